What follows belongs to an exercise in optimizing a design on an open flow for small area, a short achievable clock period and few clock cycles; a production flow would make more cautious choices. RTL that was checked went through simulation tests only; none was proved equivalent to the original. The runs stand in the order in which they began. Some may have run side by side, so a run need not build on the results above it, and the first need not be the original design. The series may have gaps, and a smaller design here may also do less where the tests do not look. Only the layout flow was run in runs 2, 3 and 7; the RTL was not checked for function there. Power is estimated from default activity; no workload was simulated.

$ cat design/flow/config.mk
export PLATFORM = sky130hd
export DESIGN_NAME = TopLevel
export DESIGN_NICKNAME = TopLevel
export VERILOG_FILES = /design/flow/design.v
export SDC_FILE = /design/flow/constraint.sdc
export NUM_CORES = 8
export LEC_CHECK = 0
export CAP_MARGIN = 40
export CORE_MARGIN = 2
export CORE_UTILIZATION = 40
export SLEW_MARGIN = 40
$ cat design/flow/constraint.sdc
create_clock -name core_clock -period 115.0 [get_ports {clock}]
set_input_delay 23.0000 -clock core_clock [delete_from_list [all_inputs] [get_ports {clock}]]
set_output_delay 23.0000 -clock core_clock [all_outputs]
set_load 0.01 [all_outputs]
$ cat design/flow/design.v
`timescale 1ns / 1ns
module Adder(
    input [31:0] a,
    input [31:0] b,
    output [31:0] sum
    );
    wire [32:0] carry;
    assign carry[0] = 1'b0;
    genvar i;
    generate
        for (i = 0; i < 32; i = i + 1) begin : bit_slice
            assign carry[i + 1] = a[i] * b[i] + (a[i] ^ b[i]) * carry[i];
            assign sum[i] = a[i] ^ b[i] ^ carry[i];
        end
    endgenerate
endmodule
module Shift(input [31:0] B, input[3:0] Op, input [31:0] A, input usigned,output [31:0] res);
	wire [31:0] left_shift;
	wire [31:0] right_shift;
	wire [31:0] aright_shift;
	assign left_shift = B << A[4:0];
	assign right_shift = B >> A[4:0];
	assign aright_shift = $signed(B) >>> A[4:0];
	assign res = (Op[0] == 1)? left_shift : (Op[1] == 1? aright_shift : right_shift);
endmodule
module BitOp(input[31:0] A, input[31:0] B, input[3:0] Op, output [31:0] res);
	wire [31:0] and_res;
	wire [31:0] or_res;
	wire [31:0] xor_res;
	wire [31:0] nor_res;
	assign and_res = A & B;
	assign or_res = A | B;
	assign xor_res = A ^ B;
	assign nor_res = ~or_res;
	assign res = Op[2] == 0? (Op[0] == 0? and_res : or_res) : (Op[0] == 0 ? xor_res : nor_res);
endmodule
module Leg(input[31:0] A, input[31:0] B, input[3:0] Op ,input usigned,output [31:0] res);
    wire less_res, less_equal_res;
    wire greater_res, greater_equal_res;
    wire less_v_res, unsigned_less_v_res, unsigned_less_res;
    wire eq_res;
	assign less_v_res = $signed(A) < $signed(B);
	assign unsigned_less_v_res = A < B;
    assign less_res = $signed(A) < 0;  
	assign less_equal_res = $signed(A) <= 0;
	assign greater_equal_res = $signed(A) >= 0;
	assign greater_res = $signed(A) > 0;
	assign eq_res = A == B;
	assign res = (~Op[3]&&~Op[2]&&~Op[1])?eq_res:(Op[2]==0 && Op[1]==0 && Op[0]==1) ? (usigned==1 ? unsigned_less_v_res: less_v_res):(Op[2]==1 ? (Op[0]==1 ? greater_equal_res : less_res):(Op[0]==1 ? greater_res : less_equal_res)); 	
endmodule
 module ALU(PC, PCSrc, A, B, Op, usigned, C, zero, over);
    input [31:0] PC;
    input [31:0] A;
    input [31:0] B;
    input [3:0] Op;
    input [2:0] PCSrc;
    input usigned;
    output [31:0] C;
    output zero;
    output over;
    wire [31:0] shift_res, aoxn_res, sum_res, leg_res, PC_res;
    wire [31:0] neg_B, b_input;
	wire cout;
	Adder neg(~B, 32'b1, neg_B);
	assign b_input = Op[0]? neg_B : B;
    Shift shift(B, Op, A, usigned, shift_res);
	BitOp bitOp(A, B, Op, aoxn_res);
	Adder adder(A, b_input, sum_res);
	Adder adder_pc(PC, 32'b1000, PC_res);
    Leg leg(A, B, Op, usigned, leg_res);
	assign over = (~Op[3] & ~Op[2] & ~Op[1]) ? ((usigned) & ((A[31] == b_input[31]) & (A[31] != sum_res[31]))) : 0;
    assign C = (PCSrc == 3'b011)? PC_res : (Op[3]? ((~Op[2] & ~Op[1] & Op[0])? leg_res : shift_res) : ((~Op[2] & ~Op[1])? sum_res : (Op[2] & Op[1])? (B << 16) : aoxn_res));
    assign zero = (C == 0) ? 1 : 0;
endmodule
`timescale 1ns / 1ns
module CU(PC, Inst, Func, busy, EX_md, B_code, RegDst, Se, RegWrite, ALUXSrc, ALUYSrc, ALUControl, MemWrite, PCSrc, MemtoReg, load_option, save_option, usigned, c_adventure, md_control, md_start, is_md, next_inst, block);
    input [5:0] Func;
    input [31:0] PC, Inst;
    input c_adventure, busy, EX_md, next_inst;
    output RegDst, Se, RegWrite, ALUXSrc, ALUYSrc, MemWrite, MemtoReg, usigned, md_start, B_code, block, is_md;
    output [2:0] PCSrc, load_option, md_control;
    output [1:0] save_option;
    output [3:0] ALUControl;
    wire R_type=~Inst[31] & ~Inst[30] & ~Inst[29] & ~Inst[28] & ~Inst[27] & ~Inst[26];
    wire ID_lb = Inst[31] & ~Inst[30] & ~Inst[29] & ~Inst[28] & ~Inst[27] & ~Inst[26];
    wire ID_lbu = Inst[31] & ~Inst[30] & ~Inst[29] & Inst[28] & ~Inst[27] & ~Inst[26];
    wire ID_lh = Inst[31] & ~Inst[30] & ~Inst[29] & ~Inst[28] & ~Inst[27] & Inst[26];
    wire ID_lhu = Inst[31] & ~Inst[30] & ~Inst[29] & Inst[28] & ~Inst[27] & Inst[26];
    wire ID_lw = Inst[31] & ~Inst[30] & ~Inst[29] & ~Inst[28] & Inst[27] & Inst[26];
    wire ID_sb = Inst[31] & ~Inst[30] & Inst[29] & ~Inst[28] & ~Inst[27] & ~Inst[26];
    wire ID_sh = Inst[31] & ~Inst[30] & Inst[29] & ~Inst[28] & ~Inst[27] & Inst[26];
    wire ID_sw = Inst[31] & ~Inst[30] & Inst[29] & ~Inst[28] & Inst[27] & Inst[26];
    wire ID_add = R_type & Func[5] & ~Func[4] & ~Func[3] & ~Func[2] & ~Func[1] & ~Func[0];
    wire ID_addu = R_type & Func[5] & ~Func[4] & ~Func[3] & ~Func[2] & ~Func[1] & Func[0];
    wire ID_sub = R_type & Func[5] & ~Func[4] & ~Func[3] & ~Func[2] & Func[1] & ~Func[0];
    wire ID_subu = R_type & Func[5] & ~Func[4] & ~Func[3] & ~Func[2] & Func[1] & Func[0];
    wire ID_sll = R_type & ~Func[5] & ~Func[4] & ~Func[3] & ~Func[2] & ~Func[1] & ~Func[0] & (PC != 0);
    wire ID_srl = R_type & ~Func[5] & ~Func[4] & ~Func[3] & ~Func[2] & Func[1] & ~Func[0];
    wire ID_sra = R_type & ~Func[5] & ~Func[4] & ~Func[3] & ~Func[2] & Func[1] & Func[0];
    wire ID_sllv = R_type & ~Func[5] & ~Func[4] & ~Func[3] & Func[2] & ~Func[1] & ~Func[0];
    wire ID_srlv = R_type & ~Func[5] & ~Func[4] & ~Func[3] & Func[2] & Func[1] & ~Func[0];
    wire ID_srav = R_type & ~Func[5] & ~Func[4] & ~Func[3] & Func[2] & Func[1] & Func[0];
    wire ID_and = R_type & Func[5] & ~Func[4] & ~Func[3] & Func[2] & ~Func[1] & ~Func[0];
    wire ID_or = R_type & Func[5] & ~Func[4] & ~Func[3] & Func[2] & ~Func[1] & Func[0];
    wire ID_xor = R_type & Func[5] & ~Func[4] & ~Func[3] & Func[2] & Func[1] & ~Func[0];
    wire ID_nor = R_type & Func[5] & ~Func[4] & ~Func[3] & Func[2] & Func[1] & Func[0];
    wire ID_addi = ~Inst[31] & ~Inst[30] & Inst[29] & ~Inst[28] & ~Inst[27] & ~Inst[26];
    wire ID_addiu = ~Inst[31] & ~Inst[30] & Inst[29] & ~Inst[28] & ~Inst[27] & Inst[26];
    wire ID_andi = ~Inst[31] & ~Inst[30] & Inst[29] & Inst[28] & ~Inst[27] & ~Inst[26];
    wire ID_ori = ~Inst[31] & ~Inst[30] & Inst[29] & Inst[28] & ~Inst[27] & Inst[26];
    wire ID_xori = ~Inst[31] & ~Inst[30] & Inst[29] & Inst[28] & Inst[27] & ~Inst[26];
    wire ID_lui = ~Inst[31] & ~Inst[30] & Inst[29] & Inst[28] & Inst[27] & Inst[26];
    wire ID_slt = R_type & Func[5] & ~Func[4] & Func[3] & ~Func[2] & Func[1] & ~Func[0];
    wire ID_slti = ~Inst[31] & ~Inst[30] & Inst[29] & ~Inst[28] & Inst[27] & ~Inst[26];
    wire ID_sltiu = ~Inst[31] & ~Inst[30] & Inst[29] & ~Inst[28] & Inst[27] & Inst[26];
    wire ID_sltu = R_type & Func[5] & ~Func[4] & Func[3] & ~Func[2] & Func[1] & Func[0];
    wire ID_beq = ~Inst[31] & ~Inst[30] & ~Inst[29] & Inst[28] & ~Inst[27] & ~Inst[26];
    wire ID_bne = ~Inst[31] & ~Inst[30] & ~Inst[29] & Inst[28] & ~Inst[27] & Inst[26];
    wire ID_blez = ~Inst[31] & ~Inst[30] & ~Inst[29] & Inst[28] & Inst[27] & ~Inst[26];
    wire ID_bgtz = ~Inst[31] & ~Inst[30] & ~Inst[29] & Inst[28] & Inst[27] & Inst[26];
    wire ID_bltz = ~Inst[31] & ~Inst[30] & ~Inst[29] & ~Inst[28] & ~Inst[27] & Inst[26] & ~Inst[16];
    wire ID_bgez = ~Inst[31] & ~Inst[30] & ~Inst[29] & ~Inst[28] & ~Inst[27] & Inst[26] & Inst[16];
    wire ID_j = ~Inst[31] & ~Inst[30] & ~Inst[29] & ~Inst[28] & Inst[27] & ~Inst[26];
    wire ID_jal = ~Inst[31] & ~Inst[30] & ~Inst[29] & ~Inst[28] & Inst[27] & Inst[26];
    wire ID_jalr = R_type & ~Func[5] & ~Func[4] & Func[3] & ~Func[2] & ~Func[1] & Func[0];
    wire ID_jr = R_type & ~Func[5] & ~Func[4] & Func[3] & ~Func[2] & ~Func[1] & ~Func[0];
    wire ID_mult = R_type & ~Func[5] & Func[4] & Func[3] & ~Func[2] & ~Func[1] & ~Func[0];
    wire ID_multu = R_type & ~Func[5] & Func[4] & Func[3] & ~Func[2] & ~Func[1] & Func[0];
    wire ID_div = R_type & ~Func[5] & Func[4] & Func[3] & ~Func[2] & Func[1] & ~Func[0];
    wire ID_divu = R_type & ~Func[5] & Func[4] & Func[3] & ~Func[2] & Func[1] & Func[0];
    wire ID_mthi = R_type & ~Func[5] & Func[4] & ~Func[3] & ~Func[2] & ~Func[1] & Func[0];
    wire ID_mtlo = R_type & ~Func[5] & Func[4] & ~Func[3] & ~Func[2] & Func[1] & Func[0];
    wire ID_mfhi = R_type & ~Func[5] & Func[4] & ~Func[3] & ~Func[2] & ~Func[1] & ~Func[0];
    wire ID_mflo = R_type & ~Func[5] & Func[4] & ~Func[3] & ~Func[2] & Func[1] & ~Func[0];
    assign RegDst = ID_lb | ID_lbu | ID_lh | ID_lhu | ID_lw | ID_addi | ID_addiu | ID_andi | ID_ori | ID_xori | ID_lui | ID_slti | ID_sltiu;
    assign Se = ID_lb | ID_lbu | ID_lh | ID_lhu | ID_lw | ID_sb | ID_sh | ID_sw | ID_addi | ID_addiu | ID_slti | ID_sltiu | ID_beq | ID_bne | ID_blez | ID_bgtz | ID_bltz | ID_bgez;
    assign RegWrite = ID_lb | ID_lbu | ID_lh | ID_lhu | ID_lw | ID_add | ID_addu | ID_sub | ID_subu | ID_sll | ID_srl | ID_sra | ID_sllv | ID_srlv | ID_srav | ID_and | ID_or | ID_xor | ID_nor | ID_addi | ID_addiu | ID_andi | ID_ori | ID_xori | ID_lui | ID_slt | ID_slti | ID_sltiu | ID_sltu | ID_mfhi | ID_mflo | ID_jalr;
    assign ALUXSrc = ID_sll | ID_srl | ID_sra;
    assign ALUYSrc = ID_add | ID_addu | ID_sub | ID_subu | ID_and | ID_or | ID_xor | ID_nor | ID_slt | ID_sltu | ID_beq | ID_bne | ID_j | ID_jal | ID_jalr | ID_jr | ID_sll | ID_srl | ID_sra | ID_sllv | ID_srlv | ID_srav;
    assign ALUControl[0] =ID_sub | ID_subu | ID_sll | ID_sllv | ID_or | ID_nor | ID_ori | ID_slt | ID_slti | ID_sltiu | ID_sltu | ID_beq | ID_bne | ID_bgtz | ID_bgez;
    assign ALUControl[1] =ID_sll | ID_sllv | ID_and | ID_or | ID_andi | ID_ori | ID_lui | ID_blez | ID_bgtz | ID_sra | ID_srav;
    assign ALUControl[2] =ID_sll | ID_sllv | ID_xor | ID_nor | ID_xori | ID_lui | ID_bltz | ID_bgez | ID_sra | ID_srav;
    assign ALUControl[3] =ID_srl | ID_sra | ID_srlv | ID_srav | ID_slt | ID_slti | ID_sltiu | ID_sltu | ID_blez | ID_bgtz | ID_bltz | ID_bgez | ID_sll | ID_sllv;
    assign MemWrite = ID_sb | ID_sh | ID_sw;
    assign PCSrc[0] = (ID_blez & c_adventure) | (ID_bgtz & c_adventure)| (ID_bltz & c_adventure)| (ID_bgez & c_adventure)| ID_jal | ID_jalr | (ID_beq & c_adventure) | (ID_bne & ~c_adventure);
    assign PCSrc[1] = ID_j | ID_jal;
    assign PCSrc[2] = ID_jalr | ID_jr;
    assign MemtoReg = ID_lb | ID_lbu | ID_lh | ID_lhu | ID_lw;
    assign load_option[0] = ID_lb | ID_lbu | ID_lh | ID_lhu;
    assign load_option[1] = ID_lh | ID_lhu;
    assign load_option[2] = ID_lh | ID_lb;
    assign save_option[0] = ID_sb;
    assign save_option[1] = ID_sh;
    assign usigned = ID_lbu | ID_lhu | ID_addu | ID_subu | ID_addiu | ID_sltiu | ID_sltu;
    assign B_code = Inst[16];
    assign md_control[0] = ID_multu | ID_divu | ID_mtlo | ID_mflo;
    assign md_control[1] = ID_div | ID_divu | ID_mtlo | ID_mthi;
    assign md_control[2] = ID_multu | ID_mult | ID_div | ID_divu;
    assign md_start = ID_multu | ID_mult | ID_div | ID_divu | ID_mthi | ID_mtlo | ID_mfhi | ID_mflo;
    assign is_md = ID_multu | ID_divu | ID_div | ID_divu;
    assign block = (EX_md | next_inst) & md_start;
endmodule
`timescale 1ns / 1ns
module Save2BE(
    save_option, BE
);
    input [1:0] save_option;
    output [3:0] BE;
    wire sb = ~save_option[1] & save_option[0];
    wire sh = save_option[1] & ~save_option[0];
    wire sw = ~save_option[1] & ~save_option[0];
    assign BE[0] = sb | sh | sw;
    assign BE[1] = sh | sw;
    assign BE[2] = sw;
    assign BE[3] = sw;    
endmodule 
module DataMemory(
    Addr, BE, Din, MemWrite, mem_we, mem_be, mem_wdata
);
    input [31:0] Din;
    input [31:0] Addr;
    input [3:0] BE;
    input MemWrite;
    output mem_we;
    output reg [3:0] mem_be;
    output reg [31:0] mem_wdata;
    wire [7:0] Din_b;
    wire [15:0] Din_h;
    assign Din_b = Din[7:0];
    assign Din_h = Din[15:0];
    always @(*) begin
        mem_be = 4'b0000;
        mem_wdata = Din;
        if (BE[3] == 1) begin
            mem_be = 4'b1111;
        end else if (BE[1] == 1) begin
            mem_wdata = {Din_h, Din_h};
            if (Addr[1] == 1) begin
                mem_be = 4'b1100;
            end else begin
                mem_be = 4'b0011;
            end
        end else if (BE[0] == 1) begin
            mem_wdata = {Din_b, Din_b, Din_b, Din_b};
            if (Addr[1] == 1) begin
                if (Addr[0] == 1) begin
                    mem_be = 4'b1000;
                end else begin
                    mem_be = 4'b0100;
                end
            end else begin
                if (Addr[0] == 1) begin
                    mem_be = 4'b0010;
                end else begin
                    mem_be = 4'b0001;
                end   
            end
        end
    end
    assign mem_we = MemWrite && (mem_be != 4'b0000);
endmodule
`timescale 1ns / 1ns
module FU(
    EX_RegWrite, EX_WriteReg, EX_MemtoReg, ME_RegWrite, ME_WriteReg, ME_MemtoReg, EX_PCSrc, ME_PCSrc, 
    ID_rs, ID_rt, ID_FA, ID_FB, ID_Op, ID_func, c_adventure, stall, stall2, EX_start
);
    input [4:0] EX_WriteReg, ME_WriteReg, ID_rs, ID_rt;
    input EX_RegWrite, ME_RegWrite, EX_MemtoReg, ME_MemtoReg, c_adventure, EX_start;
    input [5:0] ID_Op, ID_func;
    input [2:0] EX_PCSrc, ME_PCSrc;
    output reg [1:0] ID_FA, ID_FB;
    output stall, stall2;
    wire R_type = ~ID_Op[5] & ~ID_Op[4] & ~ID_Op[3] & ~ID_Op[2] & ~ID_Op[1] & ~ID_Op[0];
    wire ID_beq = ~ID_Op[5] & ~ID_Op[4] & ~ID_Op[3] & ID_Op[2] & ~ID_Op[1] & ~ID_Op[0];
    wire ID_bne = ~ID_Op[5] & ~ID_Op[4] & ~ID_Op[3] & ID_Op[2] & ~ID_Op[1] & ID_Op[0];
    wire ID_jalr = R_type & ~ID_func[5] & ~ID_func[4] & ID_func[3] & ~ID_func[2] & ~ID_func[1] & ID_func[0];
    wire ID_lui = ~ID_Op[5] & ~ID_Op[4] & ID_Op[3] & ID_Op[2] & ID_Op[1] & ID_Op[0];
    wire ID_jr = R_type & ~ID_func[5] & ~ID_func[4] & ID_func[3] & ~ID_func[2] & ~ID_func[1] & ~ID_func[0];
    wire ID_bz = ~ID_Op[5] & ~ID_Op[4] & ~ID_Op[3] & ((ID_Op[2] & ID_Op[1]) | (~ID_Op[2] & ~ID_Op[1] & ID_Op[0]));
    wire ID_rs_early = ID_beq | ID_bne | ID_jalr | ID_jr | ID_bz;
    wire ID_rt_early = ID_beq | ID_bne;
    wire EX_late = (EX_RegWrite == 1) & (EX_WriteReg != 0) & (EX_start | (EX_PCSrc == 3'b101));
    wire ME_load = (ME_RegWrite == 1) & (ME_MemtoReg == 1) & (ME_WriteReg != 0);
    wire stall_early = (((ID_rs_early & (ID_rs == EX_WriteReg)) | (ID_rt_early & (ID_rt == EX_WriteReg))) & EX_late) |
                       (((ID_rs_early & (ID_rs == ME_WriteReg)) | (ID_rt_early & (ID_rt == ME_WriteReg))) & ME_load);
    always @ (*) begin
        ID_FA = 2'b00;
        if ((((ID_rs == EX_WriteReg) & (EX_WriteReg != 0) & (EX_RegWrite == 1)) | ((ID_rs == 5'b11111) & (EX_PCSrc == 3'b011))) & ~(ID_jr & EX_MemtoReg)) begin
            ID_FA = 2'b01;
        end else if ((((ID_rs == ME_WriteReg) & (ME_WriteReg != 0) & (ME_RegWrite == 1)) | ((ID_rs == 5'b11111) & (ME_PCSrc == 3'b011))) & ~(ID_jr & ME_MemtoReg)) begin
            ID_FA = 2'b10;
        end
    end
    always @ (*) begin
        ID_FB = 2'b00;
        if (((ID_rt == EX_WriteReg) & (EX_WriteReg != 0) & (EX_RegWrite == 1)) | ((ID_rt == 5'b11111) & (EX_PCSrc == 3'b011))) begin
            ID_FB = 2'b01;
        end else if (((ID_rt == ME_WriteReg) & (ME_WriteReg != 0) & (ME_RegWrite == 1)) | ((ID_rt == 5'b11111) & (ME_PCSrc == 3'b011))) begin
            ID_FB = 2'b10;
        end
    end
    assign stall = stall2 | stall_early | (((ID_rs == EX_WriteReg) | (ID_rt == EX_WriteReg)) & (EX_MemtoReg == 1) & (EX_WriteReg != 0) & (EX_RegWrite == 1) & ~ID_lui) | (((ID_rs == ME_WriteReg) | (ID_rt == ME_WriteReg)) & (ME_MemtoReg == 1) & (ME_WriteReg != 0) & (ME_RegWrite == 1) & ID_beq);
    assign stall2 = ((ID_rs == EX_WriteReg) | (ID_rt == EX_WriteReg)) & (EX_MemtoReg == 1) & (EX_WriteReg != 0) & (EX_RegWrite == 1) & ID_beq;
endmodule
`timescale 1ns / 1ns
module MUX2X5(rd, rt, RegDst, Y);
    input [4:0] rd, rt;
    input RegDst;
    output [4:0] Y;
    function [4:0] select;
        input [4:0] rd, rt;
        input RegDst;
        case(RegDst)
            1:select = rt;
            0:select = rd;
        endcase
    endfunction
    assign Y = select(rd, rt, RegDst);
endmodule
module MUX2X32(A, B, signal, C);
    input [31:0] A, B;
    input signal;
    output [31:0] C;
    function [31:0] select;
        input [31:0] A, B;
        input signal;
        case(signal)
            0: select = A;
            1: select = B;
        endcase
    endfunction
    assign C = select(A, B, signal);
endmodule
module MUX3X32(A, B, C, signal, D);
    input [31:0] A, B, C;
    input [1:0] signal;
    output [31:0] D;
    function [31:0] select;
        input [31:0] A, B, C;
        input [1:0] signal;
        case(signal)
            2'b00: select = A;
            2'b01: select = B;
            2'b10: select = C;
        endcase
    endfunction
    assign D = select (A, B, C, signal);
endmodule
module MUX3X32_WriteInput(A, B, C, signal, D);
    input [31:0] A, B, C;
    input [1:0] signal;
    output [31:0] D;
    function [31:0] select;
        input [31:0] A, B, C;
        input [1:0] signal;
        case(signal)
            2'b00: select = A;
            2'b01: select = C;
            2'b10: select = B;
            2'b11: select = C;
        endcase
    endfunction
    assign D = select (A, B, C, signal);
endmodule
module MUX4X32_addr (PCAdd4, B, J, Jr, PCSrc, choice);
    input [31:0] PCAdd4, B, J, Jr;
    input [2:0] PCSrc;
    output [31:0] choice;
    function [31:0] select;
        input [31:0] PCAdd4, B, J, Jr;
        input [2:0] PCSrc;
        case(PCSrc)
            3'b000: select = PCAdd4;
            3'b001: select = B;
            3'b010: select = J;
            3'b011: select = J;
            3'b100: select = Jr;
            3'b101: select = Jr;
        endcase
    endfunction
    assign choice = select (PCAdd4, B, J, Jr, PCSrc);
endmodule
module MUX5X32(A, B, D, C, E, signal, F);
    input [31:0] A, B, D, C, E;
    input [2:0] signal;
    output [31:0] F;
    function [31:0] select;
        input [31:0] A, B, D, C, E;
        input [2:0] signal;
        case(signal)
            3'b000: select = E;
            3'b101: select = A;
            3'b001: select = B;
            3'b111: select = D;
            3'b011: select = C;
        endcase
    endfunction
    assign F = select(A, B, D, C, E, signal);
endmodule
module MultiplicationDivisionUnit(
    input logic reset,
    input logic clock,
    input logic [31:0] operand1,
    input logic [31:0] operand2,
    input logic [2:0] operation,
    input logic start,
    output logic busy,
    output logic [31:0] dataRead
);
localparam MUL_DELAY_CYCLES = 1;
localparam DIV_DELAY_CYCLES = 1;
localparam logic [2:0] MDU_READ_HI            = 3'd0;
localparam logic [2:0] MDU_READ_LO            = 3'd1;
localparam logic [2:0] MDU_WRITE_HI           = 3'd2;
localparam logic [2:0] MDU_WRITE_LO           = 3'd3;
localparam logic [2:0] MDU_START_SIGNED_MUL   = 3'd4;
localparam logic [2:0] MDU_START_UNSIGNED_MUL = 3'd5;
localparam logic [2:0] MDU_START_SIGNED_DIV   = 3'd6;
localparam logic [2:0] MDU_START_UNSIGNED_DIV = 3'd7;
logic [31:0] hi, lo;
logic remainingCycleCount;      
logic [31:0] savedOperand1, savedOperand2;
logic [2:0] savedOperation;
logic [63:0] resultSignedMul;
logic [63:0] resultUnsignedMul;
logic [63:0] resultSignedDiv;
logic [63:0] resultUnsignedDiv;
logic [31:0] magnitude1, magnitude2;
assign magnitude1 = savedOperand1[31] ? -savedOperand1 : savedOperand1;
assign magnitude2 = savedOperand2[31] ? -savedOperand2 : savedOperand2;
always_comb begin
    resultSignedMul   = $signed(savedOperand1) * $signed(savedOperand2);
    resultUnsignedMul = savedOperand1 * savedOperand2;
    resultSignedDiv   = {
        savedOperand1[31] ? -(magnitude1 % magnitude2) : (magnitude1 % magnitude2),
        (savedOperand1[31] ^ savedOperand2[31]) ? -(magnitude1 / magnitude2) : (magnitude1 / magnitude2)
    };
    resultUnsignedDiv = {
        savedOperand1 % savedOperand2,
        savedOperand1 / savedOperand2
    };
end
always_ff @ (posedge clock) begin
    if (reset) begin
        hi <= 0;
        lo <= 0;
        remainingCycleCount <= 0;
    end
    else begin
        if (remainingCycleCount != 0)
            remainingCycleCount <= remainingCycleCount - 1;
        if (remainingCycleCount == 1)
            case (savedOperation)
                MDU_START_SIGNED_MUL:   {hi, lo} <= resultSignedMul;
                MDU_START_UNSIGNED_MUL: {hi, lo} <= resultUnsignedMul;
                MDU_START_SIGNED_DIV:   if (savedOperand2 != 0) {hi, lo} <= resultSignedDiv;
                MDU_START_UNSIGNED_DIV: if (savedOperand2 != 0) {hi, lo} <= resultUnsignedDiv;
            endcase
        else if (remainingCycleCount == 0) begin
            case (operation)
                MDU_START_SIGNED_MUL, MDU_START_UNSIGNED_MUL,
                MDU_START_SIGNED_DIV, MDU_START_UNSIGNED_DIV: begin
                    if (start) begin
                        case (operation)
                            MDU_START_SIGNED_MUL, MDU_START_UNSIGNED_MUL: remainingCycleCount <= MUL_DELAY_CYCLES;
                            MDU_START_SIGNED_DIV, MDU_START_UNSIGNED_DIV: remainingCycleCount <= DIV_DELAY_CYCLES;
                        endcase
                        savedOperand1 <= operand1;
                        savedOperand2 <= operand2;
                        savedOperation <= operation;
                    end
                end
                MDU_WRITE_HI: hi <= operand1;
                MDU_WRITE_LO: lo <= operand1;
            endcase
        end
    end
end
always_comb
    busy = remainingCycleCount != 0;
always_comb begin
    dataRead = 0;
    case (operation)
        MDU_READ_HI: dataRead = hi;
        MDU_READ_LO: dataRead = lo;
    endcase
end
endmodule
`timescale 1ns / 1ns
module PC(NextPC, clock, reset, address, stall, stall2, block);  
    input clock;
    input reset;     
    input[31:0] NextPC;
    input stall, stall2, block;
    output reg[31:0] address;
    wire enable;
    assign enable = ~stall & ~stall2 & ~block;
    always @(posedge clock) begin  
        if (reset) begin
            address <= 32'h00003000; 
        end else if(enable == 1) begin
            address <= NextPC;  
        end
    end  
endmodule
`timescale 1ns / 1ns
module PCAdd4(PC, PCAdd4);
    input [31:0] PC;
    output [31:0] PCAdd4;
    Adder adder(PC, 32'b100, PCAdd4);
endmodule
`timescale 1ns / 1ns
module REG_EX_MEM(
    EX_RegWrite, EX_RegDst, EX_MemWrite, EX_MemtoReg, EX_WriteReg, EX_Qb, EX_Alu_Result, EX_load_option, EX_save_option, EX_PC, EX_PCSrc, EX_md_Result, EX_start, clock, reset, busy, 
    ME_RegWrite, ME_RegDst, ME_MemWrite, ME_MemtoReg, ME_WriteReg, ME_Qb, ME_Result, ME_load_option, ME_save_option, ME_PC, ME_PCSrc
);
    input [31:0] EX_Alu_Result, EX_md_Result, EX_Qb, EX_PC;
    input [4:0] EX_WriteReg;
    input [2:0] EX_load_option, EX_PCSrc;
    input [1:0] EX_save_option;
    input clock, reset;
    input EX_RegWrite, EX_RegDst, EX_MemWrite, EX_MemtoReg, EX_start, busy;
    output reg [31:0] ME_Result, ME_Qb, ME_PC;
    output reg [4:0] ME_WriteReg;
    output reg [2:0] ME_load_option, ME_PCSrc;
    output reg [1:0] ME_save_option;
    output reg ME_RegWrite, ME_RegDst, ME_MemWrite, ME_MemtoReg;
    always @(posedge clock) begin  
      if (reset) begin
          ME_Result <= 0;
          ME_MemtoReg <= 0;
          ME_MemWrite <= 0;
          ME_Qb <= 0;
          ME_RegDst <= 0;
          ME_RegWrite <= 0;
          ME_WriteReg <= 0;
          ME_load_option <= 0;
          ME_save_option <= 0;
          ME_PC <= 0;
          ME_PCSrc <= 0;
      end else begin
        ME_Result <= (EX_start & ~busy)? EX_md_Result : EX_Alu_Result;
        ME_MemtoReg <= EX_MemtoReg;
        ME_MemWrite <= EX_MemWrite;
        ME_Qb <= EX_Qb;
        ME_RegDst <= EX_RegDst;
        ME_RegWrite <= EX_RegWrite;
        ME_WriteReg <= EX_WriteReg;
        ME_load_option <= EX_load_option;
        ME_save_option <= EX_save_option;
        ME_PC <= EX_PC;
        ME_PCSrc <= EX_PCSrc;
      end
    end
endmodule
`timescale 1ns / 1ns
module REG_ID_EX(ID_B_code, ID_sa, ID_RegDst, ID_RegWrite, ID_ALUXSrc, ID_ALUYSrc, ID_ALUControl, ID_MemWrite, ID_MemtoReg, ID_WriteReg, ID_usigned, ID_Qa, ID_Qb, ID_Ext32, ID_FA, ID_FB, ID_load_option, ID_save_option, ID_PC, ID_PCSrc, ID_md_control, ID_start, ID_md, clock, reset,
                 EX_B_code, EX_sa, EX_RegDst, EX_RegWrite, EX_ALUXSrc, EX_ALUYSrc, EX_ALUControl, EX_MemWrite, EX_MemtoReg, EX_WriteReg, EX_usigned, EX_Qa, EX_Qb, EX_Ext32, EX_FA, EX_FB, EX_load_option, EX_save_option, EX_PC, EX_PCSrc, EX_md_control, EX_start, EX_md, stall, stall2, block);
    input [31:0] ID_Qa, ID_Qb, ID_Ext32, ID_sa, ID_PC;
    input [4:0] ID_WriteReg;
    input [1:0] ID_FA, ID_FB;
    input [3:0] ID_ALUControl;
    input [2:0] ID_load_option, ID_PCSrc, ID_md_control;
    input [1:0] ID_save_option;
    input clock, reset, stall, stall2, block;
    input ID_RegDst, ID_RegWrite, ID_ALUYSrc, ID_MemWrite, ID_MemtoReg, ID_ALUXSrc, ID_usigned, ID_B_code, ID_start, ID_md;
    wire enable;
    assign enable = ~stall & ~stall2 & ~block;
    output reg [31:0] EX_Qa, EX_Qb, EX_Ext32, EX_sa, EX_PC;
    output reg [1:0] EX_FA, EX_FB;
    output reg [3:0] EX_ALUControl;
    output reg [4:0] EX_WriteReg;
    output reg [2:0] EX_load_option, EX_PCSrc, EX_md_control;
    output reg [1:0] EX_save_option;
    output reg EX_RegDst, EX_RegWrite, EX_ALUYSrc, EX_MemWrite, EX_MemtoReg, EX_ALUXSrc, EX_usigned, EX_B_code, EX_start, EX_md;
    always @(posedge clock) begin  
        if (reset || enable == 0) begin  
            EX_sa <= 0;
            EX_ALUControl <= 0;
            EX_ALUXSrc <= 0;
            EX_ALUYSrc <= 0;
            EX_Ext32 <= 0;
            EX_FA <= 0;
            EX_FB <= 0;
            EX_MemtoReg <= 0;
            EX_MemWrite <= 0;
            EX_Qa <= 0;
            EX_Qb <= 0;
            EX_RegDst <= 0;
            EX_RegWrite <= 0;
            EX_WriteReg <= 0;  
            EX_usigned <= 0;
            EX_B_code <= 0;
            EX_load_option <= 0;
            EX_save_option <= 0;
            EX_PC <= 0;
            EX_PCSrc <= 0;
            EX_start <= 0;
            EX_md_control <= 0;
            EX_md <= 0;
        end else begin
            EX_sa <= ID_sa;
            EX_ALUControl <= ID_ALUControl;
            EX_ALUXSrc <= ID_ALUXSrc;
            EX_ALUYSrc <= ID_ALUYSrc;
            EX_Ext32 <= ID_Ext32;
            EX_FA <= ID_FA;
            EX_FB <= ID_FB;
            EX_MemtoReg <= ID_MemtoReg;
            EX_MemWrite <= ID_MemWrite;
            EX_Qa <= ID_Qa;
            EX_Qb <= ID_Qb;
            EX_RegDst <= ID_RegDst;
            EX_RegWrite <= ID_RegWrite;
            EX_WriteReg <= ID_WriteReg;  
            EX_usigned <= ID_usigned;
            EX_B_code <= ID_B_code;
            EX_load_option <= ID_load_option;
            EX_save_option <= ID_save_option;
            EX_PC <= ID_PC;
            EX_PCSrc <= ID_PCSrc;
            EX_start <= ID_start;
            EX_md_control <= ID_md_control;
            EX_md <= ID_md;
        end  
    end
endmodule
`timescale 1ns / 1ns
module REG_IF_ID (IF_PCAdd4, IF_Inst, IF_PC, clock, reset, ID_PCAdd4, ID_Inst, ID_PC, stall, stall2, block);
    input [31:0] IF_PCAdd4, IF_Inst, IF_PC;
    input clock, reset, stall, stall2, block;
    output reg [31:0] ID_PCAdd4, ID_Inst, ID_PC;
    wire enable;
    assign enable = ~stall & ~stall2 & ~block;
    always @(posedge clock) begin 
        if (reset) begin
            ID_Inst <= 0;
            ID_PCAdd4 <= 0 ;
            ID_PC <= 0;          
        end else if(enable == 1)begin
            ID_PCAdd4 <= IF_PCAdd4;
            ID_Inst <= IF_Inst;   
            ID_PC <= IF_PC;          
        end
    end  
endmodule
`timescale 1ns / 1ns
module REG_MEM_WB(
    ME_RegWrite, ME_MemtoReg, ME_Alu_Result, ME_Dout, ME_WriteReg, ME_load_option, ME_PC, ME_PCSrc, clock, reset,
    WB_RegWrite, WB_MemtoReg, WB_Alu_Result, WB_Dout, WB_WriteReg, WB_load_option, WB_PC, WB_PCSrc
);
    input [31:0] ME_Alu_Result, ME_Dout, ME_PC;
    input [4:0] ME_WriteReg;
    input [2:0] ME_load_option, ME_PCSrc;
    input clock, reset, ME_RegWrite, ME_MemtoReg;
    output reg [31:0] WB_Alu_Result, WB_Dout, WB_PC;
    output reg [4:0] WB_WriteReg;
    output reg [2:0] WB_load_option, WB_PCSrc;
    output reg WB_RegWrite, WB_MemtoReg;
    always @(posedge clock) begin  
      if (reset) begin
          WB_RegWrite <= 0;
          WB_MemtoReg <= 0;
          WB_Alu_Result <= 0;
          WB_Dout <= 0;
          WB_WriteReg <= 0;
          WB_load_option <= 0;
          WB_PC <= 0;
          WB_PCSrc <= 0;
      end else begin
        WB_RegWrite <= ME_RegWrite;
        WB_MemtoReg <= ME_MemtoReg;
        WB_Alu_Result <= ME_Alu_Result;
        WB_Dout <= ME_Dout;
        WB_WriteReg <= ME_WriteReg;
        WB_load_option <= ME_load_option;
        WB_PC <= ME_PC;
        WB_PCSrc <= ME_PCSrc;
      end
    end
endmodule
`timescale 1ns / 1ns
module RegisterFile(ReadReg1, ReadReg2, rd, WriteData, WriteReg, RegWrite, clock, reset, ReadData1, ReadData2, PCSrc, WB_PC, PC, we, waddr);
    input [4:0] ReadReg1, rd;
    input [4:0] ReadReg2;
    input [31:0] WriteData, PC;
    input [4:0] WriteReg;
    input RegWrite; 
    input clock;
    input reset;
    input [2:0] PCSrc;
    input [31:0] WB_PC;
    output [31:0] ReadData1;
    output [31:0] ReadData2;
    output reg we;
    output reg [4:0] waddr;
    reg [31:0] regFile[1:31];
    assign ReadData1 = (ReadReg1 == 0) ? 32'b0 : (we && waddr == ReadReg1) ? WriteData : regFile[ReadReg1];
    assign ReadData2 = (ReadReg2 == 0) ? 32'b0 : (we && waddr == ReadReg2) ? WriteData : regFile[ReadReg2];
    always @(*) begin
        we = 1'b0;
        waddr = WriteReg;
        if (PCSrc == 3'b101 && RegWrite) begin
            we = (WriteReg != 0);
        end else if (PCSrc == 3'b101) begin
            waddr = rd;
            we = (rd != 0);
        end else if (PCSrc == 3'b011) begin
            waddr = 5'd31;
            we = 1'b1;
        end else if (RegWrite) begin
            we = (WriteReg != 0);
        end 
    end
    always @(posedge clock) begin
        if (we) begin
            regFile[waddr] <= WriteData;
        end
    end
endmodule
`timescale 1ns / 1ns
module Shifter32L2(X,Sh);
    input [31:0] X;
    output [31:0] Sh;
    parameter z=2'b00;
    assign Sh={X[29:0],z};
endmodule
module ShifterCombination(X,PCADD4,Sh);
    input [25:0] X;
    input [31:0] PCADD4;
    output [31:0] Sh;
    parameter z=2'b00;
    assign Sh={PCADD4[31:28],X[25:0],z};
endmodule
`timescale 1ns / 1ns
module EXT16T32 (
    X, Se, Y
);
    input [15:0] X;
    input Se;
    output [31:0] Y;
    wire [31:0] E0, E1;
    wire [15:0] e = {16{X[15]}};
    parameter z = 16'b0;
    assign E0 = {z, X};
    assign E1 = {e, X};
    MUX2X32 mux2x32(E0, E1, Se, Y);
endmodule   
module EXT5T32 (
    sa, Y
);
    input [4:0] sa;
    output [31:0] Y;
    wire [31:0] E;
    parameter z = 27'b0;
    assign Y = {z, sa};
endmodule   
module data_ext_load (
    Dout, Addr, load_option, ext_Dout
);
    input [31:0] Dout;
    input [31:0] Addr;
    input [2:0] load_option;
    output [31:0] ext_Dout;
    wire [31:0] lb, lbu, lh, lhu, lw;
    wire [23:0] e1 = {24{Dout[7]}};
    wire [23:0] e2 = {24{Dout[15]}};
    wire [23:0] e3 = {24{Dout[23]}};
    wire [23:0] e4 = {24{Dout[31]}};
    wire [15:0] e5 = {16{Dout[15]}};
    wire [15:0] e6 = {16{Dout[31]}};
    parameter z1 = 24'b0;
    parameter z2 = 16'b0;
    assign lb = (Addr[1] == 1)? (Addr[0] == 1 ? {e4, Dout[31:24]} : {e3, Dout[23:16]}) : (Addr[0] == 1 ? {e2, Dout[15:8]} : {e1, Dout[7:0]});
    assign lh = (Addr[1] == 1)? {e6, Dout[31:16]} : {e5, Dout[15:0]};
    assign lbu = (Addr[1] == 1)? (Addr[0] == 1 ? {z1, Dout[31:24]} : {z1, Dout[23:16]}) : (Addr[0] == 1 ? {z1, Dout[15:8]} : {z1, Dout[7:0]});
    assign lhu = (Addr[1] == 1)? {z2, Dout[31:16]} : {z2, Dout[15:0]};
    assign lw = Dout;
    MUX5X32 mux5x32(lb, lbu, lh, lhu, lw, load_option, ext_Dout);
endmodule
`timescale 1ns / 1ns
module if_c_adventure(
    A, B, Op, usigned, c_adventure
);
    input [31:0] A, B;
    input [3:0] Op;
    input usigned;
    output c_adventure;
    wire less_res, less_v_res;
    wire unsigned_less_res, unsigned_less_v_res;
    wire less_equal_res;
    wire greater_equal_res;
    wire greater_res;
    wire eq_res;
	assign less_v_res = $signed(A) < $signed(B);
	assign unsigned_less_v_res = A < B ;
    assign less_res = $signed(A) < 0 ; 
	assign less_equal_res = $signed(A) <= 0 ;
	assign greater_equal_res = $signed(A) >= 0 ;
	assign greater_res = $signed(A) > 0 ;
	assign eq_res = A == B;
	assign c_adventure = (~Op[3] & ~Op[2] & ~Op[1]) ? eq_res : (Op[2] == 0 & Op[1] == 0 & Op[0] == 1) ? (usigned == 1 ? unsigned_less_v_res : less_v_res) : (Op[2] == 1 ? (Op[0] == 1 ? greater_equal_res : less_res) : (Op[0] == 1 ? greater_res : less_equal_res)); 	
endmodule
`timescale 1ns / 1ns
module TopLevel(reset, clock, imem_addr, imem_rdata, dmem_addr, dmem_we, dmem_be, dmem_wdata, dmem_rdata, rf_we, rf_waddr, rf_wdata, halt);
    input clock, reset;
    output [31:0] imem_addr;
    input [31:0] imem_rdata;
    output [31:0] dmem_addr;
    output dmem_we;
    output [3:0] dmem_be;
    output [31:0] dmem_wdata;
    input [31:0] dmem_rdata;
    output rf_we;
    output [4:0] rf_waddr;
    output [31:0] rf_wdata;
    output reg halt;
    wire [31:0] WriteInput, Alu_Y, Alu_X;
    wire [3:0] BE;
    wire c_adventure, stall, stall2, over;
    logic busy, block;
    wire Se, zero;
    reg EX_sys, ME_sys, WB_sys;
    wire [31:0] IF_PC, IF_Choose, IF_PCAdd4, IF_Inst;
    wire [31:0] ID_Ext32_L2, ID_B, ID_J, ID_PCAdd4, ID_Qa, ID_Qb, ID_rs, ID_rt, ID_Ext32, ID_Inst, ID_sa, ID_PC;
    wire [4:0] ID_WriteReg;
    wire [3:0] ID_ALUControl;
    wire [2:0] ID_PCSrc, ID_load_option, ID_md_control;
    wire [1:0] ID_FB, ID_FA, ID_save_option;
    wire ID_RegDst, ID_RegWrite, ID_ALUXSrc, ID_ALUYSrc, ID_MemtoReg, ID_MemWrite, ID_usigned, ID_B_code, ID_start, ID_md;
    wire [31:0] EX_NUM_X, EX_NUM_Y, EX_Alu_Result, EX_Qa, EX_Qb, EX_Ext32, EX_sa, EX_PC, EX_md_Result;
    wire [4:0] EX_WriteReg;
    wire [3:0] EX_ALUControl;
    wire [2:0] EX_PCSrc, EX_load_option, EX_md_control;
    wire [1:0] EX_FA, EX_FB, EX_save_option;
    wire EX_MemtoReg, EX_MemWrite, EX_usigned, EX_B_code, EX_RegDst, EX_RegWrite, EX_ALUXSrc, EX_ALUYSrc, EX_start, EX_md;
    logic [2:0] operation;
    wire [31:0] ME_Result, ME_Alu_Result, ME_NUM_Y, ME_Dout, ME_PC;
    wire [4:0] ME_WriteReg;
    wire [2:0] ME_PCSrc, ME_load_option;
    wire [1:0] ME_save_option;
    wire ME_RegDst, ME_MemtoReg, ME_MemWrite, ME_RegWrite;
    wire [31:0] WB_Alu_Result, WB_Dout, WB_ext_Dout, WB_PC;
    wire [4:0] WB_WriteReg;
    wire [2:0] WB_PCSrc, WB_load_option;
    wire WB_MemtoReg, WB_RegWrite;
    MUX4X32_addr mux4x32(IF_PCAdd4, ID_B, ID_J, ID_rs, ID_PCSrc, IF_Choose);
    PC PC(IF_Choose, clock, reset, IF_PC, stall, stall2, block);
    PCAdd4 PCAdd4(IF_PC, IF_PCAdd4);
    assign imem_addr = IF_PC;
    assign IF_Inst = imem_rdata;
    REG_IF_ID REG_IF_ID(IF_PCAdd4, IF_Inst, IF_PC, clock, reset, ID_PCAdd4, ID_Inst, ID_PC, stall, stall2, block);
    always@ (posedge clock) begin
        if (reset) begin
            EX_sys <= 1'b0;
            ME_sys <= 1'b0;
            WB_sys <= 1'b0;
            halt <= 1'b0;
        end else begin
            EX_sys <= (ID_Inst[31:26] == 6'b000000 && ID_Inst[4:0] == 5'b01100) & ~stall & ~stall2 & ~block;
            ME_sys <= EX_sys;
            WB_sys <= ME_sys;
            halt <= halt | WB_sys;
        end
    end
    CU CU(ID_PC, ID_Inst, ID_Inst[5:0], busy, EX_md, ID_B_code, ID_RegDst, Se, ID_RegWrite, ID_ALUXSrc, ID_ALUYSrc, ID_ALUControl, ID_MemWrite, ID_PCSrc, ID_MemtoReg, ID_load_option, ID_save_option, ID_usigned, c_adventure, ID_md_control, ID_start, ID_md, EX_md_control[2], block);
    MUX2X5 mux2x5(ID_Inst[15:11], ID_Inst[20:16], ID_RegDst, ID_WriteReg);
    RegisterFile register_file(ID_Inst[25:21], ID_Inst[20:16], ID_Inst[15:11], WriteInput, WB_WriteReg, WB_RegWrite, clock, reset, ID_Qa, ID_Qb, WB_PCSrc, WB_PC, WB_PC, rf_we, rf_waddr);
    assign rf_wdata = WriteInput;
    if_c_adventure if_c_adventure(ID_rs, ID_rt, ID_ALUControl, ID_usigned, c_adventure);
    FU FU(EX_RegWrite, EX_WriteReg, EX_MemtoReg, ME_RegWrite, ME_WriteReg, ME_MemtoReg, EX_PCSrc, ME_PCSrc, ID_Inst[25:21], ID_Inst[20:16], ID_FA, ID_FB, ID_Inst[31:26], ID_Inst[5:0], c_adventure, stall, stall2, EX_start);
    MUX3X32 mux3x32_ID_X(ID_Qa, EX_Alu_Result, ME_Alu_Result, ID_FA, ID_rs);
    MUX3X32 mux3x32_ID_Y(ID_Qb, EX_Alu_Result, ME_Alu_Result, ID_FB, ID_rt);
    EXT16T32 ext16t32(ID_Inst[15:0], Se, ID_Ext32);
    EXT5T32 ext5t32(ID_Inst[10:6], ID_sa);
    Shifter32L2 shifter(ID_Ext32, ID_Ext32_L2);
    Adder adder(ID_PCAdd4, ID_Ext32_L2, ID_B);
    ShifterCombination get_j_address(ID_Inst[25:0], ID_PCAdd4, ID_J);
    REG_ID_EX REG_ID_EX(ID_B_code, ID_sa, ID_RegDst, ID_RegWrite, ID_ALUXSrc, ID_ALUYSrc, ID_ALUControl, ID_MemWrite, ID_MemtoReg, ID_WriteReg, ID_usigned, ID_Qa, ID_Qb, ID_Ext32, ID_FA, ID_FB, ID_load_option, ID_save_option, ID_PC, ID_PCSrc, ID_md_control, ID_start, ID_md, clock, reset,
                 EX_B_code, EX_sa, EX_RegDst, EX_RegWrite, EX_ALUXSrc, EX_ALUYSrc, EX_ALUControl, EX_MemWrite, EX_MemtoReg, EX_WriteReg, EX_usigned, EX_Qa, EX_Qb, EX_Ext32, EX_FA, EX_FB, EX_load_option, EX_save_option, EX_PC, EX_PCSrc, EX_md_control, EX_start, EX_md, stall, stall2, block);
    assign operation = (EX_md_control == 3'b000) ? 3'd0 :
                   (EX_md_control == 3'b001) ? 3'd1 :
                   (EX_md_control == 3'b010) ? 3'd2 :
                   (EX_md_control == 3'b011) ? 3'd3 :
                   (EX_md_control == 3'b100) ? 3'd4 :
                   (EX_md_control == 3'b101) ? 3'd5 :
                   (EX_md_control == 3'b110) ? 3'd6 : 3'd7;  
    MUX3X32 mux3x32_ex_X(EX_Qa, ME_Alu_Result, WriteInput, EX_FA, EX_NUM_X);
    MUX2X32 choose_alu_x(EX_NUM_X, EX_sa, EX_ALUXSrc, Alu_X);
    MUX3X32 mux3x32_ex_Y(EX_Qb, ME_Alu_Result, WriteInput, EX_FB, EX_NUM_Y);
    MUX2X32 choose_alu_y(EX_Ext32, EX_NUM_Y, EX_ALUYSrc, Alu_Y);
    MultiplicationDivisionUnit MDU(reset, clock, EX_NUM_X, EX_NUM_Y, operation, EX_start, busy, EX_md_Result);
    ALU ALU(EX_PC, EX_PCSrc, Alu_X, Alu_Y, EX_ALUControl, EX_usigned, EX_Alu_Result, zero, over);
    REG_EX_MEM REG_EX_MEM(EX_RegWrite, EX_RegDst, EX_MemWrite, EX_MemtoReg, EX_WriteReg, EX_NUM_Y, EX_Alu_Result, EX_load_option, EX_save_option, EX_PC, EX_PCSrc, EX_md_Result, EX_start, clock, reset, EX_md_control[2], 
                          ME_RegWrite, ME_RegDst, ME_MemWrite, ME_MemtoReg, ME_WriteReg, ME_NUM_Y, ME_Result, ME_load_option, ME_save_option, ME_PC, ME_PCSrc);
    Save2BE save_to_BE(ME_save_option, BE);
    MUX2X32 mux2x32_2(ME_Result, ME_PC + 8, ME_PCSrc[0], ME_Alu_Result);
    DataMemory data_memory(ME_Alu_Result, BE, ME_NUM_Y, ME_MemWrite, dmem_we, dmem_be, dmem_wdata);
    assign dmem_addr = ME_Alu_Result;
    assign ME_Dout = dmem_rdata;
    REG_MEM_WB REG_MEM_WB(ME_RegWrite, ME_MemtoReg, ME_Alu_Result, ME_Dout, ME_WriteReg, ME_load_option, ME_PC, ME_PCSrc, clock, reset,
                          WB_RegWrite, WB_MemtoReg, WB_Alu_Result, WB_Dout, WB_WriteReg, WB_load_option, WB_PC, WB_PCSrc);
    data_ext_load data_ext_load(WB_Dout, WB_Alu_Result, WB_load_option, WB_ext_Dout);
    MUX2X32 mux2x32_3(WB_Alu_Result, WB_ext_Dout, WB_MemtoReg, WriteInput);
endmodule
$ cat design/flow/run.sh
#!/bin/bash
# synth_recipe.tcl (not shown) runs the flow's synth.tcl, then flattens the netlist and writes it again
# the make line also repeats each setting of config.mk as NAME=value (left out here)
make -C /OpenROAD-flow-scripts/flow DESIGN_CONFIG=/design/flow/config.mk WORK_HOME=/design/flow/orfs CLKGATE_MAP_FILE= SYNTH_SCRIPT=/design/flow/synth_recipe.tcl finish
==> reports/qor.yml, run 1 <==
run_status:
  status: "complete, no violations"
logic_synthesis:
  synth_seq_area_share_pct: 21.30
  synth_edf_count: 1059
  synth-adder-area-share_pct: 25.82
  ys_ff_latch: 1599
  yosys.area.top_type: "edfxtp_1"
  synthArstFlopShare_pct: 0
  netlist_top_cells_area: "edfxtp_1, fa_1, ha_1, mux4_2, dfxtp_1"
  ys_types: 127
  synthSimpleGateAreaFrac_pct: 15.94
  synth_top_area_share_pct: 15.90
  synthCells: 22240
  yosysWarnings: 15
  synth_top_family_by_area: "adder cells"
  postSynthAreaPerCell_sq_um: 8.992
  synthesis.area_sq_um: 200000
  synth_xor_xnor_area_share_pct: 4.370
  synthMuxAreaShare_pct: 8.931
  ys.flop_type: "edfxtp_1"
  synth_compound_gate_area_share_pct: 17.55
drt:
  wl_per_cell_microns: 36.31
  drtIter0Drc: 24570
  post-route-drc-count: 0
  viasPerCell: 6.438
  drt_pass1_iterations: 7
  wl_mm: 1059
  via_count: 187700
  postRouteAntennaNets: 0
timing:
  drv_slew: 0
  hold_viol: 0
  fmaxAchievable_mhz: 10.22
  slew_headroom_pct: 31.45
  tns_ns: 0
  rsz0062_at_grt: "false"
  period_share_pct: 85.09
  final.min_clock_period_ns: 97.86
  setup_viol: 0
  worst_pin_slew_ns: 1.002
  skew_ns: 0.1008
critical_path:
  start_kind: "flop"
  worstPathArrival_ns: 98.55
  path_common_cell: "ha_1"
  slowest_delay_ns: 0.89
  critPathSlowestCell: "nor4_4"
  critPathMaxFanout: 52
  worst-setup-path-type: "flop to flop"
  crit_required_ns: 115.69
  end_kind: "flop"
global_route:
  grt_pass1_vias: 181200
  grt_overflow_total: 0
  antenna_found_initial: 137
  grt_usage_pct: 40.69
  grt_max_degree: 187
  grt_pass1_wl_mm: 1456
run:
  max-cap-violations: 0
placement:
  gp_congestion: 1.106
  port_buffers: 205
  placed_area_sq_um: 214300
  hpwl_mm: 829.8
power:
  p_int_mw: 1.058
  swShare_pct: 32.79
  power.share.sequential_pct: 40.9
  powerDensity_nw_per_um2: 7.129
  pwr-share-clk_pct: 37.5
  max-vdd-ir-drop_v: 0.00001232
  combinationalPowerShare_pct: 21.6
  p_leak_nw: 92.56
  netSwitchingPower_mw: 0.5162
floorplanning:
  chipHeight_microns: 711.1
  dieArea_sq_um: 505700
  rows: 259
  io_pins: 206
  coreArea_sq_um: 497800
  initial_core_util_pct: 40.18
  die_w_microns: 711.1
cts:
  clock_path_buffers: 4
  cts.sinks: 1599
  cts_tree: "yes"
  cts_resized: 0
  clkSlewWorstSetupHoldPaths_ns: 0.06
  htree_levels: 4
  worstSkewPairLatency_ns: 0.93
  cts_buffers: 177
  cts_root_buf: "clkbuf_16"
  post_cts_buffers: 0
  ctsHoldBuffers: 0
hold_path:
  hold_path.class: "flop to flop"
layout:
  nets: 25550
  syn2layout_area_growth_pct: 10.41
  finish.instance_area_sq_um: 220800
  drive_above_1_share_pct: 11.08
-- kinds of logic after synthesis --
group                    Yosys count
XOR/XNOR                         998
buffers and inverters           3186
flip-flops                      1599
AND/OR/NAND/NOR                 6915
adder cells (fa/ha/maj)         3208
AO/OA/AOI/OAI                   5303
multiplexers                    1035
-- worst paths after layout --
check / start / end / slack [ns] / depth (start not counted)
worst max-delay path: MDU.savedOperand2[10]$_DFFE_PP_ / MDU.lo[24]$_SDFFE_PP0P_ / 17.14 / 328
worst min-delay path: REG_EX_MEM.ME_load_option[1]$_SDFF_PP0_ / REG_MEM_WB.WB_load_option[1]$_SDFF_PP0_ / 0.44 / 1
worst max register to register: MDU.savedOperand2[10]$_DFFE_PP_ / MDU.lo[24]$_SDFFE_PP0P_ / 17.14 / 328
worst min register to register: REG_EX_MEM.ME_load_option[1]$_SDFF_PP0_ / REG_MEM_WB.WB_load_option[1]$_SDFF_PP0_ / 0.44 / 1
-- synth_stat cells, types with 110 or more instances --
master and instances:
a21oi_1 1438, o22ai_1 110, and3_1 137, fa_1 1532, o21a_1 298, ha_1 1676
o31ai_1 134, nor2_1 1928, xor2_1 358, or2_2 132, edfxtp_1 1059, o211ai_1 246
dfxtp_1 540, o21bai_1 110, nand4_1 177, buf_1 241, nor4_1 115, a31oi_1 229
nand2_1 2461, mux4_2 582, inv_1 2002, a21o_1 453, a221oi_1 149, nor3_1 467
nand3_1 367, nand2b_1 191, clkbuf_1 792, mux2_2 161, a211oi_1 197, nor2b_1 287
and2_1 271, xnor2_1 640, o21ai_0 937, mux2i_1 289, or3_1 148
-- sequential cells by signal (all words and copies together) (netlist names), 4 cells and up, named ones only --
register                  count
MDU.hi                       32
MDU.lo                       32
MDU.savedOperand1            32
MDU.savedOperand2            32
PC.address                   32
REG_EX_MEM.ME_PC             32
REG_EX_MEM.ME_Qb             32
REG_EX_MEM.ME_Result         32
REG_EX_MEM.ME_WriteReg        5
REG_ID_EX.EX_ALUControl       4
REG_ID_EX.EX_Ext32           14
REG_ID_EX.EX_PC              32
REG_ID_EX.EX_Qa              32
REG_ID_EX.EX_Qb              32
REG_ID_EX.EX_WriteReg         5
REG_ID_EX.EX_sa               4
REG_IF_ID.ID_Inst            32
REG_IF_ID.ID_PC              30
REG_IF_ID.ID_PCAdd4          32
REG_MEM_WB.WB_Alu_Result     32
REG_MEM_WB.WB_Dout           32
REG_MEM_WB.WB_WriteReg        5
register_file.regFile       992
-- cell usage in the layout (no fill, tap or decap), types with 364 or more instances in the layout --
master,netlist,final
edfxtp_1,1059,1059
o21ai_0,937,876
nand3_1,367,364
mux4_2,582,582
nor2_1,1928,1872
buf_4,17,732
ha_1,1676,1675
xnor2_1,640,587
nor3_1,467,454
dfxtp_1,540,522
nand2_1,2461,2456
a21o_1,453,452
inv_1,2002,1987
a21oi_1,1438,1405
fa_1,1532,1530
-- routing by layer --
layer	wire, microns	GRT usage, %	vias up
met5	353	0	-
met1	421300	53.54	94440
li1	-	-	79430
met3	113400	10.66	2498
met4	80260	25.46	54
met2	443500	59.52	11300
-- per-stage QoR --
step	utilization, %	hold slack (ns)	setup slack [ns]	cells	power (mW)
2_1_floorplan	-	0.4138	33.56	22240	0.8025
3_3_place_gp	42.77	0.4210	15.94	28680	0.9721
3_5_place_dp	43.06	0.4285	19.46	28730	0.9752
4_1_cts	44.22	0.4445	19.12	29040	1.561
5_1_grt	44.33	0.4516	11.91	29090	1.600
6_report	44.37	0.4371	17.14	29160	1.574
-- cell type report --
type | count | area (sq um)
Fill cell | 48860 | 276900
Tap cell | 6655 | 8327
Timing Repair Buffer | 1001 | 8458
Sequential cell | 1599 | 42660
Multi-Input combinational cell | 17460 | 147700
Clock inverter | 91 | 1028
Clock buffer | 220 | 4735
Antenna cell | 101 | 252.7
Inverter | 2033 | 7636
-- worst max-delay path: cells and delay by family, from the launching register on --
kind	cells	cell delay [ns]
flip-flops	1	0.35
buffers and inverters	30	6.96
adder cells (fa/ha/maj)	32	10.51
XOR/XNOR	1	0.28
AND/OR/NAND/NOR	106	28.83
multiplexers	5	1.80
AO/OA/AOI/OAI	154	48.46
-- power by group through the flow --
stage	combinational, mW	sequential [mW]	clock [mW]
global route	0.342	0.644	0.615
floorplan	0.156	0.647	0
finish	0.340	0.643	0.591
global placement	0.317	0.655	0
detailed placement	0.320	0.655	0
CTS	0.322	0.643	0.596
Testbench counts, summed over its fixed seeds: cycles 1,234,776.
==> run 2, diff against run 1 <==
==> design/flow/design.v (replaced) <==
`timescale 1ns / 1ns
module TopLevel(reset, clock, imem_addr, imem_rdata, dmem_addr, dmem_we, dmem_be, dmem_wdata, dmem_rdata, rf_we, rf_waddr, rf_wdata, halt);
    input clock, reset;
    output [31:0] imem_addr;
    input [31:0] imem_rdata;
    output [31:0] dmem_addr;
    output dmem_we;
    output [3:0] dmem_be;
    output [31:0] dmem_wdata;
    input [31:0] dmem_rdata;
    output rf_we;
    output [4:0] rf_waddr;
    output [31:0] rf_wdata;
    output reg halt;
    reg [31:2] pc;           
    reg [31:0] ir;           
    reg        ir_v;         
    reg [31:0] m_res;        
    reg [31:0] m_sd;         
    reg [3:0]  m_be;
    reg        m_st;
    reg        m_ld;
    reg [2:0]  m_lt;         
    reg        m_we;
    reg [4:0]  m_rd;
    reg [31:0] w_data;
    reg        w_we;
    reg [4:0]  w_rd;
    reg [31:0] hi, lo, md;   
    reg        hi_v, lo_v;   
    assign imem_addr = {pc, 2'b00};
    assign dmem_addr = m_res;
    assign dmem_wdata = m_sd;
    assign dmem_be = m_be;
    assign dmem_we = m_st;
    assign rf_we = w_we;
    assign rf_waddr = w_rd;
    assign rf_wdata = w_data;
    wire [5:0] op = ir[31:26];
    wire [5:0] fn = ir[5:0];
    wire [4:0] rs = ir[25:21];
    wire [4:0] rt = ir[20:16];
    wire [4:0] rd = ir[15:11];
    wire [4:0] sa = ir[10:6];
    wire rtype    = (op == 6'd0);
    wire i_shift  = rtype & (fn[5:3] == 3'b000);
    wire i_jr     = rtype & (fn[5:1] == 5'b00100);           
    wire i_jalr   = i_jr & fn[0];
    wire i_sys    = rtype & (fn[5:2] == 4'b0011);
    wire i_mf     = rtype & (fn[5:3] == 3'b010) & ~fn[0];    
    wire i_mt     = rtype & (fn[5:3] == 3'b010) & fn[0];     
    wire i_md     = rtype & (fn[5:3] == 3'b011);             
    wire i_ralu   = rtype & fn[5];
    wire i_regimm = (op == 6'd1);
    wire i_j      = (op[5:1] == 5'b00001);                   
    wire i_jal    = i_j & op[0];
    wire i_br     = (op[5:2] == 4'b0001);                    
    wire i_ialu   = (op[5:3] == 3'b001);
    wire i_load   = (op[5:3] == 3'b100);
    wire i_store  = (op[5:3] == 3'b101);
    wire wen  = i_shift | i_ralu | i_mf | i_jalr | i_ialu | i_load | i_jal;
    wire [4:0] wdest = i_jal ? 5'd31 : (rtype ? rd : rt);
    wire use_rs = ~i_j;
    wire use_rt = rtype | i_br | i_store;
    wire md_busy;
    wire ld_hazard = m_ld & m_we & ((use_rs & (rs == m_rd)) | (use_rt & (rt == m_rd)));
    wire md_hazard = (i_mf | i_mt | i_md) & md_busy;
    wire stall = ld_hazard | md_hazard;
    wire go = ir_v & ~stall;    
    wire fa_m = m_we & (m_rd == rs);
    wire fa_w = w_we & (w_rd == rs) & ~fa_m;
    wire fb_m = m_we & (m_rd == rt);
    wire fb_w = w_we & (w_rd == rt) & ~fb_m;
    wire [31:0] ra_acc [0:31];
    wire [31:0] rb_acc [0:31];
    assign ra_acc[0] = ({32{fa_m}} & m_res) | ({32{fa_w}} & w_data)
                     | ({32{i_mf & ~fn[1] & hi_v}} & hi) | ({32{i_mf & fn[1] & lo_v}} & lo);
    assign rb_acc[0] = ({32{fb_m}} & m_res) | ({32{fb_w}} & w_data);
    genvar gi;
    generate
        for (gi = 1; gi < 32; gi = gi + 1) begin : RF
            reg [31:0] q;
            always @(posedge clock)
                if (w_we && w_rd == gi)
                    q <= w_data;
            wire sa_sel = (rs == gi) & ~fa_m & ~fa_w;
            wire sb_sel = (rt == gi) & ~fb_m & ~fb_w;
            assign ra_acc[gi] = ra_acc[gi-1] | ({32{sa_sel}} & q);
            assign rb_acc[gi] = rb_acc[gi-1] | ({32{sb_sel}} & q);
        end
    endgenerate
    wire [31:0] a = ra_acc[31];       
    wire [31:0] b_rt = rb_acc[31];    
    wire [31:2] pc4 = pc + 30'd1;
    wire i_lui   = i_ialu & (op[2:0] == 3'b111);
    wire zext    = i_ialu & op[2];
    wire use_imm = i_ialu | i_load | i_store;
    wire link    = i_jal | i_jalr;
    wire [31:0] imm = i_lui ? {ir[15:0], 16'b0} : {{16{~zext & ir[15]}}, ir[15:0]};
    wire [31:0] b = link ? {pc4, 2'b00} : (use_imm ? imm : b_rt);
    wire sub = (i_ralu & ~fn[2] & fn[1]) | (i_ialu & ~op[2] & op[1]) | i_br;
    wire is_logic = (i_ralu & ~fn[3] & fn[2]) | (i_ialu & op[2]) | link;
    wire [1:0] lsel = rtype ? fn[1:0] : op[1:0];
    wire [3:0] lut = link ? 4'b1010 :                          
                     (lsel == 2'b00) ? 4'b1000 :               
                     (lsel == 2'b01) ? 4'b1110 :               
                     (lsel == 2'b10) ? 4'b0110 :               
                     (rtype ? 4'b0001 : 4'b1010);              
    wire [31:0] bx = b ^ {32{sub}};
    wire [31:0] p, g, sum;
    wire [32:0] c;
    assign c[0] = sub;
    generate
        for (gi = 0; gi < 32; gi = gi + 1) begin : ADD
            assign p[gi] = is_logic ? lut[{a[gi], b[gi]}] : (a[gi] ^ bx[gi]);
            assign g[gi] = ~is_logic & a[gi] & bx[gi];
            assign c[gi+1] = g[gi] | (p[gi] & c[gi]);
            assign sum[gi] = p[gi] ^ c[gi];
        end
    endgenerate
    wire zero = (sum == 32'd0);
    wire slt_u = rtype ? fn[0] : op[0];
    wire lt = slt_u ? ~c[32] : ((a[31] ^ b[31]) ? a[31] : sum[31]);
    wire is_slt = (i_ralu & fn[3]) | (i_ialu & ~op[2] & op[1]);
    wire [4:0] shamt = fn[2] ? a[4:0] : sa;
    wire sh_right = fn[1];
    wire [31:0] b_rev, sh_rev;
    generate
        for (gi = 0; gi < 32; gi = gi + 1) begin : REV
            assign b_rev[gi] = b[31-gi];
        end
    endgenerate
    wire [31:0] sh_in = sh_right ? b : b_rev;
    wire [31:0] sh_out = $signed({fn[0] & b[31], sh_in}) >>> shamt;
    generate
        for (gi = 0; gi < 32; gi = gi + 1) begin : REV2
            assign sh_rev[gi] = sh_out[31-gi];
        end
    endgenerate
    wire [31:0] shres = sh_right ? sh_out : sh_rev;
    wire [31:0] res = i_shift ? shres : (is_slt ? {31'b0, lt} : sum);
    wire taken = i_br ? (op[1] ? (op[0] ^ (a[31] | zero)) : (op[0] ^ zero))
                      : (i_regimm & (rt[0] ^ a[31]));
    wire [31:2] btarget = pc + {{14{ir[15]}}, ir[15:0]};
    wire [31:2] npc = (go & i_j) ? {pc[31:28], ir[25:0]} :
                      (go & i_jr) ? a[31:2] :
                      (go & taken) ? btarget : pc4;
    wire [1:0] ssize = op[1:0];    
    wire [3:0] be = ssize[1] ? 4'b1111 :
                    ssize[0] ? (sum[1] ? 4'b1100 : 4'b0011) :
                    (4'b0001 << sum[1:0]);
    wire [31:0] sd = ssize[1] ? b_rt :
                     ssize[0] ? {2{b_rt[15:0]}} : {4{b_rt[7:0]}};
    wire [31:0] dw = dmem_rdata;
    wire [15:0] ld_h = m_res[1] ? dw[31:16] : dw[15:0];
    wire [7:0]  ld_b = m_res[0] ? ld_h[15:8] : ld_h[7:0];
    wire [31:0] ld_val = m_lt[1] ? dw :
                         m_lt[0] ? {{16{~m_lt[2] & ld_h[15]}}, ld_h} :
                                   {{24{~m_lt[2] & ld_b[7]}}, ld_b};
    reg        md_step;      
    reg        md_div;       
    reg        md_sgn;       
    reg [4:0]  md_cnt;
    reg        md_lead;      
    reg        pre_a, pre_d, post_q, post_r;
    assign md_busy = md_step | pre_a | pre_d | post_q | post_r;
    wire neg_lo = pre_a | (~pre_d & ~md_step & post_q);
    wire neg_md = ~pre_a & pre_d;
    wire neg_hi = ~pre_a & ~pre_d & ~md_step & ~post_q & post_r;
    wire mul_last = md_sgn & (md_cnt == 5'd31);
    wire do_neg = pre_a | pre_d | (~md_step & (post_q | post_r));
    reg [32:0] ax, ay;
    reg        aci;
    always @(*) begin
        if (do_neg) begin
            ax = 33'd0;
            ay = ~{1'b0, neg_lo ? lo : (neg_md ? md : hi)};
            aci = 1'b1;
        end else if (md_div) begin
            ax = {hi, lo[31]};
            ay = ~{1'b0, md};
            aci = 1'b1;
        end else begin
            ax = {md_sgn & hi[31], hi};
            ay = lo[0] ? ({md_sgn & md[31], md} ^ {33{mul_last}}) : 33'd0;
            aci = lo[0] & mul_last;
        end
    end
    wire [33:0] as;
    wire [33:0] ac;
    assign ac[0] = aci;
    generate
        for (gi = 0; gi < 33; gi = gi + 1) begin : MDADD
            assign as[gi] = ax[gi] ^ ay[gi] ^ ac[gi];
            assign ac[gi+1] = (ax[gi] & ay[gi]) | (ac[gi] & (ax[gi] ^ ay[gi]));
        end
    endgenerate
    assign as[33] = ac[33];
    wire q_bit = as[33];    
    wire skip4 = md_div & md_lead & (lo[31:28] == 4'd0) & (md_cnt[4:2] != 3'b111);
    wire x_md  = go & i_md;
    wire x_div = fn[1];
    wire x_sgn = ~fn[0];
    wire div0  = (b_rt == 32'd0);
    always @(posedge clock) begin
        if (reset) begin
            md_step <= 1'b0;
            pre_a <= 1'b0;
            pre_d <= 1'b0;
            post_q <= 1'b0;
            post_r <= 1'b0;
            hi_v <= 1'b0;
            lo_v <= 1'b0;
        end else if (x_md & ~(x_div & div0)) begin
            md_div <= x_div;
            md_sgn <= x_sgn;
            md_cnt <= 5'd0;
            md_lead <= 1'b1;
            md_step <= 1'b1;
            hi <= 32'd0;
            lo <= x_div ? a : b_rt;
            md <= x_div ? b_rt : a;
            pre_a <= x_div & x_sgn & a[31];
            pre_d <= x_div & x_sgn & b_rt[31];
            post_q <= x_div & x_sgn & (a[31] ^ b_rt[31]);
            post_r <= x_div & x_sgn & a[31];
            hi_v <= 1'b1;
            lo_v <= 1'b1;
        end else if (go & i_mt) begin
            if (fn[1]) begin
                lo <= a;
                lo_v <= 1'b1;
            end else begin
                hi <= a;
                hi_v <= 1'b1;
            end
        end else if (pre_a) begin
            lo <= as[31:0];
            pre_a <= 1'b0;
        end else if (pre_d) begin
            md <= as[31:0];
            pre_d <= 1'b0;
        end else if (md_step) begin
            md_cnt <= md_cnt + 5'd1;
            if (md_cnt == 5'd31)
                md_step <= 1'b0;
            if (~md_div) begin
                hi <= as[32:1];
                lo <= {as[0], lo[31:1]};
            end else if (skip4) begin
                lo <= {lo[27:0], 4'b0};
                md_cnt <= md_cnt + 5'd4;
            end else begin
                md_lead <= 1'b0;
                hi <= q_bit ? as[31:0] : {hi[30:0], lo[31]};
                lo <= {lo[30:0], q_bit};
            end
        end else if (post_q) begin
            lo <= as[31:0];
            post_q <= 1'b0;
        end else if (post_r) begin
            hi <= as[31:0];
            post_r <= 1'b0;
        end
    end
    always @(posedge clock) begin
        if (reset) begin
            pc <= 30'h00000c00;      
            ir_v <= 1'b0;
            m_we <= 1'b0;
            m_ld <= 1'b0;
            m_st <= 1'b0;
            w_we <= 1'b0;
            halt <= 1'b0;
        end else begin
            if (~stall) begin
                pc <= npc;
                ir <= imem_rdata;
                ir_v <= 1'b1;
            end
            m_we <= go & wen & (wdest != 5'd0);
            m_ld <= go & i_load;
            m_st <= go & i_store;
            w_we <= m_we;
            halt <= halt | (go & i_sys);
        end
        m_res <= res;
        m_sd <= sd;
        m_be <= be;
        m_lt <= op[2:0];
        m_rd <= wdest;
        w_rd <= m_rd;
        w_data <= m_ld ? ld_val : m_res;
    end
endmodule
==> run 2 against run 1 <==
  * Still clean on timing, DRC and antenna
  * Setup slack improved by 72 ns
  * Design area fell by 62%
  * Global-route usage rose by 7.2 points
  * Die area fell by 64%
  * Synthesized area fell by 64%
  * Utilization rose by 2.8 points
  * Sequential power fell by 7.3%
  * Routed wire length fell by 57%
  * Cell count fell by 68%
  * Largest cell class is now registers
  * Highest routed layer unchanged
==> reports/qor.yml, run 2 <==
run_status:
  status: "complete, no violations"  # unchanged
critical_path:
  crit_start: "w_data[28]$_DFF_P_"  # was MDU.savedOperand2[10]$_DFFE_PP_
  path_cells: "clkdlybuf4s50_1"
  crit_required_ns: 92.00  # was 115.69 ns
  critPathMaxFanout: 34  # was 52
  path_buf_inv: 1  # was 30
  timing.rr.start: "ir[18]$_DFFE_PP_"  # was MDU.savedOperand2[10]$_DFFE_PP_
  start_kind: "flop"  # unchanged
  critPathSlowestCell: "dfxtp_2"  # was nor4_4
  worstPathArrival_ns: 2.44  # was 98.55 ns
  slowest_delay_ns: 0.82  # was 0.89 ns
  worst-setup-path-type: "flop to primary output"  # was flop to flop
  critPathTopFamily: "flip-flops"  # was compound AO/OA/AOI/OAI gates
  end_kind: "primary output"  # was flop
cts:
  clkSlewWorstSetupHoldPaths_ns: 0.06  # about the same
  worstSkewPairLatency_ns: 0.89  # was 0.93 ns
  htree_levels: 4  # unchanged
  cts.sinks: 1284  # was 1599
  ctsHoldBuffers: 0  # unchanged
  cts_resized: 0  # unchanged
  clock_path_buffers: 3  # was 4
  post_cts_buffers: 0  # unchanged
  cts_root_buf: "clkbuf_16"  # unchanged
  cts_tree: "yes"  # unchanged
  cts_buffers: 150  # was 177
logic_synthesis:
  yosys.area.top_type: "edfxtp_1"  # unchanged
  synth_xor_xnor_area_share_pct: 1.754  # was 4.370%
  synthSimpleGateAreaFrac_pct: 13.28  # was 15.94%
  synth_seq_area_share_pct: 51.51  # was 21.30%
  synth_compound_gate_area_share_pct: 23.34  # was 17.55%
  netlist_top_cells_area: "edfxtp_1, a22oi_1, dfxtp_1, nand2_1, nor2_1"  # was edfxtp_1, fa_1, ha_1, mux4_2, dfxtp_1
  ys_ff_latch: 1284  # was 1599
  synth-adder-area-share_pct: 2.164  # was 25.82%
  synthCells: 6710  # was 22240
  yosys-top-cells-count: "edfxtp_1, nand2_1, nor2_1"  # was nand2_1, inv_1, nor2_1
  synth_top_area_share_pct: 47.16  # was 15.90%
  ys_types: 126  # was 127
  yosysWarnings: 1  # was 15
  ys.flop_type: "edfxtp_1"  # unchanged
  synthArstFlopShare_pct: 0  # unchanged
  synth_top_family_by_area: "compound AO/OA/AOI/OAI gates"  # was adder cells
  synthesis.area_sq_um: 71830  # was 200000 sq um
  synth_most_common_cell: "edfxtp_1"  # was nand2_1
  synthMuxAreaShare_pct: 4.000  # was 8.931%
  synth_edf_count: 1128  # was 1059
  postSynthAreaPerCell_sq_um: 10.70  # was 8.992 sq um
timing:
  period_share_pct: 22.12  # was 85.09%
  rsz0062_at_grt: "false"  # unchanged
  drv_slew: 0  # unchanged
  final.min_clock_period_ns: 25.44  # was 97.86 ns
  setup_viol: 0  # unchanged
  worst_pin_slew_ns: 1.089  # was 1.002 ns
  hold_viol: 0  # unchanged
  slew_headroom_pct: 27.37  # was 31.45%
  tns_ns: 0  # unchanged
  fmaxAchievable_mhz: 39.31  # was 10.22 MHz
  skew_ns: 0.06700  # was 0.1008 ns
layout:
  top_register: "RF.q"  # was register_file.regFile
  nets: 7094  # was 25550
  syn2layout_area_growth_pct: 17.11  # was 10.41%
  final_cell_mix: "edfxtp_1, nand2_1, nor2_1"  # was nand2_1, inv_1, nor2_1
  finalNonFillerCells: 9453  # was 29160
  finish.instance_area_sq_um: 84120  # was 220800 sq um
  layout_commonest_cell: "edfxtp_1"  # was nand2_1
  drive_above_1_share_pct: 15.06  # was 11.08%
  largest_reg_flops: 992  # unchanged
placement:
  placed_area_sq_um: 78830  # was 214300 sq um
  hpwl_mm: 295.2  # was 829.8 mm
  port_buffers: 203  # was 205
  placedCellCount: 9122  # was 28730
  gp_congestion: 1.067  # was 1.106
floorplanning:
  initial_core_util_pct: 40.26  # was 40.18%
  dieArea_sq_um: 183000  # was 505700 sq um
  coreArea_sq_um: 178400  # was 497800 sq um
  rows: 155  # was 259
  chipHeight_microns: 427.8  # was 711.1 microns
  io_pins: 206  # unchanged
  die_w_microns: 427.8  # was 711.1 microns
global_route:
  grt_pass1_vias: 66120  # was 181200
  antenna_found_initial: 55  # was 137
  grt_pass1_wl_mm: 593.7  # was 1456 mm
  grt_max_degree: 74  # was 187
  grt_overflow_total: 0  # unchanged
  grt_usage_pct: 47.86  # was 40.69%
drt:
  wl_mm: 450.2  # was 1059 mm
  wl_per_cell_microns: 47.62  # was 36.31 microns
  drtIter0Drc: 17220  # was 24570
  drt_pass1_iterations: 13  # was 7
  postRouteAntennaNets: 0  # unchanged
  via_count: 73540  # was 187700
  post-route-drc-count: 0  # unchanged
  viasPerCell: 7.779  # was 6.438
power:
  powerDensity_nw_per_um2: 17.59  # was 7.129 nW/um^2
  p_leak_nw: 28.62  # was 92.56 nW
  max-vdd-ir-drop_v: 0.00001514  # was 0.00001232 V
hold_path:
  hold_path.class: "flop to flop"  # unchanged
  min-delay-start: "m_rd[3]$_DFF_P_"  # was REG_EX_MEM.ME_load_option[1]$_SDFF_PP0_
run:
  max-cap-violations: 0  # unchanged
-- run 2: cell types whose count changed after synthesis, sizes merged, moves of 339 or more --
cell,change
clkbuf,-457
nand2,-1871
fa,-1498
dfxtp,-384
o21ai,-696
xnor2,-551
nor2,-1384
inv,-1947
mux4,-569
a22oi,+339
ha,-1607
a21o,-411
nor3,-343
a21oi,-1062
-- run 2: kinds of logic after synthesis --
logic type | Yosys count
compound gates | 2303
simple gates | 1977
flops | 1284
buf+inv | 640
mux | 258
xor+xnor | 143
fa+ha+maj | 104
other cells | 1
-- run 2: worst paths after layout --
kind                         endpoint  slack [ns]  cells after the start
setup / recovery         rf_wdata[28]       89.56                      1
hold reg to reg       w_rd[3]$_DFF_P_        0.41                      0
hold / removal        w_rd[3]$_DFF_P_        0.41                      0
setup reg to reg  pc[20]$_SDFFE_PP0N_       94.11                     87
-- run 2: metrics by stage --
step | hold WS [ns] | util, % | total power, mW | setup WS (ns)
2_1_floorplan | 0.3427 | - | 0.7454 | 88.87
3_3_place_gp | 0.4049 | 43.82 | 0.9430 | 89.60
3_5_place_dp | 0.3988 | 44.18 | 0.9456 | 89.93
4_1_cts | 0.3943 | 47.02 | 1.441 | 89.64
5_1_grt | 0.3842 | 47.09 | 1.488 | 89.58
6_report | 0.4065 | 47.15 | 1.480 | 89.56
-- run 2: layout make-up --
cell class	count	area [sq um]
clock inverter	94	1067
antenna	47	117.6
inverter	64	242.7
fill	16290	94300
clock buffer	184	3994
multi-input combinational	4787	33230
timing repair buffer	638	5519
sequential	1284	37000
tap	2355	2947
-- run 2: power by group --
group          internal [mW]  switching [mW]
logic                 0.0998           0.275
clock network          0.286           0.222
registers              0.575          0.0213
total                  0.961           0.519
-- run 2: layer usage --
layer / track usage, % / part of all wire, % / wire length, microns
met3: 24.69 / 17 / 77560
met2: 64.77 / 39 / 175100
met4: 41.81 / 11 / 51490
met5: 1.823 / 0.16 / 715
met1: 54.85 / 32 / 145300
==> run 3, diff against run 2 <==
==> design/flow/design.v (replaced) <==
`timescale 1ns / 1ns
module TopLevel(reset, clock, imem_addr, imem_rdata, dmem_addr, dmem_we, dmem_be, dmem_wdata, dmem_rdata, rf_we, rf_waddr, rf_wdata, halt);
    input clock, reset;
    output [31:0] imem_addr;
    input [31:0] imem_rdata;
    output [31:0] dmem_addr;
    output dmem_we;
    output [3:0] dmem_be;
    output [31:0] dmem_wdata;
    input [31:0] dmem_rdata;
    output rf_we;
    output [4:0] rf_waddr;
    output [31:0] rf_wdata;
    output reg halt;
    reg [31:2] pc;           
    reg [31:0] ir;           
    reg        ir_v;         
    reg [31:0] m_res;        
    reg [3:0]  m_be;
    reg        m_st;
    reg        m_ld;
    reg [2:0]  m_lt;         
    reg        m_we;
    reg [4:0]  m_rd;
    reg [31:0] w_data;
    reg        w_we;
    reg [4:0]  w_rd;
    reg [31:0] hi, lo, md;   
    reg        hi_v, lo_v;   
    reg        hi_neg, lo_neg;   
    assign imem_addr = {pc, 2'b00};
    assign dmem_addr = m_res;
    assign dmem_wdata = md;
    assign dmem_be = m_be;
    assign dmem_we = m_st;
    assign rf_we = w_we;
    assign rf_waddr = w_rd;
    assign rf_wdata = w_data;
    wire [31:2] pc_i;
    wire [31:0] m_res_i, md_i, w_data_i;
    wire [4:0]  w_rd_i;
    wire        w_we_i;
    Iso #(30) iso_pc(pc, pc_i);
    Iso #(32) iso_mres(m_res, m_res_i);
    Iso #(32) iso_md(md, md_i);
    Iso #(32) iso_wdata(w_data, w_data_i);
    Iso #(5)  iso_wrd(w_rd, w_rd_i);
    Iso #(1)  iso_wwe(w_we, w_we_i);
    wire [5:0] op = ir[31:26];
    wire [5:0] fn = ir[5:0];
    wire [4:0] rs = ir[25:21];
    wire [4:0] rt = ir[20:16];
    wire [4:0] rd = ir[15:11];
    wire [4:0] sa = ir[10:6];
    wire rtype    = (op == 6'd0);
    wire i_shift  = rtype & (fn[5:3] == 3'b000);
    wire i_jr     = rtype & (fn[5:1] == 5'b00100);           
    wire i_jalr   = i_jr & fn[0];
    wire i_sys    = rtype & (fn[5:2] == 4'b0011);
    wire i_mf     = rtype & (fn[5:3] == 3'b010) & ~fn[0];    
    wire i_mt     = rtype & (fn[5:3] == 3'b010) & fn[0];     
    wire i_md     = rtype & (fn[5:3] == 3'b011);             
    wire i_ralu   = rtype & fn[5];
    wire i_regimm = (op == 6'd1);
    wire i_j      = (op[5:1] == 5'b00001);                   
    wire i_jal    = i_j & op[0];
    wire i_br     = (op[5:2] == 4'b0001);                    
    wire i_ialu   = (op[5:3] == 3'b001);
    wire i_load   = (op[5:3] == 3'b100);
    wire i_store  = (op[5:3] == 3'b101);
    wire wen  = i_shift | i_ralu | i_mf | i_jalr | i_ialu | i_load | i_jal;
    wire [4:0] wdest = i_jal ? 5'd31 : (rtype ? rd : rt);
    wire use_rs = ~i_j;
    wire use_rt = rtype | i_br | i_store;
    wire md_busy;
    wire ld_hazard = m_ld & m_we & ((use_rs & (rs == m_rd)) | (use_rt & (rt == m_rd)));
    wire md_hazard = (i_mf | i_mt | i_md | i_store) & md_busy;    
    wire stall = ld_hazard | md_hazard;
    wire go = ir_v & ~stall;    
    wire fa_m = m_we & (m_rd == rs);
    wire fa_w = w_we_i & (w_rd_i == rs) & ~fa_m;
    wire fb_m = m_we & (m_rd == rt);
    wire fb_w = w_we_i & (w_rd_i == rt) & ~fb_m;
    wire [30:0] sel_a, sel_b;
    wire [32*31-1:0] rf_q;
    genvar gi;
    generate
        for (gi = 1; gi < 32; gi = gi + 1) begin : RF
            reg [31:0] q;
            always @(posedge clock)
                if (w_we_i && w_rd_i == gi)
                    q <= w_data_i;
            assign rf_q[32*(gi-1) +: 32] = q;
            assign sel_a[gi-1] = (rs == gi) & ~fa_m & ~fa_w;
            assign sel_b[gi-1] = (rt == gi) & ~fb_m & ~fb_w;
        end
    endgenerate
    wire [31:0] a, b_rt;      
    RdPort35 mux_a({sel_a, fa_m, fa_w, i_mf & ~fn[1] & hi_v, i_mf & fn[1] & lo_v},
                   {rf_q, m_res_i, w_data_i, hi, lo}, a);
    RdPort33 mux_b({sel_b, fb_m, fb_w}, {rf_q, m_res_i, w_data_i}, b_rt);
    wire [31:2] pc4;
    Inc30 inc_pc(pc_i, pc4);
    wire i_lui   = i_ialu & (op[2:0] == 3'b111);
    wire zext    = i_ialu & op[2];
    wire use_imm = i_ialu | i_load | i_store;
    wire link    = i_jal | i_jalr;
    wire [31:0] imm = i_lui ? {ir[15:0], 16'b0} : {{16{~zext & ir[15]}}, ir[15:0]};
    wire [31:0] b = link ? {pc4, 2'b00} : (use_imm ? imm : b_rt);
    wire m_sub = (i_ralu & ~fn[2] & fn[1]) | (i_ialu & ~op[2] & op[1]) | i_br;
    wire m_add = (i_ralu & ~fn[3] & ~fn[2] & ~fn[1]) | (i_ialu & ~op[2] & ~op[1]) | i_load | i_store;
    wire m_pass = i_mf | i_mt | i_md;
    wire nega = i_mf ? (fn[1] ? lo_neg : hi_neg) : (i_md & fn[1] & ~fn[0] & a[31]);
    wire [1:0] lsel = rtype ? fn[1:0] : op[1:0];
    wire [3:0] lut = m_sub ? 4'b1001 :                         
                     m_add ? 4'b0110 :                         
                     m_pass ? (nega ? 4'b0011 : 4'b1100) :     
                     link ? 4'b1010 :                          
                     (lsel == 2'b00) ? 4'b1000 :               
                     (lsel == 2'b01) ? 4'b1110 :               
                     (lsel == 2'b10) ? 4'b0110 :               
                     (rtype ? 4'b0001 : 4'b1010);              
    wire genen = m_sub | m_add;
    wire cin = m_sub | (m_pass & nega);
    wire [31:0] sum;
    wire cout;
    Alu alu(a, b, lut, genen, cin, sum, cout);
    wire zero = ~|sum;
    wire slt_u = rtype ? fn[0] : op[0];
    wire lt = slt_u ? ~cout : ((a[31] ^ b[31]) ? a[31] : sum[31]);
    wire is_slt = (i_ralu & fn[3]) | (i_ialu & ~op[2] & op[1]);
    wire [4:0] shamt = fn[2] ? a[4:0] : sa;
    wire sh_right = fn[1];
    wire [31:0] b_rev, sh_out, sh_rev;
    generate
        for (gi = 0; gi < 32; gi = gi + 1) begin : REV
            assign b_rev[gi] = b_rt[31-gi];
            assign sh_rev[gi] = sh_out[31-gi];
        end
    endgenerate
    Shifter shifter(b_rt, b_rev, sh_right, shamt, fn[0] & b_rt[31], sh_out);
    wire [31:0] res;
    AndOrMux #(3) mux_res({i_shift & sh_right, i_shift & ~sh_right, ~i_shift & ~is_slt},
                          {sh_out, sh_rev, sum}, res);
    wire [31:0] res_x = {res[31:1], res[0] | (is_slt & lt)};
    wire taken = i_br ? (op[1] ? (op[0] ^ (a[31] | zero)) : (op[0] ^ zero))
                      : (i_regimm & (rt[0] ^ a[31]));
    wire [31:2] btarget;
    Add30 add_br(pc_i, {{14{ir[15]}}, ir[15:0]}, btarget);
    wire [31:2] npc;
    AndOrMux30 #(4) mux_pc({go & i_j, go & i_jr, go & taken & ~i_j & ~i_jr, ~(go & (i_j | i_jr | taken))},
                           {pc_i[31:28], ir[25:0], a[31:2], btarget, pc4}, npc);
    wire [1:0] ssize = op[1:0];    
    wire st_b = i_store & ~ssize[1] & ~ssize[0];
    wire st_h = i_store & ~ssize[1] & ssize[0];
    wire st_w = ~st_b & ~st_h;
    wire [3:0] be = ssize[1] ? 4'b1111 :
                    ssize[0] ? (sum[1] ? 4'b1100 : 4'b0011) :
                    (4'b0001 << sum[1:0]);
    wire [31:0] sd = {st_w ? b_rt[31:24] : (st_h ? b_rt[15:8] : b_rt[7:0]),
                      st_w ? b_rt[23:16] : b_rt[7:0],
                      st_b ? b_rt[7:0] : b_rt[15:8],
                      b_rt[7:0]};
    wire [31:0] dw = dmem_rdata;
    wire [15:0] ld_h = m_res_i[1] ? dw[31:16] : dw[15:0];
    wire [7:0]  ld_b = m_res_i[0] ? ld_h[15:8] : ld_h[7:0];
    wire [31:0] ld_val = m_lt[1] ? dw :
                         m_lt[0] ? {{16{~m_lt[2] & ld_h[15]}}, ld_h} :
                                   {{24{~m_lt[2] & ld_b[7]}}, ld_b};
    reg        md_step;      
    reg        md_div;       
    reg        md_sgn;       
    reg        md_dneg;      
    reg [4:0]  md_cnt;       
    reg        md_lead;      
    assign md_busy = md_step;
    wire mul_last = md_sgn & (md_cnt[4:1] == 4'b1111);
    wire skip8 = md_div & md_lead & (lo[31:24] == 8'd0) & ~(md_cnt[4] & md_cnt[3]);
    wire skip4 = md_div & md_lead & (lo[31:28] == 4'd0) & ~(md_cnt[4] & md_cnt[3] & md_cnt[2]);
    wire x_md  = go & i_md;
    wire x_div = fn[1];
    wire div0  = (b_rt == 32'd0);
    wire x_start = x_md & ~(x_div & div0);
    wire x_mthi = go & i_mt & ~fn[1];
    wire x_mtlo = go & i_mt & fn[1];
    wire s_mul = md_step & ~md_div;
    wire s_sk8 = md_step & skip8;
    wire s_sk4 = md_step & skip4 & ~skip8;
    wire s_div = md_step & md_div & ~skip4 & ~skip8;
    wire [31:0] hi_n, lo_n;
    MduPath mdu(hi, lo, md_i, sum, md_div, md_sgn, md_dneg, mul_last, x_mthi, x_start | x_mtlo,
                s_mul, s_div, s_sk4, s_sk8, hi_n, lo_n);
    always @(posedge clock) begin
        if (reset) begin
            md_step <= 1'b0;
            hi_v <= 1'b0;
            lo_v <= 1'b0;
        end else begin
            if (x_start) begin
                md_div <= x_div;
                md_sgn <= ~x_div & ~fn[0];
                md_dneg <= x_div & ~fn[0] & b_rt[31];
                md_cnt <= 5'd0;
                md_lead <= 1'b1;
                md_step <= 1'b1;
                hi_neg <= x_div & ~fn[0] & a[31];
                lo_neg <= x_div & ~fn[0] & (a[31] ^ b_rt[31]);
                hi_v <= 1'b1;
                lo_v <= 1'b1;
            end else if (md_step) begin
                if (~md_div) begin
                    md_cnt <= md_cnt + 5'd2;
                    if (md_cnt[4:1] == 4'b1111)
                        md_step <= 1'b0;
                end else if (skip8) begin
                    md_cnt <= md_cnt + 5'd8;
                end else if (skip4) begin
                    md_cnt <= md_cnt + 5'd4;
                end else begin
                    md_cnt <= md_cnt + 5'd1;
                    if (md_cnt == 5'd31)
                        md_step <= 1'b0;
                    md_lead <= 1'b0;
                end
            end
            if (x_mthi) begin
                hi_neg <= 1'b0;
                hi_v <= 1'b1;
            end
            if (x_mtlo) begin
                lo_neg <= 1'b0;
                lo_v <= 1'b1;
            end
        end
        if (x_start | x_mthi | md_step)
            hi <= hi_n;
        if (x_start | x_mtlo | md_step)
            lo <= lo_n;
        if (x_start | (go & i_store))
            md <= sd;
    end
    always @(posedge clock) begin
        if (reset) begin
            pc <= 30'h00000c00;      
            ir_v <= 1'b0;
            m_we <= 1'b0;
            m_ld <= 1'b0;
            m_st <= 1'b0;
            w_we <= 1'b0;
            halt <= 1'b0;
        end else begin
            if (~stall) begin
                pc <= npc;
                ir <= imem_rdata;
                ir_v <= 1'b1;
            end
            m_we <= go & wen & (wdest != 5'd0);
            m_ld <= go & i_load;
            m_st <= go & i_store;
            w_we <= m_we;
            halt <= halt | (go & i_sys);
        end
        m_res <= res_x;
        m_be <= be;
        m_lt <= op[2:0];
        m_rd <= wdest;
        w_rd <= m_rd;
        w_data <= m_ld ? ld_val : m_res_i;
    end
endmodule
module MduPath(hi, lo, md, sum, div, sgn, dneg, mul_last, x_hi, x_lo, mul_s, dst, sk4, sk8, hi_n, lo_n);
    input [31:0] hi, lo, md, sum;
    input div, sgn, dneg, mul_last;
    input x_hi, x_lo;            
    input mul_s, dst, sk4, sk8;  
    output [31:0] hi_n, lo_n;
    wire [32:0] x1, y1;
    wire [33:0] s1;
    wire y_t = div ? dneg : lo[0];     
    wire y_f = div & ~dneg;            
    genvar i;
    generate
        for (i = 0; i < 32; i = i + 1) begin : R1
            if (i == 0) begin : B0
                C_MUX2 mx(hi[0], lo[31], div, x1[0]);
            end else begin : BN
                C_MUX2 mx(hi[i], hi[i-1], div, x1[i]);
            end
            C_MUX2 my(y_f, y_t, md[i], y1[i]);
        end
    endgenerate
    assign x1[32] = hi[31] & (div | sgn);
    assign y1[32] = div | (lo[0] & sgn & md[31]);
    Add33 row1(x1, y1, y_f, s1);
    wire q = s1[33];           
    wire [32:0] x2 = {sgn & s1[32], s1[32:1]};
    wire [32:0] y2;
    wire z_t = lo[1] & ~mul_last;      
    wire z_f = lo[1] & mul_last;       
    generate
        for (i = 0; i < 32; i = i + 1) begin : R2
            C_MUX2 my(z_f, z_t, md[i], y2[i]);
        end
    endgenerate
    assign y2[32] = (sgn & md[31]) ? z_t : z_f;
    wire [33:0] s2;
    Add33 row2(x2, y2, z_f, s2);
    wire acc = dst & q;
    wire rej = dst & ~q;
    generate
        for (i = 0; i < 32; i = i + 1) begin : H
            wire t0, t1;
            C_AOI22 g0(mul_s, s2[i+1], acc, s1[i], t0);
            C_AOI22 g1(rej, x1[i], x_hi, sum[i], t1);
            C_NAND2 g2(t0, t1, hi_n[i]);
        end
    endgenerate
    wire [31:0] lo_m = {s2[0], s1[0], lo[31:2]};
    wire [31:0] lo_d = {lo[30:0], q};
    wire [31:0] lo_4 = {lo[27:0], 4'b0};
    wire [31:0] lo_8 = {lo[23:0], 8'b0};
    generate
        for (i = 0; i < 32; i = i + 1) begin : L
            wire t0, t1;
            C_AOI222 g0(mul_s, lo_m[i], dst, lo_d[i], x_lo, sum[i], t0);
            if (i >= 4) begin : S
                C_AOI22 g1(sk4, lo_4[i], sk8, lo_8[i], t1);
                C_NAND2 g2(t0, t1, lo_n[i]);
            end else begin : Z
                assign lo_n[i] = ~t0;
            end
        end
    endgenerate
endmodule
module RdPort35(sel, d, y);
    input [34:0] sel;
    input [32*35-1:0] d;
    output [31:0] y;
    genvar k, j;
    generate
        for (k = 0; k < 32; k = k + 1) begin : BIT
            wire [34:0] col;
            for (j = 0; j < 35; j = j + 1) begin : W
                assign col[j] = d[32*j + k];
            end
            Ao35 ao(sel, col, y[k]);
        end
    endgenerate
endmodule
module RdPort33(sel, d, y);
    input [32:0] sel;
    input [32*33-1:0] d;
    output [31:0] y;
    genvar k, j;
    generate
        for (k = 0; k < 32; k = k + 1) begin : BIT
            wire [32:0] col;
            for (j = 0; j < 33; j = j + 1) begin : W
                assign col[j] = d[32*j + k];
            end
            Ao33 ao(sel, col, y[k]);
        end
    endgenerate
endmodule
module Ao35(s, d, y);
    input [34:0] s, d;
    output y;
    wire [11:0] t;
    wire n0, n1, n2;
    genvar i;
    generate
        for (i = 0; i < 11; i = i + 1) begin : G
            C_AOI222 g(s[3*i], d[3*i], s[3*i+1], d[3*i+1], s[3*i+2], d[3*i+2], t[i]);
        end
    endgenerate
    C_AOI22 g11(s[33], d[33], s[34], d[34], t[11]);
    C_NAND4 h0(t[0], t[1], t[2], t[3], n0);
    C_NAND4 h1(t[4], t[5], t[6], t[7], n1);
    C_NAND4 h2(t[8], t[9], t[10], t[11], n2);
    C_OR3 o(n0, n1, n2, y);
endmodule
module Ao33(s, d, y);
    input [32:0] s, d;
    output y;
    wire [10:0] t;
    wire n0, n1, n2;
    genvar i;
    generate
        for (i = 0; i < 11; i = i + 1) begin : G
            C_AOI222 g(s[3*i], d[3*i], s[3*i+1], d[3*i+1], s[3*i+2], d[3*i+2], t[i]);
        end
    endgenerate
    C_NAND4 h0(t[0], t[1], t[2], t[3], n0);
    C_NAND4 h1(t[4], t[5], t[6], t[7], n1);
    C_NAND3 h2(t[8], t[9], t[10], n2);
    C_OR3 o(n0, n1, n2, y);
endmodule
module AndOrMux #(parameter N = 2) (sel, d, y);
    input [N-1:0] sel;
    input [32*N-1:0] d;
    output reg [31:0] y;
    integer i;
    always @(*) begin
        y = 32'd0;
        for (i = 0; i < N; i = i + 1)
            y = y | ({32{sel[i]}} & d[32*i +: 32]);
    end
endmodule
module AndOrMux30 #(parameter N = 2) (sel, d, y);
    input [N-1:0] sel;
    input [30*N-1:0] d;
    output reg [29:0] y;
    integer i;
    always @(*) begin
        y = 30'd0;
        for (i = 0; i < N; i = i + 1)
            y = y | ({30{sel[i]}} & d[30*i +: 30]);
    end
endmodule
module Alu(a, b, lut, genen, cin, sum, cout);
    input [31:0] a, b;
    input [3:0] lut;
    input genen, cin;
    output [31:0] sum;
    output cout;
    wire [32:0] c;           
    assign c[0] = cin;
    genvar i;
    generate
        for (i = 0; i < 32; i = i + 1) begin : BIT
            wire p, gen;
            C_MUX4 m(lut[0], lut[1], lut[2], lut[3], b[i], a[i], p);
            if (i % 2 == 0) begin : EVEN
                C_AND2 ga(a[i], genen, gen);
                C_MUX2I mc(gen, c[i], p, c[i+1]);    
                C_XOR2 xs(p, c[i], sum[i]);
            end else begin : ODD
                C_NAND2 ga(a[i], genen, gen);
                C_MUX2I mc(gen, c[i], p, c[i+1]);    
                C_XNOR2 xs(p, c[i], sum[i]);
            end
        end
    endgenerate
    assign cout = c[32];
endmodule
module Shifter(d, drev, right, amt, fill, y);
    input [31:0] d, drev;
    input right;
    input [4:0] amt;
    input fill;
    output [31:0] y;
    wire [31:0] l0, l1, l2, l3, l4, l5;
    genvar i;
    generate
        for (i = 0; i < 32; i = i + 1) begin : IN
            C_MUX2I m(drev[i], d[i], right, l0[i]);     
        end
    endgenerate
    ShiftLvl #(1)  s0(l0, amt[0], ~fill, l1);
    ShiftLvl #(2)  s1(l1, amt[1], fill,  l2);    
    ShiftLvl #(4)  s2(l2, amt[2], ~fill, l3);
    ShiftLvl #(8)  s3(l3, amt[3], fill,  l4);    
    ShiftLvl #(16) s4(l4, amt[4], ~fill, l5);
    assign y = l5;
endmodule
module ShiftLvl #(parameter K = 1) (x, s, fill, y);
    input [31:0] x;
    input s, fill;
    output [31:0] y;
    genvar i;
    generate
        for (i = 0; i < 32; i = i + 1) begin : BIT
            if (i + K < 32) begin : IN
                C_MUX2I m(x[i], x[i+K], s, y[i]);
            end else begin : FILL
                C_MUX2I m(x[i], fill, s, y[i]);
            end
        end
    endgenerate
endmodule
module Add33(x, y, ci, s);
    input [32:0] x, y;
    input ci;
    output [33:0] s;
    wire [33:0] c;
    assign c[0] = ci;
    genvar i;
    generate
        for (i = 0; i < 33; i = i + 1) begin : BIT
            assign s[i] = x[i] ^ y[i] ^ c[i];
            assign c[i+1] = (x[i] & y[i]) | (c[i] & (x[i] ^ y[i]));
        end
    endgenerate
    assign s[33] = c[33];
endmodule
module Add30(x, y, s);
    input [29:0] x, y;
    output [29:0] s;
    wire [30:0] c;
    assign c[0] = 1'b0;
    genvar i;
    generate
        for (i = 0; i < 30; i = i + 1) begin : BIT
            assign s[i] = x[i] ^ y[i] ^ c[i];
            assign c[i+1] = (x[i] & y[i]) | (c[i] & (x[i] ^ y[i]));
        end
    endgenerate
endmodule
module Inc30(x, s);
    input [29:0] x;
    output [29:0] s;
    wire [30:0] c;
    assign c[0] = 1'b1;
    genvar i;
    generate
        for (i = 0; i < 30; i = i + 1) begin : BIT
            assign s[i] = x[i] ^ c[i];
            assign c[i+1] = x[i] & c[i];
        end
    endgenerate
endmodule
module C_AOI222(a0, b0, a1, b1, a2, b2, y);
    input a0, b0, a1, b1, a2, b2;
    output y;
    assign y = ~((a0 & b0) | (a1 & b1) | (a2 & b2));
endmodule
module C_AOI22(a0, b0, a1, b1, y);
    input a0, b0, a1, b1;
    output y;
    assign y = ~((a0 & b0) | (a1 & b1));
endmodule
module C_NAND4(a, b, c, d, y);
    input a, b, c, d;
    output y;
    assign y = ~(a & b & c & d);
endmodule
module C_NAND3(a, b, c, y);
    input a, b, c;
    output y;
    assign y = ~(a & b & c);
endmodule
module C_OR3(a, b, c, y);
    input a, b, c;
    output y;
    assign y = a | b | c;
endmodule
module C_MUX4(a0, a1, a2, a3, s0, s1, y);
    input a0, a1, a2, a3, s0, s1;
    output y;
    assign y = s1 ? (s0 ? a3 : a2) : (s0 ? a1 : a0);
endmodule
module C_MUX2(a0, a1, s, y);
    input a0, a1, s;
    output y;
    assign y = s ? a1 : a0;
endmodule
module C_MUX2I(a0, a1, s, y);
    input a0, a1, s;
    output y;
    assign y = ~(s ? a1 : a0);
endmodule
module C_AND2(a, b, y);
    input a, b;
    output y;
    assign y = a & b;
endmodule
module C_NAND2(a, b, y);
    input a, b;
    output y;
    assign y = ~(a & b);
endmodule
module C_XOR2(a, b, y);
    input a, b;
    output y;
    assign y = a ^ b;
endmodule
module C_XNOR2(a, b, y);
    input a, b;
    output y;
    assign y = ~(a ^ b);
endmodule
module Iso #(parameter W = 1) (a, y);
    input [W-1:0] a;
    output [W-1:0] y;
    genvar i;
    generate
        for (i = 0; i < W; i = i + 1) begin : BIT
            C_AND2 g(a[i], a[i], y[i]);
        end
    endgenerate
endmodule
==> design/flow/config.mk (replaced) <==
export PLATFORM = sky130hd
export DESIGN_NAME = TopLevel
export DESIGN_NICKNAME = TopLevel
export VERILOG_FILES = /design/flow/design.v
export SDC_FILE = /design/flow/constraint.sdc
export NUM_CORES = 8
export LEC_CHECK = 0
export CAP_MARGIN = 20
export CORE_MARGIN = 2
export CORE_UTILIZATION = 35
export PLACE_DENSITY = 0.45
export SLEW_MARGIN = 20
export SYNTH_HIERARCHICAL = 1
==> run 3 against run 2 <==
  * Setup slack improved by 0.15 ns
  * Design area fell by 12%
  * Count of clock-buffer cells in the layout increased by 5
  * Clock skew shrank 0.027 ns
  * Global-route usage fell by 17 points
  * Largest cell class unchanged
  * Clock power down 5.5%
  * Register-to-register slack better by 4.5 ns
  * Still clean on timing, DRC and antenna
  * Critical path type unchanged
==> reports/qor.yml, run 3 <==
run_status:
  status: "complete, no violations"  # unchanged
critical_path:
  path_cells: "clkdlybuf4s50_1"  # unchanged
  path_buf_inv: 1  # unchanged
  worstPathArrival_ns: 2.29  # was 2.44 ns
  crit_required_ns: 92.00  # about the same
  worst-setup-path-type: "flop to primary output"  # unchanged
  start_kind: "flop"  # unchanged
  slowest_delay_ns: 0.81  # was 0.82 ns
  end_kind: "primary output"  # unchanged
  critPathMaxFanout: 3  # was 34
  critPathSlowestCell: "dfxtp_1"  # was dfxtp_2
  critPathTopFamily: "flip-flops"  # unchanged
cts:
  clock_path_buffers: 3  # unchanged
  htree_levels: 4  # unchanged
  ctsHoldBuffers: 0  # unchanged
  worstSkewPairLatency_ns: 0.81  # was 0.89 ns
  cts_buffers: 148  # was 150
  clkSlewWorstSetupHoldPaths_ns: 0.05  # was 0.06 ns
  post_cts_buffers: 0  # unchanged
  cts_root_buf: "clkbuf_16"  # unchanged
  cts.sinks: 1251  # was 1284
  cts_resized: 0  # unchanged
  cts_tree: "yes"  # unchanged
hold_path:
  hold_path.class: "flop to flop"  # unchanged
global_route:
  grt_pass1_vias: 47140  # was 66120
  grt_usage_pct: 30.38  # was 47.86%
  grt_max_degree: 62  # was 74
  antenna_found_initial: 23  # was 55
  gr-usage-met1_pct: 39.60  # was 54.85%
  grt_overflow_total: 0  # unchanged
  grtUsageMet2_pct: 47.49  # was 64.77%
  grt_pass1_wl_mm: 387.8  # was 593.7 mm
  grt_busiest_layer: "met2"  # unchanged
  met3_usage_pct: 6.377  # was 24.69%
floorplanning:
  coreArea_sq_um: 175900  # was 178400 sq um
  dieArea_sq_um: 180300  # was 183000 sq um
  chipHeight_microns: 424.6  # was 427.8 microns
  io_pins: 206  # unchanged
  rows: 154  # was 155
  die_w_microns: 424.6  # was 427.8 microns
  initial_core_util_pct: 35.20  # was 40.26%
drt:
  post-route-drc-count: 0  # unchanged
  drt_pass1_iterations: 14  # was 13
  wl_mm: 282.0  # was 450.2 mm
  drtIter0Drc: 9263  # was 17220
  viasPerCell: 6.761  # was 7.779
  wl_per_cell_microns: 38.83  # was 47.62 microns
  postRouteAntennaNets: 0  # unchanged
  via_count: 49090  # was 73540
timing:
  tns_ns: 0  # unchanged
  worst_pin_slew_ns: 1.184  # was 1.089 ns
  rsz0062_at_grt: "false"  # unchanged
  slew_headroom_pct: 20.79  # was 27.37%
  drv_slew: 0  # unchanged
  hold_viol: 0  # unchanged
  period_share_pct: 21.99  # was 22.12%
  final.min_clock_period_ns: 25.29  # was 25.44 ns
  skew_ns: 0.03962  # was 0.06700 ns
  fmaxAchievable_mhz: 39.54  # was 39.31 MHz
  setup_viol: 0  # unchanged
power:
  p_int_mw: 0.8765  # was 0.9611 mW
  pwr-share-clk_pct: 38.1  # was 34.4%
  power.share.sequential_pct: 43.1  # was 40.3%
  powerDensity_nw_per_um2: 17.04  # was 17.59 nW/um^2
  swShare_pct: 30.30  # was 35.06%
  combinationalPowerShare_pct: 18.7  # was 25.3%
  max-vdd-ir-drop_v: 0.00001595  # was 0.00001514 V
  p_leak_nw: 25.17  # was 28.62 nW
  netSwitchingPower_mw: 0.3811  # was 0.5188 mW
layout:
  largest_reg_flops: 992  # unchanged
  nets: 4985  # was 7094
  fillers: 16190  # was 16290
  finalNonFillerCells: 7261  # was 9453
  layout_commonest_cell: "edfxtp_1"  # unchanged
  drive_above_1_share_pct: 18.31  # was 15.06%
  syn2layout_area_growth_pct: 19.18  # was 17.11%
  top_register: "RF.q"  # unchanged
  final_cell_mix: "edfxtp_1, a222oi_1, buf_4"  # was edfxtp_1, nand2_1, nor2_1
logic_synthesis:
  synthesis.area_sq_um: 61930  # was 71830 sq um
  yosysWarnings: 9  # was 1
  postSynthAreaPerCell_sq_um: 14.46  # was 10.70 sq um
  synthCells: 4282  # was 6710
placement:
  port_buffers: 203  # unchanged
  hpwl_mm: 206.4  # was 295.2 mm
  gp_congestion: 0.9469  # was 1.067
  placedCellCount: 6976  # was 9122
run:
  max-cap-violations: 0  # unchanged
-- run 3: power groups by stage --
stage | Sequential (mW) | Combinational, mW | Clock (mW)
2_1_floorplan | 0.544 | 0.0993 | 0
3_3_place_gp | 0.551 | 0.228 | 0
3_5_place_dp | 0.551 | 0.228 | 0
4_1_cts | 0.542 | 0.229 | 0.487
5_1_grt | 0.542 | 0.241 | 0.505
6_report | 0.542 | 0.236 | 0.480
-- run 3: layout make-up --
class,instances,area [sq um],area share [%]
multi-input combinational,2803,25130,34.04
antenna,10,25.02,0.03390
inverter,117,439.2,0.5950
clock buffer,189,3964,5.370
timing repair buffer,467,4041,5.475
tap,2340,2928,3.967
clock inverter,84,919.6,1.246
sequential,1251,36370,49.27
-- run 3: per-stage QoR --
step / hold WS, ns / total power [mW] / util (%) / setup slack, ns / area [sq um]
2_1_floorplan: 0.3290 / 0.6435 / - / 90.19 / 61950
4_1_cts: 0.4028 / 1.258 / 41.91 / 89.78 / 73720
6_report: 0.4034 / 1.258 / 41.96 / 89.71 / 73810
5_1_grt: 0.4151 / 1.288 / 41.95 / 89.72 / 73790
3_3_place_gp: 0.3949 / 0.7797 / 39.13 / 89.85 / 68830
3_5_place_dp: 0.3926 / 0.7798 / 39.13 / 89.84 / 68840
-- run 3: per-layer routing --
| layer | wire length (microns) | share of wire (%) |
|---|---|---|
| met1 | 111000 | 39 |
| met5 | 33 | 0.012 |
| met3 | 25780 | 9.1 |
| met2 | 128000 | 45 |
| met4 | 17140 | 6.1 |
-- run 3: worst paths after layout --
path                       from          endpoint  slack [ns]  depth (start not counted)
max reg2reg    md_div$_DFFE_PP_  hi[31]$_DFFE_PP_       98.57                         47
min             m_rd[3]$_DFF_P_   w_rd[3]$_DFF_P_        0.40                          0
min reg2reg     m_rd[3]$_DFF_P_   w_rd[3]$_DFF_P_        0.40                          0
max          w_data[13]$_DFF_P_      rf_wdata[13]       89.71                          1
==> run 4, diff against run 3 <==
--- a/design/flow/design.v
+++ b/design/flow/design.v
@@ -161,12 +161,20 @@
                       st_w ? b_rt[23:16] : b_rt[7:0],
                       st_b ? b_rt[7:0] : b_rt[15:8],
                       b_rt[7:0]};
-    wire [31:0] dw = dmem_rdata;
-    wire [15:0] ld_h = m_res_i[1] ? dw[31:16] : dw[15:0];
-    wire [7:0]  ld_b = m_res_i[0] ? ld_h[15:8] : ld_h[7:0];
-    wire [31:0] ld_val = m_lt[1] ? dw :
-                         m_lt[0] ? {{16{~m_lt[2] & ld_h[15]}}, ld_h} :
-                                   {{24{~m_lt[2] & ld_b[7]}}, ld_b};
+    wire [31:0] w_d;
+    wire l_b = m_ld & ~m_lt[1] & ~m_lt[0];
+    wire l_h = m_ld & ~m_lt[1] & m_lt[0];
+    wire l_w = m_ld & m_lt[1];
+    wire l_s = ~m_lt[2];
+    wire [1:0] la = m_res_i[1:0];
+    wire a00 = ~la[1] & ~la[0], a01 = ~la[1] & la[0], a10 = la[1] & ~la[0], a11 = la[1] & la[0];
+    LoadAlign ldal(dmem_rdata, m_res_i,
+                   l_w | (l_h & ~la[1]) | (l_b & a00), l_b & a01, (l_h & la[1]) | (l_b & a10), l_b & a11,
+                   l_w | (l_h & ~la[1]), l_h & la[1],
+                   l_w, ~m_ld,
+                   l_b & l_s & a00, l_b & l_s & a01, l_b & l_s & a10, l_b & l_s & a11,
+                   l_h & l_s & ~la[1], l_h & l_s & la[1],
+                   w_d);
     reg        md_step;      
     reg        md_div;       
     reg        md_sgn;       
@@ -217,8 +225,8 @@
                 end else if (skip4) begin
                     md_cnt <= md_cnt + 5'd4;
                 end else begin
-                    md_cnt <= md_cnt + 5'd1;
-                    if (md_cnt == 5'd31)
+                    md_cnt <= md_cnt + 5'd2;
+                    if (md_cnt[4:1] == 4'b1111)
                         md_step <= 1'b0;
                     md_lead <= 1'b0;
                 end
@@ -265,7 +273,7 @@
         m_lt <= op[2:0];
         m_rd <= wdest;
         w_rd <= m_rd;
-        w_data <= m_ld ? ld_val : m_res_i;
+        w_data <= w_d;
     end
 endmodule
 module MduPath(hi, lo, md, sum, div, sgn, dneg, mul_last, x_hi, x_lo, mul_s, dst, sk4, sk8, hi_n, lo_n);
@@ -291,32 +299,40 @@
     endgenerate
     assign x1[32] = hi[31] & (div | sgn);
     assign y1[32] = div | (lo[0] & sgn & md[31]);
-    Add33 row1(x1, y1, y_f, s1);
-    wire q = s1[33];           
-    wire [32:0] x2 = {sgn & s1[32], s1[32:1]};
-    wire [32:0] y2;
-    wire z_t = lo[1] & ~mul_last;      
-    wire z_f = lo[1] & mul_last;       
+    FastAdd33 row1(x1, y1, y_f, s1);
+    wire q1 = s1[33];          
+    wire [32:0] x2, y2;
+    wire [33:0] s2;
+    wire [31:0] r1;            
+    wire z_t = div ? dneg : (lo[1] & ~mul_last);
+    wire z_f = div ? ~dneg : (lo[1] & mul_last);
     generate
         for (i = 0; i < 32; i = i + 1) begin : R2
+            C_MUX2 mr(x1[i], s1[i], q1, r1[i]);
+            if (i == 0) begin : B0
+                C_MUX2 mx(s1[1], lo[30], div, x2[0]);
+            end else begin : BN
+                C_MUX2 mx(s1[i+1], r1[i-1], div, x2[i]);
+            end
             C_MUX2 my(z_f, z_t, md[i], y2[i]);
         end
     endgenerate
-    assign y2[32] = (sgn & md[31]) ? z_t : z_f;
-    wire [33:0] s2;
-    Add33 row2(x2, y2, z_f, s2);
-    wire acc = dst & q;
-    wire rej = dst & ~q;
+    assign x2[32] = div ? r1[31] : (sgn & s1[32]);
+    assign y2[32] = div | ((sgn & md[31]) ? z_t : z_f);
+    FastAdd33 row2(x2, y2, z_f, s2);
+    wire q2 = s2[33];
+    wire acc = dst & q2;
+    wire rej = dst & ~q2;
     generate
         for (i = 0; i < 32; i = i + 1) begin : H
             wire t0, t1;
-            C_AOI22 g0(mul_s, s2[i+1], acc, s1[i], t0);
-            C_AOI22 g1(rej, x1[i], x_hi, sum[i], t1);
+            C_AOI22 g0(mul_s, s2[i+1], acc, s2[i], t0);
+            C_AOI22 g1(rej, x2[i], x_hi, sum[i], t1);
             C_NAND2 g2(t0, t1, hi_n[i]);
         end
     endgenerate
     wire [31:0] lo_m = {s2[0], s1[0], lo[31:2]};
-    wire [31:0] lo_d = {lo[30:0], q};
+    wire [31:0] lo_d = {lo[29:0], q1, q2};
     wire [31:0] lo_4 = {lo[27:0], 4'b0};
     wire [31:0] lo_8 = {lo[23:0], 8'b0};
     generate
@@ -332,6 +348,60 @@
         end
     endgenerate
 endmodule
+module FastAdd33(x, y, ci, s);
+    input [32:0] x, y;
+    input ci;
+    output [33:0] s;
+    wire [33:0] c;             
+    assign c[0] = ci;
+    genvar i;
+    generate
+        for (i = 0; i < 33; i = i + 1) begin : BIT
+            wire p;
+            C_XOR2 xp(x[i], y[i], p);
+            if (i % 2 == 0) begin : EVEN
+                C_MUX2I mc(x[i], c[i], p, c[i+1]);     
+                C_XOR2 xs(p, c[i], s[i]);
+            end else begin : ODD
+                wire xn;
+                C_INV ix(x[i], xn);
+                C_MUX2I mc(xn, c[i], p, c[i+1]);       
+                C_XNOR2 xs(p, c[i], s[i]);
+            end
+        end
+    endgenerate
+    assign s[33] = ~c[33];     
+endmodule
+module LoadAlign(dw, res, s0, s1, s2, s3, t0, t2, u0, sr, eb0, eb1, eb2, eb3, eh0, eh1, y);
+    input [31:0] dw, res;
+    input s0, s1, s2, s3, t0, t2, u0, sr, eb0, eb1, eb2, eb3, eh0, eh1;
+    output [31:0] y;
+    wire nb0, nb1, nh0, nh1, ext_b_n, ext_n;
+    C_AOI22 gb0(eb0, dw[7], eb1, dw[15], nb0);
+    C_AOI22 gb1(eb2, dw[23], eb3, dw[31], nb1);
+    assign ext_b_n = nb0 & nb1;
+    C_AOI22 gh0(eb0, dw[7], eb1 | eh0, dw[15], nh0);
+    C_AOI22 gh1(eb2, dw[23], eb3 | eh1, dw[31], nh1);
+    assign ext_n = nh0 & nh1;
+    genvar i;
+    generate
+        for (i = 0; i < 32; i = i + 1) begin : BIT
+            wire n0, n1;
+            if (i < 8) begin : B
+                C_AOI222 g0(s0, dw[i], s1, dw[i+8], s2, dw[i+16], n0);
+                C_AOI22 g1(s3, dw[i+24], sr, res[i], n1);
+                C_NAND2 g2(n0, n1, y[i]);
+            end else if (i < 16) begin : H
+                C_AOI22 g0(t0, dw[i], t2, dw[i+16], n0);
+                C_AOI22 g1(sr, res[i], 1'b0, 1'b0, n1);
+                C_NAND3 g2(n0, n1, ext_b_n, y[i]);
+            end else begin : W
+                C_AOI22 g0(u0, dw[i], sr, res[i], n0);
+                C_NAND2 g2(n0, ext_n, y[i]);
+            end
+        end
+    endgenerate
+endmodule
 module RdPort35(sel, d, y);
     input [34:0] sel;
     input [32*35-1:0] d;
@@ -589,3 +659,8 @@
         end
     endgenerate
 endmodule
+module C_INV(a, y);
+    input a;
+    output y;
+    assign y = ~a;
+endmodule
--- a/design/flow/config.mk
+++ b/design/flow/config.mk
@@ -6,8 +6,13 @@
 export NUM_CORES = 8
 export LEC_CHECK = 0
 export CAP_MARGIN = 20
+export CELL_PAD_IN_SITES_DETAIL_PLACEMENT = 1
+export CELL_PAD_IN_SITES_GLOBAL_PLACEMENT = 1
 export CORE_MARGIN = 2
 export CORE_UTILIZATION = 35
+export CTS_BUF_LIST = sky130_fd_sc_hd__clkbuf_16
+export CTS_CLUSTER_DIAMETER = 100
+export CTS_CLUSTER_SIZE = 22
 export PLACE_DENSITY = 0.45
 export SLEW_MARGIN = 20
 export SYNTH_HIERARCHICAL = 1
==> run 4 against run 3 <==
  * Still clean
  * Die area is 1.5% higher
  * Global-route usage is 1.7 points higher
  * Routed wire length is 6.5% higher
  * First-iteration DRC count is 18% lower
  * Combinational power is 48% higher
  * Register-to-register slack worse by 1.9 ns
  * Fmax is 1.3% higher
  * Non-clock buffer count is 6 lower
  * Highest routed layer unchanged
==> reports/qor.yml, run 4 <==
global_route:
  grt_max_degree: 79  # was 62
  grt_usage_pct: 32.06  # was 30.38%
  grt_pass1_wl_mm: 410.2  # was 387.8 mm
  grt_overflow_total: 0  # unchanged
  antenna_found_initial: 30  # was 23
  grt_pass1_vias: 48370  # was 47140
layout:
  fillers: 18130  # was 16190
  nets: 4976  # was 4985
  seq_area_sq_um: 36330  # was 36370 sq um
  drive_above_1_share_pct: 18.45  # was 18.31%
  layout_commonest_cell: "edfxtp_1"  # unchanged
  finish.instance_area_sq_um: 72300  # was 73810 sq um
  multi_input_area_sq_um: 26390  # was 25130 sq um
  largest_reg_flops: 992  # unchanged
  top_register: "RF.q"  # unchanged
  syn2layout_area_growth_pct: 15.05  # was 19.18%
  final_cell_mix: "edfxtp_1, a222oi_1, mux2i_1"  # was edfxtp_1, a222oi_1, buf_4
cts:
  htree_levels: 3  # was 4
  cts_resized: 0  # unchanged
  post_cts_buffers: 0  # unchanged
  clock_path_buffers: 3  # unchanged
  clkSlewWorstSetupHoldPaths_ns: 0.10  # was 0.05 ns
  cts_tree: "yes"  # unchanged
  cts_buffers: 74  # was 148
  cts_root_buf: "clkbuf_16"  # unchanged
  cts.sinks: 1250  # was 1251
  ctsHoldBuffers: 0  # unchanged
  worstSkewPairLatency_ns: 0.78  # was 0.81 ns
timing:
  hold_viol: 0  # unchanged
  final.min_clock_period_ns: 24.95  # was 25.29 ns
  tns_ns: 0  # unchanged
  worst_pin_slew_ns: 1.196  # was 1.184 ns
  drv_slew: 0  # unchanged
  period_share_pct: 21.70  # was 21.99%
  fmaxAchievable_mhz: 40.08  # was 39.54 MHz
  rsz0062_at_grt: "false"  # unchanged
  slew_headroom_pct: 19.68  # was 20.79%
  hold_slack_ns: 0.4897  # was 0.4034 ns
  setup_viol: 0  # unchanged
  skew_ns: 0.07646  # was 0.03962 ns
drt:
  wl_per_cell_microns: 41.47  # was 38.83 microns
  drt_pass1_iterations: 13  # was 14
  postRouteAntennaNets: 0  # unchanged
  post-route-drc-count: 0  # unchanged
  viasPerCell: 6.651  # was 6.761
  drtIter0Drc: 7561  # was 9263
  via_count: 48140  # was 49090
  wl_mm: 300.2  # was 282.0 mm
logic_synthesis:
  ys_types: 74
  ys.flop_type: "edfxtp_1"
  netlist_top_cells_area: "edfxtp_1, a222oi_1, mux2i_1, dfxtp_1, mux2_4"
  postSynthAreaPerCell_sq_um: 14.35  # was 14.46 sq um
  synthesis.area_sq_um: 62850  # was 61930 sq um
  synth_most_common_cell: "edfxtp_1"
  synth_top_area_share_pct: 53.99
  synthCells: 4380  # was 4282
  yosys-top-cells-count: "edfxtp_1, a222oi_1, mux2i_1"
  ys_ff_latch: 1250
  synth_edf_count: 1130
  yosys.area.top_type: "edfxtp_1"
  yosysWarnings: 9  # unchanged
  synthArstFlopShare_pct: 0
  synth_seq_area_share_pct: 57.82
hold_path:
  hold_path.class: "flop to flop"  # unchanged
  hold_depth: 0  # unchanged
power:
  fin_total_pwr_mw: 1.193  # was 1.258 mW
  combinationalPowerShare_pct: 29.3  # was 18.7%
  max-vdd-ir-drop_v: 0.00001060  # was 0.00001595 V
  p_int_mw: 0.7631  # was 0.8765 mW
  swShare_pct: 36.03  # was 30.30%
  p_leak_nw: 24.72  # was 25.17 nW
  netSwitchingPower_mw: 0.4298  # was 0.3811 mW
  power.share.sequential_pct: 45.8  # was 43.1%
  pwr-share-clk_pct: 24.9  # was 38.1%
  powerDensity_nw_per_um2: 16.50  # was 17.04 nW/um^2
critical_path:
  path_buf_inv: 1  # unchanged
  worst_r2r_path_depth: 79  # was 47
  end_kind: "primary output"  # unchanged
  start_kind: "flop"  # unchanged
  critPathSlowestCell: "clkdlybuf4s50_1"  # was dfxtp_1
  critPathMaxFanout: 3  # unchanged
  path_cells: "clkdlybuf4s50_1"  # unchanged
  worstPathArrival_ns: 1.95  # was 2.29 ns
  worst-setup-path-type: "flop to primary output"  # unchanged
  cp_num_cells: 1  # unchanged
  slowest_delay_ns: 0.62  # was 0.81 ns
  crit_required_ns: 92.00  # about the same
  critPathTopFamily: "buffers and inverters"  # was flip-flops
floorplanning:
  initial_core_util_pct: 35.22  # was 35.20%
  dieArea_sq_um: 183000  # was 180300 sq um
  rows: 155  # was 154
  chipHeight_microns: 427.7  # was 424.6 microns
  coreArea_sq_um: 178400  # was 175900 sq um
  die_w_microns: 427.7  # was 424.6 microns
  io_pins: 206  # unchanged
placement:
  gp_congestion: 0.9459  # was 0.9469
  placed_area_sq_um: 69950  # was 68840 sq um
  hpwl_mm: 222.4  # was 206.4 mm
  port_buffers: 203  # unchanged
run:
  max-cap-violations: 0  # unchanged
run_status:
  status: "complete, no violations"  # unchanged
[run 4: cell families after synthesis]
family	share of synthesized area [%]
buffers and inverters	1.216
other	0.01792
multiplexers	10.15
XOR/XNOR	2.700
flip-flops	57.82
adder cells (fa/ha/maj)	1.607
AO/OA/AOI/OAI	18.27
AND/OR/NAND/NOR	8.230
[run 4: worst paths after layout]
check                     to                from  slack [ns]
max             rf_wdata[31]  w_data[31]$_DFF_P_       90.05
min          w_rd[2]$_DFF_P_     m_rd[2]$_DFF_P_        0.49
max reg2reg  hi[5]$_DFFE_PP_    md_div$_DFFE_PP_       96.65
min reg2reg  w_rd[2]$_DFF_P_     m_rd[2]$_DFF_P_        0.49
[run 4: layer usage]
metal,vias up,GRT usage (%),wire length [microns]
met3,437,4.770,18780
met1,25340,40.92,120600
met2,2146,52.80,142600
li1,20210,-,-
met5,-,0,13
met4,2,16.52,18140
[run 4: cell type report]
cell class | count | area share, %
sequential | 1250 | 50.25
timing repair buffer | 461 | 5.534
clock inverter | 33 | 0.5607
antenna | 4 | 0.01384
tap | 2355 | 4.075
inverter | 89 | 0.4620
multi-input combinational | 2971 | 36.50
clock buffer | 75 | 2.596
[run 4: per-module statistics from Yosys, one instance, submodules excluded, excerpt]
module | area [sq um] | times used | flops+latches | cells
FastAdd33 | 3.754 | 2 | 0 | 1
Add30 | 596.8 | 1 | 0 | 30
C_NAND3 | 5.005 | 40 | 0 | 1
C_AOI22 | 12.51 | 168 | 0 | 1
C_AOI222 | 10.01 | 744 | 0 | 1
C_AND2 | 6.256 | 148 | 0 | 1
C_INV | 3.754 | 32 | 0 | 1
[run 4: power by group through the flow]
| stage | Sequential (mW) | Clock, mW | Combinational, mW |
|---|---|---|---|
| floorplan | 0.556 | 0 | 0.143 |
| global placement | 0.556 | 0 | 0.339 |
| detailed placement | 0.557 | 0 | 0.341 |
| CTS | 0.546 | 0.305 | 0.342 |
| global route | 0.548 | 0.318 | 0.356 |
| finish | 0.546 | 0.298 | 0.349 |
[run 4: stage by stage]
stage,utilization (%),instances,worst slack [ns]
6_report,40.52,7238,90.05
5_1_grt,40.52,7235,90.04
4_1_cts,40.48,7231,89.99
3_5_place_dp,39.20,7123,89.77
3_3_place_gp,39.19,7120,89.77
2_1_floorplan,-,4399,89.83
Testbench counts for the RTL of run 4, summed over its fixed seeds: cycles 1,358,024.
==> run 5, diff against run 4 <==
--- a/design/flow/design.v
+++ b/design/flow/design.v
@@ -180,9 +180,12 @@
     reg        md_sgn;       
     reg        md_dneg;      
     reg [4:0]  md_cnt;       
+    reg        md_short;     
+    reg        md_fix;       
     reg        md_lead;      
     assign md_busy = md_step;
-    wire mul_last = md_sgn & (md_cnt[4:1] == 4'b1111);
+    wire mul_end = md_short ? (md_cnt[4:1] == 4'b0111) : (md_cnt[4:1] == 4'b1111);
+    wire mul_last = md_sgn & mul_end;
     wire skip8 = md_div & md_lead & (lo[31:24] == 8'd0) & ~(md_cnt[4] & md_cnt[3]);
     wire skip4 = md_div & md_lead & (lo[31:28] == 4'd0) & ~(md_cnt[4] & md_cnt[3] & md_cnt[2]);
     wire x_md  = go & i_md;
@@ -191,13 +194,14 @@
     wire x_start = x_md & ~(x_div & div0);
     wire x_mthi = go & i_mt & ~fn[1];
     wire x_mtlo = go & i_mt & fn[1];
-    wire s_mul = md_step & ~md_div;
+    wire s_mul = md_step & ~md_div & ~md_fix;
+    wire s_fix = md_step & md_fix;
     wire s_sk8 = md_step & skip8;
     wire s_sk4 = md_step & skip4 & ~skip8;
     wire s_div = md_step & md_div & ~skip4 & ~skip8;
     wire [31:0] hi_n, lo_n;
     MduPath mdu(hi, lo, md_i, sum, md_div, md_sgn, md_dneg, mul_last, x_mthi, x_start | x_mtlo,
-                s_mul, s_div, s_sk4, s_sk8, hi_n, lo_n);
+                s_mul, s_div, s_sk4, s_sk8, s_fix, hi_n, lo_n);
     always @(posedge clock) begin
         if (reset) begin
             md_step <= 1'b0;
@@ -209,6 +213,8 @@
                 md_sgn <= ~x_div & ~fn[0];
                 md_dneg <= x_div & ~fn[0] & b_rt[31];
                 md_cnt <= 5'd0;
+                md_short <= fn[0] ? (a[31:16] == 16'd0) : ((a[31:15] == 17'd0) | (a[31:15] == 17'h1ffff));
+                md_fix <= 1'b0;
                 md_lead <= 1'b1;
                 md_step <= 1'b1;
                 hi_neg <= x_div & ~fn[0] & a[31];
@@ -216,10 +222,14 @@
                 hi_v <= 1'b1;
                 lo_v <= 1'b1;
             end else if (md_step) begin
-                if (~md_div) begin
+                if (md_fix) begin
+                    md_step <= 1'b0;
+                end else if (~md_div) begin
                     md_cnt <= md_cnt + 5'd2;
-                    if (md_cnt[4:1] == 4'b1111)
-                        md_step <= 1'b0;
+                    if (mul_end) begin
+                        md_fix <= md_short;
+                        md_step <= md_short;
+                    end
                 end else if (skip8) begin
                     md_cnt <= md_cnt + 5'd8;
                 end else if (skip4) begin
@@ -276,13 +286,14 @@
         w_data <= w_d;
     end
 endmodule
-module MduPath(hi, lo, md, sum, div, sgn, dneg, mul_last, x_hi, x_lo, mul_s, dst, sk4, sk8, hi_n, lo_n);
+module MduPath(hi, lo, md, sum, div, sgn, dneg, mul_last, x_hi, x_lo, mul_s, dst, sk4, sk8, fix, hi_n, lo_n);
     input [31:0] hi, lo, md, sum;
     input div, sgn, dneg, mul_last;
     input x_hi, x_lo;            
     input mul_s, dst, sk4, sk8;  
+    input fix;                   
     output [31:0] hi_n, lo_n;
-    wire [32:0] x1, y1;
+    wire [32:0] x1n, y1n;
     wire [33:0] s1;
     wire y_t = div ? dneg : lo[0];     
     wire y_f = div & ~dneg;            
@@ -290,65 +301,74 @@
     generate
         for (i = 0; i < 32; i = i + 1) begin : R1
             if (i == 0) begin : B0
-                C_MUX2 mx(hi[0], lo[31], div, x1[0]);
+                C_MUX2I mx(hi[0], lo[31], div, x1n[0]);
             end else begin : BN
-                C_MUX2 mx(hi[i], hi[i-1], div, x1[i]);
+                C_MUX2I mx(hi[i], hi[i-1], div, x1n[i]);
             end
-            C_MUX2 my(y_f, y_t, md[i], y1[i]);
+            C_MUX2I my(y_f, y_t, md[i], y1n[i]);
         end
     endgenerate
-    assign x1[32] = hi[31] & (div | sgn);
-    assign y1[32] = div | (lo[0] & sgn & md[31]);
-    FastAdd33 row1(x1, y1, y_f, s1);
+    assign x1n[32] = ~(hi[31] & (div | sgn));
+    assign y1n[32] = ~(div | (lo[0] & sgn & md[31]));
+    FastAdd33N row1(x1n, y1n, ~y_f, s1);
     wire q1 = s1[33];          
-    wire [32:0] x2, y2;
-    wire [33:0] s2;
     wire [31:0] r1;            
+    wire [31:0] xd;            
+    wire [32:0] x2n, y2n;
+    wire [33:0] s2;
     wire z_t = div ? dneg : (lo[1] & ~mul_last);
     wire z_f = div ? ~dneg : (lo[1] & mul_last);
     generate
         for (i = 0; i < 32; i = i + 1) begin : R2
-            C_MUX2 mr(x1[i], s1[i], q1, r1[i]);
             if (i == 0) begin : B0
-                C_MUX2 mx(s1[1], lo[30], div, x2[0]);
+                C_MUX2 mr(lo[31], s1[0], q1, r1[0]);
+                assign xd[0] = lo[30];
             end else begin : BN
-                C_MUX2 mx(s1[i+1], r1[i-1], div, x2[i]);
+                C_MUX2 mr(hi[i-1], s1[i], q1, r1[i]);
+                assign xd[i] = r1[i-1];
             end
-            C_MUX2 my(z_f, z_t, md[i], y2[i]);
+            C_MUX2I mx(s1[i+1], xd[i], div, x2n[i]);
+            C_MUX2I my(z_f, z_t, md[i], y2n[i]);
         end
     endgenerate
-    assign x2[32] = div ? r1[31] : (sgn & s1[32]);
-    assign y2[32] = div | ((sgn & md[31]) ? z_t : z_f);
-    FastAdd33 row2(x2, y2, z_f, s2);
+    assign x2n[32] = ~(div ? r1[31] : (sgn & s1[32]));
+    assign y2n[32] = ~(div | ((sgn & md[31]) ? z_t : z_f));
+    FastAdd33N row2(x2n, y2n, ~z_f, s2);
     wire q2 = s2[33];
+    wire [31:0] hi16 = {{16{sgn & hi[31]}}, hi[31:16]};
+    wire [31:0] lo16 = {hi[15:0], lo[31:16]};
     wire acc = dst & q2;
     wire rej = dst & ~q2;
     generate
         for (i = 0; i < 32; i = i + 1) begin : H
             wire t0, t1;
-            C_AOI22 g0(mul_s, s2[i+1], acc, s2[i], t0);
-            C_AOI22 g1(rej, x2[i], x_hi, sum[i], t1);
+            C_AOI222 g0(mul_s, s2[i+1], acc, s2[i], rej, xd[i], t0);
+            C_AOI22 g1(x_hi, sum[i], fix, hi16[i], t1);
             C_NAND2 g2(t0, t1, hi_n[i]);
         end
     endgenerate
     wire [31:0] lo_m = {s2[0], s1[0], lo[31:2]};
     wire [31:0] lo_d = {lo[29:0], q1, q2};
-    wire [31:0] lo_4 = {lo[27:0], 4'b0};
-    wire [31:0] lo_8 = {lo[23:0], 8'b0};
     generate
         for (i = 0; i < 32; i = i + 1) begin : L
-            wire t0, t1;
+            wire t0, t1, t2;
             C_AOI222 g0(mul_s, lo_m[i], dst, lo_d[i], x_lo, sum[i], t0);
-            if (i >= 4) begin : S
-                C_AOI22 g1(sk4, lo_4[i], sk8, lo_8[i], t1);
-                C_NAND2 g2(t0, t1, lo_n[i]);
+            wire t3;
+            C_NAND2 g4(fix, lo16[i], t3);
+            if (i >= 8) begin : S8
+                C_NAND2 g1(sk4, lo[i-4], t1);
+                C_NAND2 g2(sk8, lo[i-8], t2);
+                C_NAND4 g3(t0, t1, t2, t3, lo_n[i]);
+            end else if (i >= 4) begin : S4
+                C_NAND2 g1(sk4, lo[i-4], t1);
+                C_NAND3 g3(t0, t1, t3, lo_n[i]);
             end else begin : Z
-                assign lo_n[i] = ~t0;
+                C_NAND2 g3(t0, t3, lo_n[i]);
             end
         end
     endgenerate
 endmodule
-module FastAdd33(x, y, ci, s);
+module FastAdd33N(x, y, ci, s);
     input [32:0] x, y;
     input ci;
     output [33:0] s;
@@ -361,16 +381,16 @@
             C_XOR2 xp(x[i], y[i], p);
             if (i % 2 == 0) begin : EVEN
                 C_MUX2I mc(x[i], c[i], p, c[i+1]);     
-                C_XOR2 xs(p, c[i], s[i]);
+                C_XNOR2 xs(p, c[i], s[i]);
             end else begin : ODD
                 wire xn;
                 C_INV ix(x[i], xn);
                 C_MUX2I mc(xn, c[i], p, c[i+1]);       
-                C_XNOR2 xs(p, c[i], s[i]);
+                C_XOR2 xs(p, c[i], s[i]);
             end
         end
     endgenerate
-    assign s[33] = ~c[33];     
+    assign s[33] = c[33];      
 endmodule
 module LoadAlign(dw, res, s0, s1, s2, s3, t0, t2, u0, sr, eb0, eb1, eb2, eb3, eh0, eh1, y);
     input [31:0] dw, res;
==> run 5 against run 4 <==
  * Sequential share of layout area about the same
  * Synthesized cell count up 2.3%
  * Hold slack worse by 0.022 ns
  * Critical path depth unchanged
  * Count of clock-buffer cells in the layout is 1 lower
  * Die area down 0.48%
  * Setup slack lost 0.029 ns
  * Still clean
  * Fmax shrank 0.12%
  * Clock power about the same
==> reports/qor.yml, run 5 <==
timing:
  hold_viol: 0  # unchanged
  tns_ns: 0  # unchanged
  skew_ns: 0.04104  # was 0.07646 ns
  slew_headroom_pct: 19.35  # was 19.68%
  fmaxAchievable_mhz: 40.03  # was 40.08 MHz
  setup_viol: 0  # unchanged
  worst_pin_slew_ns: 1.210  # was 1.196 ns
  drv_slew: 0  # unchanged
  period_share_pct: 21.72  # was 21.70%
  final.min_clock_period_ns: 24.98  # was 24.95 ns
  rsz0062_at_grt: "false"  # unchanged
  finalWorstSetupSlack_ns: 90.02  # was 90.05 ns
  hold_slack_ns: 0.4682  # was 0.4897 ns
placement:
  gp_congestion: 0.9368  # was 0.9459
  placedCellCount: 7251  # was 7123
  placed_area_sq_um: 69980  # was 69950 sq um
  hpwl_mm: 221.7  # was 222.4 mm
  port_buffers: 203  # unchanged
  pre_cts_slack_ns: 90.05  # was 89.77 ns
floorplanning:
  coreArea_sq_um: 178000  # was 178400 sq um
  chipHeight_microns: 426.7  # was 427.7 microns
  io_pins: 206  # unchanged
  rows: 155  # unchanged
  initial_core_util_pct: 35.13  # was 35.22%
  dieArea_sq_um: 182100  # was 183000 sq um
  die_w_microns: 426.7  # was 427.7 microns
layout:
  nets: 5106  # was 4976
  finish.instance_area_sq_um: 72360  # was 72300 sq um
  fillers: 18150  # was 18130
  final_cell_mix: "edfxtp_1, a222oi_1, mux2i_1"  # unchanged
  final_util_pct: 40.64  # was 40.52%
  largest_reg_flops: 992  # unchanged
  syn2layout_area_growth_pct: 15.70  # was 15.05%
  finalNonFillerCells: 7373  # was 7238
  top_register: "RF.q"  # unchanged
  drive_above_1_share_pct: 14.97  # was 18.45%
  layout_commonest_cell: "edfxtp_1"  # unchanged
global_route:
  grt_usage_pct: 32.53  # was 32.06%
  grt_max_degree: 71  # was 79
  grt_overflow_total: 0  # unchanged
  grt_pass1_wl_mm: 415.7  # was 410.2 mm
  grt_pass1_vias: 49560  # was 48370
  antenna_found_initial: 29  # was 30
logic_synthesis:
  synth_edf_count: 1132  # was 1130
  synth_xor_xnor_area_share_pct: 2.699  # was 2.700%
  ys_ff_latch: 1252  # was 1250
  ys_types: 77  # was 74
  synth-adder-area-share_pct: 1.633  # was 1.607%
  synthCells: 4479  # was 4380
  yosys-top-cells-count: "edfxtp_1, a222oi_1, mux2i_1"  # unchanged
  yosys.area.top_type: "edfxtp_1"  # unchanged
  ys.flop_type: "edfxtp_1"  # unchanged
  synthArstFlopShare_pct: 0  # unchanged
  synth_compound_gate_area_share_pct: 17.76  # was 18.27%
  synth_most_common_cell: "edfxtp_1"  # unchanged
  synthMuxAreaShare_pct: 9.215  # was 10.15%
  synth_top_family_by_area: "compound AO/OA/AOI/OAI gates"  # unchanged
  postSynthAreaPerCell_sq_um: 13.96  # was 14.35 sq um
  synthesis.area_sq_um: 62540  # was 62850 sq um
  synth_seq_area_share_pct: 58.19  # was 57.82%
  netlist_top_cells_area: "edfxtp_1, a222oi_1, mux2i_1, dfxtp_1, a22oi_2"  # was edfxtp_1, a222oi_1, mux2i_1, dfxtp_1, mux2_4
  synthSimpleGateAreaFrac_pct: 9.239  # was 8.230%
  yosysWarnings: 9  # unchanged
  synth_top_area_share_pct: 54.35  # was 53.99%
critical_path:
  start_kind: "flop"  # unchanged
  critPathTopFamily: "buffers and inverters"  # unchanged
  crit_required_ns: 92.00  # about the same
  end_kind: "primary output"  # unchanged
  critPathMaxFanout: 3  # unchanged
  slowest_delay_ns: 0.63  # was 0.62 ns
  worstPathArrival_ns: 1.98  # was 1.95 ns
  path_buf_inv: 1  # unchanged
  r2r_slack_ns: 95.95  # was 96.65 ns
  critPathSlowestCell: "clkdlybuf4s50_1"  # unchanged
  worst-setup-path-type: "flop to primary output"  # unchanged
  path_cells: "clkdlybuf4s50_1"  # unchanged
power:
  p_leak_nw: 24.54  # was 24.72 nW
  max-vdd-ir-drop_v: 0.00001156  # was 0.00001060 V
  fin_total_pwr_mw: 1.087  # was 1.193 mW
  powerDensity_nw_per_um2: 15.02  # was 16.50 nW/um^2
cts:
  htree_levels: 3  # unchanged
  cts_root_buf: "clkbuf_16"  # unchanged
  post_cts_buffers: 0  # unchanged
  cts_buffers: 73  # was 74
  worstSkewPairLatency_ns: 0.74  # was 0.78 ns
  cts_tree: "yes"  # unchanged
  clkSlewWorstSetupHoldPaths_ns: 0.10  # about the same
  cts_resized: 0  # unchanged
  cts.sinks: 1252  # was 1250
  clock_path_buffers: 3  # unchanged
  ctsHoldBuffers: 0  # unchanged
run:
  max-cap-violations: 0  # unchanged
drt:
  postRouteAntennaNets: 0  # unchanged
  via_count: 49560  # was 48140
  drtIter0Drc: 8173  # was 7561
  viasPerCell: 6.722  # was 6.651
  wl_per_cell_microns: 41.10  # was 41.47 microns
  drt_pass1_iterations: 13  # unchanged
  wl_mm: 303.1  # was 300.2 mm
  post-route-drc-count: 0  # unchanged
run_status:
  status: "complete, no violations"  # unchanged
hold_path:
  hold_path.class: "flop to flop"  # unchanged
## run 5: cell count changes after synthesis, moves of 27 or more
cell / previous run / this run
o21ai_1: 39 / 3
nor2b_1: 17 / 46
a22oi_2: 169 / 109
nand4_1: 167 / 194
a21oi_1: 81 / 40
mux2_4: 160 / 32
nand2b_1: 10 / 42
a222oi_1: 776 / 808
mux2i_1: 298 / 431
nand2_1: 214 / 264
o21ai_0: 16 / 82
nand3_1: 94 / 65
## run 5: final timing paths
check	startpoint	endpoint	cells past startpoint
worst min register to register	m_rd[3]$_DFF_P_	w_rd[3]$_DFF_P_	0
worst min-delay path	m_rd[3]$_DFF_P_	w_rd[3]$_DFF_P_	0
worst max-delay path	w_data[22]$_DFF_P_	rf_wdata[22]	1
worst max register to register	md_div$_DFFE_PP_	hi[25]$_DFFE_PP_	77
## run 5: final cells by class
cell class / count / area (sq um) / area share [%]
Inverter: 88 / 331.6 / 0.4582
Sequential cell: 1252 / 36390 / 50.30
Antenna cell: 13 / 32.53 / 0.04496
Timing Repair Buffer: 497 / 4374 / 6.045
Multi-Input combinational cell: 3064 / 26040 / 35.98
Clock buffer: 74 / 1852 / 2.559
Clock inverter: 30 / 394.1 / 0.5447
Tap cell: 2355 / 2947 / 4.072
## run 5: report_power, final
group | internal (mW) | total (mW) | switching [mW]
Clock | 0.128 | 0.296 | 0.168
Combinational | 0.0781 | 0.251 | 0.173
Sequential | 0.524 | 0.540 | 0.0159
## run 5: modules after synthesis (local to each module, per instance), excerpt
| module | cell area [sq um] | flops+latches |
|---|---|---|
| Add30 | 596.8 | 0 |
| C_INV | 3.754 | 0 |
| C_MUX2I | 10.01 | 0 |
| C_MUX4 | 22.52 | 0 |
| C_NAND2 | 3.754 | 0 |
| C_NAND3 | 5.005 | 0 |
| C_NAND4 | 6.256 | 0 |
| C_XNOR2 | 8.758 | 0 |
| C_XOR2 | 8.758 | 0 |
| MduPath | 146.4 | 0 |
| Shifter | 3.754 | 0 |
## run 5: cell families after synthesis
group,after synthesis
muxes,517
DFF,1252
buffers and inverters,179
and+or+nand+nor,1097
other,2
adders and majority gates,65
AOI/OAI and AO/OA,1176
xor gates and xnor gates,191
## run 5: routing by layer
metal	vias to the layer above	track usage [%]	wire, microns
met1	26150	41.92	121300
li1	20630	-	-
met3	458	4.466	20560
met5	-	0	55
met4	8	14.89	17160
met2	2327	54.23	144000
Testbench counts for the RTL of run 5, summed over its fixed seeds: cycles 1,329,352.
==> run 6, diff against run 5 <==
==> design/flow/flow/run.sh (new file) <==
#!/bin/bash
# The standard layout (standard.sh, unchanged), with the port buffers
# that placement inserts taken as sky130_fd_sc_hd__buf_2 instead of the
# default delay buffer. ORFS's full output goes to flow_make.log here, and
# each step's log to orfs/logs/.
set -euo pipefail
export BUFFER_PORTS_ARGS="-buffer_cell sky130_fd_sc_hd__buf_2"
bash standard.sh > flow_make.log 2>&1
==> design/flow/standard.sh (new file) <==
#!/bin/bash
# synth_recipe.tcl (not shown) runs the flow's synth.tcl, then flattens the netlist and writes it again
# the make line also repeats each setting of config.mk as NAME=value (left out here)
make -C /OpenROAD-flow-scripts/flow DESIGN_CONFIG=/design/flow/config.mk WORK_HOME=/design/flow/orfs CLKGATE_MAP_FILE= SYNTH_SCRIPT=/design/flow/synth_recipe.tcl "${@:-finish}"
removed: design/flow/run.sh
==> run 6 against run 5 <==
  * Register-to-register slack got worse by 0.32 ns
  * Hold slack got worse by 0.030 ns
  * Critical path type unchanged
  * Highest routed layer unchanged
  * Clock power barely moved
  * Sequential power barely moved
  * Non-clock buffer count fell by 17
  * Design area fell by 1.8%
  * Count of clock-buffer cells in the layout rose by 2
  * Setup slack improved by 0.44 ns
==> reports/qor.yml, run 6 <==
logic_synthesis:
  synthCells: 4479  # unchanged
  yosys.area.top_type: "edfxtp_1"  # unchanged
  synth_seq_area_share_pct: 58.19  # unchanged
  netlist_top_cells_area: "edfxtp_1, a222oi_1, mux2i_1, dfxtp_1, a22oi_2"  # unchanged
  synth_most_common_cell: "edfxtp_1"  # unchanged
  ys_types: 77  # unchanged
  synth_edf_count: 1132  # unchanged
  synth_top_area_share_pct: 54.35  # unchanged
  postSynthAreaPerCell_sq_um: 13.96  # unchanged
  synthesis.area_sq_um: 62540  # unchanged
  yosysWarnings: 9  # unchanged
  ys.flop_type: "edfxtp_1"  # unchanged
  yosys-top-cells-count: "edfxtp_1, a222oi_1, mux2i_1"  # unchanged
  synthArstFlopShare_pct: 0  # unchanged
  ys_ff_latch: 1252  # unchanged
placement:
  gp_congestion: 0.9441  # was 0.9368
  pre_cts_slack_ns: 90.58  # was 90.05 ns
  hpwl_mm: 224.0  # was 221.7 mm
  placed_area_sq_um: 68740  # was 69980 sq um
  placedCellCount: 7234  # was 7251
  port_buffers: 203  # unchanged
timing:
  period_share_pct: 21.34  # was 21.72%
  fmaxAchievable_mhz: 40.75  # was 40.03 MHz
  hold_viol: 0  # unchanged
  final.min_clock_period_ns: 24.54  # was 24.98 ns
  finalWorstSetupSlack_ns: 90.46  # was 90.02 ns
  skew_ns: 0.06341  # was 0.04104 ns
  drv_slew: 0  # unchanged
  tns_ns: 0  # unchanged
  setup_viol: 0  # unchanged
  rsz0062_at_grt: "false"  # unchanged
  worst_pin_slew_ns: 1.216  # was 1.210 ns
  slew_headroom_pct: 18.63  # was 19.35%
run_status:
  status: "complete, no violations"  # unchanged
critical_path:
  worst-setup-path-type: "flop to primary output"  # unchanged
  slowest_delay_ns: 0.59  # was 0.63 ns
  critPathTopFamily: "flip-flops"  # was buffers and inverters
  critPathMaxFanout: 3  # unchanged
  path_buf_inv: 1  # unchanged
  critPathSlowestCell: "dfxtp_1"  # was clkdlybuf4s50_1
  crit_required_ns: 92.00  # about the same
  start_kind: "flop"  # unchanged
  end_kind: "primary output"  # unchanged
  path_cells: "buf_2"  # was clkdlybuf4s50_1
  r2r_slack_ns: 95.63  # was 95.95 ns
  worstPathArrival_ns: 1.54  # was 1.98 ns
global_route:
  grt_max_degree: 68  # was 71
  antenna_found_initial: 19  # was 29
  grt_pass1_wl_mm: 415.9  # was 415.7 mm
  grt_pass1_vias: 49510  # was 49560
  grt_overflow_total: 0  # unchanged
  grt_usage_pct: 32.49  # was 32.53%
drt:
  wl_per_cell_microns: 41.23  # was 41.10 microns
  drtIter0Drc: 8138  # was 8173
  via_count: 49480  # was 49560
  drt_pass1_iterations: 9  # was 13
  post-route-drc-count: 0  # unchanged
  postRouteAntennaNets: 0  # unchanged
  viasPerCell: 6.733  # was 6.722
  wl_mm: 303.0  # was 303.1 mm
floorplanning:
  dieArea_sq_um: 182100  # unchanged
  coreArea_sq_um: 178000  # unchanged
  initial_core_util_pct: 35.13  # unchanged
  io_pins: 206  # unchanged
  die_w_microns: 426.7  # unchanged
  chipHeight_microns: 426.7  # unchanged
  rows: 155  # unchanged
cts:
  cts_tree: "yes"  # unchanged
  post_cts_buffers: 0  # unchanged
  clock_path_buffers: 3  # unchanged
  cts.sinks: 1252  # unchanged
  worstSkewPairLatency_ns: 0.76  # was 0.74 ns
  clkSlewWorstSetupHoldPaths_ns: 0.09  # was 0.10 ns
  ctsHoldBuffers: 0  # unchanged
  cts_resized: 0  # unchanged
  htree_levels: 3  # unchanged
  cts_root_buf: "clkbuf_16"  # unchanged
  cts_buffers: 74  # was 73
layout:
  fillers: 18300  # was 18150
  largest_reg_flops: 992  # unchanged
  multi_input_area_sq_um: 26010  # was 26040 sq um
  finalNonFillerCells: 7349  # was 7373
  final_cell_mix: "edfxtp_1, a222oi_1, mux2i_1"  # unchanged
  finish.instance_area_sq_um: 71090  # was 72360 sq um
  final_util_pct: 39.93  # was 40.64%
  syn2layout_area_growth_pct: 13.67  # was 15.70%
  nets: 5090  # was 5106
  top_register: "RF.q"  # unchanged
  seq_area_sq_um: 36390  # unchanged
  layout_commonest_cell: "edfxtp_1"  # unchanged
  drive_above_1_share_pct: 18.72  # was 14.97%
hold_path:
  hold_path.class: "flop to flop"  # unchanged
power:
  p_leak_nw: 24.52  # was 24.54 nW
  max-vdd-ir-drop_v: 0.00001059  # was 0.00001156 V
  powerDensity_nw_per_um2: 15.06  # was 15.02 nW/um^2
run:
  max-cap-violations: 0  # unchanged
-- run 6: cell counts after synthesis --
No cell type changed its count.
-- run 6: final cells by class --
type,instances,area share [%]
Sequential cell,1252,51.20
Multi-Input combinational cell,3064,36.59
Timing Repair Buffer,480,4.432
Tap cell,2355,4.145
Clock buffer,76,2.675
Clock inverter,29,0.4752
Inverter,88,0.4664
Antenna cell,5,0.01760
-- run 6: worst paths after layout --
path                startpoint               end  cells after the start
min reg2reg    m_rd[2]$_DFF_P_   w_rd[2]$_DFF_P_                      0
max reg2reg   md_div$_DFFE_PP_  hi[25]$_DFFE_PP_                     76
min            m_rd[2]$_DFF_P_   w_rd[2]$_DFF_P_                      0
max          m_res[24]$_DFF_P_     dmem_addr[24]                      1
-- run 6: modules after synthesis, one instance, submodules excluded, a selection --
module | area [sq um] | cells inside | times used | flops+latches
C_AOI222 | 10.01 | 1 | 776 | 0
C_MUX4 | 22.52 | 1 | 32 | 0
FastAdd33N | 7.507 | 1 | 2 | 0
Add30 | 596.8 | 30 | 1 | 0
C_XOR2 | 8.758 | 1 | 114 | 0
C_INV | 3.754 | 1 | 32 | 0
C_AND2 | 6.256 | 1 | 148 | 0
LoadAlign | 28.78 | 5 | 1 | 0
-- run 6: cell families (layout without fill, tap and decap cells) --
family	after synthesis	count (layout)	share of synthesized area (%)
buf+inv	179	673	1.248
fa+ha+maj	65	65	1.633
flops	1252	1252	58.19
mux	517	517	9.215
compound gates	1176	1176	17.76
simple gates	1097	1097	9.239
other cells	2	23	0.01201
xor+xnor	191	191	2.699
-- run 6: per-stage QoR --
stage	power (mW)	hold WS (ns)
floorplan	0.6461	0.3427
global placement	0.7772	0.4335
detailed placement	0.7780	0.4291
CTS	1.070	0.4532
global route	1.094	0.4498
finish	1.070	0.4381
-- run 6: where the power goes --
part	leakage, nW	total [mW]	internal, mW	switching [mW]
logic	12.0	0.234	0.0651	0.169
clock network	1.11	0.295	0.126	0.169
registers	11.4	0.542	0.524	0.0177
total	24.5	1.07	0.715	0.355
-- run 6: metal layers --
| metal | track usage, % | up-vias | share of wire, % |
|---|---|---|---|
| met5 | 0 | - | 0.0043 |
| met4 | 15.76 | 2 | 5.7 |
| met3 | 5.310 | 488 | 7.2 |
| met2 | 53.42 | 2460 | 47 |
| met1 | 41.60 | 25950 | 40 |
| li1 | - | 20580 | - |
==> run 7, diff against run 6 <==
--- a/design/flow/design.v
+++ b/design/flow/design.v
@@ -312,6 +312,7 @@
     assign y1n[32] = ~(div | (lo[0] & sgn & md[31]));
     FastAdd33N row1(x1n, y1n, ~y_f, s1);
     wire q1 = s1[33];          
+    wire q1n = ~q1;
     wire [31:0] r1;            
     wire [31:0] xd;            
     wire [32:0] x2n, y2n;
@@ -321,10 +322,10 @@
     generate
         for (i = 0; i < 32; i = i + 1) begin : R2
             if (i == 0) begin : B0
-                C_MUX2 mr(lo[31], s1[0], q1, r1[0]);
+                C_MUX2N mr(lo[31], s1[0], q1, q1n, r1[0]);
                 assign xd[0] = lo[30];
             end else begin : BN
-                C_MUX2 mr(hi[i-1], s1[i], q1, r1[i]);
+                C_MUX2N mr(hi[i-1], s1[i], q1, q1n, r1[i]);
                 assign xd[i] = r1[i-1];
             end
             C_MUX2I mx(s1[i+1], xd[i], div, x2n[i]);
@@ -343,8 +344,10 @@
         for (i = 0; i < 32; i = i + 1) begin : H
             wire t0, t1;
             C_AOI222 g0(mul_s, s2[i+1], acc, s2[i], rej, xd[i], t0);
-            C_AOI22 g1(x_hi, sum[i], fix, hi16[i], t1);
-            C_NAND2 g2(t0, t1, hi_n[i]);
+            wire t2;
+            C_NAND2 g1(x_hi, sum[i], t1);
+            C_NAND2 g3(fix, hi16[i], t2);
+            C_NAND3 g2(t0, t1, t2, hi_n[i]);
         end
     endgenerate
     wire [31:0] lo_m = {s2[0], s1[0], lo[31:2]};
@@ -408,16 +411,21 @@
         for (i = 0; i < 32; i = i + 1) begin : BIT
             wire n0, n1;
             if (i < 8) begin : B
+                wire n2;
                 C_AOI222 g0(s0, dw[i], s1, dw[i+8], s2, dw[i+16], n0);
-                C_AOI22 g1(s3, dw[i+24], sr, res[i], n1);
-                C_NAND2 g2(n0, n1, y[i]);
+                C_NAND2 g1(s3, dw[i+24], n1);
+                C_NAND2 g3(sr, res[i], n2);
+                C_NAND3 g2(n0, n1, n2, y[i]);
             end else if (i < 16) begin : H
-                C_AOI22 g0(t0, dw[i], t2, dw[i+16], n0);
-                C_AOI22 g1(sr, res[i], 1'b0, 1'b0, n1);
-                C_NAND3 g2(n0, n1, ext_b_n, y[i]);
+                wire n2;
+                C_NAND2 g0(t0, dw[i], n0);
+                C_NAND2 g1(t2, dw[i+16], n1);
+                C_NAND2 g3(sr, res[i], n2);
+                C_NAND4 g2(n0, n1, n2, ext_b_n, y[i]);
             end else begin : W
-                C_AOI22 g0(u0, dw[i], sr, res[i], n0);
-                C_NAND2 g2(n0, ext_n, y[i]);
+                C_NAND2 g0(u0, dw[i], n0);
+                C_NAND2 g1(sr, res[i], n1);
+                C_NAND3 g2(n0, n1, ext_n, y[i]);
             end
         end
     endgenerate
@@ -463,11 +471,11 @@
             C_AOI222 g(s[3*i], d[3*i], s[3*i+1], d[3*i+1], s[3*i+2], d[3*i+2], t[i]);
         end
     endgenerate
-    C_AOI22 g11(s[33], d[33], s[34], d[34], t[11]);
+    C_AO22 g11(s[33], d[33], s[34], d[34], t[11]);
     C_NAND4 h0(t[0], t[1], t[2], t[3], n0);
     C_NAND4 h1(t[4], t[5], t[6], t[7], n1);
-    C_NAND4 h2(t[8], t[9], t[10], t[11], n2);
-    C_OR3 o(n0, n1, n2, y);
+    C_NAND3 h2(t[8], t[9], t[10], n2);
+    C_OR4 o(n0, n1, n2, t[11], y);
 endmodule
 module Ao33(s, d, y);
     input [32:0] s, d;
@@ -684,3 +692,21 @@
     output y;
     assign y = ~a;
 endmodule
+module C_MUX2N(a0, a1, s, sn, y);
+    input a0, a1, s, sn;
+    output y;
+    wire t0, t1;
+    C_NAND2 g0(a0, sn, t0);
+    C_NAND2 g1(a1, s, t1);
+    C_NAND2 g2(t0, t1, y);
+endmodule
+module C_AO22(a0, b0, a1, b1, y);
+    input a0, b0, a1, b1;
+    output y;
+    assign y = (a0 & b0) | (a1 & b1);
+endmodule
+module C_OR4(a, b, c, d, y);
+    input a, b, c, d;
+    output y;
+    assign y = a | b | c | d;
+endmodule
==> run 7 against run 6 <==
  * Setup slack lost 0.38 ns
  * Sequential power decreased by 1%
  * Highest routed layer unchanged
  * Fmax shrank 1.5%
  * First-iteration DRC count rose by 35%
  * Clock skew down 0.020 ns
  * Utilization is 0.15 points higher
  * Register-to-register slack improved by 0.78 ns
  * Die area is 0.87% lower
  * Power shrank 0.45%
  * Clock power is 1% lower
  * Critical path type unchanged
==> reports/qor.yml, run 7 <==
timing:
  drv_slew: 0  # unchanged
  setup_viol: 0  # unchanged
  period_share_pct: 21.67  # was 21.34%
  slew_headroom_pct: 13.34  # was 18.63%
  worst_pin_slew_ns: 1.300  # was 1.216 ns
  tns_ns: 0  # unchanged
  hold_slack_ns: 0.4239  # was 0.4381 ns
  rsz0062_at_grt: "false"  # unchanged
  skew_ns: 0.04322  # was 0.06341 ns
  final.min_clock_period_ns: 24.92  # was 24.54 ns
  hold_viol: 0  # unchanged
  fmaxAchievable_mhz: 40.12  # was 40.75 MHz
layout:
  drive_above_1_share_pct: 15.45  # was 18.72%
  fillers: 18300  # about the same
  largest_reg_flops: 992  # unchanged
  nets: 5212  # was 5090
  syn2layout_area_growth_pct: 13.87  # was 13.67%
  finish.instance_area_sq_um: 70590  # was 71090 sq um
  seq_area_sq_um: 36390  # unchanged
  final_cell_mix: "edfxtp_1, a222oi_1, nand2_1"  # was edfxtp_1, a222oi_1, mux2i_1
  layout_commonest_cell: "edfxtp_1"  # unchanged
  multi_input_area_sq_um: 25530  # was 26010 sq um
  final_util_pct: 40.08  # was 39.93%
  top_register: "RF.q"  # unchanged
critical_path:
  worst_r2r_path_depth: 80  # was 76
  timing.rr.end: "hi[10]$_DFFE_PP_"  # was hi[25]$_DFFE_PP_
  r2r_slack_ns: 96.41  # was 95.63 ns
  timing.rr.start: "md_div$_DFFE_PP_"  # unchanged
  slowest_delay_ns: 0.91  # was 0.59 ns
  critPathMaxFanout: 3  # unchanged
  start_kind: "flop"  # unchanged
  critPathSlowestCell: "dfxtp_1"  # unchanged
  cp_num_cells: 1  # unchanged
  critPathTopFamily: "flip-flops"  # unchanged
  crit_start: "w_data[29]$_DFF_P_"  # was m_res[24]$_DFF_P_
  worst-setup-path-type: "flop to primary output"  # unchanged
  path_buf_inv: 1  # unchanged
  crit_end: "rf_wdata[29]"  # was dmem_addr[24]
  path_cells: "buf_2"  # unchanged
  crit_required_ns: 92.00  # about the same
  end_kind: "primary output"  # unchanged
  worstPathArrival_ns: 1.92  # was 1.54 ns
placement:
  hpwl_mm: 233.8  # was 224.0 mm
  placed_area_sq_um: 68350  # was 68740 sq um
  port_buffers: 203  # unchanged
  gp_congestion: 0.9127  # was 0.9441
global_route:
  grt_usage_pct: 36.14  # was 32.49%
  antenna_found_initial: 31  # was 19
  grt_pass1_wl_mm: 449.8  # was 415.9 mm
  grt_pass1_vias: 50390  # was 49510
  grt_max_degree: 66  # was 68
  grt_overflow_total: 0  # unchanged
logic_synthesis:
  ys_types: 77  # unchanged
  ys.flop_type: "edfxtp_1"  # unchanged
  synthArstFlopShare_pct: 0  # unchanged
  yosys.area.top_type: "edfxtp_1"  # unchanged
  synthesis.area_sq_um: 61990  # was 62540 sq um
  synth_seq_area_share_pct: 58.71  # was 58.19%
  netlist_top_cells_area: "edfxtp_1, a222oi_1, mux2i_1, dfxtp_1, nand2_1"  # was edfxtp_1, a222oi_1, mux2i_1, dfxtp_1, a22oi_2
  synth_most_common_cell: "edfxtp_1"  # unchanged
  synthCells: 4607  # was 4479
  synth_top_area_share_pct: 54.84  # was 54.35%
  postSynthAreaPerCell_sq_um: 13.46  # was 13.96 sq um
  ys_ff_latch: 1252  # unchanged
  yosys-top-cells-count: "edfxtp_1, a222oi_1, nand2_1"  # was edfxtp_1, a222oi_1, mux2i_1
  yosysWarnings: 9  # unchanged
  synth_edf_count: 1132  # unchanged
drt:
  postRouteAntennaNets: 0  # unchanged
  via_count: 52220  # was 49480
  viasPerCell: 6.988  # was 6.733
  wl_per_cell_microns: 44.92  # was 41.23 microns
  wl_mm: 335.7  # was 303.0 mm
  drt_pass1_iterations: 13  # was 9
  drtIter0Drc: 10980  # was 8138
  post-route-drc-count: 0  # unchanged
hold_path:
  hold_path.class: "flop to flop"  # unchanged
floorplanning:
  dieArea_sq_um: 180500  # was 182100 sq um
  initial_core_util_pct: 35.20  # was 35.13%
  chipHeight_microns: 424.8  # was 426.7 microns
  coreArea_sq_um: 176100  # was 178000 sq um
  rows: 154  # was 155
  die_w_microns: 424.8  # was 426.7 microns
  io_pins: 206  # unchanged
cts:
  ctsHoldBuffers: 0  # unchanged
  htree_levels: 3  # unchanged
  cts.sinks: 1252  # unchanged
  cts_tree: "yes"  # unchanged
  worstSkewPairLatency_ns: 0.76  # about the same
  post_cts_buffers: 0  # unchanged
  clkSlewWorstSetupHoldPaths_ns: 0.10  # was 0.09 ns
  cts_buffers: 72  # was 74
  cts_root_buf: "clkbuf_16"  # unchanged
  cts_resized: 0  # unchanged
  clock_path_buffers: 3  # unchanged
run_status:
  status: "complete, no violations"  # unchanged
power:
  max-vdd-ir-drop_v: 0.00001081  # was 0.00001059 V
  powerDensity_nw_per_um2: 15.09  # was 15.06 nW/um^2
  p_leak_nw: 24.67  # was 24.52 nW
  fin_total_pwr_mw: 1.065  # was 1.070 mW
run:
  max-cap-violations: 0  # unchanged
## run 7: changes by cell type in the layout (fill, tap and decap cells not counted), moves of 16 or more
cell / change
or3_1: -32
nand2_1: +176
nor2_2: -26
nor2_4: +26
a22oi_2: -104
nand4_1: -24
conb_1: -16
nand3_1: +80
or4_1: +32
mux2_4: -32
a22o_1: +32
## run 7: cell type report
| cell class | instances | share of cell area [%] |
|---|---|---|
| Antenna cell | 14 | 0.04963 |
| Clock buffer | 73 | 2.588 |
| Clock inverter | 38 | 0.5123 |
| Inverter | 89 | 0.4750 |
| Multi-Input combinational cell | 3176 | 36.16 |
| Sequential cell | 1252 | 51.56 |
| Tap cell | 2340 | 4.148 |
| Timing Repair Buffer | 491 | 4.506 |
## run 7: metrics by stage
step / setup WS [ns] / std cells
after global placement: 90.02 / 7340
after floorplan: 89.58 / 4608
final: 90.08 / 7473
after detailed placement: 90.00 / 7346
after CTS: 90.20 / 7457
after global routing: 90.06 / 7468
## run 7: cells by family after synthesis
| kind of cell | synth area share [%] |
|---|---|
| AOI/OAI and AO/OA | 16.27 |
| xor gates and xnor gates | 2.723 |
| adders and majority gates | 1.647 |
| buffers and inverters | 1.266 |
| DFF | 58.71 |
| muxes | 8.522 |
| other | 0.006049 |
| and+or+nand+nor | 10.86 |
## run 7: how the worst min path moves through the flow
stage                                 from              end  slack, ns  cells after the start
after floorplan           ir[27]$_DFFE_PP_  m_lt[1]$_DFF_P_       0.34                      0
after global placement     m_rd[3]$_DFF_P_  w_rd[3]$_DFF_P_       0.41                      0
after detailed placement   m_rd[2]$_DFF_P_  w_rd[2]$_DFF_P_       0.41                      0
after CTS                  m_rd[1]$_DFF_P_  w_rd[1]$_DFF_P_       0.42                      0
after global routing       m_rd[0]$_DFF_P_  w_rd[0]$_DFF_P_       0.44                      0
final                      m_rd[3]$_DFF_P_  w_rd[3]$_DFF_P_       0.42                      0
## run 7: routing by layer
metal  track usage (%)  routed length (microns)  up-vias
met5                 0                      209        -
met4             19.98                    22110        8
met3             8.224                    34420      636
met2             55.08                   148100     3487
met1             47.58                   130900    27210
li1                  -                        -    20880
## run 7: per-module statistics from Yosys, one instance, submodules excluded, a selection
| module | flops+latches | copies in the design |
|---|---|---|
| C_NAND3 | 0 | 124 |
| LoadAlign | 0 | 1 |
| C_AOI222 | 0 | 776 |
| C_AND2 | 0 | 148 |
| C_OR3 | 0 | 32 |
| C_AO22 | 0 | 32 |
| C_OR4 | 0 | 32 |
| C_INV | 0 | 32 |
## run 7: report_power, final
group	leakage, nW	switching, mW	internal [mW]
sequential	11.5	0.0157	0.520
combinational	12.0	0.176	0.0623
clock	1.13	0.170	0.122
total	24.7	0.361	0.704
==> run 8, diff against run 7 <==
--- a/design/flow/design.v
+++ b/design/flow/design.v
@@ -33,19 +33,23 @@
     assign dmem_wdata = md;
     assign dmem_be = m_be;
     assign dmem_we = m_st;
-    assign rf_we = w_we;
-    assign rf_waddr = w_rd;
-    assign rf_wdata = w_data;
+    reg        t_we;
+    reg [4:0]  t_rd;
+    reg [31:0] t_data;
+    reg        halt_x;       
+    assign rf_we = t_we;
+    assign rf_waddr = t_rd;
+    assign rf_wdata = t_data;
     wire [31:2] pc_i;
     wire [31:0] m_res_i, md_i, w_data_i;
     wire [4:0]  w_rd_i;
     wire        w_we_i;
-    Iso #(30) iso_pc(pc, pc_i);
-    Iso #(32) iso_mres(m_res, m_res_i);
-    Iso #(32) iso_md(md, md_i);
-    Iso #(32) iso_wdata(w_data, w_data_i);
-    Iso #(5)  iso_wrd(w_rd, w_rd_i);
-    Iso #(1)  iso_wwe(w_we, w_we_i);
+    assign pc_i = pc;
+    assign m_res_i = m_res;
+    assign md_i = md;
+    assign w_data_i = w_data;
+    assign w_rd_i = w_rd;
+    assign w_we_i = w_we;
     wire [5:0] op = ir[31:26];
     wire [5:0] fn = ir[5:0];
     wire [4:0] rs = ir[25:21];
@@ -266,6 +270,8 @@
             m_st <= 1'b0;
             w_we <= 1'b0;
             halt <= 1'b0;
+            halt_x <= 1'b0;
+            t_we <= 1'b0;
         end else begin
             if (~stall) begin
                 pc <= npc;
@@ -276,13 +282,17 @@
             m_ld <= go & i_load;
             m_st <= go & i_store;
             w_we <= m_we;
-            halt <= halt | (go & i_sys);
+            halt_x <= halt_x | (go & i_sys);
+            halt <= halt_x;
+            t_we <= w_we;
         end
         m_res <= res_x;
         m_be <= be;
         m_lt <= op[2:0];
         m_rd <= wdest;
         w_rd <= m_rd;
+        t_rd <= w_rd;
+        t_data <= w_data;
         w_data <= w_d;
     end
 endmodule
==> run 8 against run 7 <==
  * Still clean on timing, DRC and antenna
  * Combinational power rose by 51%
  * Global-route usage barely moved
  * Hold slack got worse by 0.012 ns
  * Cell count fell by 1.3%
==> reports/qor.yml, run 8 <==
cts:
  clock_path_buffers: 3  # unchanged
  post_cts_buffers: 0  # unchanged
  cts_tree: "yes"  # unchanged
  ctsHoldBuffers: 0  # unchanged
  cts_resized: 0  # unchanged
  cts_buffers: 76  # was 72
  cts_root_buf: "clkbuf_16"  # unchanged
  cts.sinks: 1291  # was 1252
  clkSlewWorstSetupHoldPaths_ns: 0.09  # was 0.10 ns
  worstSkewPairLatency_ns: 0.75  # was 0.76 ns
  htree_levels: 3  # unchanged
logic_synthesis:
  yosys.area.top_type: "edfxtp_1"  # unchanged
  synth_edf_count: 1132  # unchanged
  netlist_top_cells_area: "edfxtp_1, a222oi_1, mux2i_1, dfxtp_1, nand2_1"  # unchanged
  synth_most_common_cell: "edfxtp_1"  # unchanged
  synthArstFlopShare_pct: 0  # unchanged
  yosys-top-cells-count: "edfxtp_1, a222oi_1, mux2i_1"  # was edfxtp_1, a222oi_1, nand2_1
  synth_seq_area_share_pct: 60.24  # was 58.71%
  ys_types: 68  # was 77
  synthesis.area_sq_um: 61710  # was 61990 sq um
  synthCells: 4488  # was 4607
  synth_top_area_share_pct: 55.08  # was 54.84%
  postSynthAreaPerCell_sq_um: 13.75  # was 13.46 sq um
  yosysWarnings: 9  # unchanged
  ys.flop_type: "edfxtp_1"  # unchanged
  ys_ff_latch: 1291  # was 1252
floorplanning:
  coreArea_sq_um: 175700  # was 176100 sq um
  dieArea_sq_um: 179700  # was 180500 sq um
  rows: 154  # unchanged
  chipHeight_microns: 423.9  # was 424.8 microns
  initial_core_util_pct: 35.12  # was 35.20%
  io_pins: 206  # unchanged
  die_w_microns: 423.9  # was 424.8 microns
placement:
  gp_congestion: 0.9472  # was 0.9127
  port_buffers: 203  # unchanged
  placed_area_sq_um: 67970  # was 68350 sq um
  hpwl_mm: 231.0  # was 233.8 mm
layout:
  top_register: "RF.q"  # unchanged
  nets: 5094  # was 5212
  finish.instance_area_sq_um: 70460  # was 70590 sq um
  fillers: 18220  # was 18300
  drive_above_1_share_pct: 15.66  # was 15.45%
  seq_area_sq_um: 37180  # was 36390 sq um
  syn2layout_area_growth_pct: 14.18  # was 13.87%
  final_util_pct: 40.10  # was 40.08%
  largest_reg_flops: 992  # unchanged
  layout_commonest_cell: "edfxtp_1"  # unchanged
  final_cell_mix: "edfxtp_1, a222oi_1, nand2_1, mux2i_1, buf_4"  # was edfxtp_1, a222oi_1, nand2_1
  multi_input_area_sq_um: 24340  # was 25530 sq um
drt:
  drtIter0Drc: 10360  # was 10980
  postRouteAntennaNets: 0  # unchanged
  wl_mm: 333.6  # was 335.7 mm
  viasPerCell: 6.982  # was 6.988
  wl_per_cell_microns: 45.24  # was 44.92 microns
  drt_pass1_iterations: 11  # was 13
  via_count: 51480  # was 52220
  post-route-drc-count: 0  # unchanged
global_route:
  grt_max_degree: 82  # was 66
  antenna_found_initial: 34  # was 31
  grt_pass1_wl_mm: 449.5  # was 449.8 mm
  grt_overflow_total: 0  # unchanged
  grt_usage_pct: 36.16  # was 36.14%
  grt_pass1_vias: 50390  # about the same
critical_path:
  critPathSlowestCell: "dfxtp_1"  # unchanged
  path_cells: "buf_2"  # unchanged
  worst_r2r_path_depth: 80  # unchanged
  r2r_slack_ns: 96.32  # was 96.41 ns
  slowest_delay_ns: 0.71  # was 0.91 ns
  critPathMaxFanout: 4  # was 3
  end_kind: "primary output"  # unchanged
  path_buf_inv: 1  # unchanged
  worstPathArrival_ns: 1.70  # was 1.92 ns
  critPathTopFamily: "flip-flops"  # unchanged
  timing.rr.end: "hi[10]$_DFFE_PP_"  # unchanged
  worst-setup-path-type: "flop to primary output"  # unchanged
  crit_required_ns: 92.00  # about the same
  timing.rr.start: "md_div$_DFFE_PP_"  # unchanged
  start_kind: "flop"  # unchanged
timing:
  hold_slack_ns: 0.4121  # was 0.4239 ns
  fmaxAchievable_mhz: 40.49  # was 40.12 MHz
  tns_ns: 0  # unchanged
  setup_viol: 0  # unchanged
  hold_viol: 0  # unchanged
  rsz0062_at_grt: "false"  # unchanged
  final.min_clock_period_ns: 24.70  # was 24.92 ns
  drv_slew: 0  # unchanged
  worst_pin_slew_ns: 1.228  # was 1.300 ns
  skew_ns: 0.03024  # was 0.04322 ns
  slew_headroom_pct: 17.85  # was 13.34%
  period_share_pct: 21.48  # was 21.67%
hold_path:
  hold_path.class: "flop to flop"  # unchanged
  hold_depth: 0  # unchanged
  min-delay-start: "m_rd[2]$_DFF_P_"  # was m_rd[3]$_DFF_P_
  min_to: "w_rd[2]$_DFF_P_"  # was w_rd[3]$_DFF_P_
power:
  powerDensity_nw_per_um2: 18.22  # was 15.09 nW/um^2
  netSwitchingPower_mw: 0.4798  # was 0.3611 mW
  swShare_pct: 37.37  # was 33.90%
  fin_total_pwr_mw: 1.284  # was 1.065 mW
  p_leak_nw: 24.59  # was 24.67 nW
  pwr-share-clk_pct: 24.2  # was 27.4%
  p_int_mw: 0.8041  # was 0.7042 mW
  power.share.sequential_pct: 47.8  # was 50.3%
  max-vdd-ir-drop_v: 0.00001131  # was 0.00001081 V
  combinationalPowerShare_pct: 28.0  # was 22.4%
run:
  max-cap-violations: 0  # unchanged
run_status:
  status: "complete, no violations"  # unchanged
-- run 8: cell types whose count changed after synthesis, moves of 29 or more --
| cell | change |
|---|---|
| o21ai_0 | -52 |
| dfxtp_1 | +39 |
| and2_1 | -131 |
| nand2b_1 | -29 |
| nor2_1 | +48 |
-- run 8: worst max path at each step --
stage,slack [ns],from,cells after the start,to
2_1_floorplan,89.84,reset,3,ir[0]$_DFFE_PP_
3_3_place_gp,90.27,reset,3,ir[27]$_DFFE_PP_
3_5_place_dp,90.24,reset,5,md_cnt[1]$_SDFFCE_PP0P_
4_1_cts,90.35,m_res[21]$_DFF_P_,1,dmem_addr[21]
5_1_grt,90.31,m_res[15]$_DFF_P_,1,dmem_addr[15]
6_report,90.30,m_res[15]$_DFF_P_,1,dmem_addr[15]
-- run 8: area by class of cell --
type	instances	share of cell area, %
inverter	87	0.4635
antenna	9	0.03196
clock buffer	80	2.841
sequential	1291	52.76
timing repair buffer	483	4.626
clock inverter	59	0.5700
tap	2340	4.155
multi-input combinational	3025	34.55
-- run 8: routing by layer --
metal  up-vias  track usage (%)  wire length (microns)
met2      3302            57.62                 152800
met1     26960            45.62                 127400
met5         -                0                    118
met3       714            7.706                  31720
li1      20490                -                      -
met4        16            20.30                  21530
-- run 8: Yosys stat by module, one instance, submodules excluded, a selection --
module      area (sq um)  cells  flip-flops and latches
TopLevel           41420   2065                    1291
Add30              596.8     30                       0
Inc30              362.8     30                       0
C_MUX4             22.52      1                       0
C_AOI22            12.51      1                       0
C_MUX2I            10.01      1                       0
C_AO22             8.758      1                       0
FastAdd33N         7.507      1                       0
C_OR4              7.507      1                       0
C_AND2             6.256      1                       0
C_OR3              6.256      1                       0
C_NAND4            6.256      1                       0
C_INV              3.754      1                       0
C_NAND2            3.754      1                       0
-- run 8: logic make-up (layout without fill, tap and decap cells) --
kind of cell / Yosys count / after routing / share of synthesized area, %
AND/OR/NAND/NOR: 1203 / 1203 / 9.286
other: 1 / 11 / 0.006077
XOR/XNOR: 192 / 192 / 2.749
adder cells (fa/ha/maj): 64 / 64 / 1.638
AO/OA/AOI/OAI: 1054 / 1054 / 15.91
multiplexers: 510 / 510 / 8.964
flip-flops: 1291 / 1291 / 60.24
buffers and inverters: 173 / 709 / 1.208
-- run 8: through the flow --
stage / worst slack, ns / instances
floorplan: 89.84 / 4489
global placement: 90.27 / 7221
detailed placement: 90.24 / 7222
CTS: 90.35 / 7361
global route: 90.31 / 7365
finish: 90.30 / 7374
-- run 8: power groups by stage --
stage / clock [mW] / combinational (mW) / sequential, mW
after floorplan: 0 / 0.115 / 0.641
after global placement: 0 / 0.344 / 0.624
after detailed placement: 0 / 0.346 / 0.624
after CTS: 0.315 / 0.347 / 0.614
after global routing: 0.329 / 0.364 / 0.616
final: 0.310 / 0.359 / 0.614
Testbench counts for the RTL of run 8, summed over its fixed seeds: cycles 1,329,440.
==> run 9, diff against run 8 <==
--- a/design/flow/design.v
+++ b/design/flow/design.v
@@ -185,7 +185,6 @@
     reg        md_dneg;      
     reg [4:0]  md_cnt;       
     reg        md_short;     
-    reg        md_fix;       
     reg        md_lead;      
     assign md_busy = md_step;
     wire mul_end = md_short ? (md_cnt[4:1] == 4'b0111) : (md_cnt[4:1] == 4'b1111);
@@ -198,8 +197,8 @@
     wire x_start = x_md & ~(x_div & div0);
     wire x_mthi = go & i_mt & ~fn[1];
     wire x_mtlo = go & i_mt & fn[1];
-    wire s_mul = md_step & ~md_div & ~md_fix;
-    wire s_fix = md_step & md_fix;
+    wire s_fix = md_step & ~md_div & md_short & mul_end;
+    wire s_mul = md_step & ~md_div & ~s_fix;
     wire s_sk8 = md_step & skip8;
     wire s_sk4 = md_step & skip4 & ~skip8;
     wire s_div = md_step & md_div & ~skip4 & ~skip8;
@@ -218,7 +217,6 @@
                 md_dneg <= x_div & ~fn[0] & b_rt[31];
                 md_cnt <= 5'd0;
                 md_short <= fn[0] ? (a[31:16] == 16'd0) : ((a[31:15] == 17'd0) | (a[31:15] == 17'h1ffff));
-                md_fix <= 1'b0;
                 md_lead <= 1'b1;
                 md_step <= 1'b1;
                 hi_neg <= x_div & ~fn[0] & a[31];
@@ -226,14 +224,10 @@
                 hi_v <= 1'b1;
                 lo_v <= 1'b1;
             end else if (md_step) begin
-                if (md_fix) begin
-                    md_step <= 1'b0;
-                end else if (~md_div) begin
+                if (~md_div) begin
                     md_cnt <= md_cnt + 5'd2;
-                    if (mul_end) begin
-                        md_fix <= md_short;
-                        md_step <= md_short;
-                    end
+                    if (mul_end)
+                        md_step <= 1'b0;
                 end else if (skip8) begin
                     md_cnt <= md_cnt + 5'd8;
                 end else if (skip4) begin
@@ -346,8 +340,8 @@
     assign y2n[32] = ~(div | ((sgn & md[31]) ? z_t : z_f));
     FastAdd33N row2(x2n, y2n, ~z_f, s2);
     wire q2 = s2[33];
-    wire [31:0] hi16 = {{16{sgn & hi[31]}}, hi[31:16]};
-    wire [31:0] lo16 = {hi[15:0], lo[31:16]};
+    wire [31:0] hi16 = {{16{sgn & s2[32]}}, s2[32:17]};
+    wire [31:0] lo16 = {s2[16:1], s2[0], s1[0], lo[31:18]};
     wire acc = dst & q2;
     wire rej = dst & ~q2;
     generate
==> run 9 against run 8 <==
  * Still clean on timing, DRC and antenna
  * Synthesized cell count decreased by 0.40%
  * Clock power decreased by 1%
  * Register-to-register slack got worse by 0.32 ns
  * Setup slack improved by 0.074 ns
  * Hold slack improved by 0.0025 ns
  * Via count increased by 0.16%
  * First-iteration DRC count increased by 3.1%
  * Sequential power about the same
  * Die area increased by 0.23%
  * Flip-flop and latch count decreased by 1
  * Non-clock buffer count decreased by 6
  * Largest cell class unchanged
  * Highest routed layer unchanged
==> reports/qor.yml, run 9 <==
critical_path:
  worst_r2r_path_depth: 79  # was 80
  path_buf_inv: 1  # unchanged
  path_cells: "buf_2"  # unchanged
  crit_start: "m_res[2]$_DFF_P_"  # was m_res[15]$_DFF_P_
  crit_required_ns: 92.00  # about the same
  worstPathArrival_ns: 1.63  # was 1.70 ns
  critPathSlowestCell: "dfxtp_1"  # unchanged
  r2r_slack_ns: 96.00  # was 96.32 ns
  critPathTopFamily: "flip-flops"  # unchanged
  end_kind: "primary output"  # unchanged
  worst-setup-path-type: "flop to primary output"  # unchanged
  slowest_delay_ns: 0.66  # was 0.71 ns
  critPathMaxFanout: 4  # unchanged
  start_kind: "flop"  # unchanged
  timing.rr.start: "md_div$_DFFE_PP_"  # unchanged
  timing.rr.end: "hi[6]$_DFFE_PP_"  # was hi[10]$_DFFE_PP_
logic_synthesis:
  ys.flop_type: "edfxtp_1"  # unchanged
  synth_seq_area_share_pct: 60.05  # was 60.24%
  ys_types: 85  # was 68
  synth_most_common_cell: "edfxtp_1"  # unchanged
  yosys.area.top_type: "edfxtp_1"  # unchanged
  ys_ff_latch: 1290  # was 1291
  synthArstFlopShare_pct: 0  # unchanged
  yosys-top-cells-count: "edfxtp_1, a222oi_1, nand2_1"  # was edfxtp_1, a222oi_1, mux2i_1
  synthCells: 4470  # was 4488
  netlist_top_cells_area: "edfxtp_1, a222oi_1, mux2i_1, dfxtp_1, nand2_1"  # unchanged
  synthesis.area_sq_um: 61850  # was 61710 sq um
  postSynthAreaPerCell_sq_um: 13.84  # was 13.75 sq um
  yosysWarnings: 9  # unchanged
  synth_edf_count: 1131  # was 1132
  synth_top_area_share_pct: 54.91  # was 55.08%
cts:
  cts_root_buf: "clkbuf_16"  # unchanged
  worstSkewPairLatency_ns: 0.77  # was 0.75 ns
  clkSlewWorstSetupHoldPaths_ns: 0.09  # about the same
  post_cts_buffers: 0  # unchanged
  htree_levels: 3  # unchanged
  cts_resized: 0  # unchanged
  cts_tree: "yes"  # unchanged
  ctsHoldBuffers: 0  # unchanged
  clock_path_buffers: 3  # unchanged
  cts.sinks: 1290  # was 1291
  cts_buffers: 74  # was 76
placement:
  pre_cts_slack_ns: 90.37  # was 90.24 ns
  hpwl_mm: 230.3  # was 231.0 mm
  gp_congestion: 0.9237  # was 0.9472
  port_buffers: 203  # unchanged
run:
  max-cap-violations: 0  # unchanged
power:
  p_leak_nw: 24.47  # was 24.59 nW
  fin_total_pwr_mw: 1.273  # was 1.284 mW
  max-vdd-ir-drop_v: 0.00001091  # was 0.00001131 V
  powerDensity_nw_per_um2: 18.07  # was 18.22 nW/um^2
layout:
  final_cell_mix: "edfxtp_1, a222oi_1, nand2_1"  # was edfxtp_1, a222oi_1, nand2_1, mux2i_1, buf_4
  nets: 5064  # was 5094
  syn2layout_area_growth_pct: 13.88  # was 14.18%
  largest_reg_flops: 992  # unchanged
  final_util_pct: 40.04  # was 40.10%
  layout_commonest_cell: "edfxtp_1"  # unchanged
  drive_above_1_share_pct: 15.85  # was 15.66%
  fillers: 18110  # was 18220
  top_register: "RF.q"  # unchanged
timing:
  period_share_pct: 21.41  # was 21.48%
  drv_slew: 0  # unchanged
  final.min_clock_period_ns: 24.63  # was 24.70 ns
  tns_ns: 0  # unchanged
  worst_pin_slew_ns: 1.295  # was 1.228 ns
  finalWorstSetupSlack_ns: 90.37  # was 90.30 ns
  fmaxAchievable_mhz: 40.61  # was 40.49 MHz
  slew_headroom_pct: 13.55  # was 17.85%
  skew_ns: 0.07297  # was 0.03024 ns
  rsz0062_at_grt: "false"  # unchanged
  setup_viol: 0  # unchanged
  hold_viol: 0  # unchanged
drt:
  drt_pass1_iterations: 13  # was 11
  via_count: 51560  # was 51480
  post-route-drc-count: 0  # unchanged
  viasPerCell: 7.026  # was 6.982
  wl_mm: 332.6  # was 333.6 mm
  wl_per_cell_microns: 45.32  # was 45.24 microns
  postRouteAntennaNets: 0  # unchanged
  drtIter0Drc: 10680  # was 10360
floorplanning:
  die_w_microns: 424.4  # was 423.9 microns
  chipHeight_microns: 424.4  # was 423.9 microns
  dieArea_sq_um: 180100  # was 179700 sq um
  initial_core_util_pct: 35.16  # was 35.12%
  rows: 154  # unchanged
  coreArea_sq_um: 175900  # was 175700 sq um
  io_pins: 206  # unchanged
global_route:
  grt_pass1_wl_mm: 446.0  # was 449.5 mm
  grt_max_degree: 80  # was 82
  antenna_found_initial: 32  # was 34
  grt_overflow_total: 0  # unchanged
  grt_pass1_vias: 49960  # was 50390
  grt_usage_pct: 35.89  # was 36.16%
hold_path:
  min-delay-start: "m_rd[3]$_DFF_P_"  # was m_rd[2]$_DFF_P_
  hold_depth: 0  # unchanged
  hold_path.class: "flop to flop"  # unchanged
  min_to: "w_rd[3]$_DFF_P_"  # was w_rd[2]$_DFF_P_
run_status:
  status: "complete, no violations"  # unchanged
==> run 9: kinds of logic (layout without fill, tap and decap cells) <==
group           after synthesis  in the layout  synth area share (%)
xor+xnor                    191            191                 2.729
other cells                   1             11              0.006063
compound gates             1106           1106                 16.39
buf+inv                     172            691                 1.244
mux                         483            483                 8.514
fa+ha+maj                    65             65                 1.653
flops                      1290           1290                 60.05
simple gates               1162           1162                 9.410
==> run 9: per-stage QoR <==
stage	hold slack (ns)	instances	area [sq um]
2_1_floorplan	0.3290	4471	61860
3_3_place_gp	0.3966	7196	68010
3_5_place_dp	0.3971	7196	68020
4_1_cts	0.4170	7328	70380
5_1_grt	0.4239	7330	70420
6_report	0.4146	7339	70440
==> run 9: worst max-delay path by stage <==
stage                                         end  slack, ns  cells after the start
after detailed placement  md_cnt[1]$_SDFFCE_PP0P_      90.37                      6
after global placement    md_cnt[1]$_SDFFCE_PP0P_      90.39                      6
after CTS                            dmem_addr[2]      90.37                      1
final                                dmem_addr[2]      90.37                      1
after global routing                dmem_addr[21]      90.39                      1
after floorplan                   ir[0]$_DFFE_PP_      88.90                      3
==> run 9: Yosys stat by module, one instance, submodules excluded, a selection <==
module     area [sq um]  flip-flops and latches  cells inside
TopLevel          41570                    1290          2047
Inc30             362.8                       0            30
LoadAlign         25.02                       0             4
C_AOI22           12.51                       0             1
C_MUX2I           10.01                       0             1
C_AO22            8.758                       0             1
C_XNOR2           8.758                       0             1
C_NAND3           5.005                       0             1
C_INV             3.754                       0             1
Shifter           3.754                       0             1
C_NAND2           3.754                       0             1
==> run 9: power breakdown <==
part	internal [mW]	switching, mW	leakage (nW)	total, mW
Sequential	0.584	0.0330	11.4	0.617
Clock	0.130	0.176	1.27	0.306
Combinational	0.0886	0.260	11.8	0.349
==> run 9: final cells by class <==
class / instances / area, sq um / area share [%]
Antenna cell: 9 / 22.52 / 0.03197
Tap cell: 2340 / 2928 / 4.156
Inverter: 82 / 307.8 / 0.4370
Clock inverter: 57 / 486.7 / 0.6910
Sequential cell: 1290 / 37150 / 52.74
Multi-Input combinational cell: 3009 / 24560 / 34.86
Timing Repair Buffer: 477 / 3110 / 4.416
Clock buffer: 75 / 1877 / 2.664
==> run 9: routing by layer <==
metal | GRT usage [%] | vias to the layer above | share of wire, %
li1 | - | 20490 | -
met1 | 46.02 | 27100 | 39
met2 | 57.74 | 3299 | 46
met3 | 7.275 | 659 | 9.4
met4 | 17.79 | 16 | 6.0
met5 | 0 | - | 0.033
Testbench counts for the RTL of run 9, summed over its fixed seeds: cycles 1,325,344.

separate check: timing with driven ports:
No port has a modelled driver above. Below, the same layouts with a new extraction and two added sets of constraints.
Step 1 assumes that a clkbuf_16 drives the clock port and a buf_2 every other input.
Step 2 times the ports against the registers' clock, not the clock port: input delays grow and output delays shrink by t, the midpoint of the rising clock arrivals with the driver on.
Slacks: ideal ports / drivers / drivers and shift; pairs: ideal ports / drivers.
run	t, ns	setup WS [ns]	latest minus earliest clock arrival (ns)	worst data-port slew with drivers (ns)
run 1	0.962	17.143 / 17.143 / 17.143	0.102 / 0.102	0.09
run 2	0.955	89.564 / 89.465 / 89.585	0.068 / 0.067	0.07
run 3	0.873	89.712 / 89.627 / 89.858	0.039 / 0.040	0.08
run 4	0.824	90.047 / 89.966 / 89.732	0.077 / 0.077	0.10
run 5	0.808	90.018 / 89.929 / 90.058	0.042 / 0.042	0.07
run 6	0.807	90.458 / 90.380 / 90.556	0.063 / 0.063	0.08
run 7	0.833	90.075 / 89.986 / 90.048	0.043 / 0.043	0.36
run 8	0.829	90.300 / 90.207 / 90.200	0.033 / 0.033	0.07
run 9	0.812	90.375 / 90.292 / 90.348	0.073 / 0.073	0.04
After both steps every run listed still meets setup and hold. The setup slack of run 4, which loses most, moves by -0.081 ns with the drivers and by -0.315 ns with both steps.
